This is an optimization exercise on Yosys and OpenROAD, whose aim is small area, not a production implementation. Where RTL was checked, it was by simulation tests only, not by an equivalence proof against the original. Order is by start time. A run may have started before the one above it ended, and the first run may already hold edits. Not every run is shown, and edits may drop behaviour that the tests do not exercise. The RTL of runs 10 and 11 was laid out without a check of its function. Power is estimated from default activity; no workload was simulated.

File: flow/constraint.sdc
create_clock -name core_clock -period 22.0 [get_ports {clk}]
set_input_delay 4.4000 -clock core_clock [delete_from_list [all_inputs] [get_ports {clk}]]
set_output_delay 4.4000 -clock core_clock [all_outputs]
set_load 0.01 [all_outputs]
File: flow/run.sh
#!/bin/bash
# synth_recipe.tcl (not shown) runs the flow's synth.tcl, then flattens the netlist and writes it again
# the make line also repeats each setting of config.mk as NAME=value (left out here)
make -C /OpenROAD-flow-scripts/flow DESIGN_CONFIG=/design/flow/config.mk WORK_HOME=/design/flow/orfs CLKGATE_MAP_FILE= SYNTH_SCRIPT=/design/flow/synth_recipe.tcl finish
File: flow/config.mk
export PLATFORM = sky130hd
export DESIGN_NAME = Final_Watch
export DESIGN_NICKNAME = Final_Watch
export VERILOG_FILES = /design/flow/design.v
export SDC_FILE = /design/flow/constraint.sdc
export NUM_CORES = 4
export LEC_CHECK = 0
export CAP_MARGIN = 20
export CORE_MARGIN = 2
export CORE_UTILIZATION = 40
export SLEW_MARGIN = 20
File: flow/design.v
`timescale 1ns / 1ps
module Final_Watch(
    input clk,                
    input rst_sw,           
    input [7:1] dip_sw,      
    input [11:0] key_pad,    
    output [7:0] seg_data,
    output [7:0] seg_com,
    output [7:0] lcd_data,
    output lcd_rs, lcd_rw, lcd_e,
    output reg [3:0] led_r,
    output reg [3:0] led_g,
    output reg [3:0] led_b,
    output piezo
);
    wire rst = rst_sw;
    wire [11:0] btn;
    oneshot_universal #(.WIDTH(12)) u_key(
        .clk(clk),
        .rst(rst),
        .btn(key_pad),
        .btn_trig(btn)
    );
    reg view_24h_mode;   
    always @(posedge clk or negedge rst) begin
        if(!rst) 
            view_24h_mode <= 1;  
        else if((dip_sw[1] | dip_sw[2] | dip_sw[3] | dip_sw[4]) && btn[10])  
            view_24h_mode <= ~view_24h_mode;
    end
    reg [25:0] cnt_1s; 
    reg tick_1hz;
    always @(posedge clk or negedge rst) begin
        if(!rst) begin 
            cnt_1s   <= 0; 
            tick_1hz <= 0; 
        end
        else if(cnt_1s == 26'd4_999) begin
            cnt_1s   <= 0; 
            tick_1hz <= 1; 
        end
        else begin
            cnt_1s   <= cnt_1s + 1; 
            tick_1hz <= 0; 
        end
    end
    reg [15:0] cnt_1ms; 
    reg tick_1khz;
    always @(posedge clk or negedge rst) begin
        if(!rst) begin 
            cnt_1ms   <= 0; 
            tick_1khz <= 0; 
        end
        else if(cnt_1ms == 16'd4) begin
            cnt_1ms   <= 0; 
            tick_1khz <= 1; 
        end
        else begin
            cnt_1ms   <= cnt_1ms + 1; 
            tick_1khz <= 0; 
        end
    end
    reg [16:0] cnt_lcd; 
    reg lcd_clk;
    always @(posedge clk or negedge rst) begin
        if(!rst) begin 
            cnt_lcd <= 0; 
            lcd_clk <= 0; 
        end
        else begin
            cnt_lcd <= cnt_lcd + 1;
            lcd_clk <= cnt_lcd[3];
        end
    end
    wire [3:0] c_h10, c_h1, c_m10, c_m1, c_s10, c_s1;
    wire [127:0] lcd_clk_1, lcd_clk_2;
    Mode_Clock u_clock(
        .clk(clk),
        .rst(rst),
        .tick_1hz(tick_1hz),
        .btn(btn),
        .dip_sw(dip_sw[7:1]),
        .view_24h(view_24h_mode),
        .cur_h10(c_h10), .cur_h1(c_h1),
        .cur_m10(c_m10), .cur_m1(c_m1),
        .cur_s10(c_s10), .cur_s1(c_s1),
        .lcd_l1(lcd_clk_1),
        .lcd_l2(lcd_clk_2)
    );
    wire ring_alm;
    wire [127:0] lcd_alm_1, lcd_alm_2;
    Mode_Alarm u_alarm(
        .clk(clk),
        .rst(rst),
        .btn(btn),
        .dip_sw(dip_sw[7:1]),
        .cur_h10(c_h10), .cur_h1(c_h1),
        .cur_m10(c_m10), .cur_m1(c_m1),
        .cur_s10(c_s10), .cur_s1(c_s1),
        .alarm_ring(ring_alm),
        .lcd_l1(lcd_alm_1),
        .lcd_l2(lcd_alm_2)
    );
    wire ring_tmr;
    wire [23:0] seg_tmr;
    wire [127:0] lcd_tmr_1, lcd_tmr_2;
    Mode_Timer u_timer(
        .clk(clk),
        .rst(rst),
        .tick_1hz(tick_1hz),
        .btn(btn),
        .dip_sw(dip_sw[7:1]),
        .timer_ring(ring_tmr),
        .timer_seg_data(seg_tmr),
        .lcd_l1(lcd_tmr_1),
        .lcd_l2(lcd_tmr_2)
    );
    wire [23:0] seg_game;
    wire [127:0] lcd_game_1, lcd_game_2;
    wire [3:0] game_r, game_g, game_b;
    Mode_Game u_game(
        .clk(clk),
        .rst(rst),
        .tick_1khz(tick_1khz),
        .btn(btn),
        .dip_sw(dip_sw[7:1]),
        .led_r(game_r),
        .led_g(game_g),
        .led_b(game_b),
        .game_seg_data(seg_game),
        .lcd_l1(lcd_game_1),
        .lcd_l2(lcd_game_2)
    );
    reg [4:0] base_hour_24;
    reg [4:0] off_h;
    reg [4:0] city_hour_24;
    always @(*) begin
        base_hour_24 = (c_h10 * 5'd10) + c_h1;
        if(dip_sw[2])       off_h = 5'd10; 
        else if(dip_sw[3])  off_h = 5'd15; 
        else if(dip_sw[4])  off_h = 5'd16; 
        else                off_h = 5'd0;  
        city_hour_24 = base_hour_24 + off_h;
        if(city_hour_24 >= 5'd24)
            city_hour_24 = city_hour_24 - 5'd24;
    end
    reg [3:0] city_h10_24, city_h1_24;
    always @(*) begin
        if(city_hour_24 >= 5'd20) begin
            city_h10_24 = 4'd2;
            city_h1_24  = city_hour_24 - 5'd20;
        end
        else if(city_hour_24 >= 5'd10) begin
            city_h10_24 = 4'd1;
            city_h1_24  = city_hour_24 - 5'd10;
        end
        else begin
            city_h10_24 = 4'd0;
            city_h1_24  = city_hour_24[3:0];
        end
    end
    reg [3:0] disp_h10, disp_h1;
    always @(*) begin
        if(view_24h_mode) begin
            disp_h10 = city_h10_24;
            disp_h1  = city_h1_24;
        end
        else begin
            if(city_h10_24 == 0 && city_h1_24 == 0) begin
                disp_h10 = 4'd1;
                disp_h1  = 4'd2;
            end
            else if(city_h10_24 == 1 && city_h1_24 > 4'd2) begin
                disp_h10 = 4'd0;
                disp_h1  = city_h1_24 - 4'd2;
            end
            else if(city_h10_24 == 2) begin
                disp_h10 = (city_h1_24 >= 4'd2) ? 4'd1 : 4'd0;
                if(city_h1_24 == 4'd0)      disp_h1 = 4'd8; 
                else if(city_h1_24 == 4'd1) disp_h1 = 4'd9; 
                else                        disp_h1 = city_h1_24 - 4'd2; 
            end
            else begin
                disp_h10 = city_h10_24;
                disp_h1  = city_h1_24;
            end
        end
    end
    reg [23:0] final_seg;
    reg [5:0]  final_dots;
    reg [127:0] final_l1, final_l2;
    reg final_piezo;
    always @(*) begin
        final_seg   = {disp_h10, disp_h1, c_m10, c_m1, c_s10, c_s1};
        final_dots  = 6'b010100; 
        final_l1    = lcd_clk_1;
        final_l2    = lcd_clk_2;
        final_piezo = ring_alm; 
        led_r = 0;
        led_g = 0;
        led_b = 0;
        if(dip_sw[7]) begin
            final_seg   = seg_game;
            final_l1    = lcd_game_1;
            final_l2    = lcd_game_2;
            final_dots  = 6'b000000;
            led_r = game_r;
            led_g = game_g;
            led_b = game_b;
            final_piezo = 1'b0; 
        end
        else if(dip_sw[6]) begin
            final_seg   = seg_tmr;
            final_l1    = lcd_tmr_1;
            final_l2    = lcd_tmr_2;
            final_piezo = ring_tmr;
        end
        else if(dip_sw[5]) begin
            final_seg = {c_h10, c_h1, c_m10, c_m1, c_s10, c_s1};
            final_l1  = lcd_alm_1;
            final_l2  = lcd_alm_2;
        end
    end
    Piezo_Driver u_piezo(
        .clk(clk),
        .rst(rst),
        .en(final_piezo),
        .piezo_out(piezo)
    );
    Seven_Seg_Driver u_seg(
        .clk(clk),
        .rst(rst),
        .disp_data(final_seg),
        .dots(final_dots),
        .seg_data(seg_data),
        .seg_com(seg_com)
    );
    wire lcd_step = cnt_lcd[3] & ~lcd_clk;
    assign lcd_e = lcd_clk;
    Text_LCD_Driver u_lcd(
        .clk(clk),
        .en(lcd_step),
        .rst(rst),
        .line1_data(final_l1),
        .line2_data(final_l2),
        .LCD_RS(lcd_rs),
        .LCD_RW(lcd_rw),
        .LCD_DATA(lcd_data)
    );
endmodule
module oneshot_universal(
    input clk,
    input rst,
    input  [WIDTH-1:0] btn,
    output reg [WIDTH-1:0] btn_trig
);
    parameter WIDTH = 1;
    reg [WIDTH-1:0] btn_reg;
    always @(posedge clk or negedge rst) begin
        if(!rst) begin
            btn_reg   <= {WIDTH{1'b0}};
            btn_trig  <= {WIDTH{1'b0}};
        end
        else begin
            btn_reg  <= btn;
            btn_trig <= btn & ~btn_reg; 
        end
    end
endmodule
module Mode_Clock(
    input clk, rst,
    input tick_1hz,
    input [11:0] btn,
    input [7:1] dip_sw,
    input view_24h,
    output reg [3:0] cur_h10, cur_h1,
    output reg [3:0] cur_m10, cur_m1,
    output reg [3:0] cur_s10, cur_s1,
    output reg [127:0] lcd_l1,
    output reg [127:0] lcd_l2
);
    localparam KEY_1    = 0;
    localparam KEY_2    = 1;
    localparam KEY_3    = 2;
    localparam KEY_STAR = 9;
    localparam KEY_SHARP= 11;
    reg [1:0] state;
    always @(posedge clk or negedge rst) begin
        if(!rst) begin
            {cur_h10, cur_h1, cur_m10, cur_m1, cur_s10, cur_s1} <= 24'h12_00_00; 
        end 
        else begin
            if(tick_1hz) begin
                if(cur_s1 == 9) begin
                    cur_s1 <= 0;
                    if(cur_s10 == 5) begin
                        cur_s10 <= 0;
                        if(cur_m1 == 9) begin
                            cur_m1 <= 0;
                            if(cur_m10 == 5) begin
                                cur_m10 <= 0;
                                if(cur_h10==2 && cur_h1==3) begin
                                    cur_h10 <= 0; 
                                    cur_h1  <= 0;
                                end
                                else if(cur_h1==9) begin
                                    cur_h1  <= 0;
                                    cur_h10 <= cur_h10 + 1;
                                end
                                else cur_h1 <= cur_h1 + 1;
                            end
                            else cur_m10 <= cur_m10 + 1;
                        end
                        else cur_m1 <= cur_m1 + 1;
                    end
                    else cur_s10 <= cur_s10 + 1;
                end
                else cur_s1 <= cur_s1 + 1;
            end
            if(dip_sw[1]) begin
                case(state)
                    2'd1: begin 
                        if(btn[KEY_3]) begin
                            if(cur_h10==2 && cur_h1==3) begin 
                                cur_h10<=0; cur_h1<=0; 
                            end
                            else if(cur_h1==9) begin 
                                cur_h1<=0; cur_h10<=cur_h10+1; 
                            end
                            else cur_h1<=cur_h1+1;
                        end
                        if(btn[KEY_1]) begin
                            if(cur_h10==0 && cur_h1==0) begin 
                                cur_h10<=2; cur_h1<=3; 
                            end
                            else if(cur_h1==0) begin 
                                cur_h1<=9; cur_h10<=cur_h10-1; 
                            end
                            else cur_h1<=cur_h1-1;
                        end
                    end
                    2'd2: begin  
                        if(btn[KEY_3]) begin
                            if(cur_m1==9) begin
                                cur_m1<=0;
                                if(cur_m10==5) cur_m10<=0;
                                else           cur_m10<=cur_m10+1;
                            end 
                            else cur_m1<=cur_m1+1;
                        end
                        if(btn[KEY_1]) begin
                            if(cur_m10==0 && cur_m1==0) begin 
                                cur_m10<=5; cur_m1<=9; 
                            end
                            else if(cur_m1==0) begin 
                                cur_m1<=9;
                                if(cur_m10==0) cur_m10<=5;
                                else           cur_m10<=cur_m10-1;
                            end
                            else cur_m1<=cur_m1-1;
                        end
                    end
                    2'd3: begin  
                        if(btn[KEY_2]) begin 
                            cur_s10<=0; cur_s1<=0; 
                        end
                    end
                endcase
            end
        end
    end
    always @(posedge clk or negedge rst) begin
        if(!rst) 
            state <= 0;
        else if(dip_sw[1]) begin
            if(btn[KEY_STAR])      state <= (state==0)?3:state-1;
            else if(btn[KEY_SHARP])state <= (state==3)?0:state+1;
        end
        else 
            state <= 0;
    end
    always @(*) begin
        if(dip_sw[1]) begin
            lcd_l1 = "     Seoul      ";
            case(state)
                0: lcd_l2 = view_24h ? "    Mode:24H    " : "    Mode:12H    ";
                1: lcd_l2 = "   Adjust Hour  ";
                2: lcd_l2 = "   Adjust Min   ";
                3: lcd_l2 = "    Reset Sec   ";
            endcase
        end
        else if(dip_sw[2]) begin 
            lcd_l1="    New York    "; 
            lcd_l2 = view_24h ? "    Mode:24H    " : "    Mode:12H    ";
        end
        else if(dip_sw[3]) begin 
            lcd_l1="     London     "; 
            lcd_l2 = view_24h ? "    Mode:24H    " : "    Mode:12H    ";
        end
        else if(dip_sw[4]) begin 
            lcd_l1="     Paris      "; 
            lcd_l2 = view_24h ? "    Mode:24H    " : "    Mode:12H    "; 
        end
        else begin
            lcd_l1="                "; 
            lcd_l2="                "; 
        end
    end
endmodule
module Mode_Alarm(
    input clk, rst,
    input [11:0] btn,
    input [7:1] dip_sw,
    input [3:0] cur_h10, cur_h1,
    input [3:0] cur_m10, cur_m1,
    input [3:0] cur_s10, cur_s1,
    output alarm_ring,
    output reg [127:0] lcd_l1,
    output reg [127:0] lcd_l2
);
    localparam KEY_1    = 0;
    localparam KEY_2    = 1;
    localparam KEY_3    = 2;
    localparam KEY_STAR = 9;
    localparam KEY_0    = 10;
    localparam KEY_SHARP= 11;
    reg [2:0] state;
    reg [3:0] al_h10, al_h1, al_m10, al_m1, al_s10, al_s1;
    reg is_ringing;
    reg alarm_set; 
    always @(posedge clk or negedge rst) begin
        if(!rst) begin
            state <= 0;
            {al_h10,al_h1,al_m10,al_m1,al_s10,al_s1} <= 0;
            is_ringing <= 0;
            alarm_set  <= 0;
        end 
        else begin
            if(is_ringing && btn[KEY_0]) 
                is_ringing <= 0;
            if(state == 3'd4) begin
                if({cur_h10,cur_h1,cur_m10,cur_m1,cur_s10,cur_s1} ==
                   {al_h10,al_h1,al_m10,al_m1,al_s10,al_s1})
                    is_ringing <= 1;
            end
            if(dip_sw[5]) begin
                if(btn[KEY_STAR])       state <= (state==0)?4:state-1;
                else if(btn[KEY_SHARP]) state <= (state==4)?0:state+1;
                if(state==0 && btn[KEY_2]) begin
                    {al_h10,al_h1,al_m10,al_m1,al_s10,al_s1} <= 0;
                    alarm_set  <= 0;
                    is_ringing <= 0;
                end
                if(state==1) begin
                    if(btn[KEY_3]) begin
                        alarm_set <= 1;
                        if(al_h10==2 && al_h1==3) begin 
                            al_h10<=0; al_h1<=0; 
                        end
                        else if(al_h1==9) begin 
                            al_h1<=0; al_h10<=al_h10+1; 
                        end
                        else al_h1<=al_h1+1;
                    end
                    if(btn[KEY_1]) begin
                        alarm_set <= 1;
                        if(al_h10==0 && al_h1==0) begin 
                            al_h10<=2; al_h1<=3; 
                        end
                        else if(al_h1==0) begin 
                            al_h1<=9; al_h10<=al_h10-1; 
                        end
                        else al_h1<=al_h1-1;
                    end
                end
                else if(state==2) begin
                    if(btn[KEY_3]) begin
                        alarm_set <= 1;
                        if(al_m1==9) begin 
                            al_m1<=0; 
                            al_m10 <= (al_m10==5)?0:al_m10+1; 
                        end
                        else al_m1<=al_m1+1;
                    end
                    if(btn[KEY_1]) begin
                        alarm_set <= 1;
                        if(al_m10==0 && al_m1==0) begin 
                            al_m10<=5; al_m1<=9; 
                        end
                        else if(al_m1==0) begin 
                            al_m1<=9; 
                            al_m10 <= (al_m10==0)?5:al_m10-1; 
                        end
                        else al_m1<=al_m1-1;
                    end
                end
                else if(state==3) begin
                    if(btn[KEY_3]) begin
                        alarm_set <= 1;
                        if(al_s1==9) begin 
                            al_s1  <= 0; 
                            al_s10 <= (al_s10==5)? 0 : al_s10+1; 
                        end
                        else al_s1 <= al_s1+1;
                    end
                    if(btn[KEY_1]) begin
                        alarm_set <= 1;
                        if(al_s10==0 && al_s1==0) begin 
                            al_s10 <= 5; 
                            al_s1  <= 9; 
                        end
                        else if(al_s1==0) begin 
                            al_s1  <= 9; 
                            al_s10 <= (al_s10==0)? 5 : al_s10-1; 
                        end
                        else al_s1 <= al_s1-1;
                    end
                    if(btn[KEY_2]) begin 
                        alarm_set <= 1;
                        al_s10 <= 0; 
                        al_s1  <= 0; 
                    end
                end
            end
        end
    end
    assign alarm_ring = is_ringing;
    always @(*) begin
        lcd_l1 = "   Alarm Mode   ";
        if(state==0) begin
            if(!alarm_set)
                lcd_l2 = "Alarm:Non       ";
            else
                lcd_l2 = "Alarm:OFF       ";
        end
        else if(state==1) begin
            lcd_l2 = {"Set H ",
                (8'd48 + al_h10), (8'd48 + al_h1), ":",
                (8'd48 + al_m10), (8'd48 + al_m1), ":",
                (8'd48 + al_s10), (8'd48 + al_s1),
                "  "
            };
        end
        else if(state==2) begin
            lcd_l2 = {
                    "Set M ",
                    (8'd48 + al_h10), (8'd48 + al_h1), ":",
                    (8'd48 + al_m10), (8'd48 + al_m1), ":",
                    (8'd48 + al_s10), (8'd48 + al_s1),
                    "  "
                };
        end
        else if(state==3) begin
            lcd_l2 = {
                    "Set S ",
                    (8'd48 + al_h10), (8'd48 + al_h1), ":",
                    (8'd48 + al_m10), (8'd48 + al_m1), ":",
                    (8'd48 + al_s10), (8'd48 + al_s1),
                    "  "
                };
        end
        else begin
            if(is_ringing)
                lcd_l2 = "Alarm Ringing!! ";  
            else
                lcd_l2 = {
                    "Alarm ",
                    (8'd48 + al_h10), (8'd48 + al_h1), ":",
                    (8'd48 + al_m10), (8'd48 + al_m1), ":",
                    (8'd48 + al_s10), (8'd48 + al_s1),
                    "  "
                };
        end
    end
endmodule
module Mode_Timer(
    input clk, rst, tick_1hz,
    input [11:0] btn,
    input [7:1] dip_sw,
    output timer_ring,
    output reg [23:0] timer_seg_data,
    output reg [127:0] lcd_l1, lcd_l2
);
    localparam KEY_1    = 0;
    localparam KEY_3    = 2;
    localparam KEY_STAR = 9;
    localparam KEY_0    = 10;
    localparam KEY_SHARP= 11;
    reg [3:0] tm_m10, tm_m1, tm_s10, tm_s1;
    reg [1:0] state;   
    reg is_run, is_end;
    always @(posedge clk or negedge rst) begin
        if(!rst) begin
            state <= 0; 
            is_run <= 0; 
            is_end <= 0;
            {tm_m10,tm_m1,tm_s10,tm_s1} <= 0;
        end 
        else begin
            if(is_run && tick_1hz) begin
                if(tm_s1==0) begin
                    if(tm_s10==0) begin
                        if(tm_m1==0) begin
                            if(tm_m10==0) begin 
                                is_run <= 0; 
                                is_end <= 1;   
                            end 
                            else begin 
                                tm_m10 <= tm_m10-1; 
                                tm_m1  <= 9; 
                                tm_s10 <= 5; 
                                tm_s1  <= 9; 
                            end
                        end 
                        else begin 
                            tm_m1  <= tm_m1-1; 
                            tm_s10 <= 5; 
                            tm_s1  <= 9; 
                        end
                    end 
                    else begin 
                        tm_s10 <= tm_s10-1; 
                        tm_s1  <= 9; 
                    end
                end 
                else tm_s1 <= tm_s1-1;
            end
            if(dip_sw[6]) begin
                if(btn[KEY_STAR])      state <= (state==0)?3:state-1;
                else if(btn[KEY_SHARP])state <= (state==3)?0:state+1;
                if(state==2'd3 && btn[KEY_0]) begin
                    if(is_end) begin 
                        is_end <= 0; 
                        state  <= 0;   
                    end
                    else 
                        is_run <= ~is_run;
                end
                if(state==2'd1) begin
                    if(btn[KEY_3]) begin
                        if(tm_m1==9) begin 
                            tm_m1 <= 0; 
                            tm_m10 <= (tm_m10==5)?0:tm_m10+1; 
                        end
                        else tm_m1 <= tm_m1+1;
                    end
                    if(btn[KEY_1]) begin
                        if(tm_m10==0 && tm_m1==0) begin 
                            tm_m10<=5; tm_m1<=9; 
                        end
                        else if(tm_m1==0) begin 
                            tm_m1<=9; 
                            tm_m10 <= (tm_m10==0)?5:tm_m10-1; 
                        end
                        else tm_m1<=tm_m1-1;
                    end
                end
                if(state==2'd2) begin
                    if(btn[KEY_3]) begin
                        if(tm_s1==9) begin 
                            tm_s1<=0; 
                            tm_s10 <= (tm_s10==5)?0:tm_s10+1; 
                        end
                        else tm_s1<=tm_s1+1;
                    end
                    if(btn[KEY_1]) begin
                        if(tm_s10==0 && tm_s1==0) begin 
                            tm_s10<=5; tm_s1<=9; 
                        end
                        else if(tm_s1==0) begin 
                            tm_s1<=9; 
                            tm_s10 <= (tm_s10==0)?5:tm_s10-1; 
                        end
                        else tm_s1<=tm_s1-1;
                    end
                end
                if(state==2'd0) begin
                    {tm_m10,tm_m1,tm_s10,tm_s1} <= 0;
                    is_run <= 0;
                    is_end <= 0;
                end
            end
        end
    end
    assign timer_ring = is_end;
    always @(*) begin
        timer_seg_data = {4'h0,4'h0, tm_m10,tm_m1,tm_s10,tm_s1};
        lcd_l1 = "   Timer Mode   ";
        case(state)
            2'd0: lcd_l2 = "   Reset Mode   ";  
            2'd1: lcd_l2 = "   Set Minute   ";
            2'd2: lcd_l2 = "   Set Second   ";
            2'd3: begin
                if(is_end)      lcd_l2 = "   Time OVER!!! ";
                else if(is_run) lcd_l2 = "   Running...   ";
                else            lcd_l2 = "   Pause/Ready  ";
            end
        endcase
    end
endmodule
module Mode_Game(
    input clk, rst, tick_1khz,
    input [11:0] btn,
    input [7:1] dip_sw,
    output reg [3:0] led_r,
    output reg [3:0] led_g,
    output reg [3:0] led_b,
    output reg [23:0] game_seg_data,
    output reg [127:0] lcd_l1, lcd_l2
);
    localparam KEY_0 = 10;
    reg [1:0] g_state; 
    reg [15:0] ms_cnt;        
    reg [15:0] result_ms;    
    reg [15:0] wait_timer;    
    always @(posedge clk or negedge rst) begin
        if(!rst) begin
            g_state    <= 0; 
            ms_cnt     <= 0; 
            wait_timer <= 0;
            result_ms  <= 16'hFFFF;
            led_r <= 0; 
            led_g <= 0; 
            led_b <= 0;
        end 
        else if(dip_sw[7]) begin
            case(g_state)
                2'd0: begin
                    led_r <= 0; led_g <= 0; led_b <= 0;
                    ms_cnt     <= 0;
                    wait_timer <= 0;
                    result_ms  <= 16'hFFFF; 
                    if(btn[KEY_0]) begin
                        g_state    <= 1;
                        wait_timer <= 0;
                    end
                end
                2'd1: begin
                    led_r <= 0; 
                    led_g <= 0; 
                    led_b <= 4'hF; 
                    if(btn[KEY_0]) begin
                        g_state   <= 3;
                        result_ms <= 16'hFFFF; 
                        led_r <= 4'hF; led_g <= 0; led_b <= 0; 
                    end
                    else if(tick_1khz) begin
                        if(wait_timer >= 16'd3000) begin
                            g_state <= 2; 
                            ms_cnt  <= 0;
                        end
                        else 
                            wait_timer <= wait_timer + 1;
                    end
                end
                2'd2: begin
                    led_r <= 0; 
                    led_g <= 4'hF; 
                    led_b <= 0; 
                    if(btn[KEY_0]) begin
                        g_state   <= 3;
                        result_ms <= ms_cnt; 
                        led_r <= 4'hF; led_g <= 4'hF; led_b <= 4'hF; 
                    end
                    else if(tick_1khz) begin
                        if(ms_cnt < 16'd9999) 
                            ms_cnt <= ms_cnt + 1;
                    end
                end
                2'd3: begin
                    if(btn[KEY_0]) begin
                        g_state <= 0;
                    end
                end
            endcase
        end
    end
    reg [3:0] ms_th, ms_h, ms_t, ms_o; 
    integer tmp;
    always @(*) begin
        lcd_l1 = "  Reaction Test ";
        if(result_ms == 16'hFFFF) begin
            game_seg_data = 24'hEEEEEE;
        end
        else begin
            tmp  = result_ms;
            ms_th = tmp / 1000;
            tmp   = tmp % 1000;
            ms_h  = tmp / 100;
            tmp   = tmp % 100;
            ms_t  = tmp / 10;
            ms_o  = tmp % 10;
            game_seg_data = {4'h0, 4'h0, ms_th, ms_h, ms_t, ms_o};
        end
        case(g_state)
            2'd0: lcd_l2 = "     Start      ";
            2'd1: lcd_l2 = "     Ready      ";
            2'd2: lcd_l2 = " Wait for Green ";
            2'd3: begin
                if(result_ms == 16'hFFFF) 
                    lcd_l2 = "    Too Fast    ";
                else if(result_ms < 16'd200) 
                    lcd_l2 = "    Great       ";   
                else if(result_ms < 16'd300) 
                    lcd_l2 = "     Good       ";   
                else 
                    lcd_l2 = "     Slow       ";   
            end
        endcase
    end
endmodule
module Piezo_Driver(
    input  clk,
    input  rst,
    input  en,
    output reg piezo_out
);
    localparam integer DIV_TONE   = 5;
    localparam integer TICK_CNT   = 250;
    reg [31:0] tick_cnt;
    reg        tick;       
    always @(posedge clk or negedge rst) begin
        if (!rst) begin
            tick_cnt <= 0;
            tick     <= 0;
        end else if (!en) begin
            tick_cnt <= 0;
            tick     <= 0;
        end else begin
            if (tick_cnt >= TICK_CNT - 1) begin
                tick_cnt <= 0;
                tick     <= 1;
            end else begin
                tick_cnt <= tick_cnt + 1;
                tick     <= 0;
            end
        end
    end
    localparam integer NUM_STEPS = 6;
    reg [2:0] step_idx;        
    reg [3:0] step_len;       
    reg       step_sound_on;   
    reg [3:0] step_tick_cnt;   
    always @(*) begin
        case (step_idx)
            3'd0: begin step_sound_on = 1; step_len = 4'd2; end
            3'd1: begin step_sound_on = 0; step_len = 4'd1; end
            3'd2: begin step_sound_on = 1; step_len = 4'd2; end
            3'd3: begin step_sound_on = 0; step_len = 4'd1; end
            3'd4: begin step_sound_on = 1; step_len = 4'd6; end
            3'd5: begin step_sound_on = 0; step_len = 4'd6; end
            default: begin
                step_sound_on = 0;
                step_len      = 4'd2;
            end
        endcase
    end
    always @(posedge clk or negedge rst) begin
        if (!rst) begin
            step_idx      <= 0;
            step_tick_cnt <= 0;
        end else if (!en) begin
            step_idx      <= 0;
            step_tick_cnt <= 0;
        end else begin
            if (tick) begin
                if (step_tick_cnt + 1 >= step_len) begin
                    step_tick_cnt <= 0;
                    if (step_idx == NUM_STEPS - 1)
                        step_idx <= 0;         
                    else
                        step_idx <= step_idx + 1;
                end else begin
                    step_tick_cnt <= step_tick_cnt + 1;
                end
            end
        end
    end
    reg [31:0] tone_cnt;
    always @(posedge clk or negedge rst) begin
        if (!rst) begin
            tone_cnt  <= 0;
            piezo_out <= 0;
        end else if (!en || !step_sound_on) begin
            tone_cnt  <= 0;
            piezo_out <= 0;    
        end else begin
            if (tone_cnt >= DIV_TONE - 1) begin
                tone_cnt  <= 0;
                piezo_out <= ~piezo_out;   
            end else begin
                tone_cnt <= tone_cnt + 1;
            end
        end
    end
endmodule
module Seven_Seg_Driver(
    input clk,              
    input rst,              
    input [23:0] disp_data,                             
    input [5:0] dots,                            
    output reg [7:0] seg_data, 
    output reg [7:0] seg_com   
);
    reg [15:0] scan_cnt;
    wire tick_scan = (scan_cnt == 16'd4); 
    always @(posedge clk or negedge rst) begin
        if(!rst) 
            scan_cnt <= 0;
        else if(tick_scan) 
            scan_cnt <= 0;
        else 
            scan_cnt <= scan_cnt + 1;
    end
    reg [2:0] digit_sel; 
    always @(posedge clk or negedge rst) begin
        if(!rst) 
            digit_sel <= 0;
        else if(tick_scan) begin
            if(digit_sel >= 3'd5) digit_sel <= 0;
            else                   digit_sel <= digit_sel + 1;
        end
    end
    reg [3:0] hex_in;
    reg dot_in;
    always @(*) begin
        case(digit_sel)
            3'd0: begin seg_com = ~(8'b0000_0001); hex_in = disp_data[3:0];    dot_in = dots[0]; end  
            3'd1: begin seg_com = ~(8'b0000_0010); hex_in = disp_data[7:4];    dot_in = dots[1]; end
            3'd2: begin seg_com = ~(8'b0000_0100); hex_in = disp_data[11:8];   dot_in = dots[2]; end
            3'd3: begin seg_com = ~(8'b0000_1000); hex_in = disp_data[15:12];  dot_in = dots[3]; end
            3'd4: begin seg_com = ~(8'b0001_0000); hex_in = disp_data[19:16];  dot_in = dots[4]; end
            3'd5: begin seg_com = ~(8'b0010_0000); hex_in = disp_data[23:20];  dot_in = dots[5]; end
            default: begin seg_com = 8'hFF; hex_in = 4'h0; dot_in = 1'b0; end
        endcase
    end
    always @(*) begin
        case(hex_in)
            4'h0: seg_data[7:1] = 7'b1111110;
            4'h1: seg_data[7:1] = 7'b0110000;
            4'h2: seg_data[7:1] = 7'b1101101;
            4'h3: seg_data[7:1] = 7'b1111001;
            4'h4: seg_data[7:1] = 7'b0110011;
            4'h5: seg_data[7:1] = 7'b1011011;
            4'h6: seg_data[7:1] = 7'b1011111;
            4'h7: seg_data[7:1] = 7'b1110000;
            4'h8: seg_data[7:1] = 7'b1111111;
            4'h9: seg_data[7:1] = 7'b1111011;
            4'hA: seg_data[7:1] = 7'b1110111;  
            4'hB: seg_data[7:1] = 7'b0011111;  
            4'hC: seg_data[7:1] = 7'b1001110;  
            4'hD: seg_data[7:1] = 7'b0111101;  
            4'hE: seg_data[7:1] = 7'b1001111;  
            4'hF: seg_data[7:1] = 7'b1000111;  
            default: seg_data[7:1] = 7'b0000000;
        endcase
        seg_data[0] = dot_in;  
    end
endmodule
module Text_LCD_Driver(
    input clk, rst,
    input en,
    input [127:0] line1_data, 
    input [127:0] line2_data, 
    output reg LCD_RS, LCD_RW,
    output reg [7:0] LCD_DATA
);
    reg [2:0] state;
    parameter DELAY       = 3'b000,
              FUNCTION_SET= 3'b001,
              ENTRY_MODE  = 3'b010,
              DISP_ONOFF  = 3'b011,
              LINE1       = 3'b100,
              LINE2       = 3'b101,
              DELAY_T     = 3'b110,
              CLEAR_DISP  = 3'b111;
    integer cnt;
    always @(posedge clk or negedge rst) begin
        if(!rst) 
            state <= DELAY;
        else if(en) begin
            case(state)
                DELAY:          if(cnt == 70) state <= FUNCTION_SET;
                FUNCTION_SET:   if(cnt == 30) state <= DISP_ONOFF;
                DISP_ONOFF:     if(cnt == 30) state <= ENTRY_MODE;
                ENTRY_MODE:     if(cnt == 30) state <= LINE1;
                LINE1:          if(cnt == 16) state <= LINE2;
                LINE2:          if(cnt == 16) state <= DELAY_T;
                DELAY_T:        if(cnt == 5) state <= LINE1;
                CLEAR_DISP:     if(cnt == 5) state <= LINE1;
                default:        state <= DELAY;
            endcase
        end
    end
    always @(posedge clk or negedge rst) begin
        if(!rst) 
            cnt <= 0;
        else if(en) begin
            case(state)
                DELAY:        if(cnt >= 70) cnt <= 0; else cnt <= cnt + 1;
                FUNCTION_SET: if(cnt >= 30) cnt <= 0; else cnt <= cnt + 1;
                DISP_ONOFF:   if(cnt >= 30) cnt <= 0; else cnt <= cnt + 1;
                ENTRY_MODE:   if(cnt >= 30) cnt <= 0; else cnt <= cnt + 1;
                LINE1, LINE2: if(cnt >= 16) cnt <= 0; else cnt <= cnt + 1;
                DELAY_T,
                CLEAR_DISP:   if(cnt >= 5)  cnt <= 0; else cnt <= cnt + 1;
                default:      cnt <= 0;
            endcase
        end
    end
    always @(posedge clk or negedge rst) begin
        if(!rst) begin
            LCD_RS   <= 1'b1;
            LCD_RW   <= 1'b1;
            LCD_DATA <= 8'h00;
        end
        else if(en) begin
            case(state)
                FUNCTION_SET: begin
                    LCD_RS   <= 1'b0;
                    LCD_RW   <= 1'b0;
                    LCD_DATA <= 8'b0011_1000; 
                end
                DISP_ONOFF: begin
                    LCD_RS   <= 1'b0;
                    LCD_RW   <= 1'b0;
                    LCD_DATA <= 8'b0000_1100; 
                end
                ENTRY_MODE: begin
                    LCD_RS   <= 1'b0;
                    LCD_RW   <= 1'b0;
                    LCD_DATA <= 8'b0000_0110; 
                end
                LINE1: begin
                    if(cnt < 16) begin
                        LCD_RS   <= 1'b1;
                        LCD_RW   <= 1'b0;
                        LCD_DATA <= line1_data[(15-cnt)*8 +: 8];
                    end 
                    else begin
                        LCD_RS   <= 1'b0;
                        LCD_RW   <= 1'b0;
                        LCD_DATA <= 8'b1100_0000; 
                    end
                end
                LINE2: begin
                    if(cnt < 16) begin
                        LCD_RS   <= 1'b1;
                        LCD_RW   <= 1'b0;
                        LCD_DATA <= line2_data[(15-cnt)*8 +: 8];
                    end 
                    else begin
                        LCD_RS   <= 1'b0;
                        LCD_RW   <= 1'b0;
                        LCD_DATA <= 8'b1000_0000;
                    end
                end
                DELAY_T: begin
                    LCD_RS   <= 1'b0;
                    LCD_RW   <= 1'b0;
                    LCD_DATA <= 8'b0000_0010; 
                end
                CLEAR_DISP: begin
                    LCD_RS   <= 1'b0;
                    LCD_RW   <= 1'b0;
                    LCD_DATA <= 8'b0000_0001; 
                end
                default: begin
                    LCD_RS   <= 1'b1;
                    LCD_RW   <= 1'b1;
                    LCD_DATA <= 8'h00;
                end
            endcase
        end
    end
endmodule
==> metrics.cfg, run 1 <==
[outcome]
status=complete, no violations

[synth]
async_flop_share_pct=100
ys_top_cells_by_area=dfrtp_1 (28%), o21ai_0 (5.5%), nand2_1 (5.2%)
synth_edf_count=0
yosysTopAreaCell=dfrtp_1
yosysSeqAreaShare_pct=29.9
yosys-top-cells-count=nand2_1 (381), nor2_1 (371), dfrtp_1 (306), o21ai_0 (300), a21oi_1 (252)
synth_cell_types=132
ys_seq_elements=327
synth_top_area_share_pct=27.9
synth.avg_cell_area_um2=7.77
synth.most_common_cell=nand2_1
syn_inst=3536
yosysWarnings=9
ys.flop_type=dfrtp_1
synth_area_um2=27500

[run]
cap_violations=0

[setup_path]
crit_path_start_kind=register
path_common_cell=o211ai_1
end_kind=primary output
worstPathRequired_ps=17600
cpMaxStageDelayCell=xnor2_1
critPathMaxStageDelay_ps=730
crit_arrival_ps=14800
worst-setup-path-type=reg -> out
critical_path_peak_fanout=14

[cells_and_area]
reg_top3=u_lcd.cnt (32), u_piezo.tick_cnt (32), u_piezo.tone_cnt (32)
drive_above_1_share_pct=7.19
syn2layout_area_growth_pct=9.60
n_antenna_cell=0
fin_nets=3639
fillCellCount=6901

[clock_tree]
postCtsResizedCells=0
cts_tree=done
post-cts-setup-buffers=0
htree_levels=2
postCtsHoldBufs=0
cts_buffers=41
clock_sinks=327
cts_max_path_buffers=3
clockRootBuffer=clkbuf_16
clkSlewWorstSetupHoldPaths_ps=60
insertion_delay_ps=580

[floorplan]
initial_utilization_pct=40.2
dieArea_um2=70800
row_count=96
die_y_um=266
core_um2=68300
io_pins=61
fp.dieW_um=266

[global_route]
grt_use_met1_pct=33.0
grt_max_degree=76
busiest_layer=met2
met2_usage_pct=36.3
grt_util_met3_pct=4.14
grt_pass1_vias=24574
grt_pass1_wl_um=135000
globalRouteOverflowTotal=0
grt_usage_pct=23.4
antenna_found_initial=0

[hold_path]
hold_path_class=reg -> reg

[routing]
initialDrtViolationCount=2471
wl_um=84600
wire_per_inst_um=19.2
vias_per_cell=6.04
antenna_left=0
vias=26656
drc=0
dr.pass1.iters=6

[sta]
drv_slew=0
setup_viol_count_final=0
final_hold_viol_count=0
min_period_over_period_pct=87.3
tightest_slew_ps=1030
max_clock_freq_mhz=52.1
rsz0062_at_grt=no
finalSetupTns_ps=0
period_minus_slack_ps=19200
max_slew_margin_pct=31.3
clock_skew_ps=25.2

[placed_design]
gp_congestion=1.06
portBuffers=52
hpwl_um=60300

through the flow:
| step | worst slack [ps] | instances | hold slack (ps) | instance area [um2] | util [%] |
|---|---|---|---|---|---|
| 6_report | 2800 | 4414 | 391 | 30100 | 44.1 |
| 5_1_grt | 1640 | 4414 | 401 | 30100 | 44.1 |
| 4_1_cts | 3010 | 4412 | 394 | 30100 | 44.0 |
| 3_5_place_dp | 3640 | 4338 | 386 | 28600 | 41.8 |
| 3_3_place_gp | 3640 | 4337 | 381 | 28600 | 41.8 |
| 2_1_floorplan | 6640 | 3589 | 378 | 27700 | - |
cell type report:
type / count / area [um2] / share of cell area (%)
clock inverter: 23 / 399 / 1.33
tap: 882 / 1100 / 3.66
timing repair buffer: 85 / 766 / 2.54
inverter: 112 / 420 / 1.40
sequential: 327 / 8210 / 27.3
clock buffer: 51 / 1090 / 3.63
multi-input combinational: 2934 / 18100 / 60.2
routing by layer:
layer / wire, um / part of all wire (%) / vias up
met5: 0 / 0 / -
met4: 2740 / 3.2 / 0
met3: 6280 / 7.4 / 171
met2: 37200 / 44 / 1025
met1: 38300 / 45 / 12667
li1: - / - / 12793
worst paths after layout:
| kind | start | endpoint | slack, ps | cells past startpoint |
|---|---|---|---|---|
| setup reg to reg | u_game.result_ms[13]$_DFFE_PN1P_ | u_lcd.LCD_DATA[2]$_DFFE_PN0P_ | 16840 | 17 |
| min in group asynchronous | rst_sw | u_seg.digit_sel[1]$_DFFE_PN0N_ | 3730 | 1 |
| hold reg to reg | u_key.btn_reg[9]$_DFF_PN0_ | u_key.btn_trig[9]$_DFF_PN0_ | 390 | 1 |
| setup / recovery | u_game.result_ms[13]$_DFFE_PN1P_ | seg_data[7] | 2800 | 42 |
| hold / removal | u_key.btn_reg[9]$_DFF_PN0_ | u_key.btn_trig[9]$_DFF_PN0_ | 390 | 1 |
| max in group asynchronous | rst_sw | u_lcd.cnt[1]$_DFFE_PN0P_ | 16170 | 3 |
cell usage in the layout (no fill, tap or decap), types with 80 or more instances in the layout:
cell | netlist | layout
xor2_1 | 80 | 80
nor2_1 | 371 | 371
ha_1 | 113 | 113
nor3_1 | 109 | 108
a21oi_1 | 252 | 252
nand2_1 | 381 | 381
xnor2_1 | 97 | 97
dfrtp_1 | 306 | 305
inv_1 | 106 | 106
o21ai_0 | 300 | 300
nand3_1 | 146 | 146
critical path: cells and delay by family, from the launching register on:
family | cells | cell delay, ps
compound gates | 19 | 6310
simple gates | 13 | 3540
xor+xnor | 2 | 1320
fa+ha+maj | 3 | 920
buf+inv | 3 | 790
mux | 2 | 720
flops | 1 | 640
logic make-up after synthesis:
kind of cell | synth area share, %
xor gates and xnor gates | 5.76
DFF | 29.9
muxes | 2.29
other | 0.0273
buffers and inverters | 4.94
and+or+nand+nor | 25.0
AOI/OAI and AO/OA | 26.5
adders and majority gates | 5.59
Power of run 1 is left out: the tool's default activity adds up to more than one toggle a clock period on the data nets, which glitch-free logic cannot reach.
==> run 2: changes to the inputs <==
==> flow/design.v (replaced) <==
`timescale 1ns / 1ps
module Final_Watch(
    input clk,
    input rst_sw,
    input [7:1] dip_sw,
    input [11:0] key_pad,
    output [7:0] seg_data,
    output [7:0] seg_com,
    output [7:0] lcd_data,
    output lcd_rs, lcd_rw, lcd_e,
    output [3:0] led_r,
    output [3:0] led_g,
    output [3:0] led_b,
    output piezo
);
    wire rst = rst_sw;
    function [3:0] dec_inc;    
        input [3:0] d;
        dec_inc = {(d[3] & ~d[0]) | (d[2] & d[1] & d[0]),
                   d[2] ^ (d[1] & d[0]),
                   (d[1] ^ d[0]) & ~d[3],
                   ~d[0]};
    endfunction
    function [3:0] dec_dec;    
        input [3:0] d;
        dec_dec = {(~d[3] & ~d[2] & ~d[1] & ~d[0]) | (d[3] & d[0]),
                   (d[2] & (d[1] | d[0])) | (d[3] & ~d[0]),
                   (d[1] & d[0]) | (d[2] & ~d[1] & ~d[0]) | (d[3] & ~d[0]),
                   ~d[0]};
    endfunction
    function [2:0] sex_inc;    
        input [2:0] d;
        sex_inc = {(d[2] & ~d[0]) | (d[1] & d[0]),
                   (d[1] ^ d[0]) & ~d[2],
                   ~d[0]};
    endfunction
    function [2:0] sex_dec;    
        input [2:0] d;
        sex_dec = {(~d[2] & ~d[1] & ~d[0]) | (d[2] & d[0]),
                   (d[1] & d[0]) | (d[2] & ~d[0]),
                   ~d[0]};
    endfunction
    function [3:0] hex_inc;    
        input [3:0] d;
        hex_inc = d ^ {d[2] & d[1] & d[0], d[1] & d[0], d[0], 1'b1};
    endfunction
    function [3:0] hex_dec;    
        input [3:0] d;
        hex_dec = d ^ {~d[2] & ~d[1] & ~d[0], ~d[1] & ~d[0], ~d[0], 1'b1};
    endfunction
    reg [5:0] k_reg, k_trig;    
    wire [5:0] k_in = {key_pad[11], key_pad[10], key_pad[9], key_pad[2], key_pad[1], key_pad[0]};
    always @(posedge clk or negedge rst) begin
        if(!rst) begin
            k_reg  <= 6'd0;
            k_trig <= 6'd0;
        end else begin
            k_reg  <= k_in;
            k_trig <= k_in & ~k_reg;
        end
    end
    wire key1 = k_trig[0], key2 = k_trig[1], key3 = k_trig[2];
    wire kstar = k_trig[3], key0 = k_trig[4], ksharp = k_trig[5];
    reg [2:0] c5;
    always @(posedge clk or negedge rst) begin
        if(!rst) c5 <= 3'd0;
        else     c5 <= {(c5[1] & c5[0]) | (c5[2] & ~c5[0]), (c5[1] ^ c5[0]) & ~c5[2], ~c5[0] | c5[2]};
    end
    wire c5_is4 = (c5 == 3'd4);           
    wire tick_1khz = (c5 == 3'd5);
    reg [9:0] k1000;                       
    always @(posedge clk or negedge rst) begin
        if(!rst) k1000 <= 10'd0;
        else if(c5_is4) k1000 <= (k1000 == 10'd999) ? 10'd0 : k1000 ^ {&k1000[8:0], &k1000[7:0], &k1000[6:0], &k1000[5:0], &k1000[4:0], &k1000[3:0], &k1000[2:0], &k1000[1:0], k1000[0], 1'b1};
    end
    wire tick_1hz = tick_1khz & (k1000 == 10'd0);
    reg [3:0] cnt_lcd;
    always @(posedge clk or negedge rst) begin
        if(!rst) cnt_lcd <= 4'd0;
        else     cnt_lcd <= hex_inc(cnt_lcd);
    end
    assign lcd_e = ((cnt_lcd[3] & (cnt_lcd[2] | cnt_lcd[1] | cnt_lcd[0])) | (cnt_lcd == 4'd0)) & (c5 != 3'd0);
    wire lcd_step = (cnt_lcd == 4'd8);
    reg view_24h;
    always @(posedge clk or negedge rst) begin
        if(!rst) view_24h <= 1'b1;
        else if((dip_sw[1] | dip_sw[2] | dip_sw[3] | dip_sw[4]) && key0)
            view_24h <= ~view_24h;
    end
    reg [3:0] c_h10, c_h1, c_m1, c_s1;
    reg [2:0] c_m10, c_s10;
    reg [1:0] c_state;
    always @(posedge clk or negedge rst) begin
        if(!rst) begin
            c_h10 <= 4'd1; c_h1 <= 4'd2;
            c_m10 <= 3'd0; c_m1 <= 4'd0;
            c_s10 <= 3'd0; c_s1 <= 4'd0;
        end else begin
            if(tick_1hz) begin
                if(c_s1 == 4'd9) begin
                    c_s1 <= 4'd0;
                    if(c_s10 == 3'd5) begin
                        c_s10 <= 3'd0;
                        if(c_m1 == 4'd9) begin
                            c_m1 <= 4'd0;
                            if(c_m10 == 3'd5) begin
                                c_m10 <= 3'd0;
                                if(c_h10 == 4'd2 && c_h1 == 4'd3) begin
                                    c_h10 <= 4'd0; c_h1 <= 4'd0;
                                end
                                else if(c_h1 == 4'd9) begin
                                    c_h1 <= 4'd0; c_h10 <= hex_inc(c_h10);
                                end
                                else c_h1 <= dec_inc(c_h1);
                            end
                            else c_m10 <= sex_inc(c_m10);
                        end
                        else c_m1 <= dec_inc(c_m1);
                    end
                    else c_s10 <= sex_inc(c_s10);
                end
                else c_s1 <= dec_inc(c_s1);
            end
            if(dip_sw[1]) begin
                case(c_state)
                    2'd1: begin
                        if(key3) begin
                            if(c_h10 == 4'd2 && c_h1 == 4'd3) begin c_h10 <= 4'd0; c_h1 <= 4'd0; end
                            else if(c_h1 == 4'd9) begin c_h1 <= 4'd0; c_h10 <= hex_inc(c_h10); end
                            else c_h1 <= dec_inc(c_h1);
                        end
                        if(key1) begin
                            if(c_h10 == 4'd0 && c_h1 == 4'd0) begin c_h10 <= 4'd2; c_h1 <= 4'd3; end
                            else if(c_h1 == 4'd0) begin c_h1 <= 4'd9; c_h10 <= hex_dec(c_h10); end
                            else c_h1 <= dec_dec(c_h1);
                        end
                    end
                    2'd2: begin
                        if(key3) begin
                            if(c_m1 == 4'd9) begin
                                c_m1 <= 4'd0;
                                c_m10 <= sex_inc(c_m10);
                            end
                            else c_m1 <= dec_inc(c_m1);
                        end
                        if(key1) begin
                            if(c_m10 == 3'd0 && c_m1 == 4'd0) begin c_m10 <= 3'd5; c_m1 <= 4'd9; end
                            else if(c_m1 == 4'd0) begin
                                c_m1 <= 4'd9;
                                c_m10 <= sex_dec(c_m10);
                            end
                            else c_m1 <= dec_dec(c_m1);
                        end
                    end
                    2'd3: begin
                        if(key2) begin c_s10 <= 3'd0; c_s1 <= 4'd0; end
                    end
                    default: ;
                endcase
            end
        end
    end
    always @(posedge clk or negedge rst) begin
        if(!rst) c_state <= 2'd0;
        else if(dip_sw[1]) begin
            if(kstar)       c_state <= {c_state[1] ~^ c_state[0], ~c_state[0]};
            else if(ksharp) c_state <= {c_state[1] ^ c_state[0], ~c_state[0]};
        end
        else c_state <= 2'd0;
    end
    reg [2:0] a_state;
    reg [3:0] al_h10, al_h1, al_m1, al_s1;
    reg [2:0] al_m10, al_s10;
    reg is_ringing, alarm_set;
    reg [2:0] a_state_up, a_state_dn;
    always @(*) begin
        case(a_state)
            3'd0: begin a_state_up = 3'd1; a_state_dn = 3'd4; end
            3'd1: begin a_state_up = 3'd2; a_state_dn = 3'd0; end
            3'd2: begin a_state_up = 3'd3; a_state_dn = 3'd1; end
            3'd3: begin a_state_up = 3'd4; a_state_dn = 3'd2; end
            default: begin a_state_up = 3'd0; a_state_dn = 3'd3; end
        endcase
    end
    wire al_match = {c_h10, c_h1, c_m10, c_m1, c_s10, c_s1} ==
                    {al_h10, al_h1, al_m10, al_m1, al_s10, al_s1};
    always @(posedge clk or negedge rst) begin
        if(!rst) begin
            a_state <= 3'd0;
            {al_h10, al_h1, al_m10, al_m1, al_s10, al_s1} <= 22'd0;
            is_ringing <= 1'b0;
            alarm_set  <= 1'b0;
        end else begin
            if(is_ringing && key0) is_ringing <= 1'b0;
            if(a_state == 3'd4 && al_match) is_ringing <= 1'b1;
            if(dip_sw[5]) begin
                if(kstar)       a_state <= a_state_dn;
                else if(ksharp) a_state <= a_state_up;
                if(a_state == 3'd0 && key2) begin
                    {al_h10, al_h1, al_m10, al_m1, al_s10, al_s1} <= 22'd0;
                    alarm_set  <= 1'b0;
                    is_ringing <= 1'b0;
                end
                if(a_state == 3'd1) begin
                    if(key3) begin
                        alarm_set <= 1'b1;
                        if(al_h10 == 4'd2 && al_h1 == 4'd3) begin al_h10 <= 4'd0; al_h1 <= 4'd0; end
                        else if(al_h1 == 4'd9) begin al_h1 <= 4'd0; al_h10 <= hex_inc(al_h10); end
                        else al_h1 <= dec_inc(al_h1);
                    end
                    if(key1) begin
                        alarm_set <= 1'b1;
                        if(al_h10 == 4'd0 && al_h1 == 4'd0) begin al_h10 <= 4'd2; al_h1 <= 4'd3; end
                        else if(al_h1 == 4'd0) begin al_h1 <= 4'd9; al_h10 <= hex_dec(al_h10); end
                        else al_h1 <= dec_dec(al_h1);
                    end
                end
                else if(a_state == 3'd2) begin
                    if(key3) begin
                        alarm_set <= 1'b1;
                        if(al_m1 == 4'd9) begin
                            al_m1 <= 4'd0;
                            al_m10 <= sex_inc(al_m10);
                        end
                        else al_m1 <= dec_inc(al_m1);
                    end
                    if(key1) begin
                        alarm_set <= 1'b1;
                        if(al_m10 == 3'd0 && al_m1 == 4'd0) begin al_m10 <= 3'd5; al_m1 <= 4'd9; end
                        else if(al_m1 == 4'd0) begin
                            al_m1 <= 4'd9;
                            al_m10 <= sex_dec(al_m10);
                        end
                        else al_m1 <= dec_dec(al_m1);
                    end
                end
                else if(a_state == 3'd3) begin
                    if(key3) begin
                        alarm_set <= 1'b1;
                        if(al_s1 == 4'd9) begin
                            al_s1 <= 4'd0;
                            al_s10 <= sex_inc(al_s10);
                        end
                        else al_s1 <= dec_inc(al_s1);
                    end
                    if(key1) begin
                        alarm_set <= 1'b1;
                        if(al_s10 == 3'd0 && al_s1 == 4'd0) begin al_s10 <= 3'd5; al_s1 <= 4'd9; end
                        else if(al_s1 == 4'd0) begin
                            al_s1 <= 4'd9;
                            al_s10 <= sex_dec(al_s10);
                        end
                        else al_s1 <= dec_dec(al_s1);
                    end
                    if(key2) begin
                        alarm_set <= 1'b1;
                        al_s10 <= 3'd0;
                        al_s1  <= 4'd0;
                    end
                end
            end
        end
    end
    reg [3:0] tm_m1, tm_s1;
    reg [2:0] tm_m10, tm_s10;
    reg [1:0] t_state;
    reg is_run, is_end;
    always @(posedge clk or negedge rst) begin
        if(!rst) begin
            t_state <= 2'd0;
            is_run <= 1'b0;
            is_end <= 1'b0;
            {tm_m10, tm_m1, tm_s10, tm_s1} <= 14'd0;
        end else begin
            if(is_run && tick_1hz) begin
                if(tm_s1 == 4'd0) begin
                    if(tm_s10 == 3'd0) begin
                        if(tm_m1 == 4'd0) begin
                            if(tm_m10 == 3'd0) begin
                                is_run <= 1'b0;
                                is_end <= 1'b1;
                            end
                            else begin
                                tm_m10 <= sex_dec(tm_m10);
                                tm_m1  <= 4'd9;
                                tm_s10 <= 3'd5;
                                tm_s1  <= 4'd9;
                            end
                        end
                        else begin
                            tm_m1  <= dec_dec(tm_m1);
                            tm_s10 <= 3'd5;
                            tm_s1  <= 4'd9;
                        end
                    end
                    else begin
                        tm_s10 <= sex_dec(tm_s10);
                        tm_s1  <= 4'd9;
                    end
                end
                else tm_s1 <= dec_dec(tm_s1);
            end
            if(dip_sw[6]) begin
                if(kstar)       t_state <= {t_state[1] ~^ t_state[0], ~t_state[0]};
                else if(ksharp) t_state <= {t_state[1] ^ t_state[0], ~t_state[0]};
                if(t_state == 2'd3 && key0) begin
                    if(is_end) begin
                        is_end  <= 1'b0;
                        t_state <= 2'd0;
                    end
                    else is_run <= ~is_run;
                end
                if(t_state == 2'd1) begin
                    if(key3) begin
                        if(tm_m1 == 4'd9) begin
                            tm_m1 <= 4'd0;
                            tm_m10 <= sex_inc(tm_m10);
                        end
                        else tm_m1 <= dec_inc(tm_m1);
                    end
                    if(key1) begin
                        if(tm_m10 == 3'd0 && tm_m1 == 4'd0) begin tm_m10 <= 3'd5; tm_m1 <= 4'd9; end
                        else if(tm_m1 == 4'd0) begin
                            tm_m1 <= 4'd9;
                            tm_m10 <= sex_dec(tm_m10);
                        end
                        else tm_m1 <= dec_dec(tm_m1);
                    end
                end
                if(t_state == 2'd2) begin
                    if(key3) begin
                        if(tm_s1 == 4'd9) begin
                            tm_s1 <= 4'd0;
                            tm_s10 <= sex_inc(tm_s10);
                        end
                        else tm_s1 <= dec_inc(tm_s1);
                    end
                    if(key1) begin
                        if(tm_s10 == 3'd0 && tm_s1 == 4'd0) begin tm_s10 <= 3'd5; tm_s1 <= 4'd9; end
                        else if(tm_s1 == 4'd0) begin
                            tm_s1 <= 4'd9;
                            tm_s10 <= sex_dec(tm_s10);
                        end
                        else tm_s1 <= dec_dec(tm_s1);
                    end
                end
                if(t_state == 2'd0) begin
                    {tm_m10, tm_m1, tm_s10, tm_s1} <= 14'd0;
                    is_run <= 1'b0;
                    is_end <= 1'b0;
                end
            end
        end
    end
    reg [1:0] g_state;
    reg [3:0] g_d3, g_d2, g_d1, g_d0;
    reg g_valid, g_stale;
    wire g_all9 = (g_d3 == 4'd9) && (g_d2 == 4'd9) && (g_d1 == 4'd9) && (g_d0 == 4'd9);
    wire g_wait_done = (g_d3 == 4'd3);
    wire g_inc = tick_1khz && !key0 &&
                 ((g_state == 2'd1 && !g_wait_done) || (g_state == 2'd2 && !g_all9));
    wire g_go2 = (g_state == 2'd1) && !key0 && tick_1khz && g_wait_done;
    always @(posedge clk or negedge rst) begin
        if(!rst) begin
            g_state <= 2'd0;
            {g_d3, g_d2, g_d1, g_d0} <= 16'd0;
            g_valid <= 1'b0;
            g_stale <= 1'b0;
        end else if(dip_sw[7]) begin
            g_stale <= key0 | g_go2;
            if(g_state == 2'd0 || g_go2) begin
                {g_d3, g_d2, g_d1, g_d0} <= 16'd0;
            end else if(g_inc) begin
                g_d0 <= dec_inc(g_d0);
                if(g_d0 == 4'd9) begin
                    g_d1 <= dec_inc(g_d1);
                    if(g_d1 == 4'd9) begin
                        g_d2 <= dec_inc(g_d2);
                        if(g_d2 == 4'd9) g_d3 <= dec_inc(g_d3);
                    end
                end
            end
            case(g_state)
                2'd0: begin
                    g_valid <= 1'b0;
                    if(key0) g_state <= 2'd1;
                end
                2'd1: begin
                    if(key0) g_state <= 2'd3;
                    else if(g_go2) g_state <= 2'd2;
                end
                2'd2: begin
                    if(key0) begin
                        g_state <= 2'd3;
                        g_valid <= 1'b1;
                    end
                end
                2'd3: begin
                    if(key0) g_state <= 2'd0;
                end
            endcase
        end
    end
    reg g_r, g_g, g_b;
    always @(*) begin
        case(g_state)
            2'd0: {g_r, g_g, g_b} = g_stale ? {1'b1, g_valid, g_valid} : 3'b000;
            2'd1: {g_r, g_g, g_b} = g_stale ? 3'b000 : 3'b001;
            2'd2: {g_r, g_g, g_b} = g_stale ? 3'b001 : 3'b010;
            default: {g_r, g_g, g_b} = {1'b1, g_valid, g_valid};
        endcase
    end
    assign led_r = {4{dip_sw[7] & g_r}};
    assign led_g = {4{dip_sw[7] & g_g}};
    assign led_b = {4{dip_sw[7] & g_b}};
    reg [4:0] base_hour_24, off_h, city_hour_24;
    reg [3:0] city_h10_24, city_h1_24, disp_h10, disp_h1;
    always @(*) begin
        base_hour_24 = (c_h10 * 5'd10) + c_h1;
        if(dip_sw[2])      off_h = 5'd10;
        else if(dip_sw[3]) off_h = 5'd15;
        else if(dip_sw[4]) off_h = 5'd16;
        else               off_h = 5'd0;
        city_hour_24 = base_hour_24 + off_h;
        if(city_hour_24 >= 5'd24) city_hour_24 = city_hour_24 - 5'd24;
        if(city_hour_24 >= 5'd20) begin
            city_h10_24 = 4'd2; city_h1_24 = city_hour_24 - 5'd20;
        end else if(city_hour_24 >= 5'd10) begin
            city_h10_24 = 4'd1; city_h1_24 = city_hour_24 - 5'd10;
        end else begin
            city_h10_24 = 4'd0; city_h1_24 = city_hour_24[3:0];
        end
        if(view_24h) begin
            disp_h10 = city_h10_24; disp_h1 = city_h1_24;
        end else if(city_h10_24 == 0 && city_h1_24 == 0) begin
            disp_h10 = 4'd1; disp_h1 = 4'd2;
        end else if(city_h10_24 == 1 && city_h1_24 > 4'd2) begin
            disp_h10 = 4'd0; disp_h1 = city_h1_24 - 4'd2;
        end else if(city_h10_24 == 2) begin
            disp_h10 = (city_h1_24 >= 4'd2) ? 4'd1 : 4'd0;
            if(city_h1_24 == 4'd0)      disp_h1 = 4'd8;
            else if(city_h1_24 == 4'd1) disp_h1 = 4'd9;
            else                        disp_h1 = city_h1_24 - 4'd2;
        end else begin
            disp_h10 = city_h10_24; disp_h1 = city_h1_24;
        end
    end
    reg [2:0] digit_sel;
    always @(posedge clk or negedge rst) begin
        if(!rst) digit_sel <= 3'd0;
        else if(c5_is4) digit_sel <= sex_inc(digit_sel);
    end
    reg [3:0] hex_in;
    reg [7:0] com;
    always @(*) begin
        case(digit_sel)
            3'd0: com = 8'b1111_1110;
            3'd1: com = 8'b1111_1101;
            3'd2: com = 8'b1111_1011;
            3'd3: com = 8'b1111_0111;
            3'd4: com = 8'b1110_1111;
            default: com = 8'b1101_1111;
        endcase
        if(dip_sw[7]) begin
            if(!g_valid) hex_in = 4'hE;
            else case(digit_sel)
                3'd0: hex_in = g_d0;
                3'd1: hex_in = g_d1;
                3'd2: hex_in = g_d2;
                3'd3: hex_in = g_d3;
                default: hex_in = 4'h0;
            endcase
        end else if(dip_sw[6]) begin
            case(digit_sel)
                3'd0: hex_in = tm_s1;
                3'd1: hex_in = {1'b0, tm_s10};
                3'd2: hex_in = tm_m1;
                3'd3: hex_in = {1'b0, tm_m10};
                default: hex_in = 4'h0;
            endcase
        end else begin
            case(digit_sel)
                3'd0: hex_in = c_s1;
                3'd1: hex_in = {1'b0, c_s10};
                3'd2: hex_in = c_m1;
                3'd3: hex_in = {1'b0, c_m10};
                3'd4: hex_in = dip_sw[5] ? c_h1 : disp_h1;
                default: hex_in = dip_sw[5] ? c_h10 : disp_h10;
            endcase
        end
    end
    assign seg_com = com;
    reg [6:0] seg7;
    always @(*) begin
        case(hex_in)
            4'h0: seg7 = 7'b1111110;
            4'h1: seg7 = 7'b0110000;
            4'h2: seg7 = 7'b1101101;
            4'h3: seg7 = 7'b1111001;
            4'h4: seg7 = 7'b0110011;
            4'h5: seg7 = 7'b1011011;
            4'h6: seg7 = 7'b1011111;
            4'h7: seg7 = 7'b1110000;
            4'h8: seg7 = 7'b1111111;
            4'h9: seg7 = 7'b1111011;
            4'hA: seg7 = 7'b1110111;
            4'hB: seg7 = 7'b0011111;
            4'hC: seg7 = 7'b1001110;
            4'hD: seg7 = 7'b0111101;
            4'hE: seg7 = 7'b1001111;
            default: seg7 = 7'b1000111;
        endcase
    end
    assign seg_data = {seg7, ~dip_sw[7] & (digit_sel == 3'd2 || digit_sel == 3'd4)};
    wire pz_en = ~dip_sw[7] & (dip_sw[6] ? is_end : is_ringing);
    reg [2:0] pz_lo;       
    reg [5:0] pz_hi;       
    reg [4:0] pz_p;        
    wire pz_tick = pz_hi[5] & pz_hi[4] & pz_hi[1];
    reg pz_on;
    always @(*) begin
        case(pz_p)
            5'd0, 5'd1, 5'd3, 5'd4, 5'd6, 5'd7, 5'd8, 5'd9, 5'd10, 5'd11, 5'd18, 5'd19: pz_on = 1'b1;
            default: pz_on = 1'b0;
        endcase
    end
    always @(posedge clk or negedge rst) begin
        if(!rst) begin
            pz_lo <= 3'd0; pz_hi <= 6'd0; pz_p <= 5'd0;
        end else if(!pz_en) begin
            pz_lo <= 3'd0; pz_hi <= 6'd0; pz_p <= 5'd0;
        end else begin
            pz_lo <= {pz_lo[1] & pz_lo[0], pz_lo[1] ^ pz_lo[0], ~pz_lo[0] & ~pz_lo[2]};
            if(pz_tick) pz_hi <= 6'd0;
            else if(pz_lo[2]) pz_hi <= pz_hi ^ {&pz_hi[4:0], &pz_hi[3:0], &pz_hi[2:0], &pz_hi[1:0], pz_hi[0], 1'b1};
            if(pz_tick) pz_p <= (pz_p == 5'd19) ? 5'd2 : pz_p ^ {&pz_p[3:0], &pz_p[2:0], &pz_p[1:0], pz_p[0], 1'b1};
        end
    end
    wire pz_late = |pz_p[4:1];
    assign piezo = pz_on & (pz_hi[0] ^ (pz_late & ~(pz_lo[2] | pz_lo[1] | pz_lo[0])));
    localparam DELAY = 3'b000, FUNCTION_SET = 3'b001, ENTRY_MODE = 3'b010,
               DISP_ONOFF = 3'b011, LINE1 = 3'b100, LINE2 = 3'b101, DELAY_T = 3'b110;
    reg [2:0] l_state;
    reg [6:0] l_cnt;
    reg l_rs, l_rw;
    reg [7:0] l_data;
    wire [3:0] ci = l_cnt[3:0];
    wire [6:0] l_cnt_inc = l_cnt ^ {&l_cnt[5:0], &l_cnt[4:0], &l_cnt[3:0], &l_cnt[2:0], &l_cnt[1:0], l_cnt[0], 1'b1};
    wire line2 = l_state[0];
    reg [7:0] ch;
    always @(*) begin
        ch = 8'h20;
        if(!line2) begin
            if(dip_sw[7]) begin
                case(ci)
                    4'd2: ch = 8'h52;
                    4'd3: ch = 8'h65;
                    4'd4: ch = 8'h61;
                    4'd5: ch = 8'h63;
                    4'd6: ch = 8'h74;
                    4'd7: ch = 8'h69;
                    4'd8: ch = 8'h6F;
                    4'd9: ch = 8'h6E;
                    4'd11: ch = 8'h54;
                    4'd12: ch = 8'h65;
                    4'd13: ch = 8'h73;
                    4'd14: ch = 8'h74;
                    default: ch = 8'h20;
                endcase
            end
            else if(dip_sw[6]) begin
                case(ci)
                    4'd3: ch = 8'h54;
                    4'd4: ch = 8'h69;
                    4'd5: ch = 8'h6D;
                    4'd6: ch = 8'h65;
                    4'd7: ch = 8'h72;
                    4'd9: ch = 8'h4D;
                    4'd10: ch = 8'h6F;
                    4'd11: ch = 8'h64;
                    4'd12: ch = 8'h65;
                    default: ch = 8'h20;
                endcase
            end
            else if(dip_sw[5]) begin
                case(ci)
                    4'd3: ch = 8'h41;
                    4'd4: ch = 8'h6C;
                    4'd5: ch = 8'h61;
                    4'd6: ch = 8'h72;
                    4'd7: ch = 8'h6D;
                    4'd9: ch = 8'h4D;
                    4'd10: ch = 8'h6F;
                    4'd11: ch = 8'h64;
                    4'd12: ch = 8'h65;
                    default: ch = 8'h20;
                endcase
            end
            else if(dip_sw[1]) begin
                case(ci)
                    4'd5: ch = 8'h53;
                    4'd6: ch = 8'h65;
                    4'd7: ch = 8'h6F;
                    4'd8: ch = 8'h75;
                    4'd9: ch = 8'h6C;
                    default: ch = 8'h20;
                endcase
            end
            else if(dip_sw[2]) begin
                case(ci)
                    4'd4: ch = 8'h4E;
                    4'd5: ch = 8'h65;
                    4'd6: ch = 8'h77;
                    4'd8: ch = 8'h59;
                    4'd9: ch = 8'h6F;
                    4'd10: ch = 8'h72;
                    4'd11: ch = 8'h6B;
                    default: ch = 8'h20;
                endcase
            end
            else if(dip_sw[3]) begin
                case(ci)
                    4'd5: ch = 8'h4C;
                    4'd6: ch = 8'h6F;
                    4'd7: ch = 8'h6E;
                    4'd8: ch = 8'h64;
                    4'd9: ch = 8'h6F;
                    4'd10: ch = 8'h6E;
                    default: ch = 8'h20;
                endcase
            end
            else if(dip_sw[4]) begin
                case(ci)
                    4'd5: ch = 8'h50;
                    4'd6: ch = 8'h61;
                    4'd7: ch = 8'h72;
                    4'd8: ch = 8'h69;
                    4'd9: ch = 8'h73;
                    default: ch = 8'h20;
                endcase
            end
        end else begin
            if(dip_sw[7]) begin
                case(g_state)
                    2'd0: begin
                        case(ci)
                            4'd5: ch = 8'h53;
                            4'd6: ch = 8'h74;
                            4'd7: ch = 8'h61;
                            4'd8: ch = 8'h72;
                            4'd9: ch = 8'h74;
                            default: ch = 8'h20;
                        endcase
                    end
                    2'd1: begin
                        case(ci)
                            4'd5: ch = 8'h52;
                            4'd6: ch = 8'h65;
                            4'd7: ch = 8'h61;
                            4'd8: ch = 8'h64;
                            4'd9: ch = 8'h79;
                            default: ch = 8'h20;
                        endcase
                    end
                    2'd2: begin
                        case(ci)
                            4'd1: ch = 8'h57;
                            4'd2: ch = 8'h61;
                            4'd3: ch = 8'h69;
                            4'd4: ch = 8'h74;
                            4'd6: ch = 8'h66;
                            4'd7: ch = 8'h6F;
                            4'd8: ch = 8'h72;
                            4'd10: ch = 8'h47;
                            4'd11: ch = 8'h72;
                            4'd12: ch = 8'h65;
                            4'd13: ch = 8'h65;
                            4'd14: ch = 8'h6E;
                            default: ch = 8'h20;
                        endcase
                    end
                    default: begin
                        if(!g_valid) begin
                            case(ci)
                                4'd4: ch = 8'h54;
                                4'd5: ch = 8'h6F;
                                4'd6: ch = 8'h6F;
                                4'd8: ch = 8'h46;
                                4'd9: ch = 8'h61;
                                4'd10: ch = 8'h73;
                                4'd11: ch = 8'h74;
                                default: ch = 8'h20;
                            endcase
                        end
                        else if(g_d3 == 4'd0 && g_d2[3:1] == 3'd0) begin
                            case(ci)
                                4'd4: ch = 8'h47;
                                4'd5: ch = 8'h72;
                                4'd6: ch = 8'h65;
                                4'd7: ch = 8'h61;
                                4'd8: ch = 8'h74;
                                default: ch = 8'h20;
                            endcase
                        end
                        else if(g_d3 == 4'd0 && g_d2[3:2] == 2'd0 && !(g_d2[1] & g_d2[0])) begin
                            case(ci)
                                4'd5: ch = 8'h47;
                                4'd6: ch = 8'h6F;
                                4'd7: ch = 8'h6F;
                                4'd8: ch = 8'h64;
                                default: ch = 8'h20;
                            endcase
                        end
                        else begin
                            case(ci)
                                4'd5: ch = 8'h53;
                                4'd6: ch = 8'h6C;
                                4'd7: ch = 8'h6F;
                                4'd8: ch = 8'h77;
                                default: ch = 8'h20;
                            endcase
                        end
                    end
                endcase
            end else if(dip_sw[6]) begin
                case(t_state)
                    2'd0: begin
                        case(ci)
                            4'd3: ch = 8'h52;
                            4'd4: ch = 8'h65;
                            4'd5: ch = 8'h73;
                            4'd6: ch = 8'h65;
                            4'd7: ch = 8'h74;
                            4'd9: ch = 8'h4D;
                            4'd10: ch = 8'h6F;
                            4'd11: ch = 8'h64;
                            4'd12: ch = 8'h65;
                            default: ch = 8'h20;
                        endcase
                    end
                    2'd1: begin
                        case(ci)
                            4'd3: ch = 8'h53;
                            4'd4: ch = 8'h65;
                            4'd5: ch = 8'h74;
                            4'd7: ch = 8'h4D;
                            4'd8: ch = 8'h69;
                            4'd9: ch = 8'h6E;
                            4'd10: ch = 8'h75;
                            4'd11: ch = 8'h74;
                            4'd12: ch = 8'h65;
                            default: ch = 8'h20;
                        endcase
                    end
                    2'd2: begin
                        case(ci)
                            4'd3: ch = 8'h53;
                            4'd4: ch = 8'h65;
                            4'd5: ch = 8'h74;
                            4'd7: ch = 8'h53;
                            4'd8: ch = 8'h65;
                            4'd9: ch = 8'h63;
                            4'd10: ch = 8'h6F;
                            4'd11: ch = 8'h6E;
                            4'd12: ch = 8'h64;
                            default: ch = 8'h20;
                        endcase
                    end
                    default: begin
                        if(is_end) begin
                            case(ci)
                                4'd3: ch = 8'h54;
                                4'd4: ch = 8'h69;
                                4'd5: ch = 8'h6D;
                                4'd6: ch = 8'h65;
                                4'd8: ch = 8'h4F;
                                4'd9: ch = 8'h56;
                                4'd10: ch = 8'h45;
                                4'd11: ch = 8'h52;
                                4'd12: ch = 8'h21;
                                4'd13: ch = 8'h21;
                                4'd14: ch = 8'h21;
                                default: ch = 8'h20;
                            endcase
                        end
                        else if(is_run) begin
                            case(ci)
                                4'd3: ch = 8'h52;
                                4'd4: ch = 8'h75;
                                4'd5: ch = 8'h6E;
                                4'd6: ch = 8'h6E;
                                4'd7: ch = 8'h69;
                                4'd8: ch = 8'h6E;
                                4'd9: ch = 8'h67;
                                4'd10: ch = 8'h2E;
                                4'd11: ch = 8'h2E;
                                4'd12: ch = 8'h2E;
                                default: ch = 8'h20;
                            endcase
                        end
                        else begin
                            case(ci)
                                4'd3: ch = 8'h50;
                                4'd4: ch = 8'h61;
                                4'd5: ch = 8'h75;
                                4'd6: ch = 8'h73;
                                4'd7: ch = 8'h65;
                                4'd8: ch = 8'h2F;
                                4'd9: ch = 8'h52;
                                4'd10: ch = 8'h65;
                                4'd11: ch = 8'h61;
                                4'd12: ch = 8'h64;
                                4'd13: ch = 8'h79;
                                default: ch = 8'h20;
                            endcase
                        end
                    end
                endcase
            end else if(dip_sw[5]) begin
                case(a_state)
                    3'd0: begin
                        if(!alarm_set) begin
                            case(ci)
                                4'd0: ch = 8'h41;
                                4'd1: ch = 8'h6C;
                                4'd2: ch = 8'h61;
                                4'd3: ch = 8'h72;
                                4'd4: ch = 8'h6D;
                                4'd5: ch = 8'h3A;
                                4'd6: ch = 8'h4E;
                                4'd7: ch = 8'h6F;
                                4'd8: ch = 8'h6E;
                                default: ch = 8'h20;
                            endcase
                        end
                        else begin
                            case(ci)
                                4'd0: ch = 8'h41;
                                4'd1: ch = 8'h6C;
                                4'd2: ch = 8'h61;
                                4'd3: ch = 8'h72;
                                4'd4: ch = 8'h6D;
                                4'd5: ch = 8'h3A;
                                4'd6: ch = 8'h4F;
                                4'd7: ch = 8'h46;
                                4'd8: ch = 8'h46;
                                default: ch = 8'h20;
                            endcase
                        end
                    end
                    3'd1: begin
                        case(ci)
                            4'd0: ch = 8'h53;
                            4'd1: ch = 8'h65;
                            4'd2: ch = 8'h74;
                            4'd4: ch = 8'h48;
                            4'd6: ch = {4'h3, al_h10};
                            4'd7: ch = {4'h3, al_h1};
                            4'd8: ch = 8'h3A;
                            4'd9: ch = {4'h3, {1'b0, al_m10}};
                            4'd10: ch = {4'h3, al_m1};
                            4'd11: ch = 8'h3A;
                            4'd12: ch = {4'h3, {1'b0, al_s10}};
                            4'd13: ch = {4'h3, al_s1};
                            default: ch = 8'h20;
                        endcase
                    end
                    3'd2: begin
                        case(ci)
                            4'd0: ch = 8'h53;
                            4'd1: ch = 8'h65;
                            4'd2: ch = 8'h74;
                            4'd4: ch = 8'h4D;
                            4'd6: ch = {4'h3, al_h10};
                            4'd7: ch = {4'h3, al_h1};
                            4'd8: ch = 8'h3A;
                            4'd9: ch = {4'h3, {1'b0, al_m10}};
                            4'd10: ch = {4'h3, al_m1};
                            4'd11: ch = 8'h3A;
                            4'd12: ch = {4'h3, {1'b0, al_s10}};
                            4'd13: ch = {4'h3, al_s1};
                            default: ch = 8'h20;
                        endcase
                    end
                    3'd3: begin
                        case(ci)
                            4'd0: ch = 8'h53;
                            4'd1: ch = 8'h65;
                            4'd2: ch = 8'h74;
                            4'd4: ch = 8'h53;
                            4'd6: ch = {4'h3, al_h10};
                            4'd7: ch = {4'h3, al_h1};
                            4'd8: ch = 8'h3A;
                            4'd9: ch = {4'h3, {1'b0, al_m10}};
                            4'd10: ch = {4'h3, al_m1};
                            4'd11: ch = 8'h3A;
                            4'd12: ch = {4'h3, {1'b0, al_s10}};
                            4'd13: ch = {4'h3, al_s1};
                            default: ch = 8'h20;
                        endcase
                    end
                    default: begin
                        if(is_ringing) begin
                            case(ci)
                                4'd0: ch = 8'h41;
                                4'd1: ch = 8'h6C;
                                4'd2: ch = 8'h61;
                                4'd3: ch = 8'h72;
                                4'd4: ch = 8'h6D;
                                4'd6: ch = 8'h52;
                                4'd7: ch = 8'h69;
                                4'd8: ch = 8'h6E;
                                4'd9: ch = 8'h67;
                                4'd10: ch = 8'h69;
                                4'd11: ch = 8'h6E;
                                4'd12: ch = 8'h67;
                                4'd13: ch = 8'h21;
                                4'd14: ch = 8'h21;
                                default: ch = 8'h20;
                            endcase
                        end
                        else begin
                            case(ci)
                                4'd0: ch = 8'h41;
                                4'd1: ch = 8'h6C;
                                4'd2: ch = 8'h61;
                                4'd3: ch = 8'h72;
                                4'd4: ch = 8'h6D;
                                4'd6: ch = {4'h3, al_h10};
                                4'd7: ch = {4'h3, al_h1};
                                4'd8: ch = 8'h3A;
                                4'd9: ch = {4'h3, {1'b0, al_m10}};
                                4'd10: ch = {4'h3, al_m1};
                                4'd11: ch = 8'h3A;
                                4'd12: ch = {4'h3, {1'b0, al_s10}};
                                4'd13: ch = {4'h3, al_s1};
                                default: ch = 8'h20;
                            endcase
                        end
                    end
                endcase
            end else if(dip_sw[1]) begin
                case(c_state)
                    2'd0: begin
                        if(view_24h) begin
                            case(ci)
                                4'd4: ch = 8'h4D;
                                4'd5: ch = 8'h6F;
                                4'd6: ch = 8'h64;
                                4'd7: ch = 8'h65;
                                4'd8: ch = 8'h3A;
                                4'd9: ch = 8'h32;
                                4'd10: ch = 8'h34;
                                4'd11: ch = 8'h48;
                                default: ch = 8'h20;
                            endcase
                        end
                        else begin
                            case(ci)
                                4'd4: ch = 8'h4D;
                                4'd5: ch = 8'h6F;
                                4'd6: ch = 8'h64;
                                4'd7: ch = 8'h65;
                                4'd8: ch = 8'h3A;
                                4'd9: ch = 8'h31;
                                4'd10: ch = 8'h32;
                                4'd11: ch = 8'h48;
                                default: ch = 8'h20;
                            endcase
                        end
                    end
                    2'd1: begin
                        case(ci)
                            4'd3: ch = 8'h41;
                            4'd4: ch = 8'h64;
                            4'd5: ch = 8'h6A;
                            4'd6: ch = 8'h75;
                            4'd7: ch = 8'h73;
                            4'd8: ch = 8'h74;
                            4'd10: ch = 8'h48;
                            4'd11: ch = 8'h6F;
                            4'd12: ch = 8'h75;
                            4'd13: ch = 8'h72;
                            default: ch = 8'h20;
                        endcase
                    end
                    2'd2: begin
                        case(ci)
                            4'd3: ch = 8'h41;
                            4'd4: ch = 8'h64;
                            4'd5: ch = 8'h6A;
                            4'd6: ch = 8'h75;
                            4'd7: ch = 8'h73;
                            4'd8: ch = 8'h74;
                            4'd10: ch = 8'h4D;
                            4'd11: ch = 8'h69;
                            4'd12: ch = 8'h6E;
                            default: ch = 8'h20;
                        endcase
                    end
                    default: begin
                        case(ci)
                            4'd4: ch = 8'h52;
                            4'd5: ch = 8'h65;
                            4'd6: ch = 8'h73;
                            4'd7: ch = 8'h65;
                            4'd8: ch = 8'h74;
                            4'd10: ch = 8'h53;
                            4'd11: ch = 8'h65;
                            4'd12: ch = 8'h63;
                            default: ch = 8'h20;
                        endcase
                    end
                endcase
            end else if(dip_sw[2] | dip_sw[3] | dip_sw[4]) begin
                if(view_24h) begin
                    case(ci)
                        4'd4: ch = 8'h4D;
                        4'd5: ch = 8'h6F;
                        4'd6: ch = 8'h64;
                        4'd7: ch = 8'h65;
                        4'd8: ch = 8'h3A;
                        4'd9: ch = 8'h32;
                        4'd10: ch = 8'h34;
                        4'd11: ch = 8'h48;
                        default: ch = 8'h20;
                    endcase
                end
                else begin
                    case(ci)
                        4'd4: ch = 8'h4D;
                        4'd5: ch = 8'h6F;
                        4'd6: ch = 8'h64;
                        4'd7: ch = 8'h65;
                        4'd8: ch = 8'h3A;
                        4'd9: ch = 8'h31;
                        4'd10: ch = 8'h32;
                        4'd11: ch = 8'h48;
                        default: ch = 8'h20;
                    endcase
                end
            end
        end
    end
    always @(posedge clk or negedge rst) begin
        if(!rst) begin
            l_state <= DELAY;
            l_cnt <= 7'd0;
        end else if(lcd_step) begin
            case(l_state)
                DELAY: begin
                    if(l_cnt == 7'd70) begin l_state <= FUNCTION_SET; l_cnt <= 7'd0; end
                    else l_cnt <= l_cnt_inc;
                end
                FUNCTION_SET: begin
                    if(l_cnt == 7'd30) begin l_state <= DISP_ONOFF; l_cnt <= 7'd0; end
                    else l_cnt <= l_cnt_inc;
                end
                DISP_ONOFF: begin
                    if(l_cnt == 7'd30) begin l_state <= ENTRY_MODE; l_cnt <= 7'd0; end
                    else l_cnt <= l_cnt_inc;
                end
                ENTRY_MODE: begin
                    if(l_cnt == 7'd30) begin l_state <= LINE1; l_cnt <= 7'd0; end
                    else l_cnt <= l_cnt_inc;
                end
                LINE1: begin
                    if(l_cnt == 7'd16) begin l_state <= LINE2; l_cnt <= 7'd0; end
                    else l_cnt <= l_cnt_inc;
                end
                LINE2: begin
                    if(l_cnt == 7'd16) begin l_state <= DELAY_T; l_cnt <= 7'd0; end
                    else l_cnt <= l_cnt_inc;
                end
                default: begin
                    if(l_cnt == 7'd5) begin l_state <= LINE1; l_cnt <= 7'd0; end
                    else l_cnt <= l_cnt_inc;
                end
            endcase
        end
    end
    always @(posedge clk or negedge rst) begin
        if(!rst) begin
            l_rs <= 1'b1; l_rw <= 1'b1; l_data <= 8'h00;
        end else if(lcd_step) begin
            case(l_state)
                DELAY:        begin l_rs <= 1'b1; l_rw <= 1'b1; l_data <= 8'h00; end
                FUNCTION_SET: begin l_rs <= 1'b0; l_rw <= 1'b0; l_data <= 8'h38; end
                DISP_ONOFF:   begin l_rs <= 1'b0; l_rw <= 1'b0; l_data <= 8'h0C; end
                ENTRY_MODE:   begin l_rs <= 1'b0; l_rw <= 1'b0; l_data <= 8'h06; end
                LINE1, LINE2: begin
                    l_rw <= 1'b0;
                    if(!l_cnt[4]) begin l_rs <= 1'b1; l_data <= ch; end
                    else begin l_rs <= 1'b0; l_data <= line2 ? 8'h80 : 8'hC0; end
                end
                default:      begin l_rs <= 1'b0; l_rw <= 1'b0; l_data <= 8'h02; end
            endcase
        end
    end
    assign lcd_rs = l_rs;
    assign lcd_rw = l_rw;
    assign lcd_data = l_data;
endmodule
--- a/flow/config.mk
+++ b/flow/config.mk
@@ -5,6 +5,7 @@
 export SDC_FILE = /design/flow/constraint.sdc
 export NUM_CORES = 4
 export LEC_CHECK = 0
+export ABC_AREA = 1
 export CAP_MARGIN = 20
 export CORE_MARGIN = 2
 export CORE_UTILIZATION = 40
==> run 2 against run 1 <==
Still clean. Die area shrank 45%. Global-route usage grew 6.2 points. Area after synthesis shrank 45%. Cell count shrank 37%. Utilization grew 0.81 points. Critical path depth grew 2. Hold slack gained 1.6 ps. Register-to-register slack gained 560 ps. Setup slack gained 4400 ps. Routed wire length shrank 32%. Critical path type is now in -> out. Critical endpoint is now seg_data[2].
==> metrics.cfg, run 2 <==
[clock_tree]
insertion_delay_ps=480  ; was 580 ps
post-cts-setup-buffers=0  ; unchanged
cts_max_path_buffers=2  ; was 3
cts_buffers=17  ; was 41
clockRootBuffer=clkbuf_16  ; unchanged
htree_levels=4  ; was 2
postCtsHoldBufs=0  ; unchanged
clkSlewWorstSetupHoldPaths_ps=70  ; was 60 ps
postCtsResizedCells=0  ; unchanged
cts_tree=done  ; unchanged
clock_sinks=156  ; was 327

[synth]
syn_inst=2261  ; was 3,536
async_flop_share_pct=100  ; unchanged
yosysSeqAreaShare_pct=26.1  ; was 29.9%
ys_top_cells_by_area=dfrtp_1 (25%), nand2_1 (9.6%), ha_1 (9.2%)  ; was dfrtp_1 (28%), o21ai_0 (5.5%), nand2_1 (5.2%)
synth_edf_count=0  ; unchanged
ys.flop_type=dfrtp_1  ; unchanged
synth.most_common_cell=nand2_1  ; unchanged
synth_top_area_share_pct=25.2  ; was 27.9%
yosysWarnings=1  ; was 9
synth.avg_cell_area_um2=6.64  ; was 7.77 um2
synth_area_um2=15000  ; was 27,500 um2
synth_cell_types=65  ; was 132
yosysTopAreaCell=dfrtp_1  ; unchanged
ys_seq_elements=156  ; was 327
yosys-top-cells-count=nand2_1 (384), inv_1 (329), nor2_1 (265), o21ai_0 (206)  ; was nand2_1 (381), nor2_1 (371), dfrtp_1 (306), o21ai_0 (300), a21oi_1 (252)

[power]
power.total_uw=1930
ir_worst_vdd_mv=0.103
p_per_area_nw_per_um2=117
p_leak_uw=0.00771

[setup_path]
path_buf_inv=8  ; was 3
worst-setup-path-type=in -> out  ; was reg -> out
reg2reg_from=l_cnt[0]$_DFFE_PN0N_  ; was u_game.result_ms[13]$_DFFE_PN1P_
cpMaxStageDelayCell=clkdlybuf4s50_1  ; was xnor2_1
critical_path_peak_fanout=8  ; was 14
path_common_cell=nand2_1  ; was o211ai_1
crit_path_start_kind=input port  ; was register
crit_arrival_ps=10440  ; was 14,800 ps
end_kind=primary output  ; unchanged
worstPathRequired_ps=17600  ; about the same
critPathMaxStageDelay_ps=590  ; was 730 ps
critPathTopFamily=simple AND/OR/NAND/NOR gates  ; was compound AO/OA/AOI/OAI gates
startpoint=dip_sw[2]  ; was u_game.result_ms[13]$_DFFE_PN1P_

[cells_and_area]
final_cell_mix=nand2_1 (384), inv_1 (329), nor2_1 (264), o21ai_0 (206)  ; was nand2_1 (381), nor2_1 (371), dfrtp_1 (305), o21ai_0 (300), a21oi_1 (252)
syn2layout_area_growth_pct=10.0  ; was 9.60%
reg_top3=k1000 (10), l_data (8), l_cnt (7)  ; was u_lcd.cnt (32), u_piezo.tick_cnt (32), u_piezo.tone_cnt (32)
largest_reg_flops=10
fin_nets=2411  ; was 3,639
top_register=k1000
layout_commonest_cell=nand2_1  ; unchanged
final_core_util_pct=44.9  ; was 44.1%
fillCellCount=3869  ; was 6,901
drive_above_1_share_pct=3.93  ; was 7.19%

[hold_path]
hold_start=k_reg[3]$_DFF_PN0_  ; was u_key.btn_reg[9]$_DFF_PN0_
hold_path_class=reg -> reg  ; unchanged

[global_route]
grt_pass1_vias=15551  ; was 24,574
grt_pass1_wl_um=89100  ; was 135,000 um
grt_usage_pct=29.6  ; was 23.4%
grt_max_degree=88  ; was 76
globalRouteOverflowTotal=0  ; unchanged
antenna_found_initial=1  ; was 0

[placed_design]
gp_congestion=1.01  ; was 1.06
hpwl_um=43500  ; was 60,300 um
portBuffers=52  ; unchanged

[routing]
dr.pass1.iters=7  ; was 6
wl_um=57300  ; was 84,600 um
antenna_left=0  ; unchanged
vias=16528  ; was 26,656
initialDrtViolationCount=1782  ; was 2,471
wire_per_inst_um=20.8  ; was 19.2 um
drc=0  ; unchanged
vias_per_cell=5.99  ; was 6.04

[sta]
setup_viol_count_final=0  ; unchanged
tightest_slew_ps=1140  ; was 1030 ps
clock_skew_ps=14.7  ; was 25.2 ps
period_minus_slack_ps=14840  ; was 19,200 ps
rsz0062_at_grt=no  ; unchanged
drv_slew=0  ; unchanged
final_hold_viol_count=0  ; unchanged
finalSetupTns_ps=0  ; unchanged
max_slew_margin_pct=24.2  ; was 31.3%
min_period_over_period_pct=67.4  ; was 87.3%
max_clock_freq_mhz=67.4  ; was 52.1 MHz

[floorplan]
fp.dieW_um=198  ; was 266 um
initial_utilization_pct=40.8  ; was 40.2%
row_count=70  ; was 96
core_um2=36800  ; was 68,300 um2
io_pins=61  ; unchanged
die_y_um=198  ; was 266 um
dieArea_um2=39100  ; was 70,800 um2

[run]
cap_violations=0  ; unchanged

[outcome]
status=complete, no violations  ; unchanged

## run 2: cell count changes after synthesis, moves of 83 or more
cell	previous run	this run
nor2_1	371	265
xnor2_1	97	14
o21ai_0	300	206
clkbuf_1	161	55
inv_1	106	329
dfrtp_1	306	151
a21oi_1	252	151
## run 2: where the power goes
part           internal, uW  switching, uW
Combinational           406            759
Sequential              351            107
Clock                   160            150
Total                   917           1020
## run 2: metrics by stage
| step | cells | setup slack (ps) | cell area [um2] | hold slack [ps] |
|---|---|---|---|---|
| global placement | 2726 | 7280 | 15900 | 381 |
| detailed placement | 2726 | 7220 | 15900 | 381 |
| global route | 2758 | 6600 | 16500 | 413 |
| finish | 2759 | 7160 | 16500 | 392 |
| CTS | 2758 | 7200 | 16500 | 393 |
| floorplan | 2262 | 9050 | 15000 | 376 |
## run 2: cell type report
class	count	area, um2	share of cell area, %
clock buffer	18	429	2.60
inverter	347	1300	7.89
multi-input combinational	1685	9470	57.4
sequential	156	3910	23.7
tap	468	586	3.55
antenna	1	2.50	0.0152
timing repair buffer	70	657	3.98
clock inverter	14	153	0.925
## run 2: metal layers
metal / up-vias / part of all wire, % / GRT usage, %
met5: - / 0 / 0
met4: 0 / 3.5 / 11.7
met3: 162 / 9.2 / 6.80
met2: 836 / 44 / 45.5
met1: 7769 / 44 / 40.1
li1: 7761 / - / -
## run 2: cells by family (layout without fill, tap and decap cells)
kind of cell / after synthesis / after routing / synth area share (%)
compound gates: 619 / 619 / 25.1
other cells: 1 / 3 / 0.0250
xor+xnor: 40 / 40 / 2.39
fa+ha+maj: 113 / 113 / 9.57
buf+inv: 421 / 449 / 10.9
simple gates: 911 / 911 / 26.0
flops: 156 / 156 / 26.1
## run 2: worst paths after layout
kind                                         end  slack (ps)  depth (start not counted)
max                                  seg_data[2]        7160                         44
min                          k_trig[3]$_DFF_PN0_         390                          1
max reg2reg                l_data[3]$_DFFE_PN0N_       17400                         18
min reg2reg                  k_trig[3]$_DFF_PN0_         390                          1
max in group asynchronous   k1000[1]$_DFFE_PN0N_       16600                          2
min in group asynchronous      c_h1[0]$_DFF_PN0_        3940                          1
==> run 3: changes to the inputs <==
--- a/flow/design.v
+++ b/flow/design.v
@@ -542,7 +542,6 @@
                DISP_ONOFF = 3'b011, LINE1 = 3'b100, LINE2 = 3'b101, DELAY_T = 3'b110;
     reg [2:0] l_state;
     reg [6:0] l_cnt;
-    reg l_rs, l_rw;
     reg [7:0] l_data;
     wire [3:0] ci = l_cnt[3:0];
     wire [6:0] l_cnt_inc = l_cnt ^ {&l_cnt[5:0], &l_cnt[4:0], &l_cnt[3:0], &l_cnt[2:0], &l_cnt[1:0], l_cnt[0], 1'b1};
@@ -1081,23 +1080,20 @@
     end
     always @(posedge clk or negedge rst) begin
         if(!rst) begin
-            l_rs <= 1'b1; l_rw <= 1'b1; l_data <= 8'h00;
+            l_data <= 8'h00;
         end else if(lcd_step) begin
             case(l_state)
-                DELAY:        begin l_rs <= 1'b1; l_rw <= 1'b1; l_data <= 8'h00; end
-                FUNCTION_SET: begin l_rs <= 1'b0; l_rw <= 1'b0; l_data <= 8'h38; end
-                DISP_ONOFF:   begin l_rs <= 1'b0; l_rw <= 1'b0; l_data <= 8'h0C; end
-                ENTRY_MODE:   begin l_rs <= 1'b0; l_rw <= 1'b0; l_data <= 8'h06; end
-                LINE1, LINE2: begin
-                    l_rw <= 1'b0;
-                    if(!l_cnt[4]) begin l_rs <= 1'b1; l_data <= ch; end
-                    else begin l_rs <= 1'b0; l_data <= line2 ? 8'h80 : 8'hC0; end
-                end
-                default:      begin l_rs <= 1'b0; l_rw <= 1'b0; l_data <= 8'h02; end
+                DELAY:        l_data <= 8'h00;
+                FUNCTION_SET: l_data <= 8'h38;
+                DISP_ONOFF:   l_data <= 8'h0C;
+                ENTRY_MODE:   l_data <= 8'h06;
+                LINE1, LINE2: l_data <= !l_cnt[4] ? ch : (line2 ? 8'h80 : 8'hC0);
+                default:      l_data <= 8'h02;
             endcase
         end
     end
-    assign lcd_rs = l_rs;
-    assign lcd_rw = l_rw;
+    wire l_first = (l_state == DELAY) || (l_state == FUNCTION_SET && l_cnt == 7'd0);
+    assign lcd_rw = l_first;
+    assign lcd_rs = l_first || (l_state[2:1] == 2'b10 && l_cnt != 7'd0);
     assign lcd_data = l_data;
 endmodule
==> flow/flow/run.sh (new file) <==
#!/bin/bash
# Own flow: the standard synthesis, then the same synthesis again with an
# area-oriented ABC script and without adder cells; if the registers of the
# two netlists agree (names and cell types) the second netlist is laid out
# by the standard flow, otherwise the standard one is.
set -u
W=$(pwd)
R=$W/orfs/results/$FLOW_PLATFORM/Final_Watch/base
bash standard.sh synth > std_synth.log 2>&1 || exit 1
cp $R/1_2_yosys.v $W/ref_1_2_yosys.v
make -C $FLOW_HOME DESIGN_CONFIG=$W/config.mk WORK_HOME=$W/orfs CLKGATE_MAP_FILE= \
  SYNTH_SCRIPT=$W/flow/my_synth.tcl ADDER_MAP_FILE= do-yosys > my_synth.log 2>&1
ok=0
if [ -s $R/1_2_yosys.v ] && grep -q "endmodule" $R/1_2_yosys.v; then
  cp $R/1_2_yosys.v $W/own_1_2_yosys.v
  python3 $W/flow/fixnames.py $W/ref_1_2_yosys.v $W/own_1_2_yosys.v $W/own_fixed_1_2_yosys.v > fixnames.log 2>&1 \
    && cp $W/own_fixed_1_2_yosys.v $R/1_2_yosys.v
  python3 $W/flow/regs.py $W/ref_1_2_yosys.v > regs_ref.txt
  python3 $W/flow/regs.py $R/1_2_yosys.v > regs_own.txt
  if [ -s regs_ref.txt ] && cmp -s regs_ref.txt regs_own.txt; then ok=1; fi
fi
if [ $ok = 1 ]; then
  echo "own synthesis used" > synth_choice.txt
else
  echo "registers differ or own synthesis failed: standard synthesis used" > synth_choice.txt
  cp $W/ref_1_2_yosys.v $R/1_2_yosys.v
fi
touch $R/1_2_yosys.v
BUFFER_PORTS_ARGS="-buffer_cell sky130_fd_sc_hd__buf_1" bash standard.sh > std_layout.log 2>&1
==> flow/flow/area.abc (new file) <==
strash
&get -n
&deepsyn -T 60
&put
dch -f
amap
topo
==> flow/flow/fixnames.py (new file) <==
# Gives the flip-flops of the own netlist (argv[2]) that have generated names
# (_NNNN_) the name that the standard netlist (argv[1]) gives the flip-flop
# driving the same Q net. Writes the result to argv[3].
import re, sys
FF = re.compile(r'^(\s*)(sky130_fd_sc_hd__(?:df|sdf|edf|dl)\w*)\s+(\S+)\s*\((.*?)\);', re.M | re.S)
def flops(text):
    out = {}
    for m in FF.finditer(text):
        q = re.search(r'\.Q\(\s*(.*?)\s*\)', m.group(4))
        if q:
            out[q.group(1)] = (m.group(3), m.group(2))
    return out
ref = open(sys.argv[1]).read()
own = open(sys.argv[2]).read()
rf, of = flops(ref), flops(own)
names = set(re.findall(r'(?<![\w\\$])(_\d+_)(?!\w)', own))
ren = {}
for q, (rn, rt) in rf.items():
    if q not in of:
        continue
    on, ot = of[q]
    if on != rn:
        if not re.fullmatch(r'_\d+_', on) or rn in names:
            sys.exit("cannot rename %s to %s" % (on, rn))
        ren[on] = rn
def sub(m):
    n = m.group(3)
    if n in ren:
        return m.group(0).replace(' ' + n + ' ', ' ' + ren[n] + ' ', 1)
    return m.group(0)
new = FF.sub(sub, own)
open(sys.argv[3], 'w').write(new)
print("renamed", ren)
==> flow/flow/my_synth.tcl (new file) <==
# The standard synthesis (synth_recipe.tcl) with two changes: no adder-cell
# extraction (ADDER_MAP_FILE is empty on the make line) and an area-oriented
# ABC script for the combinational logic. Registers are mapped as before.
proc synth {args} { yosys synth -nofsm -noshare {*}$args }
set my_abc_script [file join [file dirname [file normalize [info script]]] area.abc]
proc abc {args} {
  global my_abc_script
  set out {}
  set skip 0
  foreach a $args {
    if {$skip} { set skip 0; continue }
    if {$a eq "-script"} { set skip 1; continue }
    lappend out $a
  }
  yosys abc -script $my_abc_script {*}$out
}
source $::env(SCRIPTS_DIR)/synth.tcl
# left out here: clear keep_hierarchy, flatten, clean up, hide names made inside functions, write 1_2_yosys.v
==> flow/flow/regs.py (new file) <==
# Lists the flip-flop instances (name, cell type without drive strength) of a netlist.
import re, sys
s = open(sys.argv[1]).read()
regs = sorted((n, re.sub(r'_\d+$', '', t)) for t, n in
              re.findall(r'^\s*(sky130_fd_sc_hd__(?:df|sdf|edf|dl)\w*)\s+(\S+)\s*\(', s, re.M))
for n, t in regs:
    print(t, n)
==> flow/standard.sh (new file) <==
#!/bin/bash
# synth_recipe.tcl (not shown) runs the flow's synth.tcl, then flattens the netlist and writes it again
# the make line also repeats each setting of config.mk as NAME=value (left out here)
make -C /OpenROAD-flow-scripts/flow DESIGN_CONFIG=/design/flow/config.mk WORK_HOME=/design/flow/orfs CLKGATE_MAP_FILE= SYNTH_SCRIPT=/design/flow/synth_recipe.tcl "${@:-finish}"
--- a/flow/config.mk
+++ b/flow/config.mk
@@ -5,8 +5,8 @@
 export SDC_FILE = /design/flow/constraint.sdc
 export NUM_CORES = 4
 export LEC_CHECK = 0
-export ABC_AREA = 1
 export CAP_MARGIN = 20
 export CORE_MARGIN = 2
 export CORE_UTILIZATION = 40
+export CTS_BUF_LIST = sky130_fd_sc_hd__clkbuf_8
 export SLEW_MARGIN = 20
removed: flow/run.sh
==> run 3 against run 2 <==
Sequential share of layout area rose by 7.8 points. Synthesized cell count fell by 29%. Still clean. Via count is 22% lower. Utilization fell by 0.51 points. Area after synthesis shrank 26%. Die area decreased by 25%. Non-clock buffer count grew 2. Combinational power shrank 57%. Flip-flop and latch count decreased by 2. First-iteration DRC count is 26% lower. Global-route usage is 3.1 points higher.
==> metrics.cfg, run 3 <==
[outcome]
status=complete, no violations  ; unchanged

[synth]
ys_seq_elements=154  ; was 156
yosys-top-cells-count=nor2_1 (370), clkinv_1 (238), dfrtp_1 (151), nand2_1 (124), o21ai_0 (112)  ; was nand2_1 (384), inv_1 (329), nor2_1 (265), o21ai_0 (206)
synth_area_um2=11100  ; was 15,000 um2
ys.flop_type=dfrtp_1  ; unchanged
ys_top_cells_by_area=dfrtp_1 (34%), nor2_1 (12%), clkinv_1 (8.0%)  ; was dfrtp_1 (25%), nand2_1 (9.6%), ha_1 (9.2%)
async_flop_share_pct=100  ; unchanged
synth_cell_types=53  ; was 65
synth_top_area_share_pct=33.9  ; was 25.2%
synth.most_common_cell=nor2_1  ; was nand2_1
syn_inst=1604  ; was 2,261
yosysSeqAreaShare_pct=34.6  ; was 26.1%
synth_edf_count=0  ; unchanged
yosysWarnings=1  ; unchanged
yosysTopAreaCell=dfrtp_1  ; unchanged
synth.avg_cell_area_um2=6.94  ; was 6.64 um2

[floorplan]
dieArea_um2=29200  ; was 39,100 um2
fp.dieW_um=171  ; was 198 um
core_um2=27600  ; was 36,800 um2
row_count=61  ; was 70
io_pins=61  ; unchanged
die_y_um=171  ; was 198 um
initial_utilization_pct=40.3  ; was 40.8%

[sta]
final_hold_viol_count=0  ; unchanged
max_clock_freq_mhz=70.9  ; was 67.4 MHz
rsz0062_at_grt=no  ; unchanged
drv_slew=0  ; unchanged
clock_skew_ps=22.6  ; was 14.7 ps
max_slew_margin_pct=40.5  ; was 24.2%
setup_viol_count_final=0  ; unchanged
min_period_over_period_pct=64.1  ; was 67.4%
period_minus_slack_ps=14110  ; was 14,840 ps
finalSetupTns_ps=0  ; unchanged
tightest_slew_ps=882  ; was 1140 ps

[clock_tree]
htree_levels=4  ; unchanged
postCtsHoldBufs=0  ; unchanged
cts_tree=done  ; unchanged
cts_buffers=17  ; unchanged
cts_max_path_buffers=2  ; unchanged
postCtsResizedCells=0  ; unchanged
post-cts-setup-buffers=0  ; unchanged
insertion_delay_ps=500  ; was 480 ps
clockRootBuffer=clkbuf_8  ; was clkbuf_16
clkSlewWorstSetupHoldPaths_ps=70  ; about the same
clock_sinks=154  ; was 156

[cells_and_area]
n_antenna_cell=0  ; was 1
stdcell_count=2076  ; was 2,759
fillCellCount=2961  ; was 3,869
multi_input_area_um2=6310  ; was 9470 um2
fin_nets=1706  ; was 2,411
largest_reg_flops=10  ; unchanged
area.sequential_um2=3860  ; was 3910 um2
reg_top3=k1000 (10), l_data (8), l_cnt (7)  ; unchanged
layout_commonest_cell=nor2_1  ; was nand2_1
top_register=k1000  ; unchanged
syn2layout_area_growth_pct=10.1  ; was 10.0%
drive_above_1_share_pct=3.00  ; was 3.93%
final_cell_mix=nor2_1 (370), clkinv_1 (238), dfrtp_1 (151), nand2_1 (124), o21ai_0 (112)  ; was nand2_1 (384), inv_1 (329), nor2_1 (264), o21ai_0 (206)

[setup_path]
worst-setup-path-type=in -> out  ; unchanged
end_kind=primary output  ; unchanged
cpMaxStageDelayCell=a2111oi_0  ; was clkdlybuf4s50_1
worstPathRequired_ps=17600  ; about the same
crit_arrival_ps=9710  ; was 10,440 ps
r2r-end=l_data[1]$_DFFE_PN0N_  ; was l_data[3]$_DFFE_PN0N_
critical_path_peak_fanout=11  ; was 8
critPathTopFamily=compound AO/OA/AOI/OAI gates  ; was simple AND/OR/NAND/NOR gates
path_buf_inv=5  ; was 8
path_common_cell=o21ai_0  ; was nand2_1
worstRegToRegCells=15  ; was 18
r2r_slack_ps=16540  ; was 17,400 ps
critPathMaxStageDelay_ps=630  ; was 590 ps
reg2reg_from=l_cnt[3]$_DFFE_PN0N_  ; was l_cnt[0]$_DFFE_PN0N_
crit_path_start_kind=input port  ; unchanged

[power]
p_per_area_nw_per_um2=93.4  ; was 117 nW/um2
p_comb_share_pct=43.8  ; was 60.3%
net-switching-power_uw=549  ; was 1020 uW
p_int_uw=596  ; was 917 uW
swShare_pct=48.0  ; was 52.5%
power.total_uw=1150  ; was 1930 uW
ir_worst_vdd_mv=0.0489  ; was 0.103 mV
p_clk_share_pct=18.0  ; was 16.0%
p_leak_uw=0.00452  ; was 0.00771 uW
pwr-share-seq_pct=38.2  ; was 23.7%

[placed_design]
portBuffers=52  ; unchanged
place_inst=2043  ; was 2,726
hpwl_um=36600  ; was 43,500 um
gp_congestion=1.05  ; was 1.01

[global_route]
grt_max_degree=75  ; was 88
globalRouteOverflowTotal=0  ; unchanged
grt_pass1_vias=12085  ; was 15,551
antenna_found_initial=0  ; was 1
grt_pass1_wl_um=71800  ; was 89,100 um
grt_usage_pct=32.7  ; was 29.6%

[routing]
drc=0  ; unchanged
vias_per_cell=6.22  ; was 5.99
wire_per_inst_um=22.7  ; was 20.8 um
vias=12915  ; was 16,528
wl_um=47100  ; was 57,300 um
antenna_left=0  ; unchanged
initialDrtViolationCount=1318  ; was 1,782
dr.pass1.iters=6  ; was 7

[hold_path]
holdPathEnd=k_trig[2]$_DFF_PN0_  ; was k_trig[3]$_DFF_PN0_
holdPathStages=1  ; unchanged
hold_start=k_reg[2]$_DFF_PN0_  ; was k_reg[3]$_DFF_PN0_
hold_path_class=reg -> reg  ; unchanged

[run]
cap_violations=0  ; unchanged

[run 3: cell count changes after synthesis, sizes merged, moves of 58 or more]
| cell | delta |
|---|---|
| o21ai | -102 |
| nand3 | -112 |
| a21oi | -58 |
| nor2 | +104 |
| nand2 | -276 |
| clkinv | +224 |
| inv | -333 |
| ha | -110 |
[run 3: power by group through the flow]
stage | Clock [uW] | Sequential (uW) | Combinational, uW
3_5_place_dp | 0 | 438 | 488
4_1_cts | 213 | 434 | 490
5_1_grt | 226 | 444 | 557
2_1_floorplan | 0 | 402 | 360
6_report | 206 | 438 | 502
3_3_place_gp | 0 | 440 | 485
[run 3: routing by layer]
metal / global-route usage [%] / share of wire [%] / vias to the layer above
li1: - / - / 5957
met1: 44.1 / 43 / 6124
met2: 50.2 / 43 / 709
met3: 7.17 / 9.4 / 125
met4: 14.6 / 4.5 / 0
met5: 0 / 0 / -
[run 3: worst reg2reg max path, stage by stage (launching register included)]
cell	delay (ps)
dfrtp_1	770
clkinv_1	510
nor2_1	380
clkinv_1	100
buf_4	210
nor2_1	610
clkinv_1	540
nor2_1	320
clkinv_1	350
o21ai_0	400
a2111oi_0	110
or3_1	440
a31o_1	300
a31oi_1	220
a21oi_1	50
o21ai_0	80
[run 3: area by class of cell]
class	instances	share of cell area, %
timing repair buffer	72	3.01
tap	378	3.86
clock buffer	20	2.25
sequential	154	31.5
clock inverter	12	0.694
inverter	238	7.29
multi-input combinational	1202	51.4
[run 3: through the flow]
stage | hold WS (ps) | worst slack, ps | util [%] | area (um2)
after floorplan | 378 | 9540 | - | 11100
after global placement | 381 | 8160 | 43.0 | 11900
after detailed placement | 383 | 8020 | 43.0 | 11900
after CTS | 394 | 7980 | 44.3 | 12200
after global routing | 402 | 7360 | 44.4 | 12300
final | 392 | 7890 | 44.4 | 12300
[run 3: how the worst max path moves through the flow]
stage | startpoint | end | slack [ps] | cells past startpoint
finish | dip_sw[2] | seg_data[7] | 7890 | 26
global route | dip_sw[2] | seg_data[7] | 7360 | 26
CTS | dip_sw[2] | seg_data[7] | 7980 | 26
detailed placement | dip_sw[2] | seg_data[7] | 8020 | 26
global placement | dip_sw[2] | seg_data[7] | 8160 | 26
floorplan | dip_sw[3] | seg_data[7] | 9540 | 28
[run 3: logic make-up (layout without fill, tap and decap cells)]
kind of cell | Yosys count | count (layout) | synth area share [%]
AOI/OAI and AO/OA | 493 | 493 | 29.2
buffers and inverters | 249 | 342 | 8.76
DFF | 154 | 154 | 34.6
other | 1 | 2 | 0.0337
and+or+nand+nor | 707 | 707 | 27.4
==> run 4: changes to the inputs <==
--- a/flow/flow/run.sh
+++ b/flow/flow/run.sh
@@ -26,4 +26,4 @@
   cp $W/ref_1_2_yosys.v $R/1_2_yosys.v
 fi
 touch $R/1_2_yosys.v
-BUFFER_PORTS_ARGS="-buffer_cell sky130_fd_sc_hd__buf_1" bash standard.sh > std_layout.log 2>&1
+CTS_ARGS="-sink_clustering_enable -repair_clock_nets -buf_list sky130_fd_sc_hd__clkbuf_8 -dont_use_dummy_load" BUFFER_PORTS_ARGS="-buffer_cell sky130_fd_sc_hd__buf_1" bash standard.sh > std_layout.log 2>&1
==> run 4 against run 3 <==
Still clean. Clock power decreased by 19%. Setup slack better by 31 ps. Sequential power is essentially flat. Cell area down 1.0%. Area after synthesis stayed put. Clock-buffer cell count fell by 3. Highest routed layer unchanged.
==> metrics.cfg, run 4 <==
[setup_path]
critPathTopFamily=compound AO/OA/AOI/OAI gates  ; unchanged
cp-endpoint=seg_data[7]  ; unchanged
crit_path_start_kind=input port  ; unchanged
critPathMaxStageDelay_ps=610  ; was 630 ps
r2r_slack_ps=16450  ; was 16,540 ps
worstRegToRegCells=15  ; unchanged
startpoint=dip_sw[2]  ; unchanged
cpMaxStageDelayCell=a2111oi_0  ; unchanged
r2r-end=l_data[1]$_DFFE_PN0N_  ; unchanged
crit_arrival_ps=9680  ; was 9710 ps
critical_path_peak_fanout=11  ; unchanged
reg2reg_from=l_cnt[3]$_DFFE_PN0N_  ; unchanged
path_buf_inv=5  ; unchanged
end_kind=primary output  ; unchanged
cp.depth=26  ; unchanged
worstPathRequired_ps=17600  ; about the same
path_common_cell=o21ai_0  ; unchanged
worst-setup-path-type=in -> out  ; unchanged

[synth]
synth.most_common_cell=nor2_1  ; unchanged
synth.avg_cell_area_um2=6.94  ; unchanged
synth_edf_count=0  ; unchanged
synth_top_area_share_pct=33.9  ; unchanged
yosysTopAreaCell=dfrtp_1  ; unchanged
ys.flop_type=dfrtp_1  ; unchanged
yosys-top-cells-count=nor2_1 (370), clkinv_1 (238), dfrtp_1 (151), nand2_1 (124), o21ai_0 (112)  ; unchanged
synth_cell_types=53  ; unchanged
yosysSeqAreaShare_pct=34.6  ; unchanged
ys_top_cells_by_area=dfrtp_1 (34%), nor2_1 (12%), clkinv_1 (8.0%)  ; unchanged
yosysWarnings=1  ; unchanged
syn_inst=1604  ; unchanged
async_flop_share_pct=100  ; unchanged
synth_area_um2=11100  ; unchanged
ys_seq_elements=154  ; unchanged

[power]
p_per_area_nw_per_um2=91.0  ; was 93.4 nW/um2
power.total_uw=1100  ; was 1150 uW
p_leak_uw=0.00444  ; was 0.00452 uW
ir_worst_vdd_mv=0.0454  ; was 0.0489 mV

[sta]
drv_slew=0  ; unchanged
timing.final.ws_setup_ps=7920  ; was 7890 ps
final_hold_viol_count=0  ; unchanged
tightest_slew_ps=916  ; was 882 ps
max_clock_freq_mhz=71.0  ; was 70.9 MHz
rsz0062_at_grt=no  ; unchanged
period_minus_slack_ps=14080  ; was 14,110 ps
hold_slack_ps=391  ; was 392 ps
setup_viol_count_final=0  ; unchanged
finalSetupTns_ps=0  ; unchanged
min_period_over_period_pct=64.0  ; was 64.1%
clock_skew_ps=34.6  ; was 22.6 ps
max_slew_margin_pct=38.7  ; was 40.5%

[cells_and_area]
largest_reg_flops=10  ; unchanged
drive_above_1_share_pct=2.44  ; was 3.00%
top_register=k1000  ; unchanged
reg_top3=k1000 (10), l_data (8), l_cnt (7)  ; unchanged
n_antenna_cell=0  ; unchanged
area.sequential_um2=3860  ; unchanged
syn2layout_area_growth_pct=8.96  ; was 10.1%
multi_input_area_um2=6310  ; unchanged
fillCellCount=2961  ; unchanged
final_cell_mix=nor2_1 (370), clkinv_1 (238), dfrtp_1 (151), nand2_1 (124), o21ai_0 (112)  ; unchanged
stdcell_count=2061  ; was 2,076
fin_nets=1706  ; unchanged
layout_commonest_cell=nor2_1  ; unchanged

[clock_tree]
postCtsHoldBufs=0  ; unchanged
cts_tree=done  ; unchanged
clockRootBuffer=clkbuf_8  ; unchanged
cts_buffers=17  ; unchanged
postCtsResizedCells=0  ; unchanged
clkSlewWorstSetupHoldPaths_ps=60  ; was 70 ps
htree_levels=4  ; unchanged
post-cts-setup-buffers=0  ; unchanged
clock_sinks=154  ; unchanged
insertion_delay_ps=500  ; about the same
cts_max_path_buffers=2  ; unchanged

[routing]
dr.pass1.iters=5  ; was 6
wl_um=47000  ; was 47,100 um
vias_per_cell=6.24  ; was 6.22
antenna_left=0  ; unchanged
initialDrtViolationCount=1326  ; was 1,318
drc=0  ; unchanged
vias=12864  ; was 12,915
wire_per_inst_um=22.8  ; was 22.7 um

[floorplan]
row_count=61  ; unchanged
die_y_um=171  ; unchanged
io_pins=61  ; unchanged
initial_utilization_pct=40.3  ; unchanged
dieArea_um2=29200  ; unchanged
fp.dieW_um=171  ; unchanged
core_um2=27600  ; unchanged

[global_route]
grt_pass1_wl_um=71600  ; was 71,800 um
globalRouteOverflowTotal=0  ; unchanged
grt_usage_pct=32.6  ; was 32.7%
grt_pass1_vias=12059  ; was 12,085
grt_max_degree=75  ; unchanged
antenna_found_initial=0  ; unchanged

[placed_design]
hpwl_um=36600  ; unchanged
place_inst=2043  ; unchanged
post-place-ws_ps=8020  ; unchanged
gp_congestion=1.05  ; unchanged
portBuffers=52  ; unchanged

[outcome]
status=complete, no violations  ; unchanged

[hold_path]
hold_path_class=reg -> reg  ; unchanged

[run]
cap_violations=0  ; unchanged

[run 4: kinds of logic (layout without fill, tap and decap cells)]
group,Yosys count,in the layout,synth area share (%)
AND/OR/NAND/NOR,707,707,27.4
flip-flops,154,154,34.6
AO/OA/AOI/OAI,493,493,29.2
other,1,2,0.0337
buffers and inverters,249,327,8.76
[run 4: layout make-up]
cell class,count,share of cell area [%]
clock buffers,17,1.93
inverters,238,7.36
multi-input cells,1202,52.0
flip-flops and latches,154,31.8
well taps,378,3.90
repair buffers,72,3.04
[run 4: how the worst min path moves through the flow]
stage                                to  slack (ps)               start  depth (start not counted)
detailed placement  k_trig[2]$_DFF_PN0_         380  k_reg[2]$_DFF_PN0_                          1
CTS                 k_trig[2]$_DFF_PN0_         390  k_reg[2]$_DFF_PN0_                          1
finish              k_trig[2]$_DFF_PN0_         390  k_reg[2]$_DFF_PN0_                          1
global route        k_trig[2]$_DFF_PN0_         400  k_reg[2]$_DFF_PN0_                          1
floorplan           k_trig[0]$_DFF_PN0_         380  k_reg[0]$_DFF_PN0_                          1
global placement    k_trig[5]$_DFF_PN0_         380  k_reg[5]$_DFF_PN0_                          1
[run 4: routing by layer]
metal  global-route usage, %  part of all wire, %  vias up
li1                        -                    -     5939
met1                    44.0                   43     6087
met2                    50.1                   43      702
met3                    7.12                  9.2      136
met4                    14.7                  4.6        0
met5                       0                    0        -
[run 4: report_power, final]
| part | total [uW] | switching [uW] | internal [uW] |
|---|---|---|---|
| registers | 438 | 97.6 | 340 |
| clock network | 166 | 98.0 | 68.0 |
| logic | 500 | 339 | 161 |
[run 4: stage by stage]
step | instance area [um2] | util, %
global placement | 11900 | 43.0
CTS | 12100 | 43.8
floorplan | 11100 | -
finish | 12100 | 43.9
global route | 12100 | 43.9
detailed placement | 11900 | 43.0
==> run 5: changes to the inputs <==
--- a/flow/design.v
+++ b/flow/design.v
@@ -68,18 +68,19 @@
     end
     wire c5_is4 = (c5 == 3'd4);           
     wire tick_1khz = (c5 == 3'd5);
-    reg [9:0] k1000;                       
-    always @(posedge clk or negedge rst) begin
-        if(!rst) k1000 <= 10'd0;
-        else if(c5_is4) k1000 <= (k1000 == 10'd999) ? 10'd0 : k1000 ^ {&k1000[8:0], &k1000[7:0], &k1000[6:0], &k1000[5:0], &k1000[4:0], &k1000[3:0], &k1000[2:0], &k1000[1:0], k1000[0], 1'b1};
-    end
-    wire tick_1hz = tick_1khz & (k1000 == 10'd0);
     reg [3:0] cnt_lcd;
     always @(posedge clk or negedge rst) begin
         if(!rst) cnt_lcd <= 4'd0;
         else     cnt_lcd <= hex_inc(cnt_lcd);
     end
     assign lcd_e = ((cnt_lcd[3] & (cnt_lcd[2] | cnt_lcd[1] | cnt_lcd[0])) | (cnt_lcd == 4'd0)) & (c5 != 3'd0);
+    reg [6:0] k125;
+    always @(posedge clk or negedge rst) begin
+        if(!rst) k125 <= 7'd0;
+        else if(c5_is4 && cnt_lcd[2:0] == 3'd7)
+            k125 <= (k125 == 7'd124) ? 7'd0 : k125 ^ {&k125[5:0], &k125[4:0], &k125[3:0], &k125[2:0], &k125[1:0], k125[0], 1'b1};
+    end
+    wire tick_1hz = tick_1khz & (cnt_lcd[2:0] == 3'd0) & (k125 == 7'd0);
     wire lcd_step = (cnt_lcd == 4'd8);
     reg view_24h;
     always @(posedge clk or negedge rst) begin
==> flow/flow/area.abc (replaced) <==
strash
&get -n
&deepsyn -J 100
&put
dch -f
amap
topo
--- a/flow/config.mk
+++ b/flow/config.mk
@@ -5,8 +5,9 @@
 export SDC_FILE = /design/flow/constraint.sdc
 export NUM_CORES = 4
 export LEC_CHECK = 0
-export CAP_MARGIN = 20
+export CAP_MARGIN = 10
 export CORE_MARGIN = 2
 export CORE_UTILIZATION = 40
 export CTS_BUF_LIST = sky130_fd_sc_hd__clkbuf_8
-export SLEW_MARGIN = 20
+export GPL_TIMING_DRIVEN = 0
+export SLEW_MARGIN = 10
==> run 5 against run 4 <==
Global-route usage decreased by 0.60 points. Hold slack lost 24 ps. Routed wire length down 4.5%. Total power is 1.7% lower. Die area down 2.8%. Via count decreased by 3.0%. Cell count fell by 3.7%. Synthesized cell count down 2.3%. Combinational power is 4% lower. Sequential share of layout area up 0.30 points. Critical path type unchanged. Still clean.
==> metrics.cfg, run 5 <==
[outcome]
status=complete, no violations  ; unchanged

[clock_tree]
cts_buffers=17  ; unchanged
clkSlewWorstSetupHoldPaths_ps=90  ; was 60 ps
postCtsHoldBufs=0  ; unchanged
clock_sinks=151  ; was 154
post-cts-setup-buffers=0  ; unchanged
htree_levels=4  ; unchanged
cts_max_path_buffers=2  ; unchanged
clockRootBuffer=clkbuf_8  ; unchanged
postCtsResizedCells=0  ; unchanged
cts_tree=done  ; unchanged
insertion_delay_ps=490  ; was 500 ps

[routing]
drc=0  ; unchanged
initialDrtViolationCount=1482  ; was 1,326
wl_met2_um=19300  ; was 20,400 um
antenna_left=0  ; unchanged
wl_met3_um=4110  ; was 4300 um
wire_per_inst_um=22.6  ; was 22.8 um
vias_per_cell=6.29  ; was 6.24
vias=12482  ; was 12,864
wl_met1_um=19400  ; was 20,100 um
wl_um=44900  ; was 47,000 um
highest_layer=met4  ; unchanged
dr.pass1.iters=10  ; was 5

[power]
p_clk_share_pct=15.6  ; was 15.0%
p_comb_share_pct=44.3  ; was 45.3%
p_int_uw=559  ; was 569 uW
swShare_pct=48.5  ; about the same
net-switching-power_uw=526  ; was 535 uW
ir_worst_vdd_mv=0.0498  ; was 0.0454 mV
p_per_area_nw_per_um2=92.1  ; was 91.0 nW/um2
pwr-share-seq_pct=40.0  ; was 39.6%
p_leak_uw=0.00435  ; was 0.00444 uW

[global_route]
grt_max_degree=34  ; was 75
grt_usage_pct=32.0  ; was 32.6%
antenna_found_initial=0  ; unchanged
grt_pass1_vias=11717  ; was 12,059
globalRouteOverflowTotal=0  ; unchanged
grt_pass1_wl_um=69400  ; was 71,600 um

[synth]
synthSimpleGateAreaFrac_pct=28.6  ; was 27.4%
yosysTopAreaCell=dfrtp_1  ; unchanged
synthAdderAreaFrac_pct=0  ; unchanged
syn_inst=1567  ; was 1,604
ys_top_cells_by_area=dfrtp_1 (34%), nor2_1 (14%), clkinv_1 (8.1%)  ; was dfrtp_1 (34%), nor2_1 (12%), clkinv_1 (8.0%)
yosysWarnings=1  ; unchanged
synthMuxAreaShare_pct=0  ; unchanged
ys_seq_elements=151  ; was 154
yosys-top-cells-count=nor2_1 (399), clkinv_1 (232), dfrtp_1 (148), nand2_1 (115), o21ai_0 (108)  ; was nor2_1 (370), clkinv_1 (238), dfrtp_1 (151), nand2_1 (124), o21ai_0 (112)
synth.most_common_cell=nor2_1  ; unchanged
yosysSeqAreaShare_pct=35.0  ; was 34.6%
synth-xor-area-share_pct=0  ; unchanged
synth.avg_cell_area_um2=6.90  ; was 6.94 um2
synth_edf_count=0  ; unchanged
synth_top_family_by_area=simple AND/OR/NAND/NOR gates  ; was compound AO/OA/AOI/OAI gates
async_flop_share_pct=100  ; unchanged
synth_top_area_share_pct=34.3  ; was 33.9%
synth_compound_area_share_pct=27.6  ; was 29.2%
ys.flop_type=dfrtp_1  ; unchanged
synth_cell_types=51  ; was 53
synth_area_um2=10800  ; was 11,100 um2

[sta]
max_slew_margin_pct=33.5  ; was 38.7%
drv_slew=0  ; unchanged
max_clock_freq_mhz=71.2  ; was 71.0 MHz
clock_skew_ps=38.6  ; was 34.6 ps
tightest_slew_ps=993  ; was 916 ps
finalSetupTns_ps=0  ; unchanged
period_minus_slack_ps=14050  ; was 14,080 ps
setup_viol_count_final=0  ; unchanged
rsz0062_at_grt=no  ; unchanged
timing.final.ws_setup_ps=7950  ; was 7920 ps
min_period_over_period_pct=63.9  ; was 64.0%
final_hold_viol_count=0  ; unchanged

[setup_path]
critical_path_peak_fanout=6  ; was 11
worstPathRequired_ps=17600  ; about the same
critPathMaxStageDelay_ps=510  ; was 610 ps
crit_arrival_ps=9650  ; was 9680 ps
cpMaxStageDelayCell=a2111oi_0  ; unchanged
path_common_cell=nand2_1  ; was o21ai_0
r2r-end=l_data[3]$_DFFE_PN0N_  ; was l_data[1]$_DFFE_PN0N_
crit_path_start_kind=input port  ; unchanged
startpoint=dip_sw[2]  ; unchanged
reg2reg_from=l_cnt[2]$_DFFE_PN0N_  ; was l_cnt[3]$_DFFE_PN0N_
worst-setup-path-type=in -> out  ; unchanged
r2r_slack_ps=15840  ; was 16,450 ps
worstRegToRegCells=11  ; was 15
end_kind=primary output  ; unchanged

[floorplan]
row_count=60  ; was 61
die_y_um=168  ; was 171 um
core_um2=26700  ; was 27,600 um2
dieArea_um2=28400  ; was 29,200 um2
initial_utilization_pct=40.5  ; was 40.3%
fp.dieW_um=168  ; was 171 um
io_pins=61  ; unchanged

[cells_and_area]
stdcell_count=1984  ; was 2,061
drive_above_1_share_pct=2.25  ; was 2.44%
reg_top3=l_data (8), k125 (7), l_cnt (7)  ; was k1000 (10), l_data (8), l_cnt (7)
layout_commonest_cell=nor2_1  ; unchanged
area.sequential_um2=3780  ; was 3860 um2
final_core_util_pct=44.1  ; was 43.9%
top_register=l_data  ; was k1000
multi_input_area_um2=6080  ; was 6310 um2
largest_reg_flops=8  ; was 10
final_cell_mix=nor2_1 (399), clkinv_1 (232), dfrtp_1 (148), nand2_1 (115), o21ai_0 (108)  ; was nor2_1 (370), clkinv_1 (238), dfrtp_1 (151), nand2_1 (124), o21ai_0 (112)
fin_nets=1665  ; was 1,706
fillCellCount=2842  ; was 2,961
syn2layout_area_growth_pct=8.98  ; was 8.96%

[placed_design]
place_inst=1966  ; was 2,043
post-place-ws_ps=8110  ; was 8020 ps
hpwl_um=35200  ; was 36,600 um
gp_congestion=1.02  ; was 1.05
portBuffers=52  ; unchanged

[hold_path]
hold_path_class=reg -> reg  ; unchanged
holdPathStages=1  ; unchanged
hold_start=k_reg[1]$_DFF_PN0_  ; was k_reg[2]$_DFF_PN0_
holdPathEnd=k_trig[1]$_DFF_PN0_  ; was k_trig[2]$_DFF_PN0_

[run]
cap_violations=0  ; unchanged

run 5: cell types whose count changed after synthesis, sizes merged, moves of 8 or more:
cell	before	now
a21oi	94	72
nor3	85	77
o22ai	54	71
o221ai	26	9
nand2	124	115
a31oi	33	19
o21a	22	14
nor2	370	399
a211oi	31	40
run 5: critical path, delay by kind of cell:
family / cells / cell delay [ps]
buffers and inverters: 7 / 1230
AND/OR/NAND/NOR: 16 / 2220
AO/OA/AOI/OAI: 10 / 1790
run 5: through the flow:
stage	cell area [um2]	total power [uW]	hold slack [ps]
2_1_floorplan	10800	735	378
3_3_place_gp	11400	896	380
3_5_place_dp	11500	900	383
4_1_cts	11800	1070	370
5_1_grt	11800	1160	397
6_report	11800	1080	366
run 5: power by group through the flow:
| stage | Combinational [uW] | Sequential [uW] | Clock (uW) |
|---|---|---|---|
| after CTS | 469 | 428 | 173 |
| after global routing | 536 | 440 | 184 |
| final | 481 | 434 | 169 |
| after global placement | 462 | 434 | 0 |
| after detailed placement | 467 | 433 | 0 |
| after floorplan | 339 | 396 | 0 |
run 5: logic make-up after synthesis:
logic type | after synthesis
buf+inv | 243
other cells | 1
compound gates | 451
flops | 151
simple gates | 721
run 5: layer usage:
metal	global-route usage, %	vias to the layer above
met4	14.8	0
met3	6.61	134
met5	0	-
met2	48.0	668
li1	-	5773
met1	44.5	5907
run 5: worst max-delay path by stage:
| stage | depth (start not counted) | endpoint |
|---|---|---|
| 2_1_floorplan | 28 | seg_data[5] |
| 3_3_place_gp | 33 | seg_data[5] |
| 3_5_place_dp | 33 | seg_data[5] |
| 4_1_cts | 33 | seg_data[5] |
| 5_1_grt | 33 | seg_data[5] |
| 6_report | 33 | seg_data[5] |
run 5: layout make-up:
cell class	count	area share, %
repair buffers	57	2.58
multi-input cells	1174	51.6
well taps	341	3.62
flip-flops and latches	151	32.1
clock buffers	17	1.99
inverters	232	7.39
diodes	1	0.0212
plain buffers	11	0.701
==> run 6: changes to the inputs <==
==> flow/config.mk (replaced) <==
export PLATFORM = sky130hd
export DESIGN_NAME = Final_Watch
export DESIGN_NICKNAME = Final_Watch
export VERILOG_FILES = /design/flow/design.v
export SDC_FILE = /design/flow/constraint.sdc
export NUM_CORES = 4
export LEC_CHECK = 0
export CAP_MARGIN = 20
export CORE_MARGIN = 2
export CORE_UTILIZATION = 40
export CTS_BUF_LIST = sky130_fd_sc_hd__clkbuf_8
export SLEW_MARGIN = 20
==> run 6 against run 5 <==
Total power decreased by 0.74%. Clock-buffer cell count is the same. Sequential power is essentially flat. Still clean. Cell area down 0.53%. Synthesized cell count unchanged. Via count is 0.78% lower. Clock power is essentially flat. Critical path depth unchanged. Utilization down 0.23 points. Critical path type unchanged. Combinational power decreased by 2%. Largest power group unchanged.
==> metrics.cfg, run 6 <==
[global_route]
grt_usage_pct=31.5  ; was 32.0%
grt_pass1_wl_um=68300  ; was 69,400 um
globalRouteOverflowTotal=0  ; unchanged
antenna_found_initial=1  ; was 0
busiest_layer=met2  ; unchanged
grt_use_met1_pct=42.7  ; was 44.5%
grt_max_degree=74  ; was 34
grt_util_met3_pct=7.12  ; was 6.61%
met2_usage_pct=48.0  ; about the same
grt_pass1_vias=11560  ; was 11,717

[sta]
finalSetupTns_ps=0  ; unchanged
setup_viol_count_final=0  ; unchanged
max_slew_margin_pct=23.8  ; was 33.5%
period_minus_slack_ps=13790  ; was 14,050 ps
rsz0062_at_grt=no  ; unchanged
drv_slew=0  ; unchanged
final_hold_viol_count=0  ; unchanged
tightest_slew_ps=1130  ; was 993 ps
clock_skew_ps=30.7  ; was 38.6 ps
max_clock_freq_mhz=72.5  ; was 71.2 MHz
min_period_over_period_pct=62.7  ; was 63.9%

[synth]
yosys-top-cells-count=nor2_1 (399), clkinv_1 (232), dfrtp_1 (148), nand2_1 (115), o21ai_0 (108)  ; unchanged
synth_area_um2=10800  ; unchanged
synth_top_area_share_pct=34.3  ; unchanged
ys_seq_elements=151  ; unchanged
async_flop_share_pct=100  ; unchanged
synth.avg_cell_area_um2=6.90  ; unchanged
ys_top_cells_by_area=dfrtp_1 (34%), nor2_1 (14%), clkinv_1 (8.1%)  ; unchanged
syn_inst=1567  ; unchanged
synth.most_common_cell=nor2_1  ; unchanged
yosysSeqAreaShare_pct=35.0  ; unchanged
ys.flop_type=dfrtp_1  ; unchanged
synth_cell_types=51  ; unchanged
synth_edf_count=0  ; unchanged
yosysTopAreaCell=dfrtp_1  ; unchanged
yosysWarnings=1  ; unchanged

[power]
p_per_area_nw_per_um2=91.9  ; was 92.1 nW/um2
p_leak_uw=0.00433  ; was 0.00435 uW
p_int_uw=552  ; was 559 uW
pwr-share-seq_pct=40.3  ; was 40.0%
p_clk_share_pct=16.0  ; was 15.6%
p_comb_share_pct=43.7  ; was 44.3%
swShare_pct=48.8  ; was 48.5%
ir_worst_vdd_mv=0.0489  ; was 0.0498 mV
net-switching-power_uw=525  ; was 526 uW

[placed_design]
place_inst=1967  ; was 1,966
gp_congestion=1.03  ; was 1.02
hpwl_um=34700  ; was 35,200 um
portBuffers=52  ; unchanged

[routing]
vias_per_cell=6.24  ; was 6.29
antenna_left=0  ; unchanged
drc=0  ; unchanged
vias=12385  ; was 12,482
dr.pass1.iters=8  ; was 10
wl_um=44600  ; was 44,900 um
initialDrtViolationCount=1568  ; was 1,482
wire_per_inst_um=22.5  ; was 22.6 um

[floorplan]
row_count=60  ; unchanged
core_um2=26700  ; unchanged
fp.dieW_um=168  ; unchanged
dieArea_um2=28400  ; unchanged
initial_utilization_pct=40.5  ; unchanged
io_pins=61  ; unchanged
die_y_um=168  ; unchanged

[clock_tree]
insertion_delay_ps=470  ; was 490 ps
cts_max_path_buffers=2  ; unchanged
postCtsHoldBufs=0  ; unchanged
htree_levels=4  ; unchanged
clock_sinks=151  ; unchanged
clkSlewWorstSetupHoldPaths_ps=90  ; about the same
clockRootBuffer=clkbuf_8  ; unchanged
postCtsResizedCells=0  ; unchanged
cts_tree=done  ; unchanged
post-cts-setup-buffers=0  ; unchanged
cts_buffers=17  ; unchanged

[cells_and_area]
reg_top3=l_data (8), k125 (7), l_cnt (7)  ; unchanged
n_antenna_cell=0  ; was 1
multi_input_area_um2=6080  ; unchanged
fin_nets=1666  ; was 1,665
fillCellCount=2841  ; was 2,842
drive_above_1_share_pct=2.31  ; was 2.25%
area.sequential_um2=3780  ; unchanged
layout_commonest_cell=nor2_1  ; unchanged
syn2layout_area_growth_pct=8.40  ; was 8.98%
top_register=l_data  ; unchanged
final_cell_mix=nor2_1 (399), clkinv_1 (232), dfrtp_1 (148), nand2_1 (115), o21ai_0 (108)  ; unchanged
largest_reg_flops=8  ; unchanged
stdcell_count=1984  ; unchanged

[setup_path]
critical_path_peak_fanout=6  ; unchanged
end_kind=primary output  ; unchanged
critPathMaxStageDelay_ps=420  ; was 510 ps
cpMaxStageDelayCell=a2111oi_0  ; unchanged
crit_arrival_ps=9390  ; was 9650 ps
crit_path_start_kind=input port  ; unchanged
worst-setup-path-type=in -> out  ; unchanged
worstPathRequired_ps=17600  ; about the same
path_common_cell=nand2_1  ; unchanged

[run]
cap_violations=0  ; unchanged

[outcome]
status=complete, no violations  ; unchanged

[hold_path]
hold_path_class=reg -> reg  ; unchanged

run 6: cell counts after synthesis:
Identical to the previous run, type by type.
run 6: layer usage:
metal	up-vias	wire, um
met4	2	2080
met1	5825	19100
met2	653	19300
li1	5759	-
met5	-	16
met3	146	4130
run 6: power groups by stage:
stage | Clock (uW) | Sequential [uW] | Combinational [uW]
after floorplan | 0 | 396 | 339
after global placement | 0 | 433 | 454
after detailed placement | 0 | 432 | 457
after CTS | 177 | 428 | 459
after global routing | 187 | 440 | 522
final | 172 | 434 | 471
run 6: cell families after synthesis:
| kind of cell | synth area share, % |
|---|---|
| flops | 35.0 |
| other cells | 0.0347 |
| simple gates | 28.6 |
| compound gates | 27.6 |
| buf+inv | 8.82 |
run 6: worst max-delay path: cells and delay by family:
family / cells / cell delay (ps)
compound gates: 10 / 1690
buf+inv: 7 / 1180
simple gates: 16 / 2110
run 6: stage by stage:
stage / hold slack [ps] / setup WS, ps / total power (uW) / utilization [%] / instance area, um2
after floorplan: 378 / 9710 / 735 / - / 10800
after global placement: 382 / 8350 / 887 / 43.0 / 11500
after detailed placement: 383 / 8270 / 890 / 43.0 / 11500
after CTS: 397 / 8230 / 1060 / 43.9 / 11700
after global routing: 407 / 7500 / 1150 / 43.9 / 11700
final: 396 / 8210 / 1080 / 43.9 / 11700
run 6: final timing paths:
| path | start | to | slack, ps | depth (start not counted) |
|---|---|---|---|---|
| max | dip_sw[2] | seg_data[5] | 8210 | 33 |
| min | k_reg[5]$_DFF_PN0_ | k_trig[5]$_DFF_PN0_ | 400 | 1 |
| max reg2reg | l_cnt[1]$_DFFE_PN0N_ | l_data[1]$_DFFE_PN0N_ | 16510 | 13 |
| min reg2reg | k_reg[5]$_DFF_PN0_ | k_trig[5]$_DFF_PN0_ | 400 | 1 |
| max in group asynchronous | rst_sw | t_state[1]$_DFFE_PN0P_ | 16190 | 3 |
| min in group asynchronous | rst_sw | c_h10[1]$_DFF_PN0_ | 3910 | 1 |
run 6: final cells by class:
class	count	area share (%)
clock buffers	17	2.00
inverters	232	7.43
multi-input cells	1174	51.9
flip-flops and latches	151	32.3
well taps	341	3.64
repair buffers	69	2.79
==> run 7: changes to the inputs <==
--- a/flow/flow/run.sh
+++ b/flow/flow/run.sh
@@ -26,4 +26,4 @@
   cp $W/ref_1_2_yosys.v $R/1_2_yosys.v
 fi
 touch $R/1_2_yosys.v
-CTS_ARGS="-sink_clustering_enable -repair_clock_nets -buf_list sky130_fd_sc_hd__clkbuf_8 -dont_use_dummy_load" BUFFER_PORTS_ARGS="-buffer_cell sky130_fd_sc_hd__buf_1" bash standard.sh > std_layout.log 2>&1
+CTS_ARGS="-sink_clustering_enable -repair_clock_nets -buf_list sky130_fd_sc_hd__clkbuf_8 -root_buf sky130_fd_sc_hd__clkbuf_16 -sink_clustering_buffer sky130_fd_sc_hd__clkbuf_4 -dont_use_dummy_load" BUFFER_PORTS_ARGS="-buffer_cell sky130_fd_sc_hd__buf_1" bash standard.sh > std_layout.log 2>&1
==> run 7 against run 6 <==
Non-clock buffer count unchanged. Global-route usage barely moved. Routed wire length about the same. Critical path depth unchanged. Cell count about the same. Synthesized cell count unchanged. Utilization grew 0.051 points. Critical path type unchanged. Critical endpoint unchanged. Largest cell class unchanged.
==> metrics.cfg, run 7 <==
[outcome]
status=complete, no violations  ; unchanged

[setup_path]
r2r-end=l_data[1]$_DFFE_PN0N_  ; unchanged
worstRegToRegCells=13  ; unchanged
cpMaxStageDelayCell=a2111oi_0  ; unchanged
critical_path_peak_fanout=6  ; unchanged
critPathMaxStageDelay_ps=420  ; about the same
crit_path_start_kind=input port  ; unchanged
crit_arrival_ps=9390  ; about the same
path_common_cell=nand2_1  ; unchanged
worst-setup-path-type=in -> out  ; unchanged
r2r_slack_ps=16500  ; was 16,510 ps
reg2reg_from=l_cnt[1]$_DFFE_PN0N_  ; unchanged
worstPathRequired_ps=17600  ; about the same
end_kind=primary output  ; unchanged

[placed_design]
place_inst=1967  ; unchanged
hpwl_um=34700  ; unchanged
gp_congestion=1.03  ; unchanged
portBuffers=52  ; unchanged

[routing]
wl_um=44700  ; was 44,600 um
wire_per_inst_um=22.5  ; about the same
initialDrtViolationCount=1488  ; was 1,568
antenna_left=0  ; unchanged
vias_per_cell=6.24  ; about the same
drc=0  ; unchanged
vias=12394  ; was 12,385
dr.pass1.iters=6  ; was 8

[clock_tree]
insertion_delay_ps=390  ; was 470 ps
clockRootBuffer=clkbuf_16  ; was clkbuf_8
clock_sinks=151  ; unchanged
cts_buffers=17  ; unchanged
postCtsResizedCells=0  ; unchanged
cts_tree=done  ; unchanged
htree_levels=4  ; unchanged
cts_max_path_buffers=2  ; unchanged
post-cts-setup-buffers=0  ; unchanged
postCtsHoldBufs=0  ; unchanged
clkSlewWorstSetupHoldPaths_ps=90  ; about the same

[run]
cap_violations=0  ; unchanged

[cells_and_area]
reg_top3=l_data (8), k125 (7), l_cnt (7)  ; unchanged
largest_reg_flops=8  ; unchanged
fin_nets=1666  ; unchanged
final_cell_mix=nor2_1 (399), clkinv_1 (232), dfrtp_1 (148), nand2_1 (115), o21ai_0 (108)  ; unchanged
drive_above_1_share_pct=2.31  ; unchanged
syn2layout_area_growth_pct=8.53  ; was 8.40%
layout_commonest_cell=nor2_1  ; unchanged
top_register=l_data  ; unchanged
final_core_util_pct=43.9  ; about the same
area.sequential_um2=3780  ; unchanged
multi_input_area_um2=6080  ; unchanged
stdcell_count=1985  ; was 1,984
fillCellCount=2841  ; unchanged

[synth]
syn_inst=1567  ; unchanged
yosys-top-cells-count=nor2_1 (399), clkinv_1 (232), dfrtp_1 (148), nand2_1 (115), o21ai_0 (108)  ; unchanged
ys.flop_type=dfrtp_1  ; unchanged
synth_area_um2=10800  ; unchanged
synth_edf_count=0  ; unchanged
synth.avg_cell_area_um2=6.90  ; unchanged
yosysSeqAreaShare_pct=35.0  ; unchanged
async_flop_share_pct=100  ; unchanged
ys_top_cells_by_area=dfrtp_1 (34%), nor2_1 (14%), clkinv_1 (8.1%)  ; unchanged
yosysWarnings=1  ; unchanged
yosysTopAreaCell=dfrtp_1  ; unchanged
synth.most_common_cell=nor2_1  ; unchanged
synth_cell_types=51  ; unchanged
synth_top_area_share_pct=34.3  ; unchanged
ys_seq_elements=151  ; unchanged

[global_route]
grt_max_degree=74  ; unchanged
grt_pass1_wl_um=68400  ; was 68,300 um
antenna_found_initial=1  ; unchanged
grt_pass1_vias=11557  ; was 11,560
grt_usage_pct=31.5  ; about the same
globalRouteOverflowTotal=0  ; unchanged

[power]
p_leak_uw=0.00434  ; was 0.00433 uW
ir_worst_vdd_mv=0.0485  ; was 0.0489 mV
p_per_area_nw_per_um2=92.2  ; was 91.9 nW/um2

[sta]
finalSetupTns_ps=0  ; unchanged
clock_skew_ps=29.7  ; was 30.7 ps
tightest_slew_ps=1140  ; was 1130 ps
max_slew_margin_pct=23.6  ; was 23.8%
period_minus_slack_ps=13790  ; about the same
rsz0062_at_grt=no  ; unchanged
setup_viol_count_final=0  ; unchanged
drv_slew=0  ; unchanged
min_period_over_period_pct=62.7  ; about the same
final_hold_viol_count=0  ; unchanged
max_clock_freq_mhz=72.5  ; about the same

[floorplan]
io_pins=61  ; unchanged
dieArea_um2=28400  ; unchanged
die_y_um=168  ; unchanged
row_count=60  ; unchanged
initial_utilization_pct=40.5  ; unchanged
core_um2=26700  ; unchanged
fp.dieW_um=168  ; unchanged

[hold_path]
holdPathStages=1  ; unchanged
holdPathEnd=k_trig[5]$_DFF_PN0_  ; unchanged
hold_start=k_reg[5]$_DFF_PN0_  ; unchanged
hold_path_class=reg -> reg  ; unchanged

## run 7: cell counts after synthesis
No cell type changed its count.
## run 7: cell type report
type	count	share of cell area, %
antenna	1	0.0213
clock buffer	17	2.09
inverter	232	7.42
multi-input combinational	1174	51.8
sequential	151	32.2
tap	341	3.64
timing repair buffer	69	2.78
## run 7: per-stage QoR
step | total power (uW) | setup slack, ps | hold WS, ps | cell area [um2]
6_report | 1080 | 8210 | 396 | 11700
5_1_grt | 1150 | 7500 | 407 | 11700
4_1_cts | 1070 | 8230 | 397 | 11700
3_5_place_dp | 890 | 8270 | 383 | 11500
3_3_place_gp | 887 | 8350 | 382 | 11500
2_1_floorplan | 735 | 9710 | 378 | 10800
## run 7: power breakdown
part / internal, uW / switching (uW)
Sequential: 335 / 99.0
Combinational: 149 / 322
Clock: 73.3 / 104
Total: 557 / 526
## run 7: worst max-delay path: cells and delay by family
kind | cells | cell delay [ps]
AND/OR/NAND/NOR | 16 | 2130
buffers and inverters | 7 | 1190
AO/OA/AOI/OAI | 10 | 1690
## run 7: worst max path at each step
stage / cells past startpoint / from / slack, ps / end
finish: 33 / dip_sw[2] / 8210 / seg_data[5]
floorplan: 28 / dip_sw[2] / 9710 / seg_data[5]
global route: 29 / dip_sw[2] / 7500 / seg_data[5]
CTS: 33 / dip_sw[2] / 8230 / seg_data[5]
global placement: 33 / dip_sw[2] / 8350 / seg_data[5]
detailed placement: 33 / dip_sw[2] / 8270 / seg_data[5]
## run 7: routing by layer
metal / track usage [%] / wire length (um) / up-vias
li1: - / - / 5757
met1: 42.6 / 19000 / 5841
met5: 0 / 16 / -
met2: 48.3 / 19400 / 655
met4: 13.7 / 1950 / 2
met3: 7.59 / 4310 / 139
## run 7: kinds of logic (layout without fill, tap and decap cells)
family	after synthesis	in the layout	share of synthesized area, %
compound gates	451	451	27.6
other cells	1	3	0.0347
flops	151	151	35.0
simple gates	721	721	28.6
buf+inv	243	318	8.82
==> run 8: changes to the inputs <==
--- a/flow/flow/run.sh
+++ b/flow/flow/run.sh
@@ -26,4 +26,4 @@
   cp $W/ref_1_2_yosys.v $R/1_2_yosys.v
 fi
 touch $R/1_2_yosys.v
-CTS_ARGS="-sink_clustering_enable -repair_clock_nets -buf_list sky130_fd_sc_hd__clkbuf_8 -root_buf sky130_fd_sc_hd__clkbuf_16 -sink_clustering_buffer sky130_fd_sc_hd__clkbuf_4 -dont_use_dummy_load" BUFFER_PORTS_ARGS="-buffer_cell sky130_fd_sc_hd__buf_1" bash standard.sh > std_layout.log 2>&1
+CTS_ARGS="-sink_clustering_enable -repair_clock_nets -buf_list sky130_fd_sc_hd__clkbuf_8 -dont_use_dummy_load" BUFFER_PORTS_ARGS="-buffer_cell sky130_fd_sc_hd__buf_1" bash standard.sh > std_layout.log 2>&1
--- a/flow/config.mk
+++ b/flow/config.mk
@@ -5,8 +5,8 @@
 export SDC_FILE = /design/flow/constraint.sdc
 export NUM_CORES = 4
 export LEC_CHECK = 0
-export CAP_MARGIN = 20
+export CAP_MARGIN = 0
 export CORE_MARGIN = 2
 export CORE_UTILIZATION = 40
 export CTS_BUF_LIST = sky130_fd_sc_hd__clkbuf_8
-export SLEW_MARGIN = 20
+export SLEW_MARGIN = 0
==> run 8 against run 7 <==
Still clean on timing, DRC and antenna. Total power fell by 0.50%. Critical path depth did not move. Non-clock buffer count did not move. Sequential power barely moved. Sequential share of layout area barely moved. Combinational power barely moved. Flip-flop and latch count did not move. Clock power fell by 3%. Utilization fell by 0.051 points. Cell area fell by 0.12%. Die area did not move. Highest routed layer unchanged.
==> metrics.cfg, run 8 <==
[routing]
wl_um=44600  ; was 44,700 um
vias=12385  ; was 12,394
wire_per_inst_um=22.5  ; about the same
vias_per_cell=6.24  ; about the same
antenna_left=0  ; unchanged
initialDrtViolationCount=1568  ; was 1,488
drc=0  ; unchanged
dr.pass1.iters=8  ; was 6

[floorplan]
dieArea_um2=28400  ; unchanged
core_um2=26700  ; unchanged
io_pins=61  ; unchanged
fp.dieW_um=168  ; unchanged
row_count=60  ; unchanged
die_y_um=168  ; unchanged
initial_utilization_pct=40.5  ; unchanged

[power]
p_comb_share_pct=43.7  ; was 43.5%
ir_worst_vdd_mv=0.0489  ; was 0.0485 mV
p_clk_share_pct=16.0  ; was 16.4%
p_per_area_nw_per_um2=91.9  ; was 92.2 nW/um2
p_leak_uw=0.00433  ; was 0.00434 uW
net-switching-power_uw=525  ; was 526 uW
swShare_pct=48.8  ; was 48.6%
pwr-share-seq_pct=40.3  ; was 40.1%
p_int_uw=552  ; was 557 uW
power.total_uw=1080  ; about the same

[synth]
synth_area_um2=10800  ; unchanged
ys_seq_elements=151  ; unchanged
synth_compound_area_share_pct=27.6  ; unchanged
async_flop_share_pct=100  ; unchanged
synth_top_family_by_area=simple AND/OR/NAND/NOR gates  ; unchanged
synth_cell_types=51  ; unchanged
yosysWarnings=1  ; unchanged
yosysSeqAreaShare_pct=35.0  ; unchanged
syn_inst=1567  ; unchanged
synthSimpleGateAreaFrac_pct=28.6  ; unchanged
synthAdderAreaFrac_pct=0  ; unchanged
synth_top_area_share_pct=34.3  ; unchanged
yosys-top-cells-count=nor2_1 (399), clkinv_1 (232), dfrtp_1 (148), nand2_1 (115), o21ai_0 (108)  ; unchanged
synthMuxAreaShare_pct=0  ; unchanged
yosysTopAreaCell=dfrtp_1  ; unchanged
synth_edf_count=0  ; unchanged
synth.avg_cell_area_um2=6.90  ; unchanged
ys_top_cells_by_area=dfrtp_1 (34%), nor2_1 (14%), clkinv_1 (8.1%)  ; unchanged
synth.most_common_cell=nor2_1  ; unchanged
synth-xor-area-share_pct=0  ; unchanged
ys.flop_type=dfrtp_1  ; unchanged

[sta]
rsz0062_at_grt=no  ; unchanged
hold_slack_ps=396  ; about the same
max_slew_margin_pct=23.8  ; was 23.6%
period_minus_slack_ps=13790  ; about the same
setup_viol_count_final=0  ; unchanged
min_period_over_period_pct=62.7  ; about the same
finalSetupTns_ps=0  ; unchanged
clock_skew_ps=30.7  ; was 29.7 ps
drv_slew=0  ; unchanged
final_hold_viol_count=0  ; unchanged
tightest_slew_ps=1130  ; was 1140 ps
max_clock_freq_mhz=72.5  ; about the same

[clock_tree]
cts_tree=done  ; unchanged
clockRootBuffer=clkbuf_8  ; was clkbuf_16
postCtsResizedCells=0  ; unchanged
clkSlewWorstSetupHoldPaths_ps=90  ; about the same
post-cts-setup-buffers=0  ; unchanged
cts_buffers=17  ; unchanged
insertion_delay_ps=470  ; was 390 ps
htree_levels=4  ; unchanged
cts_max_path_buffers=2  ; unchanged
postCtsHoldBufs=0  ; unchanged
clock_sinks=151  ; unchanged

[cells_and_area]
top_register=l_data  ; unchanged
reg_top3=l_data (8), k125 (7), l_cnt (7)  ; unchanged
stdcell_count=1984  ; was 1,985
largest_reg_flops=8  ; unchanged
drive_above_1_share_pct=2.31  ; unchanged
fin_nets=1666  ; unchanged
n_antenna_cell=0  ; was 1
layout_commonest_cell=nor2_1  ; unchanged
final_core_util_pct=43.9  ; about the same
final_cell_mix=nor2_1 (399), clkinv_1 (232), dfrtp_1 (148), nand2_1 (115), o21ai_0 (108)  ; unchanged
syn2layout_area_growth_pct=8.40  ; was 8.53%

[setup_path]
end_kind=primary output  ; unchanged
crit_arrival_ps=9390  ; about the same
worstPathRequired_ps=17600  ; about the same
path_buf_inv=7  ; unchanged
cpMaxStageDelayCell=a2111oi_0  ; unchanged
path_common_cell=nand2_1  ; unchanged
worst-setup-path-type=in -> out  ; unchanged
critPathMaxStageDelay_ps=420  ; about the same
crit_path_start_kind=input port  ; unchanged
critical_path_peak_fanout=6  ; unchanged
r2r_slack_ps=16510  ; was 16,500 ps
critPathTopFamily=simple AND/OR/NAND/NOR gates  ; unchanged

[global_route]
grt_max_degree=74  ; unchanged
antenna_found_initial=1  ; unchanged
globalRouteOverflowTotal=0  ; unchanged
grt_pass1_wl_um=68300  ; was 68,400 um
grt_usage_pct=31.5  ; about the same
grt_pass1_vias=11560  ; was 11,557

[placed_design]
gp_congestion=1.03  ; unchanged
portBuffers=52  ; unchanged
place_inst=1967  ; unchanged
hpwl_um=34700  ; unchanged

[hold_path]
hold_path_class=reg -> reg  ; unchanged

[outcome]
status=complete, no violations  ; unchanged

[run]
cap_violations=0  ; unchanged

run 8: cell counts after synthesis:
Identical to the previous run, type by type.
run 8: routing by layer:
| metal | share of wire (%) | global-route usage [%] | up-vias | wire length [um] |
|---|---|---|---|---|
| li1 | - | - | 5759 | - |
| met1 | 43 | 42.7 | 5825 | 19100 |
| met2 | 43 | 48.0 | 653 | 19300 |
| met3 | 9.3 | 7.12 | 146 | 4130 |
| met4 | 4.7 | 14.3 | 2 | 2080 |
| met5 | 0.036 | 0 | - | 16 |
run 8: power by group through the flow:
stage / combinational (uW) / sequential [uW] / clock, uW
2_1_floorplan: 339 / 396 / 0
5_1_grt: 522 / 440 / 187
3_5_place_dp: 457 / 432 / 0
6_report: 471 / 434 / 172
3_3_place_gp: 454 / 433 / 0
4_1_cts: 459 / 428 / 177
run 8: metrics by stage:
| step | instance area [um2] | worst slack, ps |
|---|---|---|
| 2_1_floorplan | 10800 | 9710 |
| 3_3_place_gp | 11500 | 8350 |
| 3_5_place_dp | 11500 | 8270 |
| 4_1_cts | 11700 | 8230 |
| 5_1_grt | 11700 | 7500 |
| 6_report | 11700 | 8210 |
run 8: logic make-up (layout without fill, tap and decap cells):
group,after synthesis,count (layout)
AOI/OAI and AO/OA,451,451
buffers and inverters,243,318
DFF,151,151
other,1,2
and+or+nand+nor,721,721
run 8: cell type report:
class                   instances  area [um2]
fillers                      2841       15000
well taps                     341         427
clock buffers                  17         234
flip-flops and latches        151        3780
inverters                     232         871
repair buffers                 69         327
multi-input cells            1174        6080
run 8: path summary, 6_finish.rpt:
kind,cells after the start,to,start
worst max-delay path,33,seg_data[5],dip_sw[2]
worst min-delay path,1,k_trig[5]$_DFF_PN0_,k_reg[5]$_DFF_PN0_
worst max register to register,13,l_data[1]$_DFFE_PN0N_,l_cnt[1]$_DFFE_PN0N_
worst min register to register,1,k_trig[5]$_DFF_PN0_,k_reg[5]$_DFF_PN0_
max in group asynchronous,3,t_state[1]$_DFFE_PN0P_,rst_sw
min in group asynchronous,1,c_h10[1]$_DFF_PN0_,rst_sw
==> run 9: changes to the inputs <==
==> flow/config.mk (replaced) <==
export PLATFORM = sky130hd
export DESIGN_NAME = Final_Watch
export DESIGN_NICKNAME = Final_Watch
export VERILOG_FILES = /design/flow/design.v
export SDC_FILE = /design/flow/constraint.sdc
export NUM_CORES = 4
export LEC_CHECK = 0
export CAP_MARGIN = 20
export CORE_MARGIN = 2
export CORE_UTILIZATION = 60
export CTS_BUF_LIST = sky130_fd_sc_hd__clkbuf_8
export SLEW_MARGIN = 20
==> run 9 against run 8 <==
Still clean on timing, DRC and antenna. Clock skew increased by 8.0 ps. Hold slack lost 5.9 ps. Synthesized cell count is the same. Combinational power rose by 1%. Maximum frequency fell by 2.8%. Register-to-register slack better by 180 ps. Area after synthesis unchanged. Sequential power barely moved. Global-route usage increased by 13 points. Cell count shrank 5.8%.
==> metrics.cfg, run 9 <==
[global_route]
antenna_found_initial=0  ; was 1
grt_pass1_vias=12318  ; was 11,560
grt_pass1_wl_um=66700  ; was 68,300 um
grt_usage_pct=44.4  ; was 31.5%
met2_usage_pct=66.3  ; was 48.0%
grt_util_met3_pct=14.4  ; was 7.12%
grt_use_met1_pct=57.6  ; was 42.7%
globalRouteOverflowTotal=0  ; unchanged
busiest_layer=met2  ; unchanged
grt_max_degree=81  ; was 74

[cells_and_area]
drive_above_1_share_pct=2.13  ; was 2.31%
fin_nets=1663  ; was 1,666
layout_commonest_cell=nor2_1  ; unchanged
fillCellCount=1596  ; was 2,841
top_register=l_data  ; unchanged
final_core_util_pct=64.8  ; was 43.9%
n_antenna_cell=0  ; unchanged
syn2layout_area_growth_pct=6.93  ; was 8.40%
reg_top3=l_data (8), k125 (7), l_cnt (7)  ; unchanged
final_cell_mix=nor2_1 (399), clkinv_1 (232), dfrtp_1 (148), nand2_1 (115), o21ai_0 (108)  ; unchanged
largest_reg_flops=8  ; unchanged

[power]
power.total_uw=1080  ; about the same
ir_worst_vdd_mv=0.0679  ; was 0.0489 mV
p_per_area_nw_per_um2=93.2  ; was 91.9 nW/um2
p_leak_uw=0.00432  ; was 0.00433 uW

[clock_tree]
postCtsResizedCells=0  ; unchanged
clkSlewWorstSetupHoldPaths_ps=70  ; was 90 ps
cts_buffers=17  ; unchanged
clock_sinks=151  ; unchanged
clockRootBuffer=clkbuf_8  ; unchanged
cts_tree=done  ; unchanged
postCtsHoldBufs=0  ; unchanged
htree_levels=4  ; unchanged
cts_max_path_buffers=2  ; unchanged
post-cts-setup-buffers=0  ; unchanged
insertion_delay_ps=490  ; was 470 ps

[synth]
yosysSeqAreaShare_pct=35.0  ; unchanged
synth.most_common_cell=nor2_1  ; unchanged
yosysWarnings=1  ; unchanged
ys_seq_elements=151  ; unchanged
yosysTopAreaCell=dfrtp_1  ; unchanged
ys.flop_type=dfrtp_1  ; unchanged
yosys-top-cells-count=nor2_1 (399), clkinv_1 (232), dfrtp_1 (148), nand2_1 (115), o21ai_0 (108)  ; unchanged
synthMuxAreaShare_pct=0  ; unchanged
synth_area_um2=10800  ; unchanged
ys_top_cells_by_area=dfrtp_1 (34%), nor2_1 (14%), clkinv_1 (8.1%)  ; unchanged
synth_compound_area_share_pct=27.6  ; unchanged
syn_inst=1567  ; unchanged
synth_top_area_share_pct=34.3  ; unchanged
async_flop_share_pct=100  ; unchanged
synth-xor-area-share_pct=0  ; unchanged
synth_cell_types=51  ; unchanged
synthAdderAreaFrac_pct=0  ; unchanged
synth.avg_cell_area_um2=6.90  ; unchanged
synth_top_family_by_area=simple AND/OR/NAND/NOR gates  ; unchanged
synth_edf_count=0  ; unchanged
synthSimpleGateAreaFrac_pct=28.6  ; unchanged

[sta]
rsz0062_at_grt=no  ; unchanged
max_clock_freq_mhz=70.5  ; was 72.5 MHz
period_minus_slack_ps=14180  ; was 13,790 ps
min_period_over_period_pct=64.4  ; was 62.7%
max_slew_margin_pct=22.2  ; was 23.8%
final_hold_viol_count=0  ; unchanged
timing.final.ws_setup_ps=7820  ; was 8210 ps
drv_slew=0  ; unchanged
clock_skew_ps=38.7  ; was 30.7 ps
hold_slack_ps=390  ; was 396 ps
tightest_slew_ps=1160  ; was 1130 ps
setup_viol_count_final=0  ; unchanged
finalSetupTns_ps=0  ; unchanged

[setup_path]
worst-setup-path-type=in -> out  ; unchanged
critPathMaxStageDelay_ps=630  ; was 420 ps
startpoint=dip_sw[2]  ; unchanged
crit_path_start_kind=input port  ; unchanged
critical_path_peak_fanout=6  ; unchanged
worstPathRequired_ps=17600  ; about the same
reg2reg_from=l_cnt[1]$_DFFE_PN0N_  ; unchanged
crit_arrival_ps=9780  ; was 9390 ps
path_common_cell=nand2_1  ; unchanged
end_kind=primary output  ; unchanged
cpMaxStageDelayCell=a2111oi_0  ; unchanged

[floorplan]
fp.dieW_um=138  ; was 168 um
dieArea_um2=19100  ; was 28,400 um2
die_y_um=138  ; was 168 um
initial_utilization_pct=60.6  ; was 40.5%
row_count=49  ; was 60
core_um2=17800  ; was 26,700 um2
io_pins=61  ; unchanged

[placed_design]
portBuffers=52  ; unchanged
gp_congestion=1.11  ; was 1.03
hpwl_um=33000  ; was 34,700 um
post-place-ws_ps=8310  ; was 8270 ps

[run]
cap_violations=0  ; unchanged

[routing]
wl_um=43000  ; was 44,600 um
antenna_left=0  ; unchanged
drc=0  ; unchanged
wire_per_inst_um=23.0  ; was 22.5 um
initialDrtViolationCount=2028  ; was 1,568
vias_per_cell=6.97  ; was 6.24
dr.pass1.iters=9  ; was 8
vias=13026  ; was 12,385

[hold_path]
hold_start=k_reg[3]$_DFF_PN0_  ; was k_reg[5]$_DFF_PN0_
hold_path_class=reg -> reg  ; unchanged

[outcome]
status=complete, no violations  ; unchanged

## run 9: cell types whose count changed in the layout (fill, tap and decap cells not counted)
cell,change
buf_6,+1
buf_4,-4
## run 9: cells by family after synthesis
logic type             Yosys count
AND/OR/NAND/NOR                721
AO/OA/AOI/OAI                  451
buffers and inverters          243
flip-flops                     151
other                            1
## run 9: cell type report
| class | instances | area [um2] | share of cell area [%] |
|---|---|---|---|
| tap | 229 | 287 | 2.48 |
| multi-input combinational | 1174 | 6080 | 52.6 |
| sequential | 151 | 3780 | 32.7 |
| inverter | 232 | 871 | 7.53 |
| clock buffer | 17 | 234 | 2.02 |
| timing repair buffer | 66 | 308 | 2.66 |
## run 9: critical path, delay by kind of cell
kind,cells,cell delay (ps)
AO/OA/AOI/OAI,10,1860
AND/OR/NAND/NOR,16,2220
buffers and inverters,7,1280
## run 9: worst paths after layout
check	end	slack, ps	cells past startpoint
max	seg_data[5]	7820	33
min	k_trig[3]$_DFF_PN0_	390	1
max reg2reg	l_data[2]$_DFFE_PN0N_	16690	14
min reg2reg	k_trig[3]$_DFF_PN0_	390	1
max in group asynchronous	pz_hi[0]$_DFFE_PN0P_	16480	3
min in group asynchronous	asynchronous set/reset pin	4080	2
## run 9: where the power goes
part	internal [uW]	leakage [uW]	switching (uW)
Sequential	335	0.00195	96.5
Combinational	149	0.00224	328
Clock	68.2	0.000122	101
## run 9: routing by layer
layer | routed length (um) | up-vias | share of wire (%)
met5 | 0 | - | 0
met4 | 2890 | 0 | 6.7
met3 | 6230 | 256 | 14
met2 | 17900 | 1115 | 42
met1 | 16000 | 5907 | 37
li1 | - | 5748 | -
## run 9: per-stage QoR
stage,cell area [um2],instances
4_1_cts,11600,1869
3_3_place_gp,11300,1852
3_5_place_dp,11300,1852
2_1_floorplan,10800,1568
5_1_grt,11600,1869
6_report,11600,1869
==> run 10: changes to the inputs <==
--- a/flow/design.v
+++ b/flow/design.v
@@ -543,7 +543,7 @@
                DISP_ONOFF = 3'b011, LINE1 = 3'b100, LINE2 = 3'b101, DELAY_T = 3'b110;
     reg [2:0] l_state;
     reg [6:0] l_cnt;
-    reg [7:0] l_data;
+    reg [6:0] l_data;    
     wire [3:0] ci = l_cnt[3:0];
     wire [6:0] l_cnt_inc = l_cnt ^ {&l_cnt[5:0], &l_cnt[4:0], &l_cnt[3:0], &l_cnt[2:0], &l_cnt[1:0], l_cnt[0], 1'b1};
     wire line2 = l_state[0];
@@ -1081,20 +1081,20 @@
     end
     always @(posedge clk or negedge rst) begin
         if(!rst) begin
-            l_data <= 8'h00;
+            l_data <= 7'h00;
         end else if(lcd_step) begin
             case(l_state)
-                DELAY:        l_data <= 8'h00;
-                FUNCTION_SET: l_data <= 8'h38;
-                DISP_ONOFF:   l_data <= 8'h0C;
-                ENTRY_MODE:   l_data <= 8'h06;
-                LINE1, LINE2: l_data <= !l_cnt[4] ? ch : (line2 ? 8'h80 : 8'hC0);
-                default:      l_data <= 8'h02;
+                DELAY:        l_data <= 7'h00;
+                FUNCTION_SET: l_data <= 7'h38;
+                DISP_ONOFF:   l_data <= 7'h0C;
+                ENTRY_MODE:   l_data <= 7'h06;
+                LINE1, LINE2: l_data <= !l_cnt[4] ? ch[6:0] : (line2 ? 7'h00 : 7'h40);
+                default:      l_data <= 7'h02;
             endcase
         end
     end
     wire l_first = (l_state == DELAY) || (l_state == FUNCTION_SET && l_cnt == 7'd0);
     assign lcd_rw = l_first;
     assign lcd_rs = l_first || (l_state[2:1] == 2'b10 && l_cnt != 7'd0);
-    assign lcd_data = l_data;
+    assign lcd_data = {(l_state == LINE2 || l_state == DELAY_T) && l_cnt == 7'd0, l_data};
 endmodule
--- a/flow/config.mk
+++ b/flow/config.mk
@@ -7,6 +7,6 @@
 export LEC_CHECK = 0
 export CAP_MARGIN = 20
 export CORE_MARGIN = 2
-export CORE_UTILIZATION = 60
+export CORE_UTILIZATION = 40
 export CTS_BUF_LIST = sky130_fd_sc_hd__clkbuf_8
 export SLEW_MARGIN = 20
==> run 10 against run 9 <==
Still clean on timing, DRC and antenna. Maximum frequency increased by 8.9%. Utilization decreased by 21 points. Hold slack got worse by 22 ps. Die area increased by 49%. Global-route usage decreased by 12 points. Sequential share of layout area decreased by 0.84 points. Non-clock buffer count increased by 2. Flip-flop and latch count decreased by 1. Cell area increased by 1.9%. Sequential power decreased by 2%. Clock power increased by 4%. Largest power group unchanged. Highest routed layer unchanged.
==> metrics.cfg, run 10 <==
[cells_and_area]
final_core_util_pct=44.0  ; was 64.8%
drive_above_1_share_pct=2.25  ; was 2.13%
reg_top3=k125 (7), l_cnt (7), l_data (7)  ; was l_data (8), k125 (7), l_cnt (7)
layout_commonest_cell=nor2_1  ; unchanged
final_cell_mix=nor2_1 (368), clkinv_1 (245), dfrtp_1 (147), nand2_1 (137), a21oi_1 (99)  ; was nor2_1 (399), clkinv_1 (232), dfrtp_1 (148), nand2_1 (115), o21ai_0 (108)
finish.instance_area_um2=11800  ; was 11,600 um2
fin_nets=1665  ; was 1,663
syn2layout_area_growth_pct=8.30  ; was 6.93%

[sta]
max_clock_freq_mhz=76.8  ; was 70.5 MHz
tightest_slew_ps=1020  ; was 1160 ps
clock_skew_ps=38.6  ; was 38.7 ps
period_minus_slack_ps=13010  ; was 14,180 ps
final_hold_viol_count=0  ; unchanged
finalSetupTns_ps=0  ; unchanged
drv_slew=0  ; unchanged
min_period_over_period_pct=59.2  ; was 64.4%
max_slew_margin_pct=31.9  ; was 22.2%
rsz0062_at_grt=no  ; unchanged
setup_viol_count_final=0  ; unchanged

[clock_tree]
clkSlewWorstSetupHoldPaths_ps=110  ; was 70 ps
insertion_delay_ps=480  ; was 490 ps
cts_buffers=17  ; unchanged
clock_sinks=150  ; was 151
htree_levels=4  ; unchanged
postCtsResizedCells=0  ; unchanged
cts_max_path_buffers=2  ; unchanged
cts_tree=done  ; unchanged
postCtsHoldBufs=0  ; unchanged
clockRootBuffer=clkbuf_8  ; unchanged
post-cts-setup-buffers=0  ; unchanged

[power]
p_leak_uw=0.00437  ; was 0.00432 uW
ir_worst_vdd_mv=0.0440  ; was 0.0679 mV
p_per_area_nw_per_um2=89.8  ; was 93.2 nW/um2

[global_route]
grt_usage_pct=32.1  ; was 44.4%
grt_max_degree=70  ; was 81
grt_pass1_wl_um=70100  ; was 66,700 um
grt_pass1_vias=11892  ; was 12,318
globalRouteOverflowTotal=0  ; unchanged
antenna_found_initial=1  ; was 0

[floorplan]
initial_utilization_pct=40.6  ; was 60.6%
fp.dieW_um=169  ; was 138 um
io_pins=61  ; unchanged
core_um2=26800  ; was 17,800 um2
die_y_um=169  ; was 138 um
dieArea_um2=28500  ; was 19,100 um2
row_count=60  ; was 49

[synth]
yosysTopAreaCell=dfrtp_1  ; unchanged
ys_seq_elements=150  ; was 151
ys.flop_type=dfrtp_1  ; unchanged
yosysSeqAreaShare_pct=34.5  ; was 35.0%
synth.most_common_cell=nor2_1  ; unchanged
yosysWarnings=1  ; unchanged
synth_cell_types=50  ; was 51
synth_edf_count=0  ; unchanged
async_flop_share_pct=100  ; unchanged
synth_top_area_share_pct=33.8  ; was 34.3%
syn_inst=1567  ; unchanged
synth_area_um2=10900  ; was 10,800 um2
yosys-top-cells-count=nor2_1 (368), clkinv_1 (245), dfrtp_1 (147), nand2_1 (137), a21oi_1 (99)  ; was nor2_1 (399), clkinv_1 (232), dfrtp_1 (148), nand2_1 (115), o21ai_0 (108)
ys_top_cells_by_area=dfrtp_1 (34%), nor2_1 (13%), clkinv_1 (8.4%)  ; was dfrtp_1 (34%), nor2_1 (14%), clkinv_1 (8.1%)
synth.avg_cell_area_um2=6.95  ; was 6.90 um2

[routing]
drc=0  ; unchanged
dr.pass1.iters=9  ; unchanged
vias_per_cell=6.43  ; was 6.97
vias=12759  ; was 13,026
initialDrtViolationCount=1552  ; was 2,028
wire_per_inst_um=23.0  ; about the same
wl_um=45700  ; was 43,000 um
antenna_left=0  ; unchanged

[placed_design]
gp_congestion=1.04  ; was 1.11
place_area_um2=11600  ; was 11,300 um2
hpwl_um=34900  ; was 33,000 um
portBuffers=52  ; unchanged

[setup_path]
path_buf_inv=7  ; unchanged
end_kind=primary output  ; unchanged
crit_path_start_kind=input port  ; unchanged
worstPathRequired_ps=17600  ; about the same
crit_arrival_ps=8610  ; was 9780 ps
cp_cell_sequence=buf_1 > clkinv_1 > nor2_1 > clkinv_1 > nor2_1 > o32ai_1 > nor2_1 > a21oi_1 > or2_0 > o22ai_1 > clkinv_1 > a21oi_1 > o21ai_0 > clkinv_1 > nand2_1 > o21a_1 > nor2_1 > a211oi_1 > nor3_1 > clkinv_1 > o21ai_0 > nor2_1 > a31oi_1 > buf_1
worst-setup-path-type=in -> out  ; unchanged
cpMaxStageDelayCell=nor3_1  ; was a2111oi_0
critPathTopFamily=simple AND/OR/NAND/NOR gates  ; unchanged
critical_path_peak_fanout=5  ; was 6
critPathMaxStageDelay_ps=570  ; was 630 ps

[hold_path]
hold_path_class=reg -> reg  ; unchanged

[run]
cap_violations=0  ; unchanged

[outcome]
status=complete, no violations  ; unchanged

==> run 10: changes by cell type in the layout (fill, tap and decap cells not counted), sizes merged, moves of 5 or more <==
cell / delta
a211oi: -12
nor3: -9
a21oi: +27
o22ai: -23
nor2: -31
clkinv: +13
a31oi: +12
o21ai: -20
o221ai: +10
o32ai: +11
nand3: -9
nand2: +22
a221oi: +6
nor4: -5
==> run 10: report_power, final <==
| part | switching, uW | leakage [uW] | internal, uW |
|---|---|---|---|
| clock network | 106 | 0.000122 | 68.5 |
| logic | 310 | 0.00234 | 149 |
| registers | 92.4 | 0.00191 | 332 |
| total | 509 | 0.00437 | 549 |
==> run 10: cell type report <==
class | count | area, um2
diodes | 1 | 2.50
repair buffers | 68 | 319
multi-input cells | 1162 | 6130
flip-flops and latches | 150 | 3760
fillers | 2861 | 15000
inverters | 245 | 920
clock buffers | 17 | 234
well taps | 341 | 427
==> run 10: metrics by stage <==
step / cells / hold WS [ps] / power, uW / setup slack, ps
6_report: 1984 / 368 / 1060 / 8990
4_1_cts: 1983 / 371 / 1050 / 9020
5_1_grt: 1983 / 383 / 1120 / 8540
3_5_place_dp: 1966 / 388 / 870 / 9040
3_3_place_gp: 1966 / 381 / 865 / 9120
2_1_floorplan: 1568 / 378 / 721 / 10080
==> run 10: worst paths after layout <==
kind,start,endpoint,slack (ps),depth (start not counted)
min,k_reg[4]$_DFF_PN0_,k_trig[4]$_DFF_PN0_,370,1
max in group asynchronous,rst_sw,tm_m1[3]$_DFF_PN0_,16110,3
min in group asynchronous,rst_sw,c_h1[0]$_DFF_PN0_,3920,1
min reg2reg,k_reg[4]$_DFF_PN0_,k_trig[4]$_DFF_PN0_,370,1
max reg2reg,l_cnt[3]$_DFFE_PN0N_,l_data[1]$_DFFE_PN0N_,15800,16
max,dip_sw[3],seg_data[4],8990,24
==> run 10: kinds of logic (layout without fill, tap and decap cells) <==
| logic type | count (synthesis) | in the layout | synth area share, % |
|---|---|---|---|
| AND/OR/NAND/NOR | 691 | 691 | 27.1 |
| buffers and inverters | 256 | 330 | 9.21 |
| AO/OA/AOI/OAI | 469 | 469 | 29.1 |
| flip-flops | 150 | 150 | 34.5 |
| other | 1 | 3 | 0.0345 |
==> run 10: routing by layer <==
| layer | up-vias | part of all wire (%) | track usage (%) |
|---|---|---|---|
| met1 | 6032 | 42 | 44.3 |
| met3 | 149 | 9.5 | 5.14 |
| li1 | 5827 | - | - |
| met4 | 0 | 5.0 | 16.0 |
| met2 | 751 | 43 | 48.9 |
| met5 | - | 0 | 0 |
==> run 11: changes to the inputs <==
--- a/flow/design.v
+++ b/flow/design.v
@@ -542,10 +542,11 @@
     localparam DELAY = 3'b000, FUNCTION_SET = 3'b001, ENTRY_MODE = 3'b010,
                DISP_ONOFF = 3'b011, LINE1 = 3'b100, LINE2 = 3'b101, DELAY_T = 3'b110;
     reg [2:0] l_state;
-    reg [6:0] l_cnt;
-    reg [6:0] l_data;    
+    reg [4:0] l_cnt;
+    reg [7:0] l_data;
     wire [3:0] ci = l_cnt[3:0];
-    wire [6:0] l_cnt_inc = l_cnt ^ {&l_cnt[5:0], &l_cnt[4:0], &l_cnt[3:0], &l_cnt[2:0], &l_cnt[1:0], l_cnt[0], 1'b1};
+    wire [4:0] l_cnt_inc = l_cnt ^ {&l_cnt[3:0], &l_cnt[2:0], &l_cnt[1:0], l_cnt[0], 1'b1};
+    wire l_delay_end = (k125 == 7'd28) && (c5 == 3'd3);
     wire line2 = l_state[0];
     reg [7:0] ch;
     always @(*) begin
@@ -1045,35 +1046,34 @@
     always @(posedge clk or negedge rst) begin
         if(!rst) begin
             l_state <= DELAY;
-            l_cnt <= 7'd0;
+            l_cnt <= 5'd0;
         end else if(lcd_step) begin
             case(l_state)
                 DELAY: begin
-                    if(l_cnt == 7'd70) begin l_state <= FUNCTION_SET; l_cnt <= 7'd0; end
-                    else l_cnt <= l_cnt_inc;
+                    if(l_delay_end) l_state <= FUNCTION_SET;
                 end
                 FUNCTION_SET: begin
-                    if(l_cnt == 7'd30) begin l_state <= DISP_ONOFF; l_cnt <= 7'd0; end
+                    if(l_cnt == 5'd30) begin l_state <= DISP_ONOFF; l_cnt <= 5'd0; end
                     else l_cnt <= l_cnt_inc;
                 end
                 DISP_ONOFF: begin
-                    if(l_cnt == 7'd30) begin l_state <= ENTRY_MODE; l_cnt <= 7'd0; end
+                    if(l_cnt == 5'd30) begin l_state <= ENTRY_MODE; l_cnt <= 5'd0; end
                     else l_cnt <= l_cnt_inc;
                 end
                 ENTRY_MODE: begin
-                    if(l_cnt == 7'd30) begin l_state <= LINE1; l_cnt <= 7'd0; end
+                    if(l_cnt == 5'd30) begin l_state <= LINE1; l_cnt <= 5'd0; end
                     else l_cnt <= l_cnt_inc;
                 end
                 LINE1: begin
-                    if(l_cnt == 7'd16) begin l_state <= LINE2; l_cnt <= 7'd0; end
+                    if(l_cnt == 5'd16) begin l_state <= LINE2; l_cnt <= 5'd0; end
                     else l_cnt <= l_cnt_inc;
                 end
                 LINE2: begin
-                    if(l_cnt == 7'd16) begin l_state <= DELAY_T; l_cnt <= 7'd0; end
+                    if(l_cnt == 5'd16) begin l_state <= DELAY_T; l_cnt <= 5'd0; end
                     else l_cnt <= l_cnt_inc;
                 end
                 default: begin
-                    if(l_cnt == 7'd5) begin l_state <= LINE1; l_cnt <= 7'd0; end
+                    if(l_cnt == 5'd5) begin l_state <= LINE1; l_cnt <= 5'd0; end
                     else l_cnt <= l_cnt_inc;
                 end
             endcase
@@ -1081,20 +1081,20 @@
     end
     always @(posedge clk or negedge rst) begin
         if(!rst) begin
-            l_data <= 7'h00;
+            l_data <= 8'h00;
         end else if(lcd_step) begin
             case(l_state)
-                DELAY:        l_data <= 7'h00;
-                FUNCTION_SET: l_data <= 7'h38;
-                DISP_ONOFF:   l_data <= 7'h0C;
-                ENTRY_MODE:   l_data <= 7'h06;
-                LINE1, LINE2: l_data <= !l_cnt[4] ? ch[6:0] : (line2 ? 7'h00 : 7'h40);
-                default:      l_data <= 7'h02;
+                DELAY:        l_data <= 8'h00;
+                FUNCTION_SET: l_data <= 8'h38;
+                DISP_ONOFF:   l_data <= 8'h0C;
+                ENTRY_MODE:   l_data <= 8'h06;
+                LINE1, LINE2: l_data <= !l_cnt[4] ? ch : (line2 ? 8'h80 : 8'hC0);
+                default:      l_data <= 8'h02;
             endcase
         end
     end
-    wire l_first = (l_state == DELAY) || (l_state == FUNCTION_SET && l_cnt == 7'd0);
+    wire l_first = (l_state == DELAY) || (l_state == FUNCTION_SET && l_cnt == 5'd0);
     assign lcd_rw = l_first;
-    assign lcd_rs = l_first || (l_state[2:1] == 2'b10 && l_cnt != 7'd0);
-    assign lcd_data = {(l_state == LINE2 || l_state == DELAY_T) && l_cnt == 7'd0, l_data};
+    assign lcd_rs = l_first || (l_state[2:1] == 2'b10 && l_cnt != 5'd0);
+    assign lcd_data = l_data;
 endmodule
==> run 11 against run 10 <==
Maximum frequency down 7.1%. Via count is 0.16% higher. Total power increased by 3.2%. Highest routed layer unchanged. Cell area up 0.15%.
==> metrics.cfg, run 11 <==
[outcome]
status=complete, no violations  ; unchanged

[synth]
synth_area_um2=10900  ; about the same
yosysWarnings=1  ; unchanged
ys.flop_type=dfrtp_1  ; unchanged
synth_cell_types=53  ; was 50
ys_seq_elements=149  ; was 150
yosys-top-cells-count=nor2_1 (384), clkinv_1 (235), dfrtp_1 (146), nand2_1 (125), o21ai_0 (104)  ; was nor2_1 (368), clkinv_1 (245), dfrtp_1 (147), nand2_1 (137), a21oi_1 (99)
synth_top_area_share_pct=33.5  ; was 33.8%
async_flop_share_pct=100  ; unchanged
yosysSeqAreaShare_pct=34.2  ; was 34.5%
ys_top_cells_by_area=dfrtp_1 (34%), nor2_1 (13%), clkinv_1 (8.1%)  ; was dfrtp_1 (34%), nor2_1 (13%), clkinv_1 (8.4%)
synth.avg_cell_area_um2=6.93  ; was 6.95 um2
syn_inst=1573  ; was 1,567
synth.most_common_cell=nor2_1  ; unchanged
yosysTopAreaCell=dfrtp_1  ; unchanged
synth_edf_count=0  ; unchanged

[global_route]
grt_max_degree=67  ; was 70
grt_pass1_vias=11952  ; was 11,892
grt_usage_pct=32.5  ; was 32.1%
grt_pass1_wl_um=70900  ; was 70,100 um
globalRouteOverflowTotal=0  ; unchanged
antenna_found_initial=2  ; was 1

[sta]
max_clock_freq_mhz=71.4  ; was 76.8 MHz
rsz0062_at_grt=no  ; unchanged
max_slew_margin_pct=37.3  ; was 31.9%
setup_viol_count_final=0  ; unchanged
period_minus_slack_ps=14000  ; was 13,010 ps
final_hold_viol_count=0  ; unchanged
clock_skew_ps=34.8  ; was 38.6 ps
drv_slew=0  ; unchanged
timing.final.ws_setup_ps=8000  ; was 8990 ps
tightest_slew_ps=916  ; was 1020 ps
finalSetupTns_ps=0  ; unchanged
min_period_over_period_pct=63.7  ; was 59.2%

[clock_tree]
clock_sinks=149  ; was 150
postCtsResizedCells=0  ; unchanged
htree_levels=4  ; unchanged
insertion_delay_ps=490  ; was 480 ps
cts_tree=done  ; unchanged
post-cts-setup-buffers=0  ; unchanged
cts_max_path_buffers=2  ; unchanged
postCtsHoldBufs=0  ; unchanged
clkSlewWorstSetupHoldPaths_ps=70  ; was 110 ps
cts_buffers=17  ; unchanged
clockRootBuffer=clkbuf_8  ; unchanged

[setup_path]
crit_path_start_kind=input port  ; unchanged
cpMaxStageDelayCell=a2111oi_0  ; was nor3_1
worst-setup-path-type=in -> out  ; unchanged
path_buf_inv=5  ; was 7
critical_path_peak_fanout=6  ; was 5
reg2reg_from=l_cnt[2]$_DFFE_PN0P_  ; was l_cnt[3]$_DFFE_PN0N_
cp-endpoint=seg_data[6]  ; was seg_data[4]
cp_cell_sequence=buf_1 > clkinv_1 > nor2_1 > clkinv_1 > o21ai_0 > nand2_1 > o21a_1 > o21a_1 > a21oi_1 > or2_0 > nor3_1 > o22ai_1 > o221ai_1 > a2111oi_0 > a2111oi_0 > nor3_1 > clkinv_1 > nand2_1 > o221ai_1 > a22oi_1 > buf_1  ; was buf_1 > clkinv_1 > nor2_1 > clkinv_1 > nor2_1 > o32ai_1 > nor2_1 > a21oi_1 > or2_0 > o22ai_1 > clkinv_1 > a21oi_1 > o21ai_0 > clkinv_1 > nand2_1 > o21a_1 > nor2_1 > a211oi_1 > nor3_1 > clkinv_1 > o21ai_0 > nor2_1 > a31oi_1 > buf_1
path_common_cell=clkinv_1
r2r-end=l_data[3]$_DFFE_PN0N_  ; was l_data[1]$_DFFE_PN0N_
critPathTopFamily=compound AO/OA/AOI/OAI gates  ; was simple AND/OR/NAND/NOR gates
worstPathRequired_ps=17600  ; about the same
startpoint=dip_sw[3]  ; unchanged
cp.depth=21  ; was 24
crit_arrival_ps=9600  ; was 8610 ps
critPathMaxStageDelay_ps=840  ; was 570 ps
worstRegToRegCells=15  ; was 16
r2r_slack_ps=15580  ; was 15,800 ps
end_kind=primary output  ; unchanged

[power]
net-switching-power_uw=532  ; was 509 uW
ir_worst_vdd_mv=0.0449  ; was 0.0440 mV
swShare_pct=48.7  ; was 48.1%
p_comb_share_pct=45.9  ; was 43.4%
p_clk_share_pct=15.4  ; was 16.5%
p_per_area_nw_per_um2=92.5  ; was 89.8 nW/um2
pwr-share-seq_pct=38.6  ; was 40.1%
p_leak_uw=0.00432  ; was 0.00437 uW
p_int_uw=560  ; was 549 uW

[routing]
vias_per_cell=6.42  ; was 6.43
dr.pass1.iters=7  ; was 9
vias=12779  ; was 12,759
antenna_left=0  ; unchanged
drc=0  ; unchanged
wl_um=45900  ; was 45,700 um
wire_per_inst_um=23.1  ; was 23.0 um
initialDrtViolationCount=1496  ; was 1,552

[cells_and_area]
fillCellCount=2852  ; was 2,861
largest_reg_flops=8
syn2layout_area_growth_pct=8.29  ; was 8.30%
top_register=l_data
reg_top3=l_data (8), k125 (7)  ; was k125 (7), l_cnt (7), l_data (7)
final_cell_mix=nor2_1 (384), clkinv_1 (235), dfrtp_1 (146), nand2_1 (125), o21ai_0 (104)  ; was nor2_1 (368), clkinv_1 (245), dfrtp_1 (147), nand2_1 (137), a21oi_1 (99)
drive_above_1_share_pct=2.25  ; about the same
layout_commonest_cell=nor2_1  ; unchanged
fin_nets=1671  ; was 1,665

[floorplan]
row_count=60  ; unchanged
die_y_um=169  ; about the same
core_um2=26900  ; was 26,800 um2
dieArea_um2=28600  ; was 28,500 um2
fp.dieW_um=169  ; about the same
initial_utilization_pct=40.6  ; about the same
io_pins=61  ; unchanged

[hold_path]
hold_path_class=reg -> reg  ; unchanged
hold_start=k_reg[2]$_DFF_PN0_  ; was k_reg[4]$_DFF_PN0_

[placed_design]
post-place-ws_ps=8240  ; was 9040 ps
hpwl_um=35300  ; was 34,900 um
gp_congestion=1.08  ; was 1.04
portBuffers=52  ; unchanged

[run]
cap_violations=0  ; unchanged

## run 11: kinds of logic (layout without fill, tap and decap cells)
logic type | Yosys count | count (layout) | synth area share [%]
AOI/OAI and AO/OA | 466 | 466 | 29.0
buffers and inverters | 246 | 320 | 8.85
other | 1 | 3 | 0.0344
and+or+nand+nor | 711 | 711 | 27.9
DFF | 149 | 149 | 34.2
## run 11: how the worst min path moves through the flow
| stage | end | cells after the start |
|---|---|---|
| floorplan | k_trig[0]$_DFF_PN0_ | 1 |
| global placement | k_trig[3]$_DFF_PN0_ | 1 |
| detailed placement | k_trig[0]$_DFF_PN0_ | 1 |
| CTS | k_trig[2]$_DFF_PN0_ | 1 |
| global route | k_trig[0]$_DFF_PN0_ | 1 |
| finish | k_trig[2]$_DFF_PN0_ | 1 |
## run 11: power by group through the flow
stage                     clock network [uW]  registers (uW)  logic (uW)
after detailed placement                   0             421         486
after CTS                                173             417         488
after floorplan                            0             387         362
after global placement                     0             421         479
after global routing                     183             428         556
final                                    169             421         501
## run 11: cell type report
class | instances | area, um2 | share of cell area, %
Timing Repair Buffer | 68 | 319 | 2.70
Sequential cell | 149 | 3730 | 31.6
Antenna cell | 1 | 2.50 | 0.0212
Clock buffer | 17 | 234 | 1.98
Inverter | 235 | 882 | 7.47
Multi-Input combinational cell | 1179 | 6210 | 52.6
Tap cell | 341 | 427 | 3.61
## run 11: per-layer routing
metal | routed length, um | track usage [%]
met5 | 0 | 0
met4 | 1900 | 12.7
met3 | 5200 | 8.81
met2 | 19400 | 48.7
met1 | 19400 | 44.7
## run 11: stage by stage
| step | instances | power, uW | hold slack [ps] | instance area, um2 | util [%] |
|---|---|---|---|---|---|
| after floorplan | 1574 | 750 | 378 | 10900 | - |
| after global placement | 1972 | 900 | 383 | 11600 | 43.0 |
| after detailed placement | 1972 | 907 | 387 | 11600 | 43.0 |
| after CTS | 1989 | 1080 | 398 | 11800 | 43.9 |
| after global routing | 1989 | 1170 | 407 | 11800 | 43.9 |
| final | 1990 | 1090 | 396 | 11800 | 43.9 |
## run 11: worst register-to-register path, stage by stage (launching register included)
cell      delay, ps
dfrtp_1         760
clkinv_1        590
nor2_1          640
clkinv_1        690
nor2_1          590
clkinv_1        390
nor2_1          580
clkinv_1        420
o21ai_0         380
nor2_1          100
o221a_1         290
a31oi_1         170
nor3_1           90
a311oi_1        460
a221oi_1        100
o21ai_0         120
==> run 12: changes to the inputs <==
--- a/flow/design.v
+++ b/flow/design.v
@@ -446,10 +446,22 @@
             disp_h10 = city_h10_24; disp_h1 = city_h1_24;
         end
     end
-    reg [2:0] digit_sel;
+    reg [1:0] dig3;
     always @(posedge clk or negedge rst) begin
-        if(!rst) digit_sel <= 3'd0;
-        else if(c5_is4) digit_sel <= sex_inc(digit_sel);
+        if(!rst) dig3 <= 2'd0;
+        else if(c5_is4) dig3 <= {dig3[0], ~dig3[1] & ~dig3[0]};
+    end
+    wire dig_odd = cnt_lcd[0] ^ (c5[0] & ~c5[2]);
+    reg [2:0] digit_sel;
+    always @(*) begin
+        case({dig_odd, dig3})
+            3'b0_00: digit_sel = 3'd0;
+            3'b1_01: digit_sel = 3'd1;
+            3'b0_10: digit_sel = 3'd2;
+            3'b1_00: digit_sel = 3'd3;
+            3'b0_01: digit_sel = 3'd4;
+            default: digit_sel = 3'd5;
+        endcase
     end
     reg [3:0] hex_in;
     reg [7:0] com;
==> run 12 against run 11 <==
Cell area is 1.9% lower. Combinational power is 9.4% lower. Clock power is 3% higher. Area after synthesis is 2.2% lower. Hold slack worse by 16 ps. Flip-flop and latch count is 1 lower. Maximum frequency is 3.3% lower. Synthesized cell count is 0.70% lower. First-iteration DRC count is 13% lower. Routed wire length is 1.4% higher. Critical path type unchanged. Critical endpoint is now seg_data[2].
==> metrics.cfg, run 12 <==
[outcome]
status=complete, no violations  ; unchanged

[synth]
synth_top_area_share_pct=34.0  ; was 33.5%
yosysSeqAreaShare_pct=34.8  ; was 34.2%
ys_top_cells_by_area=dfrtp_1 (34%), nor2_1 (14%), clkinv_1 (8.4%)  ; was dfrtp_1 (34%), nor2_1 (13%), clkinv_1 (8.1%)
syn_inst=1562  ; was 1,573
synth_area_um2=10700  ; was 10,900 um2
ys.flop_type=dfrtp_1  ; unchanged
synth.most_common_cell=nor2_1  ; unchanged
ys_seq_elements=148  ; was 149
synth_edf_count=0  ; unchanged
synth.avg_cell_area_um2=6.83  ; was 6.93 um2
yosysTopAreaCell=dfrtp_1  ; unchanged
yosysWarnings=1  ; unchanged
async_flop_share_pct=100  ; unchanged
yosys-top-cells-count=nor2_1 (392), clkinv_1 (239), dfrtp_1 (145), nand2_1 (127), o21ai_0 (114)  ; was nor2_1 (384), clkinv_1 (235), dfrtp_1 (146), nand2_1 (125), o21ai_0 (104)
synth_cell_types=50  ; was 53

[power]
p_comb_share_pct=43.0  ; was 45.9%
swShare_pct=48.7  ; about the same
p_per_area_nw_per_um2=91.2  ; was 92.5 nW/um2
pwr-share-seq_pct=40.6  ; was 38.6%
p_leak_uw=0.00431  ; was 0.00432 uW
p_clk_share_pct=16.4  ; was 15.4%
net-switching-power_uw=514  ; was 532 uW
p_int_uw=542  ; was 560 uW
ir_worst_vdd_mv=0.0518  ; was 0.0449 mV

[sta]
finalSetupTns_ps=0  ; unchanged
period_minus_slack_ps=14490  ; was 14,000 ps
rsz0062_at_grt=no  ; unchanged
setup_viol_count_final=0  ; unchanged
drv_slew=0  ; unchanged
max_slew_margin_pct=21.9  ; was 37.3%
clock_skew_ps=46.8  ; was 34.8 ps
tightest_slew_ps=1140  ; was 916 ps
timing.final.ws_setup_ps=7510  ; was 8000 ps
min_period_over_period_pct=65.8  ; was 63.7%
max_clock_freq_mhz=69.0  ; was 71.4 MHz
final_hold_viol_count=0  ; unchanged

[routing]
dr.pass1.iters=17  ; was 7
vias_per_cell=6.28  ; was 6.42
vias=12395  ; was 12,779
wire_per_inst_um=23.6  ; was 23.1 um
wl_met1_um=19800  ; was 19,400 um
initialDrtViolationCount=1301  ; was 1,496
antenna_left=0  ; unchanged
highest_layer=met4  ; unchanged
wl_met3_um=4860  ; was 5200 um
wl_um=46500  ; was 45,900 um
drc=0  ; unchanged
wl_met2_um=20400  ; was 19,400 um

[global_route]
grt_max_degree=63  ; was 67
antenna_found_initial=1  ; was 2
grt_pass1_wl_um=71500  ; was 70,900 um
grt_pass1_vias=11839  ; was 11,952
grt_usage_pct=33.6  ; was 32.5%
globalRouteOverflowTotal=0  ; unchanged

[floorplan]
die_y_um=167  ; was 169 um
initial_utilization_pct=40.8  ; was 40.6%
core_um2=26100  ; was 26,900 um2
fp.dieW_um=167  ; was 169 um
row_count=59  ; was 60
dieArea_um2=28000  ; was 28,600 um2
io_pins=61  ; unchanged

[cells_and_area]
stdcell_count=1975  ; was 1,990
final_cell_mix=nor2_1 (392), clkinv_1 (239), dfrtp_1 (145), nand2_1 (127), o21ai_0 (114)  ; was nor2_1 (384), clkinv_1 (235), dfrtp_1 (146), nand2_1 (125), o21ai_0 (104)
multi_input_area_um2=5980  ; was 6210 um2
layout_commonest_cell=nor2_1  ; unchanged
largest_reg_flops=8  ; unchanged
fin_nets=1663  ; was 1,671
reg_top3=l_data (8), k125 (7)  ; unchanged
fillCellCount=2812  ; was 2,852
area.sequential_um2=3710  ; was 3730 um2
top_register=l_data  ; unchanged
syn2layout_area_growth_pct=8.60  ; was 8.29%
drive_above_1_share_pct=2.44  ; was 2.25%
n_antenna_cell=0  ; was 1

[clock_tree]
clkSlewWorstSetupHoldPaths_ps=120  ; was 70 ps
cts_max_path_buffers=2  ; unchanged
cts_tree=done  ; unchanged
htree_levels=4  ; unchanged
postCtsHoldBufs=0  ; unchanged
clock_sinks=148  ; was 149
insertion_delay_ps=490  ; about the same
postCtsResizedCells=0  ; unchanged
post-cts-setup-buffers=0  ; unchanged
cts_buffers=17  ; unchanged
clockRootBuffer=clkbuf_8  ; unchanged

[setup_path]
worstPathRequired_ps=17600  ; about the same
end_kind=primary output  ; unchanged
worst-setup-path-type=in -> out  ; unchanged
critical_path_peak_fanout=6  ; unchanged
crit_arrival_ps=10090  ; was 9600 ps
crit_path_start_kind=input port  ; unchanged
worstRegToRegCells=13  ; was 15

[placed_design]
place_inst=1958  ; was 1,972
hpwl_um=36500  ; was 35,300 um
post-place-ws_ps=7690  ; was 8240 ps
gp_congestion=1.02  ; was 1.08
portBuffers=52  ; unchanged

[hold_path]
hold_path_class=reg -> reg  ; unchanged
holdPathStages=1  ; unchanged

[run]
cap_violations=0  ; unchanged

==> run 12: cell count changes in the layout (fill, tap and decap cells not counted), sizes merged, moves of 7 or more <==
cell | before | now
a211oi | 21 | 29
o21a | 16 | 7
o22ai | 67 | 56
o221ai | 17 | 8
o21ai | 104 | 114
nor2 | 384 | 392
a221oi | 20 | 10
a21oi | 66 | 94
nor3 | 79 | 72
==> run 12: layout make-up <==
class / instances / share of cell area (%)
Clock buffer: 17 / 2.02
Inverter: 239 / 7.75
Multi-Input combinational cell: 1165 / 51.7
Sequential cell: 148 / 32.0
Tap cell: 335 / 3.62
Timing Repair Buffer: 71 / 2.95
==> run 12: cells by family after synthesis <==
kind of cell           share of synthesized area (%)
other                                         0.0352
buffers and inverters                           9.19
DFF                                             34.8
and+or+nand+nor                                 27.7
AOI/OAI and AO/OA                               28.3
==> run 12: worst max-delay path, stage by stage <==
cell       delay [ps]
buf_1             110
clkinv_1          110
nor2_1            140
clkinv_1          160
nor2_1            210
clkinv_1          110
o21ai_0           340
clkinv_1          110
o22ai_1           240
clkinv_1          120
a211oi_1          240
o21ai_0           160
o311ai_0          200
nor2_1            140
nor2_1            140
nor2_1             60
nor2_1            130
o22a_1            170
or3_1             120
nor2_1             40
a311oi_1          430
a2111oi_0         230
a2111oi_1         880
nand2_1           210
o21ai_0           380
o41ai_1           130
o21ai_0           200
buf_1             170
==> run 12: power by group through the flow <==
stage,sequential [uW],clock (uW),combinational [uW]
final,429,174,454
after global routing,435,189,509
after CTS,423,180,445
after detailed placement,428,0,443
after global placement,430,0,439
after floorplan,388,0,332
==> run 12: stage by stage <==
stage               hold WS, ps  instance area (um2)  util [%]  total power, uW
finish                      381                11600      44.3             1060
global route                383                11600      44.3             1130
CTS                         373                11600      44.3             1050
detailed placement          384                11300      43.4              872
global placement            382                11300      43.4              869
floorplan                   378                10700         -              720
==> run 12: final timing paths <==
| kind | slack (ps) | to | start |
|---|---|---|---|
| max | 7510 | seg_data[2] | dip_sw[3] |
| min | 380 | k_trig[5]$_DFF_PN0_ | k_reg[5]$_DFF_PN0_ |
| min reg2reg | 380 | k_trig[5]$_DFF_PN0_ | k_reg[5]$_DFF_PN0_ |
| max in group asynchronous | 16820 | g_d1[2]$_DFFE_PN0P_ | rst_sw |
| min in group asynchronous | 3910 | tm_m1[3]$_DFF_PN0_ | rst_sw |
| max reg2reg | 16590 | l_data[0]$_DFFE_PN0N_ | l_cnt[2]$_DFFE_PN0P_ |
==> run 12: routing by layer <==
metal / global-route usage [%] / up-vias
met5: 0 / -
met4: 11.4 / 0
met3: 7.78 / 110
met2: 52.1 / 654
met1: 46.2 / 5905
li1: - / 5726
==> run 13: changes to the inputs <==
--- a/flow/config.mk
+++ b/flow/config.mk
@@ -7,6 +7,6 @@
 export LEC_CHECK = 0
 export CAP_MARGIN = 20
 export CORE_MARGIN = 2
-export CORE_UTILIZATION = 40
+export CORE_UTILIZATION = 60
 export CTS_BUF_LIST = sky130_fd_sc_hd__clkbuf_8
 export SLEW_MARGIN = 20
==> run 13 against run 12 <==
Highest routed layer unchanged. Non-clock buffer count down 3. Via count up 4.5%. Cell count down 5.7%. Area after synthesis unchanged. Combinational power up 1%. Still clean on timing, DRC and antenna. Critical endpoint unchanged. First-iteration DRC count up 49%. Largest cell class unchanged.
==> metrics.cfg, run 13 <==
[outcome]
status=complete, no violations  ; unchanged

[clock_tree]
postCtsHoldBufs=0  ; unchanged
clockRootBuffer=clkbuf_8  ; unchanged
htree_levels=4  ; unchanged
cts_buffers=17  ; unchanged
post-cts-setup-buffers=0  ; unchanged
clock_sinks=148  ; unchanged
postCtsResizedCells=0  ; unchanged
cts_max_path_buffers=2  ; unchanged
clkSlewWorstSetupHoldPaths_ps=90  ; was 120 ps
cts_tree=done  ; unchanged
insertion_delay_ps=490  ; about the same

[synth]
yosysSeqAreaShare_pct=34.8  ; unchanged
yosysTopAreaCell=dfrtp_1  ; unchanged
synth_edf_count=0  ; unchanged
yosys-top-cells-count=nor2_1 (392), clkinv_1 (239), dfrtp_1 (145), nand2_1 (127), o21ai_0 (114)  ; unchanged
synth.avg_cell_area_um2=6.83  ; unchanged
synth_area_um2=10700  ; unchanged
synth.most_common_cell=nor2_1  ; unchanged
ys.flop_type=dfrtp_1  ; unchanged
ys_top_cells_by_area=dfrtp_1 (34%), nor2_1 (14%), clkinv_1 (8.4%)  ; unchanged
yosysWarnings=1  ; unchanged
synth_cell_types=50  ; unchanged
syn_inst=1562  ; unchanged
async_flop_share_pct=100  ; unchanged
ys_seq_elements=148  ; unchanged
synth_top_area_share_pct=34.0  ; unchanged

[floorplan]
fp.dieW_um=137  ; was 167 um
row_count=48  ; was 59
io_pins=61  ; unchanged
die_y_um=137  ; was 167 um
dieArea_um2=18900  ; was 28,000 um2
core_um2=17400  ; was 26,100 um2
initial_utilization_pct=61.4  ; was 40.8%

[placed_design]
portBuffers=52  ; unchanged
gp_congestion=1.15  ; was 1.02
place_inst=1844  ; was 1,958
hpwl_um=32500  ; was 36,500 um

[global_route]
grt_usage_pct=45.1  ; was 33.6%
grt_max_degree=56  ; was 63
grt_pass1_wl_um=63900  ; was 71,500 um
globalRouteOverflowTotal=0  ; unchanged
grt_pass1_vias=11694  ; was 11,839
antenna_found_initial=0  ; was 1

[setup_path]
worst-setup-path-type=in -> out  ; unchanged
startpoint=dip_sw[2]  ; was dip_sw[3]
critical_path_peak_fanout=6  ; unchanged
crit_arrival_ps=10090  ; about the same
end_kind=primary output  ; unchanged
cpMaxStageDelayCell=a2111oi_0  ; was a2111oi_1
critPathTopFamily=compound AO/OA/AOI/OAI gates  ; unchanged
worstPathRequired_ps=17600  ; about the same
critPathMaxStageDelay_ps=690  ; was 880 ps
cp.depth=27  ; was 28
reg2reg_from=l_cnt[2]$_DFFE_PN0P_  ; unchanged
crit_path_start_kind=input port  ; unchanged
path_buf_inv=8  ; was 7
worstRegToRegCells=14  ; was 13

[sta]
tightest_slew_ps=1070  ; was 1140 ps
setup_viol_count_final=0  ; unchanged
finalSetupTns_ps=0  ; unchanged
period_minus_slack_ps=14490  ; about the same
max_clock_freq_mhz=69.0  ; about the same
clock_skew_ps=37.2  ; was 46.8 ps
drv_slew=0  ; unchanged
rsz0062_at_grt=no  ; unchanged
min_period_over_period_pct=65.9  ; was 65.8%
max_slew_margin_pct=27.9  ; was 21.9%
final_hold_viol_count=0  ; unchanged

[power]
p_per_area_nw_per_um2=92.3  ; was 91.2 nW/um2
ir_worst_vdd_mv=0.0772  ; was 0.0518 mV
p_leak_uw=0.00429  ; was 0.00431 uW

[cells_and_area]
drive_above_1_share_pct=2.32  ; was 2.44%
fin_nets=1660  ; was 1,663
area.sequential_um2=3710  ; unchanged
top_register=l_data  ; unchanged
stdcell_count=1862  ; was 1,975
fillCellCount=1561  ; was 2,812
layout_commonest_cell=nor2_1  ; unchanged
n_antenna_cell=0  ; unchanged
final_cell_mix=nor2_1 (392), clkinv_1 (239), dfrtp_1 (145), nand2_1 (127), o21ai_0 (114)  ; unchanged
multi_input_area_um2=5990  ; was 5980 um2
syn2layout_area_growth_pct=7.12  ; was 8.60%
largest_reg_flops=8  ; unchanged
reg_top3=l_data (8), k125 (7)  ; unchanged

[routing]
vias_per_cell=6.96  ; was 6.28
antenna_left=0  ; unchanged
initialDrtViolationCount=1944  ; was 1,301
dr.pass1.iters=10  ; was 17
wire_per_inst_um=22.8  ; was 23.6 um
drc=0  ; unchanged
wl_um=42400  ; was 46,500 um
vias=12957  ; was 12,395

[hold_path]
hold_path_class=reg -> reg  ; unchanged
holdPathStages=1  ; unchanged
hold_start=k_reg[1]$_DFF_PN0_  ; was k_reg[5]$_DFF_PN0_

[run]
cap_violations=0  ; unchanged

==> run 13: cell counts after synthesis <==
No cell type changed its count.
==> run 13: power breakdown <==
group          leakage (uW)  internal, uW  switching [uW]
clock network      0.000122          68.2             100
registers           0.00194           327             100
logic               0.00224           147             312
==> run 13: final timing paths <==
kind / slack (ps) / endpoint
max: 7510 / seg_data[2]
min: 400 / k_trig[1]$_DFF_PN0_
max reg2reg: 17200 / l_data[0]$_DFFE_PN0N_
min reg2reg: 400 / k_trig[1]$_DFF_PN0_
max in group asynchronous: 16210 / g_state[1]$_DFFE_PN0P_
min in group asynchronous: 3930 / c_h10[1]$_DFF_PN0_
==> run 13: worst register-to-register path: stages (launching register included) <==
cell and delay (ps):
dfrtp_1 600, clkinv_1 470, nor2_1 200, buf_4 200, clkinv_1 420, nor2_1 540
nor2_1 150, nor2_1 600, o21ai_0 420, nor3_1 390, a211oi_1 70, o21ai_0 310
o211ai_1 160, nand2_1 90, o21ai_0 70
==> run 13: cell families after synthesis <==
group / after synthesis / share of synthesized area (%)
and+or+nand+nor: 700 / 27.7
DFF: 148 / 34.8
other: 1 / 0.0352
buffers and inverters: 250 / 9.19
AOI/OAI and AO/OA: 463 / 28.3
==> run 13: area by class of cell <==
type	instances	area share [%]
sequential	148	32.5
multi-input combinational	1165	52.4
timing repair buffer	68	2.77
inverter	239	7.85
tap	225	2.46
clock buffer	17	2.05
==> run 13: stage by stage <==
| step | power, uW | util [%] | hold WS [ps] | cell area [um2] | worst slack (ps) |
|---|---|---|---|---|---|
| final | 1050 | 65.8 | 397 | 11400 | 7510 |
| after global routing | 1110 | 65.8 | 406 | 11400 | 7000 |
| after CTS | 1020 | 65.8 | 398 | 11400 | 7350 |
| after global placement | 841 | 64.4 | 379 | 11200 | 7810 |
| after floorplan | 720 | - | 378 | 10700 | 8910 |
| after detailed placement | 857 | 64.4 | 384 | 11200 | 7390 |
==> run 13: routing by layer <==
layer	part of all wire, %	wire length (um)	up-vias	GRT usage [%]
li1	-	-	5716	-
met1	37	15700	5839	58.4
met2	42	17700	1129	66.8
met3	16	6600	273	16.8
met4	5.7	2420	0	21.0
met5	0	0	-	0
==> run 14: changes to the inputs <==
--- a/flow/design.v
+++ b/flow/design.v
@@ -555,7 +555,7 @@
                DISP_ONOFF = 3'b011, LINE1 = 3'b100, LINE2 = 3'b101, DELAY_T = 3'b110;
     reg [2:0] l_state;
     reg [4:0] l_cnt;
-    reg [7:0] l_data;
+    reg [6:0] l_data;    
     wire [3:0] ci = l_cnt[3:0];
     wire [4:0] l_cnt_inc = l_cnt ^ {&l_cnt[3:0], &l_cnt[2:0], &l_cnt[1:0], l_cnt[0], 1'b1};
     wire l_delay_end = (k125 == 7'd28) && (c5 == 3'd3);
@@ -952,8 +952,8 @@
                         end
                     end
                 endcase
-            end else if(dip_sw[1]) begin
-                case(c_state)
+            end else if(dip_sw[1] | dip_sw[2] | dip_sw[3] | dip_sw[4]) begin
+                case(dip_sw[1] ? c_state : 2'd0)
                     2'd0: begin
                         if(view_24h) begin
                             case(ci)
@@ -1025,33 +1025,6 @@
                         endcase
                     end
                 endcase
-            end else if(dip_sw[2] | dip_sw[3] | dip_sw[4]) begin
-                if(view_24h) begin
-                    case(ci)
-                        4'd4: ch = 8'h4D;
-                        4'd5: ch = 8'h6F;
-                        4'd6: ch = 8'h64;
-                        4'd7: ch = 8'h65;
-                        4'd8: ch = 8'h3A;
-                        4'd9: ch = 8'h32;
-                        4'd10: ch = 8'h34;
-                        4'd11: ch = 8'h48;
-                        default: ch = 8'h20;
-                    endcase
-                end
-                else begin
-                    case(ci)
-                        4'd4: ch = 8'h4D;
-                        4'd5: ch = 8'h6F;
-                        4'd6: ch = 8'h64;
-                        4'd7: ch = 8'h65;
-                        4'd8: ch = 8'h3A;
-                        4'd9: ch = 8'h31;
-                        4'd10: ch = 8'h32;
-                        4'd11: ch = 8'h48;
-                        default: ch = 8'h20;
-                    endcase
-                end
             end
         end
     end
@@ -1093,20 +1066,20 @@
     end
     always @(posedge clk or negedge rst) begin
         if(!rst) begin
-            l_data <= 8'h00;
+            l_data <= 7'h00;
         end else if(lcd_step) begin
             case(l_state)
-                DELAY:        l_data <= 8'h00;
-                FUNCTION_SET: l_data <= 8'h38;
-                DISP_ONOFF:   l_data <= 8'h0C;
-                ENTRY_MODE:   l_data <= 8'h06;
-                LINE1, LINE2: l_data <= !l_cnt[4] ? ch : (line2 ? 8'h80 : 8'hC0);
-                default:      l_data <= 8'h02;
+                DELAY:        l_data <= 7'h00;
+                FUNCTION_SET: l_data <= 7'h38;
+                DISP_ONOFF:   l_data <= 7'h0C;
+                ENTRY_MODE:   l_data <= 7'h06;
+                LINE1, LINE2: l_data <= !l_cnt[4] ? ch[6:0] : (line2 ? 7'h00 : 7'h40);
+                default:      l_data <= 7'h02;
             endcase
         end
     end
     wire l_first = (l_state == DELAY) || (l_state == FUNCTION_SET && l_cnt == 5'd0);
     assign lcd_rw = l_first;
     assign lcd_rs = l_first || (l_state[2:1] == 2'b10 && l_cnt != 5'd0);
-    assign lcd_data = l_data;
+    assign lcd_data = {(l_state == LINE2 || l_state == DELAY_T) && l_cnt == 5'd0, l_data};
 endmodule
--- a/flow/config.mk
+++ b/flow/config.mk
@@ -7,6 +7,6 @@
 export LEC_CHECK = 0
 export CAP_MARGIN = 20
 export CORE_MARGIN = 2
-export CORE_UTILIZATION = 60
+export CORE_UTILIZATION = 40
 export CTS_BUF_LIST = sky130_fd_sc_hd__clkbuf_8
 export SLEW_MARGIN = 20
==> run 14 against run 13 <==
Non-clock buffer count is 1 lower. Clock skew fell by 1.8 ps. Combinational power increased by 2%. Utilization is 21 points lower. Critical path type unchanged. Sequential share of layout area shrank 0.69 points. Setup slack got worse by 430 ps. Hold slack worse by 5.7 ps. Largest power group unchanged. Critical endpoint is now seg_data[5]. Cell area is 1.5% higher. Critical path depth increased by 6. Still clean on timing, DRC and antenna. Routed wire length rose by 1.5%.
==> metrics.cfg, run 14 <==
[clock_tree]
clockRootBuffer=clkbuf_8  ; unchanged
post-cts-setup-buffers=0  ; unchanged
htree_levels=4  ; unchanged
insertion_delay_ps=480  ; was 490 ps
clkSlewWorstSetupHoldPaths_ps=70  ; was 90 ps
postCtsHoldBufs=0  ; unchanged
cts_max_path_buffers=2  ; unchanged
clock_sinks=147  ; was 148
cts_tree=done  ; unchanged
postCtsResizedCells=0  ; unchanged
cts_buffers=17  ; unchanged

[floorplan]
die_y_um=168  ; was 137 um
fp.dieW_um=168  ; was 137 um
core_um2=26100  ; was 17,400 um2
io_pins=61  ; unchanged
dieArea_um2=28100  ; was 18,900 um2
row_count=59  ; was 48
initial_utilization_pct=41.0  ; was 61.4%

[global_route]
grt_usage_pct=30.8  ; was 45.1%
grt_pass1_wl_um=67300  ; was 63,900 um
antenna_found_initial=0  ; unchanged
grt_max_degree=73  ; was 56
grt_pass1_vias=11467  ; was 11,694
globalRouteOverflowTotal=0  ; unchanged

[routing]
vias_per_cell=6.35  ; was 6.96
initialDrtViolationCount=1778  ; was 1,944
dr.pass1.iters=8  ; was 10
vias=12371  ; was 12,957
antenna_left=0  ; unchanged
wire_per_inst_um=22.1  ; was 22.8 um
wl_um=43000  ; was 42,400 um
drc=0  ; unchanged

[setup_path]
crit_path_start_kind=input port  ; unchanged
worstRegToRegCells=18  ; was 14
end_kind=primary output  ; unchanged
r2r_slack_ps=16800  ; was 17,200 ps
critPathMaxStageDelay_ps=420  ; was 690 ps
reg2reg_from=l_cnt[0]$_DFFE_PN0P_  ; was l_cnt[2]$_DFFE_PN0P_
crit_arrival_ps=10520  ; was 10,090 ps
worst-setup-path-type=in -> out  ; unchanged
r2r-end=l_data[0]$_DFFE_PN0N_  ; unchanged
worstPathRequired_ps=17600  ; about the same
critical_path_peak_fanout=11  ; was 6
cpMaxStageDelayCell=a221oi_1  ; was a2111oi_0
path_common_cell=clkinv_1

[cells_and_area]
reg_top3=k125 (7), l_data (7)  ; was l_data (8), k125 (7)
n_antenna_cell=0  ; unchanged
stdcell_count=1947  ; was 1,862
layout_commonest_cell=nor2_1  ; unchanged
final_core_util_pct=44.4  ; was 65.8%
fillCellCount=2783  ; was 1,561
final_cell_mix=nor2_1 (349), clkinv_1 (242), dfrtp_1 (144), nand2_1 (115), o21ai_0 (93)  ; was nor2_1 (392), clkinv_1 (239), dfrtp_1 (145), nand2_1 (127), o21ai_0 (114)
finish.instance_area_um2=11600  ; was 11,400 um2
drive_above_1_share_pct=2.23  ; was 2.32%
fin_nets=1635  ; was 1,660
syn2layout_area_growth_pct=8.27  ; was 7.12%

[synth]
ys_seq_elements=147  ; was 148
synth_top_area_share_pct=33.7  ; was 34.0%
ys.flop_type=dfrtp_1  ; unchanged
synth.most_common_cell=nor2_1  ; unchanged
yosysTopAreaCell=dfrtp_1  ; unchanged
synth_cell_types=54  ; was 50
async_flop_share_pct=100  ; unchanged
synth.avg_cell_area_um2=6.96  ; was 6.83 um2
yosys-top-cells-count=nor2_1 (349), clkinv_1 (242), dfrtp_1 (144), nand2_1 (115), o21ai_0 (93)  ; was nor2_1 (392), clkinv_1 (239), dfrtp_1 (145), nand2_1 (127), o21ai_0 (114)
yosysSeqAreaShare_pct=34.4  ; was 34.8%
yosysWarnings=1  ; unchanged
ys_top_cells_by_area=dfrtp_1 (34%), nor2_1 (12%), clkinv_1 (8.5%)  ; was dfrtp_1 (34%), nor2_1 (14%), clkinv_1 (8.4%)
syn_inst=1538  ; was 1,562
synth_area_um2=10700  ; about the same
synth_edf_count=0  ; unchanged

[sta]
finalSetupTns_ps=0  ; unchanged
max_slew_margin_pct=26.0  ; was 27.9%
rsz0062_at_grt=no  ; unchanged
tightest_slew_ps=1080  ; was 1070 ps
setup_viol_count_final=0  ; unchanged
timing.final.ws_setup_ps=7080  ; was 7510 ps
final_hold_viol_count=0  ; unchanged
min_period_over_period_pct=67.8  ; was 65.9%
period_minus_slack_ps=14920  ; was 14,490 ps
drv_slew=0  ; unchanged
max_clock_freq_mhz=67.0  ; was 69.0 MHz
clock_skew_ps=35.3  ; was 37.2 ps

[placed_design]
portBuffers=52  ; unchanged
post-place-ws_ps=7350  ; was 7390 ps
hpwl_um=32900  ; was 32,500 um
gp_congestion=1.03  ; was 1.15
place_inst=1930  ; was 1,844
place_area_um2=11400  ; was 11,200 um2

[hold_path]
holdPathEnd=k_trig[3]$_DFF_PN0_  ; was k_trig[1]$_DFF_PN0_
hold_path_class=reg -> reg  ; unchanged
holdPathStages=1  ; unchanged
hold_start=k_reg[3]$_DFF_PN0_  ; was k_reg[1]$_DFF_PN0_

[power]
p_leak_uw=0.00429  ; about the same
p_per_area_nw_per_um2=91.9  ; was 92.3 nW/um2
ir_worst_vdd_mv=0.0628  ; was 0.0772 mV

[run]
cap_violations=0  ; unchanged

[outcome]
status=complete, no violations  ; unchanged

## run 14: changes by cell type after synthesis, moves of 9 or more
cell / change
o32ai_1: -9
a21oi_1: -12
o211ai_1: +10
o21ai_0: -21
nor2_1: -43
a31oi_1: +10
nand2_1: -12
nor3_1: +15
o21a_1: +12
## run 14: worst max path at each step
stage,startpoint,endpoint,slack [ps]
after global placement,dip_sw[2],seg_data[5],7460
final,dip_sw[2],seg_data[5],7080
after CTS,dip_sw[2],seg_data[5],7300
after global routing,dip_sw[2],seg_data[6],6390
after detailed placement,dip_sw[2],seg_data[5],7350
after floorplan,dip_sw[2],seg_data[6],8570
## run 14: where the power goes
part	internal [uW]	leakage [uW]	switching [uW]	total [uW]
sequential	328	0.00192	99.9	428
clock	68.2	0.000122	101	169
combinational	155	0.00225	313	469
## run 14: critical path, delay by kind of cell
kind,cells,cell delay [ps]
and+or+nand+nor,8,1200
AOI/OAI and AO/OA,16,3560
buffers and inverters,9,1330
## run 14: cell type report
| class | instances | area [um2] | area share, % |
|---|---|---|---|
| Multi-Input combinational cell | 1139 | 6040 | 52.1 |
| Sequential cell | 147 | 3680 | 31.8 |
| Inverter | 242 | 908 | 7.84 |
| Tap cell | 335 | 419 | 3.62 |
| Timing Repair Buffer | 67 | 312 | 2.69 |
| Clock buffer | 17 | 234 | 2.02 |
## run 14: cells by family after synthesis
kind of cell / count (synthesis) / synth area share, %
other cells: 1 / 0.0350
compound gates: 471 / 29.4
flops: 147 / 34.4
simple gates: 666 / 26.9
buf+inv: 253 / 9.26
## run 14: stage by stage
stage,hold WS [ps],power (uW)
2_1_floorplan,378,737
3_3_place_gp,381,881
3_5_place_dp,383,884
4_1_cts,392,1050
5_1_grt,401,1140
6_report,391,1070
## run 14: routing by layer
| metal | part of all wire, % | GRT usage (%) | vias up |
|---|---|---|---|
| met3 | 9.3 | 5.20 | 137 |
| met1 | 43 | 43.2 | 5831 |
| li1 | - | - | 5699 |
| met5 | 0 | 0 | - |
| met2 | 43 | 47.2 | 704 |
| met4 | 4.5 | 13.0 | 0 |

==> static timing again, ports no longer ideal <==
Ports are ideal in the flow. The routed layouts listed here were re-timed in OpenROAD.
Step 1: set_driving_cell puts a clkbuf_16 on clk and a buf_2 on each other input, an assumption about the parent block.
Step 2 times the ports against the registers' clock, not the clock port: input delays grow and output delays shrink by t, the midpoint of the rising clock arrivals with the driver on.
a / b / c = ideal / step 1 / step 2; a / b = the first two.
| run | shift t [ns] | setup slack, ns | worst hold slack (ns) | worst setup path at the end |
|---|---|---|---|---|
| run 1 | 0.632 | 2.796 / 2.731 / 3.363 | 0.391 / 0.391 / 0.391 | register to output |
| run 2 | 0.523 | 7.163 / 7.138 / 7.138 | 0.392 / 0.392 / 0.392 | input to output |
| run 3 | 0.533 | 7.891 / 7.863 / 7.863 | 0.392 / 0.392 / 0.392 | input to output |
| run 4 | 0.528 | 7.922 / 7.894 / 7.894 | 0.391 / 0.391 / 0.391 | input to output |
| run 5 | 0.518 | 7.949 / 7.916 / 7.916 | 0.366 / 0.366 / 0.366 | input to output |
| run 6 | 0.499 | 8.213 / 8.178 / 8.178 | 0.396 / 0.396 / 0.396 | input to output |
| run 7 | 0.430 | 8.212 / 8.176 / 8.176 | 0.396 / 0.396 / 0.396 | input to output |
| run 8 | 0.499 | 8.213 / 8.178 / 8.178 | 0.396 / 0.396 / 0.396 | input to output |
| run 9 | 0.512 | 7.822 / 7.791 / 7.791 | 0.390 / 0.390 / 0.390 | input to output |
| run 10 | 0.505 | 8.986 / 8.961 / 8.961 | 0.368 / 0.368 / 0.368 | input to output |
| run 11 | 0.515 | 7.995 / 7.967 / 7.967 | 0.396 / 0.396 / 0.396 | input to output |
| run 12 | 0.512 | 7.515 / 7.489 / 7.489 | 0.381 / 0.381 / 0.381 | input to output |
| run 13 | 0.512 | 7.509 / 7.488 / 7.488 | 0.397 / 0.397 / 0.397 | input to output |
| run 14 | 0.510 | 7.083 / 7.060 / 7.060 | 0.391 / 0.391 / 0.391 | input to output |
After both steps setup and hold are still met in every run listed. For run 7, which loses most, drivers alone change the setup slack by -0.036 ns; drivers and shift together by -0.036 ns.
